Background: an optimization exercise with open tools, aiming at small area. Do not read the settings as production practice.
Where RTL was checked, it was by simulation tests only, not by an equivalence proof against the original.
The runs stand in the order in which they began. Some may have run side by side, so a run need not build on the results above it, and the first need not be the original design.
Not every run is shown, and edits may drop behaviour that the tests do not exercise.
Only the layout flow was run in runs 9 and 10; the RTL was not checked for function there.
No driver is modelled on the clock port, so clock power and skew are understated where the tree is cut down; a real chip needs a root buffer or a tree.

[flow/config.mk]
export PLATFORM = sky130hd
export DESIGN_NAME = controllerModule
export DESIGN_NICKNAME = controllerModule
export VERILOG_FILES = /design/flow/design.v
export SDC_FILE = /design/flow/constraint.sdc
export NUM_CORES = 4
export LEC_CHECK = 0
export CAP_MARGIN = 20
export CORE_MARGIN = 2
export CORE_UTILIZATION = 40
export SLEW_MARGIN = 20
[flow/constraint.sdc]
create_clock -name core_clock -period 20.0 [get_ports {CLK}]
set_input_delay 4.0000 -clock core_clock [delete_from_list [all_inputs] [get_ports {CLK}]]
set_output_delay 4.0000 -clock core_clock [all_outputs]
set_load 0.01 [all_outputs]
[flow/design.v]
module BCDCounterA(CLK, D, ENABLE, LOAD, UP, CLR, Q, CO);
input CLK, ENABLE, LOAD, UP, CLR;
input [3:0] D;
output reg CO;
output reg [3:0] Q;
always @ (posedge CLK) begin
	if(CLR == 1) begin
		if(LOAD == 1 && ENABLE == 1) begin
			Q <= D;
		end
		else if(LOAD == 0 && ENABLE == 1 && UP == 1) begin
			Q <= Q + 4'd1;
			if(Q == 4'd9) begin
				Q <= 4'd0;
				CO <= 1'b1;
			end
			else begin
				CO <= 1'b0;
			end
		end
		else if(LOAD == 0 && ENABLE == 1 && UP == 0) begin
			Q <= Q - 4'd1;
			if(Q == 4'd0) begin
				Q <= 4'd9;
				CO <= 1'b1;
			end
			else begin
				CO <= 1'b0;
			end
		end
	end
	else begin
		Q <= 4'd0;
	end
end
endmodule
module BCD4(CLK, D1, D2, D3, D4, Q1, Q2, Q3, Q4, CLR, LOAD, ENABLE);
   input CLK, LOAD, CLR, ENABLE;
   input [3:0] D1, D2, D3, D4;
   output [3:0]Q1, Q2, Q3, Q4;
   wire CO;
   wire CO2, CO3, CO4, ENABLE2, ENABLE3, ENABLE4;
   BCDCounterA T1(CLK, D1, ENABLE, LOAD, 1'b0, CLR, Q1, CO);
   BCDCounterA T2(CLK, D2, ENABLE2, LOAD, 1'b0, CLR, Q2, CO2);
   BCDCounterA T3(CLK, D3, ENABLE3, LOAD, 1'b0, CLR, Q3, CO3);
   BCDCounterA T4(CLK, D4, ENABLE4, LOAD, 1'b0, CLR, Q4, CO4);
   assign ENABLE2 = (ENABLE && ((Q1 == 4'd0))) || (LOAD == 1);
   assign ENABLE3 = (ENABLE2 && ((Q2 == 4'd0))) || (LOAD == 1);
   assign ENABLE4 = (ENABLE3 && ((Q3 == 4'd0))) || (LOAD == 1);
endmodule
module Adder9999(S1, S2, S3, S4, Q1, Q2, Q3, Q4, binVal, Load);
input [3:0] Q1, Q2, Q3, Q4;
input [13:0] binVal;
input Load;
output reg [3:0] S1, S2, S3, S4;
integer i;
reg [3:0] thousand, hundred, ten, one;
reg [14:0] binSum;
always @ (*) begin
   binSum = (((Q1) + (Q2 * 10) + (Q3 * 100) + (Q4 * 1000) + binVal) > 9999) ? 9999 : ((Q1) + (Q2 * 10) + (Q3 * 100) + (Q4 * 1000) + binVal);
   thousand = 0;
   hundred = 0;
   ten = 0;
   one = 0;
   for(i = 13; i >=0; i = i - 1) begin
      if(thousand >= 5) begin
         thousand = thousand + 3;
      end
      if(hundred >= 5) begin
         hundred = hundred + 3;
      end
      if(ten >= 5) begin
         ten = ten + 3;
      end
      if(one >= 5) begin
         one = one + 3;
      end
      thousand = thousand << 1;
      thousand[0] = hundred[3];
      hundred = hundred << 1;
      hundred[0] = ten[3];
      ten = ten << 1;
      ten[0] = one[3];
      one = one << 1;
      one[0] = binSum[i];
   end
   S4 = thousand;
   S3 = hundred;
   S2 = ten;
   S1 = one;
end
endmodule
module controllerModule(B0, B1, B2, B3, RST, _4BCD, Q1, Q2, Q3, Q4, CLK);
   input B0, B1, B2, B3, RST, CLK;
   output [15:0] _4BCD;
   wire CLR;
   reg [13:0] addTime;
   output [3:0] Q1, Q2, Q3, Q4;
   wire Enable;
   wire [3:0] S1, S2, S3, S4, D1, D2, D3, D4;
   reg Load;
   reg Load_q;
   wire Press;
   assign CLR = ~RST;
   always @ (*)
   begin
      if(B0) begin
         addTime = 50;
         Load = 1;
      end
      else if(B1) begin
         addTime = 150;
         Load = 1;
      end
      else if(B2) begin
         addTime = 200;
         Load = 1;
      end
      else if(B3) begin
         addTime = 500;
         Load = 1;
      end
      else begin
         addTime = 0;
         Load = 0;
      end
   end
   always @ (posedge CLK) begin
      if(RST) Load_q <= 1'b0;
      else Load_q <= Load;
   end
   assign Press = Load && !Load_q;
   Adder9999 adder(S1, S2, S3, S4, Q1, Q2, Q3, Q4, addTime, Press);
   assign D1 = S1;
   assign D2 = S2;
   assign D3 = S3;
   assign D4 = S4;
   BCD4 bcd(CLK, D1, D2, D3, D4, Q1, Q2, Q3, Q4, CLR, Press, Enable);
   assign _4BCD = {Q4, Q3, Q2, Q1};
   assign Enable = (({Q4, Q3, Q2, Q1} > 0) && !Load) || (Press);
endmodule
[flow/run.sh]
#!/bin/bash
# synth_recipe.tcl (not shown) runs the flow's synth.tcl, then flattens the netlist and writes it again
# the make line also repeats each setting of config.mk as NAME=value (left out here)
make -C /OpenROAD-flow-scripts/flow DESIGN_CONFIG=/design/flow/config.mk WORK_HOME=/design/flow/orfs CLKGATE_MAP_FILE= SYNTH_SCRIPT=/design/flow/synth_recipe.tcl finish
==> flow_summary.yaml, run 1 <==
yosys:
  synth_compound_area_share_pct: 30.3
  avgSynthCellArea_um2: 7.68
  synth_top_area_cell: "ha_1"
  netlist_instances: 889
  seq_area_frac_synth_pct: 4.98
  netlist.area_leader.share_pct: 15.8
  synth_fa_ha_area_share_pct: 22.8
  ys.flop_type: "dfxtp_1"
  yosys.area_share.simple_pct: 22.9
  yosysWarnings: 3
  netlist_area_um2: 6830
  synth-edff-count: 0
  synth_top_family_by_area: "compound AO/OA/AOI/OAI gates"
  async_reset_ff_share_pct: 0
  synthXorXnorAreaFrac_pct: 6.29
  ys_seq_elements: 17
  synthTopCellsByArea: "ha_1, fa_1, dfxtp_1"
  synthMuxAreaShare_pct: 5.30
  yosysUniqueCellTypes: 106
sta:
  min_period_ns: 17.59
  setup_viol: 0
  hold_slack_ns: 0.675
  rsz0062_at_grt: "false"
  finClkSkew_ns: 0.00275
  layout_worst_path_cycle_share_pct: 87.9
  hold_viol: 0
  slew_viol_final: 0
  tightest_slew_ns: 0.767
  setup_tns_ns: 0
  timing.final.ws_setup_ns: 2.41
  max_freq_mhz: 56.9
  relSlewSlack_pct: 47.6
clock_network:
  cts-hold-fix-buffers: 0
  clock_latency_ns: 0.25
  cts_num_sinks: 17
  htreeDepth: 1
  clk_path_buf_depth: 2
  post_cts_buffers: 0
  tritoncts: "done"
  numCtsBuffers: 3
  cts_root_buffer: "clkbuf_16"
  cts_resized: 0
  clk_pin_slew_ns: 0.05
setup_path:
  r2r_slack_ns: 4.36
  critPathLaunchType: "input port"
  worst_r2r_path_depth: 61
  cp-end-kind: "flop"
  arrival_ns: 17.72
  rr_startpoint: "bcd.T4.Q[1]"
  reg2reg_to: "bcd.T4.Q[2]"
  slowest_stage: "o31ai_1"
  path_class: "input port to flop"
  critPathMaxFanout: 11
  cpPeakStageDelay_ns: 0.65
  required_ns: 20.14
  worst_path_most_repeated_cell: "ha_1"
floorplan:
  start_util_pct: 41.0
  ioPinCount: 38
  row_count: 47
  dieWidth_um: 135
  dieArea_um2: 18100
  dieHeight_um: 135
  core_area_um2: 16600
global_routing:
  grt_max_degree: 21
  grt_pass1_vias: 5808
  grt_util_all_layers_pct: 18.6
  grt_pass1_wl_um: 28700
  grt_overflow_total: 0
  antenna_found_initial: 0
cells_and_area:
  syn2layout_area_growth_pct: 8.32
  nets: 1021
  drive_gt1_share_pct: 10.1
  layout_commonest_cell: "ha_1"
  fillerInstances: 1725
  most-common-layout-cells: "ha_1, inv_1, nand2_1, nor2_1, a21oi_1"
  insertedDiodeCount: 0
hold_path:
  hp-class: "flop to flop"
  whs_path_depth: 2
  min_to: "bcd.T1.Q[0]"
  hp-start: "bcd.T1.Q[0]"
placed_design:
  detailed_place_hpwl_um: 13900
  dp_slack_ns: 2.30
  finalWeightedCongestion: 0.887
  portBuffers: 37
drt:
  drt_iter0_drc: 389
  drt-pass1-iter-count: 5
  route.detailed.drc: 0
  wl_um: 16900
  ant_nets: 0
  num_vias: 6457
  vias_per_cell: 5.74
  wire_per_inst_um: 15.0
status:
  status: "timing/DRC/antenna clean"
run:
  maxCapViolCount: 0
## layout make-up
| class | count | area, µm² | area share, % |
|---|---|---|---|
| Clock inverter | 1 | 5.00 | 0.0677 |
| Tap cell | 220 | 275 | 3.72 |
| Inverter | 83 | 312 | 4.21 |
| Multi-Input combinational cell | 760 | 6000 | 81.1 |
| Timing Repair Buffer | 40 | 393 | 5.31 |
| Clock buffer | 3 | 75.1 | 1.02 |
| Sequential cell | 17 | 340 | 4.60 |
## stage by stage
stage / utilization (%) / cell area, µm² / std cells
after floorplan: - / 6840 / 891
after global placement: 44.0 / 7320 / 1120
after detailed placement: 44.0 / 7320 / 1120
after CTS: 44.4 / 7400 / 1124
after global routing: 44.4 / 7400 / 1124
final: 44.4 / 7400 / 1124
## critical path: cells and delay by family
kind                       cells  cell delay [ns]
AOI/OAI and AO/OA             19             4.29
xor gates and xnor gates       4             1.08
adders and majority gates     13             3.75
buffers and inverters          9             1.25
muxes                          2             0.67
and+or+nand+nor               14             2.65
## state kept, by name, indices dropped and copies added (netlist names)
name      cells
Load_q        1
bcd.T2.Q      4
bcd.T4.Q      4
bcd.T1.Q      4
bcd.T3.Q      4
## per-layer routing
metal	GRT usage [%]	vias up	part of all wire, %
li1	-	3300	-
met1	27.8	3032	51
met2	30.8	119	45
met3	1.05	6	3.3
met4	1.58	0	0.60
met5	0	-	0
## cell usage after synthesis (all sizes together), types with 4 or more instances
cell	count
o31ai	6
mux2	10
xnor2	28
a31oi	14
and3	7
a2111oi	6
xor2	15
nor4	5
a32o	4
nor3b	5
nand3b	4
ha	86
dfxtp	17
nor2	70
nor3	22
o21ai	47
nand4	11
o21a	10
nand2b	12
clkbuf	8
o311ai	4
o21bai	4
a21o	17
a211oi	17
fa	24
a221oi	8
buf	23
nand3	30
and2	16
inv	82
or4	4
a21oi	57
a31o	7
a32oi	5
nand2	70
a2bb2oi	4
nor2b	13
a311oi	7
o211ai	16
o211a	5
or2	10
or3	12
a21boi	4
mux2i	20
## kinds of logic after synthesis
logic type / Yosys count
AND/OR/NAND/NOR: 301
flip-flops: 17
AO/OA/AOI/OAI: 272
adder cells (fa/ha/maj): 110
XOR/XNOR: 44
buffers and inverters: 114
multiplexers: 30
other: 1
## worst max-delay path by stage
stage          from           to  slack (ns)  cells after the start
2_1_floorplan    B3  bcd.T4.Q[2]        4.14                     61
3_3_place_gp     B3  bcd.T4.Q[2]        2.75                     60
3_5_place_dp     B3  bcd.T4.Q[2]        2.30                     61
4_1_cts          B3  bcd.T4.Q[2]        2.49                     61
5_1_grt          B3  bcd.T4.Q[2]        1.31                     60
6_report         B2  bcd.T4.Q[2]        2.41                     61
Power of run 1 is left out: the tool's default activity adds up to more than one toggle a clock period on the data nets, which glitch-free logic cannot reach.
==> inputs of run 2 (changes only) <==
==> flow/design.v (replaced) <==
module controllerModule(B0, B1, B2, B3, RST, _4BCD, Q1, Q2, Q3, Q4, CLK);
   input B0, B1, B2, B3, RST, CLK;
   output [15:0] _4BCD;
   output reg [3:0] Q1, Q2, Q3, Q4;
   reg Load_q;
   wire Load  = B0 | B1 | B2 | B3;
   wire Press = Load & ~Load_q;
   wire z1 = (Q1 == 4'd0);
   wire z2 = (Q2 == 4'd0);
   wire z3 = (Q3 == 4'd0);
   wire z4 = (Q4 == 4'd0);
   wire nz = ~(z1 & z2 & z3 & z4);
   wire t5 = B0 | B1;
   wire h1 = ~B0 & B1;
   wire h2 = ~B0 & ~B1 & B2;
   wire h5 = ~B0 & ~B1 & ~B2;
   wire [4:0] ts = Q2 + (t5 ? 5'd5 : 5'd0);
   wire cT = ts > 5'd9;
   wire [3:0] tn = cT ? ts - 5'd10 : ts[3:0];
   wire [4:0] hs = Q3 + {h5, h2, h1 | h5} + cT;
   wire cH = hs > 5'd9;
   wire [3:0] hn = cH ? hs - 5'd10 : hs[3:0];
   wire [4:0] ks = Q4 + cH;
   wire sat = ks > 5'd9;
   always @(posedge CLK) begin
      if (RST) begin
         Load_q <= 1'b0;
         Q1 <= 4'd0; Q2 <= 4'd0; Q3 <= 4'd0; Q4 <= 4'd0;
      end else begin
         Load_q <= Load;
         if (Press) begin
            if (sat) begin
               Q1 <= 4'd9; Q2 <= 4'd9; Q3 <= 4'd9; Q4 <= 4'd9;
            end else begin
               Q2 <= tn; Q3 <= hn; Q4 <= ks[3:0];
            end
         end else if (!Load && nz) begin
            Q1 <= z1 ? 4'd9 : Q1 - 4'd1;
            if (z1) Q2 <= z2 ? 4'd9 : Q2 - 4'd1;
            if (z1 & z2) Q3 <= z3 ? 4'd9 : Q3 - 4'd1;
            if (z1 & z2 & z3) Q4 <= Q4 - 4'd1;
         end
      end
   end
   assign _4BCD = {Q4, Q3, Q2, Q1};
endmodule
==> run 2 against run 1 <==
Still clean. Via count decreased by 76%. Worst hold slack got worse by 0.14 ns. First-iteration DRC count down 69%.
==> flow_summary.yaml, run 2 <==
sta:
  setup_viol: 0
  tightest_slew_ns: 0.896
  relSlewSlack_pct: 39.7
  rsz0062_at_grt: "false"
  min_period_ns: 9.89
  slew_viol_final: 0
  finClkSkew_ns: 0.00146
  max_freq_mhz: 101
  setup_tns_ns: 0
  hold_viol: 0
  layout_worst_path_cycle_share_pct: 49.4
clock_network:
  cts_num_sinks: 17
  cts_root_buffer: "clkbuf_8"
  clk_path_buf_depth: 2
  cts-hold-fix-buffers: 0
  tritoncts: "done"
  cts_resized: 0
  clock_latency_ns: 0.26
  numCtsBuffers: 3
  post_cts_buffers: 0
  htreeDepth: 1
  clk_pin_slew_ns: 0.07
yosys:
  yosys.area_share.simple_pct: 24.2
  synthTopCellsByArea: "dfxtp_1, ha_1, buf_4"
  synth_fa_ha_area_share_pct: 11.0
  synth-edff-count: 0
  netlist.area_leader.share_pct: 21.0
  async_reset_ff_share_pct: 0
  netlist_area_um2: 1620
  synthXorXnorAreaFrac_pct: 2.70
  synthMuxAreaShare_pct: 2.63
  synth.top_cells.by_count: "nor2_1, a21oi_1, dfxtp_1, buf_4, o21ai_0"
  synth.most_common_cell: "nor2_1"
  ys.flop_type: "dfxtp_1"
  synth_top_area_cell: "dfxtp_1"
  synth_compound_area_share_pct: 26.9
  yosysWarnings: 1
  ys_seq_elements: 17
  yosysUniqueCellTypes: 52
  seq_area_frac_synth_pct: 21.0
  netlist_instances: 209
  avgSynthCellArea_um2: 7.75
  synth_top_family_by_area: "compound AO/OA/AOI/OAI gates"
status:
  status: "timing/DRC/antenna clean"
cells_and_area:
  fillerInstances: 399
  most-common-layout-cells: "clkdlybuf4s50_1, nor2_1, dfxtp_1, a21oi_1, o21ai_0"
  final_util_pct: 49.7
  drive_gt1_share_pct: 7.86
  nets: 249
  syn2layout_area_growth_pct: 20.9
  insertedDiodeCount: 0
  finish.instance_area_um2: 1960
  layout_commonest_cell: "clkdlybuf4s50_1"
floorplan:
  dieArea_um2: 4580
  ioPinCount: 38
  dieWidth_um: 67.6
  row_count: 23
  core_area_um2: 3940
  start_util_pct: 41.1
  dieHeight_um: 67.6
hold_path:
  whs_path_depth: 2
  hp-class: "flop to flop"
drt:
  wl_um: 3800
  drt-pass1-iter-count: 4
  num_vias: 1564
  wire_per_inst_um: 13.6
  vias_per_cell: 5.61
  drt_iter0_drc: 120
  ant_nets: 0
  route.detailed.drc: 0
placed_design:
  detailed_place_hpwl_um: 2810
  finalWeightedCongestion: 0.809
  portBuffers: 37
  postPlaceCellArea_um2: 1910
global_routing:
  grt_pass1_wl_um: 6160
  grt_overflow_total: 0
  antenna_found_initial: 0
  grt_util_all_layers_pct: 17.4
  grt_pass1_vias: 1313
  grt_max_degree: 18
setup_path:
  reg2reg_to: "Q3[1]"
  required_ns: 20.16
  worst_r2r_path_depth: 23
  r2r_slack_ns: 14.26
  critPathLaunchType: "input port"
  endpoint: "Q3[1]"
  worst_path_most_repeated_cell: "ha_1"
  slowest_stage: "o31ai_1"
  critPathMaxFanout: 7
  arrival_ns: 10.04
  startpoint: "B1"
  path_class: "input port to flop"
  cp-end-kind: "flop"
  cpPeakStageDelay_ns: 0.80
  rr_startpoint: "Q2[0]"
run:
  maxCapViolCount: 0
-- run 2: cell count changes in the layout (fill, tap and decap cells not counted), sizes merged, moves of 18 or more --
cell,change
ha,-75
inv,-69
nand2,-63
nor2,-47
a21oi,-40
o21ai,-31
nand3,-26
xnor2,-24
fa,-22
mux2i,-18
-- run 2: how the worst min path moves through the flow --
stage / start / endpoint / slack (ns)
floorplan: Q1[3] / Q1[3] / 0.53
global placement: Q1[3] / Q1[3] / 0.52
detailed placement: Q1[3] / Q1[3] / 0.53
CTS: Q1[3] / Q1[3] / 0.54
global route: Q1[3] / Q1[3] / 0.61
finish: Q1[3] / Q1[3] / 0.54
-- run 2: per-layer routing --
metal	track usage [%]	up-vias	wire, µm
met4	2.30	0	0
met5	0	-	0
met3	3.50	0	194
met1	25.0	717	1880
li1	-	798	-
met2	27.3	49	1730
-- run 2: critical path, delay by kind of cell --
family,cells,cell delay [ns]
adder cells (fa/ha/maj),7,1.93
AO/OA/AOI/OAI,9,2.62
buffers and inverters,4,0.68
AND/OR/NAND/NOR,4,0.62
XOR/XNOR,1,0.19
-- run 2: kinds of logic after synthesis --
| group | count (synthesis) |
|---|---|
| AOI/OAI and AO/OA | 67 |
| xor gates and xnor gates | 5 |
| adders and majority gates | 13 |
| buffers and inverters | 34 |
| DFF | 17 |
| muxes | 4 |
| and+or+nand+nor | 69 |
-- run 2: area by class of cell --
| class | count | area [µm²] | share of cell area (%) |
|---|---|---|---|
| clock buffer | 3 | 41.3 | 2.11 |
| clock inverter | 1 | 5.00 | 0.255 |
| inverter | 13 | 48.8 | 2.49 |
| multi-input combinational | 158 | 1090 | 55.7 |
| sequential | 17 | 340 | 17.4 |
| tap | 50 | 62.6 | 3.19 |
| timing repair buffer | 37 | 370 | 18.9 |
-- run 2: metrics by stage --
step           instances  hold slack (ns)  setup WS (ns)
4_1_cts              279            0.536          10.14
2_1_floorplan        209            0.532          11.03
3_3_place_gp         275            0.521          10.04
3_5_place_dp         275            0.526           9.88
5_1_grt              279            0.608           9.57
6_report             279            0.537          10.11
Power of run 2 is not shown: the default activity estimate is doubtful for this run.
==> inputs of run 3 (changes only) <==
==> flow/design.v (replaced) <==
module controllerModule(B0, B1, B2, B3, RST, _4BCD, Q1, Q2, Q3, Q4, CLK);
   input B0, B1, B2, B3, RST, CLK;
   output [15:0] _4BCD;
   output reg [3:0] Q1, Q2, Q3, Q4;
   reg Load_q;
   wire Load  = B0 | B1 | B2 | B3;
   wire Press = Load & ~Load_q;
   wire z1 = ~(Q1[3] | Q1[2] | Q1[1] | Q1[0]);
   wire z2 = ~(Q2[3] | Q2[2] | Q2[1] | Q2[0]);
   wire z3 = ~(Q3[3] | Q3[2] | Q3[1] | Q3[0]);
   wire z4 = ~(Q4[3] | Q4[2] | Q4[1] | Q4[0]);
   wire d1 = ~Load & ~(z1 & z2 & z3 & z4);
   wire d2 = d1 & z1;
   wire d3 = d2 & z2;
   wire d4 = d3 & z3;
   function [3:0] tdec;
      input [3:0] q;
      tdec = {~q[0] & ~q[1] & ~q[2],
              ~q[0] & ~q[1] & (q[2] | q[3]),
              ~q[0] & (q[1] | q[2] | q[3]),
              1'b1};
   endfunction
   function [3:1] tup2;
      input [3:0] q;
      tup2 = {q[1] & q[2] | q[3], q[1], ~q[3]};
   endfunction
   function [3:0] tup5;
      input [3:0] q;
      tup5 = {q[3] | ~q[2] & q[1] & q[0] | q[2] & ~q[1] & ~q[0],
              ~(q[3] & ~q[0] | ~q[2] & q[1] & q[0]),
              q[0] & ~q[2] & ~q[3] | ~q[0] & (q[1] & q[2] | q[3]),
              1'b1};
   endfunction
   wire t5 = B0 | B1;
   wire cT = t5 & (Q2[3] | Q2[2] & (Q2[1] | Q2[0]));
   wire e1 = B0 ? cT : B1 & ~cT;
   wire e2 = ~B0 & (B1 ? cT : B2);
   wire e5 = ~B0 & ~B1 & ~B2;
   wire h9 = Q3[3] & Q3[0];
   wire cH = e1 & h9 | e2 & Q3[3] | e5 & (Q3[3] | Q3[2] & (Q3[1] | Q3[0]));
   wire k9 = Q4[3] & Q4[0];
   wire S = Press & cH & k9;
   wire [3:0] a2 = {4{t5}} & tup5(Q2);
   wire u3 = e2 | e1 & Q3[0];
   wire [3:0] a3 = e5 ? tup5(Q3) : {{3{u3}} & tup2(Q3), e1};
   wire u4 = cH & ~k9 & Q4[0];
   wire [3:0] a4 = {{3{u4}} & tup2(Q4), cH & ~k9};
   wire [3:0] f1 = {4{d1}} & tdec(Q1);
   wire [3:0] f2 = Press ? a2 : {4{d2}} & tdec(Q2);
   wire [3:0] f3 = Press ? a3 : {4{d3}} & tdec(Q3);
   wire [3:0] f4 = Press ? a4 : {4{d4}} & tdec(Q4);
   always @(posedge CLK) begin
      Load_q <= ~RST & Load;
      Q1 <= RST ? 4'd0 : S ? 4'd9 : Q1 ^ f1;
      Q2 <= RST ? 4'd0 : S ? 4'd9 : Q2 ^ f2;
      Q3 <= RST ? 4'd0 : S ? 4'd9 : Q3 ^ f3;
      Q4 <= RST ? 4'd0 : Q4 ^ f4;
   end
   assign _4BCD = {Q4, Q3, Q2, Q1};
endmodule
==> flow/flow/run.sh (new file) <==
#!/bin/bash
# Own layout flow: the standard ORFS flow, with three changes that only
# affect how the layout is made:
#  - ABC maps the logic with an area-oriented script (flow/abc_area.script)
#    instead of the speed script (the clock period leaves plenty of slack);
#  - every input and output port still gets its own buffer, but a buf_1;
#  - the clock tree uses small clock buffers (CTS_BUF_LIST in config.mk).
set -euo pipefail
W=$(pwd)
rm -rf "$W/scripts"
cp -r "$FLOW_HOME/scripts" "$W/scripts"
cp "$W/flow/abc_area.script" "$W/scripts/abc_speed.script"
export SCRIPTS_DIR="$W/scripts"
export BUFFER_PORTS_ARGS="-buffer_cell sky130_fd_sc_hd__buf_1"
bash standard.sh > "$W/standard.log" 2>&1
==> flow/flow/abc_area.script (new file) <==
strash
&get -n
&deepsyn -T 30
&put
dch -f
&get -n
&nf -a -R 1000
&put
==> flow/standard.sh (new file) <==
#!/bin/bash
# synth_recipe.tcl (not shown) runs the flow's synth.tcl, then flattens the netlist and writes it again
# the make line also repeats each setting of config.mk as NAME=value (left out here)
make -C /OpenROAD-flow-scripts/flow DESIGN_CONFIG=/design/flow/config.mk WORK_HOME=/design/flow/orfs CLKGATE_MAP_FILE= SYNTH_SCRIPT=/design/flow/synth_recipe.tcl "${@:-finish}"
--- a/flow/config.mk
+++ b/flow/config.mk
@@ -8,4 +8,7 @@
 export CAP_MARGIN = 20
 export CORE_MARGIN = 2
 export CORE_UTILIZATION = 40
+export CTS_BUF_LIST = sky130_fd_sc_hd__clkbuf_4
+export CTS_CLUSTER_DIAMETER = 200
+export CTS_CLUSTER_SIZE = 30
 export SLEW_MARGIN = 20
removed: flow/run.sh
==> run 3 against run 2 <==
Clock skew increased by 0.0036 ns. Worst hold slack got worse by 0.014 ns. Sequential share of layout area increased by 14 points. Setup slack improved by 2.2 ns. Largest cell class unchanged. Highest routed layer is now met4. Register-to-register slack improved by 2.0 ns. First-iteration DRC count decreased by 91%. Clock-buffer cell count increased by 1. Cell count decreased by 33%. Sequential cell count unchanged. Synthesized cell count decreased by 37%.
==> flow_summary.yaml, run 3 <==
status:
  status: "timing/DRC/antenna clean"
hold_path:
  whs_path_depth: 2
  hp-start: "Q1[1]"
  hp-class: "flop to flop"
global_routing:
  met2_usage_pct: 26.1
  grt_pass1_wl_um: 3510
  busiest_layer: "met2"
  grt_max_degree: 11
  grt_util_all_layers_pct: 16.7
  grt_overflow_total: 0
  antenna_found_initial: 0
  gr-usage-met3_pct: 6.01
  grt_pass1_vias: 778
  grt_util_met1_pct: 21.9
clock_network:
  clk_pin_slew_ns: 0.10
  cts-hold-fix-buffers: 0
  post_cts_buffers: 0
  cts_root_buffer: "clkbuf_4"
  htreeDepth: 1
  tritoncts: "done"
  clock_latency_ns: 0.29
  cts_num_sinks: 17
  cts_resized: 0
  clk_path_buf_depth: 2
  numCtsBuffers: 3
sta:
  layout_worst_path_cycle_share_pct: 38.3
  finClkSkew_ns: 0.00505
  slew_viol_final: 0
  max_freq_mhz: 130
  setup_tns_ns: 0
  tightest_slew_ns: 0.736
  hold_viol: 0
  timing.final.ws_setup_ns: 12.33
  rsz0062_at_grt: "false"
  setup_viol: 0
  relSlewSlack_pct: 49.6
  min_period_ns: 7.67
setup_path:
  cp-end-kind: "flop"
  path_class: "input port to flop"
  rr_startpoint: "Q1[0]"
  slowest_stage: "or3_1"
  critPathLaunchType: "input port"
  critPathMaxFanout: 6
  arrival_ns: 7.85
  worst_r2r_path_depth: 14
  crit_chain: "buf_1 > or3_1 > or3_1 > or2_0 > nor3_1 > nand2_1 > nor3_1 > nand2_1 > or3_1 > or4_1 > nor2_1 > nor3_1 > nor2_1 > nor2_1 > o21bai_1 > a21oi_1"
  cpPeakStageDelay_ns: 0.47
  required_ns: 20.18
  startpoint: "B0"
drt:
  drt_iter0_drc: 11
  route.detailed.drc: 0
  ant_nets: 0
  wl_um: 2300
  drt-pass1-iter-count: 4
  wire_per_inst_um: 12.3
  vias_per_cell: 5.32
  num_vias: 995
cells_and_area:
  finish.instance_area_um2: 1100
  most-common-layout-cells: "buf_1, nor2_1, dfxtp_1, a21oi_1, o21ai_0"
  drive_gt1_share_pct: 2.55
  syn2layout_area_growth_pct: 8.55
  insertedDiodeCount: 0
  nets: 164
  layout_commonest_cell: "buf_1"
placed_design:
  portBuffers: 37
  dp_slack_ns: 12.01
  postPlaceCellArea_um2: 1070
  detailed_place_hpwl_um: 1690
  finalWeightedCongestion: 0.780
floorplan:
  dieHeight_um: 54.2
  dieArea_um2: 2940
  core_area_um2: 2430
  ioPinCount: 38
  start_util_pct: 41.5
  row_count: 18
  dieWidth_um: 54.2
yosys:
  ys.flop_type: "dfxtp_1"
  avgSynthCellArea_um2: 7.65
  seq_area_frac_synth_pct: 33.7
  synthTopCellsByArea: "dfxtp_1, buf_4, nor2_1"
  netlist_area_um2: 1010
  yosysUniqueCellTypes: 29
  netlist.area_leader.share_pct: 33.7
  synth.most_common_cell: "nor2_1"
  yosysWarnings: 1
  synth-edff-count: 0
  async_reset_ff_share_pct: 0
  synth_top_area_cell: "dfxtp_1"
  netlist_instances: 132
  synth.top_cells.by_count: "nor2_1, dfxtp_1, buf_4, a21oi_1, o21ai_0"
  ys_seq_elements: 17
run:
  maxCapViolCount: 0
## run 3: worst paths after layout
check,slack [ns],end
worst min register to register,0.52,Q1[1]
worst max register to register,16.25,Q4[2]
worst max-delay path,12.33,Q4[2]
worst min-delay path,0.52,Q1[1]
## run 3: area by class of cell
type | count | area, µm²
multi-input cells | 98 | 546
fillers | 268 | 1340
well taps | 30 | 37.5
repair buffers | 37 | 139
inverters | 1 | 3.75
clock buffers | 4 | 30.0
flip-flops and latches | 17 | 340
## run 3: per-layer routing
metal	wire, µm	vias to the layer above
met1	1100	436
met2	996	39
li1	-	515
met4	26	0
met5	0	-
met3	184	5
## run 3: worst max-delay path: cells and delay by family
family | cells | cell delay (ns)
AOI/OAI and AO/OA | 2 | 0.17
and+or+nand+nor | 13 | 3.55
buffers and inverters | 1 | 0.12
## run 3: stage by stage
step / cells / hold WS (ns) / util [%]
after floorplan: 132 / 0.506 / -
after global placement: 183 / 0.479 / 43.8
after detailed placement: 183 / 0.517 / 43.8
after CTS: 187 / 0.533 / 45.1
after global routing: 187 / 0.560 / 45.1
final: 187 / 0.523 / 45.1
## run 3: cells by family (layout without fill, tap and decap cells)
group           Yosys count  after routing  share of synthesized area [%]
simple gates             55             55                           27.0
buf+inv                  17             42                           12.3
xor+xnor                  3              3                           2.60
compound gates           39             39                           23.4
mux                       1              1                          0.991
flops                    17             17                           33.7
Power of run 3 is not shown: the default activity estimate is doubtful for this run.
==> inputs of run 4 (changes only) <==
--- a/flow/flow/run.sh
+++ b/flow/flow/run.sh
@@ -12,4 +12,5 @@
 cp "$W/flow/abc_area.script" "$W/scripts/abc_speed.script"
 export SCRIPTS_DIR="$W/scripts"
 export BUFFER_PORTS_ARGS="-buffer_cell sky130_fd_sc_hd__buf_1"
+export CTS_ARGS="-buf_list sky130_fd_sc_hd__clkbuf_4 -root_buf sky130_fd_sc_hd__clkbuf_4 -dont_use_dummy_load -repair_clock_nets"
 bash standard.sh > "$W/standard.log" 2>&1
--- a/flow/config.mk
+++ b/flow/config.mk
@@ -9,6 +9,4 @@
 export CORE_MARGIN = 2
 export CORE_UTILIZATION = 40
 export CTS_BUF_LIST = sky130_fd_sc_hd__clkbuf_4
-export CTS_CLUSTER_DIAMETER = 200
-export CTS_CLUSTER_SIZE = 30
 export SLEW_MARGIN = 20
==> run 4 against run 3 <==
Sequential share of layout area barely moved. Register-to-register slack improved by 0.10 ns. Setup slack improved by 0.20 ns. Sequential cell count did not move. Fmax rose by 2.7%. Clock-buffer cell count fell by 1. Utilization fell by 0.36 points. Global-route usage rose by 1.0 points. Area after synthesis rose by 0.87%.
==> flow_summary.yaml, run 4 <==
status:
  status: "timing/DRC/antenna clean"
sta:
  timing.final.ws_setup_ns: 12.53
  layout_worst_path_cycle_share_pct: 37.3
  hold_slack_ns: 0.532
  setup_viol: 0
  min_period_ns: 7.47
  slew_viol_final: 0
  relSlewSlack_pct: 36.8
  max_freq_mhz: 134
  setup_tns_ns: 0
  finClkSkew_ns: 0.00574
  tightest_slew_ns: 0.924
  rsz0062_at_grt: "false"
  hold_viol: 0
cells_and_area:
  most-common-layout-cells: "buf_1, dfxtp_1, nor2_1, a21oi_1, nor3_1"
  drive_gt1_share_pct: 1.92
  fillerInstances: 259
  layout_commonest_cell: "buf_1"
  final_util_pct: 44.7
  nets: 164
  syn2layout_area_growth_pct: 7.74
  insertedDiodeCount: 0
yosys:
  netlist_instances: 132
  synth.top_cells.by_count: "dfxtp_1, buf_4, nor2_1, a21oi_1, nor3_1"
  synth_compound_area_share_pct: 23.8
  synth.most_common_cell: "dfxtp_1"
  synth-edff-count: 0
  avgSynthCellArea_um2: 7.72
  seq_area_frac_synth_pct: 33.4
  ys_seq_elements: 17
  synth_top_area_cell: "dfxtp_1"
  ys.flop_type: "dfxtp_1"
  synth_top_family_by_area: "simple AND/OR/NAND/NOR gates"
  netlist_area_um2: 1020
  netlist.area_leader.share_pct: 33.4
  yosysWarnings: 1
  synth_fa_ha_area_share_pct: 0
  synthXorXnorAreaFrac_pct: 3.44
  yosysUniqueCellTypes: 29
  synthMuxAreaShare_pct: 0.983
  yosys.area_share.simple_pct: 25.8
  async_reset_ff_share_pct: 0
  synthTopCellsByArea: "dfxtp_1, buf_4, a21oi_1"
clock_network:
  cts-hold-fix-buffers: 0
  tritoncts: "done"
  post_cts_buffers: 0
  htreeDepth: 1
  clk_pin_slew_ns: 0.10
  numCtsBuffers: 3
  clock_latency_ns: 0.29
  cts_num_sinks: 17
  clk_path_buf_depth: 2
  cts_root_buffer: "clkbuf_4"
  cts_resized: 0
placed_design:
  finalWeightedCongestion: 0.796
  portBuffers: 37
  dp_slack_ns: 12.26
  detailed_place_hpwl_um: 1770
global_routing:
  antenna_found_initial: 0
  grt_pass1_vias: 844
  grt_max_degree: 12
  grt_overflow_total: 0
  grt_util_all_layers_pct: 17.7
  grt_pass1_wl_um: 3770
hold_path:
  hp-class: "flop to flop"
  whs_path_depth: 1
setup_path:
  critPathLaunchType: "input port"
  worst_r2r_path_depth: 13
  required_ns: 20.18
  critPathMaxFanout: 6
  arrival_ns: 7.65
  cp-end-kind: "flop"
  path_class: "input port to flop"
drt:
  wire_per_inst_um: 12.4
  vias_per_cell: 5.37
  wl_um: 2300
  drt_iter0_drc: 24
  drt-pass1-iter-count: 4
  num_vias: 999
  ant_nets: 0
  route.detailed.drc: 0
floorplan:
  dieArea_um2: 2970
  core_area_um2: 2450
  dieWidth_um: 54.5
  row_count: 18
  ioPinCount: 38
  dieHeight_um: 54.5
  start_util_pct: 41.5
run:
  maxCapViolCount: 0
run 4: worst paths after layout:
path               from    end  slack [ns]
setup / recovery     B0  Q4[2]       12.53
hold / removal    Q4[2]  Q4[2]        0.53
setup reg to reg  Q1[0]  Q4[2]       16.35
hold reg to reg   Q4[2]  Q4[2]        0.53
run 4: critical path, stage by stage:
cell	delay, ns
buf_1	0.12
or3_1	0.43
or4_1	0.50
or3_1	0.35
nor3_1	0.21
nand2_1	0.19
or4_1	0.48
nand2b_1	0.23
nor4_1	0.25
nor2b_1	0.35
nor3_1	0.11
nor2_1	0.18
nor2_1	0.09
o21bai_1	0.12
a21oi_1	0.05
run 4: area by class of cell:
type	count	area (µm²)	area share [%]
clock buffer	3	22.5	2.05
inverter	2	7.51	0.684
multi-input combinational	97	551	50.2
sequential	17	340	31.0
tap	30	37.5	3.42
timing repair buffer	37	139	12.7
run 4: logic make-up (layout without fill, tap and decap cells):
logic type | Yosys count | after routing
flip-flops | 17 | 17
AND/OR/NAND/NOR | 54 | 54
buffers and inverters | 18 | 42
multiplexers | 1 | 1
XOR/XNOR | 4 | 4
AO/OA/AOI/OAI | 38 | 38
run 4: metrics by stage:
step,instance area (µm²),cells
after floorplan,1020,132
after global placement,1070,183
after detailed placement,1070,183
after CTS,1100,186
after global routing,1100,186
final,1100,186
run 4: metal layers:
| metal | up-vias | track usage, % | wire length, µm |
|---|---|---|---|
| li1 | 513 | - | - |
| met1 | 446 | 22.9 | 1050 |
| met2 | 36 | 29.3 | 1090 |
| met3 | 4 | 2.46 | 134 |
| met4 | 0 | 7.50 | 25 |
| met5 | - | 0 | 0 |
Power of run 4 is not shown: the default activity estimate is doubtful for this run.
==> inputs of run 5 (changes only) <==
--- a/flow/flow/run.sh
+++ b/flow/flow/run.sh
@@ -12,5 +12,5 @@
 cp "$W/flow/abc_area.script" "$W/scripts/abc_speed.script"
 export SCRIPTS_DIR="$W/scripts"
 export BUFFER_PORTS_ARGS="-buffer_cell sky130_fd_sc_hd__buf_1"
-export CTS_ARGS="-buf_list sky130_fd_sc_hd__clkbuf_4 -root_buf sky130_fd_sc_hd__clkbuf_4 -dont_use_dummy_load -repair_clock_nets"
+export CTS_ARGS="-buf_list sky130_fd_sc_hd__clkbuf_8 -root_buf sky130_fd_sc_hd__clkbuf_8 -dont_use_dummy_load -repair_clock_nets"
 bash standard.sh > "$W/standard.log" 2>&1
==> run 5 against run 4 <==
Still clean. Sequential share of layout area down 0.28 points. Cell count unchanged. Global-route usage down 0.12 points. Worst hold slack worse by 0.014 ns. Synthesized cell count unchanged. Critical path depth up 1. Utilization up 0.83 points. Cell area up 0.91%. Highest routed layer unchanged. Setup slack worse by 0.25 ns.
==> flow_summary.yaml, run 5 <==
setup_path:
  critPathMaxFanout: 6
  rr_startpoint: "Q1[0]"
  slowest_stage: "or3_1"
  startpoint: "B0"
  arrival_ns: 7.86
  path_delay_family: "simple AND/OR/NAND/NOR gates"
  critical_path_buf_inv_count: 1
  path_class: "input port to flop"
  cp-end-kind: "flop"
  crit_chain: "buf_1 > or3_1 > or3_1 > or2_0 > nor3_1 > nand2_1 > nor3_1 > nand2_1 > or3_1 > or4_1 > nor2_1 > nor3_1 > nor2_1 > nor2_1 > o21bai_1 > a21oi_1"
  critPathLaunchType: "input port"
  required_ns: 20.14
  cpPeakStageDelay_ns: 0.47
sta:
  rsz0062_at_grt: "false"
  setup_tns_ns: 0
  tightest_slew_ns: 0.749
  relSlewSlack_pct: 48.8
  timing.final.ws_setup_ns: 12.28
  hold_viol: 0
  hold_slack_ns: 0.518
  finClkSkew_ns: 0.000470
  setup_viol: 0
  max_freq_mhz: 130
  min_period_ns: 7.72
  slew_viol_final: 0
  layout_worst_path_cycle_share_pct: 38.6
drt:
  drt-pass1-iter-count: 4
  vias_per_cell: 5.35
  ant_nets: 0
  wl_um: 2340
  drt_iter0_drc: 10
  num_vias: 996
  wire_per_inst_um: 12.6
  route.detailed.drc: 0
cells_and_area:
  fillerInstances: 265
  nets: 164
  most-common-layout-cells: "buf_1, nor2_1, dfxtp_1, a21oi_1, o21ai_0"
  syn2layout_area_growth_pct: 9.67
  layout_commonest_cell: "buf_1"
  insertedDiodeCount: 0
  drive_gt1_share_pct: 1.92
global_routing:
  grt_pass1_vias: 787
  met2_usage_pct: 27.3
  busiest_layer: "met2"
  gr-usage-met3_pct: 6.01
  grt_max_degree: 11
  grt_overflow_total: 0
  grt_util_all_layers_pct: 17.6
  antenna_found_initial: 0
  grt_util_met1_pct: 22.1
  grt_pass1_wl_um: 3610
placed_design:
  detailed_place_hpwl_um: 1690
  dp_slack_ns: 12.01
  finalWeightedCongestion: 0.780
  portBuffers: 37
clock_network:
  cts_num_sinks: 17
  clk_pin_slew_ns: 0.06
  cts-hold-fix-buffers: 0
  post_cts_buffers: 0
  clk_path_buf_depth: 2
  htreeDepth: 1
  clock_latency_ns: 0.25
  cts_resized: 0
  numCtsBuffers: 3
  cts_root_buffer: "clkbuf_8"
  tritoncts: "done"
yosys:
  netlist.area_leader.share_pct: 33.7
  synth_top_area_cell: "dfxtp_1"
  async_reset_ff_share_pct: 0
  ys_seq_elements: 17
  ys.flop_type: "dfxtp_1"
  synth.most_common_cell: "nor2_1"
  yosysWarnings: 1
  avgSynthCellArea_um2: 7.65
  synth-edff-count: 0
  yosysUniqueCellTypes: 29
  synth.top_cells.by_count: "nor2_1, dfxtp_1, buf_4, a21oi_1, o21ai_0"
  seq_area_frac_synth_pct: 33.7
  netlist_area_um2: 1010
  synthTopCellsByArea: "dfxtp_1, buf_4, nor2_1"
  netlist_instances: 132
hold_path:
  hp-class: "flop to flop"
  hp-start: "Q1[1]"
floorplan:
  ioPinCount: 38
  core_area_um2: 2430
  dieArea_um2: 2940
  start_util_pct: 41.5
  dieHeight_um: 54.2
  row_count: 18
  dieWidth_um: 54.2
run:
  maxCapViolCount: 0
status:
  status: "timing/DRC/antenna clean"
==> run 5: changes by cell type in the layout (fill, tap and decap cells not counted), moves of 3 or more <==
| cell | previous run | this run |
|---|---|---|
| nor2_1 | 16 | 19 |
| clkbuf_8 | 0 | 3 |
| a31oi_1 | 4 | 7 |
| o21ai_0 | 5 | 9 |
| nor3_1 | 10 | 7 |
| nand2b_1 | 8 | 3 |
| clkbuf_4 | 3 | 0 |
==> run 5: metal layers <==
metal,vias to the layer above,wire length [µm]
met2,41,1020
met4,0,41
met5,-,0
met3,5,181
li1,511,-
met1,439,1100
==> run 5: worst reg2reg max path: cells and delay by family, from the launching register on <==
family	cells	cell delay [ns]
AND/OR/NAND/NOR	12	3.13
flip-flops	1	0.33
AO/OA/AOI/OAI	2	0.17
==> run 5: kinds of logic after synthesis <==
| group | share of synthesized area (%) |
|---|---|
| XOR/XNOR | 2.60 |
| AND/OR/NAND/NOR | 27.0 |
| multiplexers | 0.991 |
| buffers and inverters | 12.3 |
| AO/OA/AOI/OAI | 23.4 |
| flip-flops | 33.7 |
==> run 5: final cells by class <==
cell class	instances	area (µm²)	share of cell area, %
Sequential cell	17	340	30.7
Inverter	1	3.75	0.339
Timing Repair Buffer	37	139	12.5
Tap cell	30	37.5	3.39
Clock buffer	3	41.3	3.73
Multi-Input combinational cell	98	546	49.3
==> run 5: path summary, 6_finish.rpt <==
check | to | slack (ns) | cells after the start
max | Q4[2] | 12.28 | 16
min reg2reg | Q1[1] | 0.52 | 2
min | Q1[1] | 0.52 | 2
max reg2reg | Q4[2] | 16.26 | 14
==> run 5: through the flow <==
stage	utilization, %	area [µm²]	instances
finish	45.5	1110	186
global route	45.5	1110	186
CTS	45.5	1110	186
detailed placement	43.8	1070	183
global placement	43.8	1070	183
floorplan	-	1010	132
Power of run 5 is not shown: the default activity estimate is doubtful for this run.
==> inputs of run 6 (changes only) <==
--- a/flow/flow/run.sh
+++ b/flow/flow/run.sh
@@ -12,5 +12,5 @@
 cp "$W/flow/abc_area.script" "$W/scripts/abc_speed.script"
 export SCRIPTS_DIR="$W/scripts"
 export BUFFER_PORTS_ARGS="-buffer_cell sky130_fd_sc_hd__buf_1"
-export CTS_ARGS="-buf_list sky130_fd_sc_hd__clkbuf_8 -root_buf sky130_fd_sc_hd__clkbuf_8 -dont_use_dummy_load -repair_clock_nets"
+export CTS_ARGS="-buf_list sky130_fd_sc_hd__clkbuf_4 -root_buf sky130_fd_sc_hd__clkbuf_4 -dont_use_dummy_load -repair_clock_nets"
 bash standard.sh > "$W/standard.log" 2>&1
--- a/flow/config.mk
+++ b/flow/config.mk
@@ -6,7 +6,7 @@
 export NUM_CORES = 4
 export LEC_CHECK = 0
 export CAP_MARGIN = 20
-export CORE_MARGIN = 2
-export CORE_UTILIZATION = 40
+export CORE_AREA = 2 2 66 66
 export CTS_BUF_LIST = sky130_fd_sc_hd__clkbuf_4
+export DIE_AREA = 0 0 68 68
 export SLEW_MARGIN = 20
==> run 6 against run 5 <==
Utilization fell by 17 points. Clock skew is 0.017 ns higher. Non-clock buffer count unchanged. Cell count rose by 11%. Via count decreased by 1.6%. Die area grew 57%. Critical path type unchanged. Largest cell class unchanged.
==> flow_summary.yaml, run 6 <==
status:
  status: "timing/DRC/antenna clean"
cells_and_area:
  most-common-layout-cells: "buf_1, nor2_1, dfxtp_1, a21oi_1, o21ai_0"
  drive_gt1_share_pct: 1.92
  nets: 164
  insertedDiodeCount: 0
  finish.instance_area_um2: 1110
  fillerInstances: 456
  syn2layout_area_growth_pct: 10.3
  final_cells: 206
  layout_commonest_cell: "buf_1"
placed_design:
  portBuffers: 37
  dp.cells: 203
  detailed_place_hpwl_um: 1790
  finalWeightedCongestion: 0.771
  postPlaceCellArea_um2: 1090
  dp_slack_ns: 11.98
yosys:
  synthMuxAreaShare_pct: 0.991
  netlist_area_um2: 1010
  synth_fa_ha_area_share_pct: 0
  synth.top_cells.by_count: "nor2_1, dfxtp_1, buf_4, a21oi_1, o21ai_0"
  netlist.area_leader.share_pct: 33.7
  seq_area_frac_synth_pct: 33.7
  async_reset_ff_share_pct: 0
  yosys.area_share.simple_pct: 27.0
  synthXorXnorAreaFrac_pct: 2.60
  synth_compound_area_share_pct: 23.4
  netlist_instances: 132
  ys_seq_elements: 17
  synth-edff-count: 0
  yosysWarnings: 1
  synth_top_family_by_area: "simple AND/OR/NAND/NOR gates"
  synth_top_area_cell: "dfxtp_1"
  synthTopCellsByArea: "dfxtp_1, buf_4, nor2_1"
  ys.flop_type: "dfxtp_1"
  yosysUniqueCellTypes: 29
  avgSynthCellArea_um2: 7.65
  synth.most_common_cell: "nor2_1"
sta:
  rsz0062_at_grt: "false"
  setup_tns_ns: 0
  setup_viol: 0
  layout_worst_path_cycle_share_pct: 38.8
  relSlewSlack_pct: 47.0
  max_freq_mhz: 129
  tightest_slew_ns: 0.775
  slew_viol_final: 0
  hold_viol: 0
  min_period_ns: 7.75
  finClkSkew_ns: 0.0170
  timing.final.ws_setup_ns: 12.25
global_routing:
  grt_util_all_layers_pct: 10.4
  grt_pass1_wl_um: 3650
  antenna_found_initial: 0
  grt_max_degree: 11
  grt_pass1_vias: 798
  grt_overflow_total: 0
setup_path:
  path_class: "input port to flop"
  critPathMaxFanout: 6
  arrival_ns: 7.92
  cp-end-kind: "flop"
  required_ns: 20.17
  critPathLaunchType: "input port"
floorplan:
  core_area_um2: 3970
  ioPinCount: 38
  row_count: 23
  dieArea_um2: 4620
  dieWidth_um: 68
  dieHeight_um: 68
  start_util_pct: 25.4
drt:
  ant_nets: 0
  drt-pass1-iter-count: 4
  route.detailed.drc: 0
  vias_per_cell: 4.76
  num_vias: 980
  wl_um: 2360
  wire_per_inst_um: 11.5
  drt_iter0_drc: 60
clock_network:
  htreeDepth: 1
  tritoncts: "done"
  cts-hold-fix-buffers: 0
  clk_path_buf_depth: 2
  post_cts_buffers: 0
  clk_pin_slew_ns: 0.11
  numCtsBuffers: 3
  cts_resized: 0
  cts_num_sinks: 17
  clock_latency_ns: 0.30
  cts_root_buffer: "clkbuf_4"
hold_path:
  hp-class: "flop to flop"
run:
  maxCapViolCount: 0
-- run 6: cell count changes in the layout (fill, tap and decap cells not counted) --
cell	previous run	this run
clkbuf_8	3	0
clkbuf_4	0	3
-- run 6: per-stage QoR --
step                      util [%]  hold WS (ns)
after floorplan                  -         0.506
after global placement        27.5         0.494
after detailed placement      27.5         0.501
after CTS                     28.0         0.517
after global routing          28.0         0.559
final                         28.0         0.512
-- run 6: cell families (layout without fill, tap and decap cells) --
group                     Yosys count  in the layout
xor gates and xnor gates            3              3
DFF                                17             17
AOI/OAI and AO/OA                  39             39
and+or+nand+nor                    55             55
buffers and inverters              17             41
muxes                               1              1
-- run 6: worst paths after layout --
| kind | from | to | slack, ns | cells after the start |
|---|---|---|---|---|
| hold reg to reg | Q1[1] | Q1[1] | 0.51 | 2 |
| setup / recovery | B0 | Q4[2] | 12.25 | 16 |
| setup reg to reg | Q1[0] | Q4[2] | 16.17 | 14 |
| hold / removal | Q1[1] | Q1[1] | 0.51 | 2 |
-- run 6: layer usage --
metal / up-vias / global-route usage, % / share of wire, %
met5: - / 0 / 0
met4: 0 / 2.25 / 0.59
met3: 2 / 3.45 / 6.1
met2: 30 / 15.9 / 42
met1: 434 / 14.3 / 51
li1: 514 / - / -
-- run 6: worst max-delay path, cell delays in order --
cell	delay (ns)
buf_1	0.12
or3_1	0.47
or3_1	0.40
or2_0	0.25
nor3_1	0.35
nand2_1	0.14
nor3_1	0.38
nand2_1	0.17
or3_1	0.41
or4_1	0.47
nor2_1	0.23
nor3_1	0.09
nor2_1	0.17
nor2_1	0.09
o21bai_1	0.13
a21oi_1	0.05
-- run 6: layout make-up --
class	instances	area (µm²)	share of cell area, %
repair buffers	37	139	12.5
well taps	50	62.6	5.62
multi-input cells	98	546	49.0
clock buffers	3	22.5	2.02
flip-flops and latches	17	340	30.6
inverters	1	3.75	0.337
Power of run 6 is not shown: the default activity estimate is doubtful for this run.
==> inputs of run 7 (changes only) <==
--- a/flow/flow/run.sh
+++ b/flow/flow/run.sh
@@ -12,5 +12,6 @@
 cp "$W/flow/abc_area.script" "$W/scripts/abc_speed.script"
 export SCRIPTS_DIR="$W/scripts"
 export BUFFER_PORTS_ARGS="-buffer_cell sky130_fd_sc_hd__buf_1"
-export CTS_ARGS="-buf_list sky130_fd_sc_hd__clkbuf_4 -root_buf sky130_fd_sc_hd__clkbuf_4 -dont_use_dummy_load -repair_clock_nets"
+export CTS_ARGS="-buf_list sky130_fd_sc_hd__clkbuf_8 -root_buf sky130_fd_sc_hd__clkbuf_8 -dont_use_dummy_load -repair_clock_nets"
+export POST_CTS_TCL="$W/flow/post_cts.tcl"
 bash standard.sh > "$W/standard.log" 2>&1
==> flow/flow/post_cts.tcl (new file) <==
# Collapse the clock tree to its root buffer: the design has only 17 registers,
# which one clock buffer drives within the slew limit.
set block [ord::get_db_block]
set root [$block findInst clkbuf_0_CLK]
set root_net [[$root findITerm X] getNet]
foreach inst [$block getInsts] {
  set name [$inst getName]
  if { $inst eq $root } { continue }
  if { ![string match "clkbuf_*" $name] } { continue }
  set in_net [[$inst findITerm A] getNet]
  if { $in_net eq "NULL" || [$in_net getName] ne [$root_net getName] } { continue }
  set onet [[$inst findITerm X] getNet]
  foreach it [$onet getITerms] {
    if { [[$it getInst] getName] eq $name } { continue }
    $it disconnect
    $it connect $root_net
  }
  [$inst findITerm A] disconnect
  [$inst findITerm X] disconnect
  odb::dbInst_destroy $inst
  odb::dbNet_destroy $onet
  puts "post_cts: removed clock buffer $name"
}
detailed_placement
check_placement -verbose
estimate_parasitics -placement
report_clock_min_period
--- a/flow/config.mk
+++ b/flow/config.mk
@@ -7,6 +7,6 @@
 export LEC_CHECK = 0
 export CAP_MARGIN = 20
 export CORE_AREA = 2 2 66 66
-export CTS_BUF_LIST = sky130_fd_sc_hd__clkbuf_4
+export CTS_BUF_LIST = sky130_fd_sc_hd__clkbuf_8
 export DIE_AREA = 0 0 68 68
 export SLEW_MARGIN = 20
==> run 7 against run 6 <==
Sequential cell count unchanged. Via count grew 6.7%. Clock skew down 0.015 ns. Highest routed layer unchanged. Die area is the same. Synthesized cell count is 5.3% higher. First-iteration DRC count increased by 33%. Cell area up 2.1%.
==> flow_summary.yaml, run 7 <==
floorplan:
  start_util_pct: 26.2
  dieHeight_um: 68
  dieWidth_um: 68
  row_count: 23
  ioPinCount: 38
  core_area_um2: 3970
  dieArea_um2: 4620
global_routing:
  grt_util_met1_pct: 18.0
  met2_usage_pct: 21.1
  grt_overflow_total: 0
  grt_pass1_wl_um: 4060
  grt_util_all_layers_pct: 13.3
  gr-usage-met3_pct: 2.30
  grt_pass1_vias: 899
  busiest_layer: "met2"
  grt_max_degree: 18
  antenna_found_initial: 0
drt:
  route.detailed.drc: 0
  drt-pass1-iter-count: 4
  wl_um: 2560
  vias_per_cell: 4.96
  num_vias: 1046
  ant_nets: 0
  drt_iter0_drc: 80
  wire_per_inst_um: 12.1
placed_design:
  detailed_place_hpwl_um: 1930
  portBuffers: 37
  dp_slack_ns: 11.83
  finalWeightedCongestion: 0.850
sta:
  slew_viol_final: 0
  rsz0062_at_grt: "false"
  min_period_ns: 7.98
  tightest_slew_ns: 0.956
  max_freq_mhz: 125
  timing.final.ws_setup_ns: 12.02
  hold_slack_ns: 0.518
  setup_viol: 0
  relSlewSlack_pct: 34.6
  layout_worst_path_cycle_share_pct: 39.9
  setup_tns_ns: 0
  finClkSkew_ns: 0.00180
  hold_viol: 0
cells_and_area:
  nets: 169
  insertedDiodeCount: 0
  most-common-layout-cells: "buf_1, nor2_1, dfxtp_1, a21oi_1, nand2_1"
  drive_gt1_share_pct: 0.621
  final_util_pct: 28.6
  layout_commonest_cell: "buf_1"
  fillerInstances: 437
  syn2layout_area_growth_pct: 9.12
yosys:
  seq_area_frac_synth_pct: 32.7
  async_reset_ff_share_pct: 0
  ys.flop_type: "dfxtp_1"
  avgSynthCellArea_um2: 7.50
  yosysWarnings: 1
  ys_seq_elements: 17
  synth-edff-count: 0
  synth.top_cells.by_count: "nor2_1, dfxtp_1, buf_4, a21oi_1, nand2_1"
  yosysUniqueCellTypes: 26
  synth.most_common_cell: "nor2_1"
  synthTopCellsByArea: "dfxtp_1, buf_4, nor2_1"
  netlist_instances: 139
  netlist.area_leader.share_pct: 32.7
  netlist_area_um2: 1040
  synth_top_area_cell: "dfxtp_1"
setup_path:
  reg2reg_to: "Q3[0]"
  r2r_slack_ns: 16.00
  slowest_stage: "nor4_1"
  cp-end-kind: "flop"
  rr_startpoint: "Q1[0]"
  worst_r2r_path_depth: 13
  critPathMaxFanout: 7
  critical_path_buf_inv_count: 1
  required_ns: 20.05
  path_class: "input port to flop"
  path_delay_family: "simple AND/OR/NAND/NOR gates"
  critPathLaunchType: "input port"
  cpPeakStageDelay_ns: 0.79
  worst_path_most_repeated_cell: "or3_1"
  crit_chain: "buf_1 > or3_1 > or3_1 > or2_0 > nand2b_1 > or3_1 > or3_1 > nor3_1 > nand2b_1 > nor4_1 > nor2_1 > a311oi_1 > o21ai_0 > a21oi_1 > nor2_1"
  arrival_ns: 8.04
status:
  status: "timing/DRC/antenna clean"
run:
  maxCapViolCount: 0
hold_path:
  hp-start: "Q4[2]"
  min_to: "Q4[2]"
  whs_path_depth: 1
  hp-class: "flop to flop"
clock_network:
  cts_num_sinks: 17
  clock_latency_ns: 0.17
  clk_pin_slew_ns: 0.11
## run 7: cell count changes in the layout (fill, tap and decap cells not counted), moves of 3 or more
cell      delta
clkbuf_4     -3
nor4_1       +3
a31oi_1      -3
nand2_1      +3
nor2b_1      -3
## run 7: final cells by class
class | instances | area [µm²] | share of cell area (%)
Clock buffer | 1 | 13.8 | 1.21
Inverter | 3 | 11.3 | 0.990
Multi-Input combinational cell | 103 | 571 | 50.2
Timing Repair Buffer | 37 | 139 | 12.2
Tap cell | 50 | 62.6 | 5.50
Sequential cell | 17 | 340 | 29.9
## run 7: worst max-delay path by stage
stage               startpoint  endpoint  slack [ns]  depth (start not counted)
global placement            B0     Q3[0]       11.97                         15
detailed placement          B0     Q3[0]       11.83                         15
finish                      B0     Q3[0]       12.02                         15
floorplan                   B0     Q3[0]       12.50                         14
global route                B0     Q3[0]       11.47                         15
## run 7: cell families after synthesis
family | Yosys count | share of synthesized area, %
AOI/OAI and AO/OA | 38 | 22.8
buffers and inverters | 19 | 12.6
xor gates and xnor gates | 3 | 2.52
and+or+nand+nor | 59 | 26.5
muxes | 3 | 2.88
DFF | 17 | 32.7
## run 7: routing by layer
| metal | vias to the layer above | part of all wire [%] | wire [µm] |
|---|---|---|---|
| met2 | 39 | 45 | 1150 |
| met3 | 2 | 6.8 | 174 |
| met1 | 472 | 48 | 1220 |
| li1 | 533 | - | - |
| met4 | 0 | 0.51 | 13 |
| met5 | - | 0 | 0 |
## run 7: through the flow
stage	instance area, µm²	instances
2_1_floorplan	1040	139
3_3_place_gp	1120	210
3_5_place_dp	1120	210
5_1_grt	1140	211
6_report	1140	211
Power of run 7 is not shown: the default activity estimate is doubtful for this run.
==> inputs of run 8 (changes only) <==
==> flow/design.v (replaced) <==
module controllerModule(B0, B1, B2, B3, RST, _4BCD, Q1, Q2, Q3, Q4, CLK);
  input B0;
  wire B0;
  input B1;
  wire B1;
  input B2;
  wire B2;
  input B3;
  wire B3;
  input RST;
  wire RST;
  output [15:0] _4BCD;
  wire [15:0] _4BCD;
  output [3:0] Q1;
  reg [3:0] Q1;
  output [3:0] Q2;
  reg [3:0] Q2;
  output [3:0] Q3;
  reg [3:0] Q3;
  output [3:0] Q4;
  reg [3:0] Q4;
  input CLK;
  wire CLK;
  wire _000_;
  wire _001_;
  wire _002_;
  wire _003_;
  wire _004_;
  wire _005_;
  wire _006_;
  wire _007_;
  wire _008_;
  wire _009_;
  wire _010_;
  wire _011_;
  wire _012_;
  wire _013_;
  wire _014_;
  wire _015_;
  wire _016_;
  wire _017_;
  wire _018_;
  wire _019_;
  wire _020_;
  wire _021_;
  wire _022_;
  wire _023_;
  wire _024_;
  wire _025_;
  wire _026_;
  wire _027_;
  wire _028_;
  wire _029_;
  wire _030_;
  wire _031_;
  wire _032_;
  wire _033_;
  wire _034_;
  wire _035_;
  wire _036_;
  wire _037_;
  wire _038_;
  wire _039_;
  wire _040_;
  wire _041_;
  wire _042_;
  wire _043_;
  wire _044_;
  wire _045_;
  wire _046_;
  wire _047_;
  wire _048_;
  wire _049_;
  wire _050_;
  wire _051_;
  wire _052_;
  wire _053_;
  wire _054_;
  wire _055_;
  wire _056_;
  wire _057_;
  wire _058_;
  wire _059_;
  wire _060_;
  wire _061_;
  wire _062_;
  wire _063_;
  wire _064_;
  wire _065_;
  wire _066_;
  wire _067_;
  wire _068_;
  wire _069_;
  wire _070_;
  wire _071_;
  wire _072_;
  wire _073_;
  wire _074_;
  wire _075_;
  wire _076_;
  wire _077_;
  wire _078_;
  wire _079_;
  wire _080_;
  wire _081_;
  wire _082_;
  wire _083_;
  wire _084_;
  wire _085_;
  wire _086_;
  wire _087_;
  wire _088_;
  wire _089_;
  wire _090_;
  wire _091_;
  wire _092_;
  wire _093_;
  wire _094_;
  wire _095_;
  wire _096_;
  wire _097_;
  wire _098_;
  wire _099_;
  wire _100_;
  wire _101_;
  wire _102_;
  wire _103_;
  wire _104_;
  wire _105_;
  wire _106_;
  wire _107_;
  wire _108_;
  wire _109_;
  wire _110_;
  wire _111_;
  wire _112_;
  wire _113_;
  wire _114_;
  wire _115_;
  wire _116_;
  wire _117_;
  wire _118_;
  wire _119_;
  wire _120_;
  wire _121_;
  wire _122_;
  wire _123_;
  wire _124_;
  wire _125_;
  wire _126_;
  wire _127_;
  wire _128_;
  wire _129_;
  wire _130_;
  wire _131_;
  wire _132_;
  wire _133_;
  wire _134_;
  wire _135_;
  wire _136_;
  wire _137_;
  wire _138_;
  wire _139_;
  wire _140_;
  wire _141_;
  wire _142_;
  wire _143_;
  wire _144_;
  wire _145_;
  wire _146_;
  wire _147_;
  wire _148_;
  wire _149_;
  wire _150_;
  wire _151_;
  wire _152_;
  wire _153_;
  wire _154_;
  wire _155_;
  wire _156_;
  wire _157_;
  wire _158_;
  wire _159_;
  wire _160_;
  wire _161_;
  wire _162_;
  wire _163_;
  wire _164_;
  wire _165_;
  wire _166_;
  wire _167_;
  wire _168_;
  wire _169_;
  wire _170_;
  wire _171_;
  wire _172_;
  wire _173_;
  wire _174_;
  wire _175_;
  wire _176_;
  wire _177_;
  wire _178_;
  wire _179_;
  wire _180_;
  wire _181_;
  wire _182_;
  wire _183_;
  wire _184_;
  wire _185_;
  wire _186_;
  wire _187_;
  wire _188_;
  wire _189_;
  wire _190_;
  wire _191_;
  wire _192_;
  wire _193_;
  wire _194_;
  wire _195_;
  wire _196_;
  wire _197_;
  wire _198_;
  wire _199_;
  wire _200_;
  wire _201_;
  wire _202_;
  wire _203_;
  wire _204_;
  wire _205_;
  wire _206_;
  wire _207_;
  wire _208_;
  wire _209_;
  wire _210_;
  wire _211_;
  wire _212_;
  wire _213_;
  wire _214_;
  wire _215_;
  wire _216_;
  wire _217_;
  wire _218_;
  wire _219_;
  wire _220_;
  wire _221_;
  wire _222_;
  wire _223_;
  wire _224_;
  wire _225_;
  wire _226_;
  wire _227_;
  wire _228_;
  wire _229_;
  wire _230_;
  wire _231_;
  wire _232_;
  wire _233_;
  wire _234_;
  wire _235_;
  wire _236_;
  wire _237_;
  wire _238_;
  wire _239_;
  wire _240_;
  wire _241_;
  wire _242_;
  wire _243_;
  wire _244_;
  wire _245_;
  wire _246_;
  wire _247_;
  wire _248_;
  wire _249_;
  wire _250_;
  wire _251_;
  wire _252_;
  wire _253_;
  wire _254_;
  wire _255_;
  wire _256_;
  wire _257_;
  wire _258_;
  wire _259_;
  wire _260_;
  wire _261_;
  wire _262_;
  wire _263_;
  wire _264_;
  wire _265_;
  wire _266_;
  wire _267_;
  wire _268_;
  wire _269_;
  wire _270_;
  wire _271_;
  wire _272_;
  wire _273_;
  wire _274_;
  wire _275_;
  wire _276_;
  wire _277_;
  wire _278_;
  wire _279_;
  wire _280_;
  wire _281_;
  wire _282_;
  wire _283_;
  wire _284_;
  wire _285_;
  wire _286_;
  wire _287_;
  wire _288_;
  wire _289_;
  wire _290_;
  wire _291_;
  wire _292_;
  wire _293_;
  wire _294_;
  wire _295_;
  wire _296_;
  wire _297_;
  wire _298_;
  wire _299_;
  wire _300_;
  wire _301_;
  wire _302_;
  wire _303_;
  wire _304_;
  wire _305_;
  wire _306_;
  wire _307_;
  wire _308_;
  wire _309_;
  wire _310_;
  wire _311_;
  wire _312_;
  wire _313_;
  wire _314_;
  wire _315_;
  wire _316_;
  wire _317_;
  wire _318_;
  wire _319_;
  wire _320_;
  wire _321_;
  wire _322_;
  wire _323_;
  wire _324_;
  wire _325_;
  wire _326_;
  wire _327_;
  wire _328_;
  wire _329_;
  wire _330_;
  wire _331_;
  wire _332_;
  wire _333_;
  wire _334_;
  wire _335_;
  wire _336_;
  wire _337_;
  wire _338_;
  wire _339_;
  wire _340_;
  wire _341_;
  wire _342_;
  wire _343_;
  wire _344_;
  wire _345_;
  wire _346_;
  wire _347_;
  wire _348_;
  wire _349_;
  wire _350_;
  wire _351_;
  wire _352_;
  wire _353_;
  wire _354_;
  wire _355_;
  wire _356_;
  wire _357_;
  wire _358_;
  wire _359_;
  wire _360_;
  wire _361_;
  wire _362_;
  wire _363_;
  wire _364_;
  wire _365_;
  wire _366_;
  wire _367_;
  wire _368_;
  wire _369_;
  wire _370_;
  wire _371_;
  wire _372_;
  wire _373_;
  wire _374_;
  wire _375_;
  wire _376_;
  wire _377_;
  wire _378_;
  wire _379_;
  wire _380_;
  wire _381_;
  wire _382_;
  wire _383_;
  wire _384_;
  wire _385_;
  wire _386_;
  wire _387_;
  wire _388_;
  wire _389_;
  wire _390_;
  wire _391_;
  wire _392_;
  wire _393_;
  wire _394_;
  wire _395_;
  wire _396_;
  wire _397_;
  wire _398_;
  wire _399_;
  wire _400_;
  wire _401_;
  wire _402_;
  wire _403_;
  wire _404_;
  wire _405_;
  wire _406_;
  wire _407_;
  wire _408_;
  wire _409_;
  wire _410_;
  wire _411_;
  wire _412_;
  wire _413_;
  wire _414_;
  wire _415_;
  wire _416_;
  wire _417_;
  wire _418_;
  wire _419_;
  wire _420_;
  wire _421_;
  wire _422_;
  wire _423_;
  wire _424_;
  wire _425_;
  wire _426_;
  wire _427_;
  wire _428_;
  wire _429_;
  wire _430_;
  wire _431_;
  wire _432_;
  wire _433_;
  wire _434_;
  wire _435_;
  wire _436_;
  wire _437_;
  wire _438_;
  wire _439_;
  wire _440_;
  wire _441_;
  wire _442_;
  wire _443_;
  wire _444_;
  wire _445_;
  wire _446_;
  wire _447_;
  wire _448_;
  wire _449_;
  wire _450_;
  wire _451_;
  wire _452_;
  wire _453_;
  wire _454_;
  wire _455_;
  wire _456_;
  wire _457_;
  wire _458_;
  wire _459_;
  wire _460_;
  wire _461_;
  reg Load_q;
  always @(posedge CLK)
    Q4[0] <= _098_;
  always @(posedge CLK)
    Q4[1] <= _094_;
  always @(posedge CLK)
    Q4[2] <= _081_;
  always @(posedge CLK)
    Q4[3] <= _059_;
  always @(posedge CLK)
    Q3[1] <= _079_;
  always @(posedge CLK)
    Q3[2] <= _063_;
  always @(posedge CLK)
    Q3[0] <= _075_;
  always @(posedge CLK)
    Q3[3] <= _033_;
  always @(posedge CLK)
    Q2[1] <= _069_;
  always @(posedge CLK)
    Q2[2] <= _089_;
  always @(posedge CLK)
    Q2[0] <= _044_;
  always @(posedge CLK)
    Q2[3] <= _092_;
  always @(posedge CLK)
    Q1[1] <= _038_;
  always @(posedge CLK)
    Q1[2] <= _049_;
  always @(posedge CLK)
    Q1[0] <= _100_;
  always @(posedge CLK)
    Q1[3] <= _046_;
  always @(posedge CLK)
    Load_q <= _000_;
  assign _082_ = ~Q2[0];
  assign _014_ = ~Q3[0];
  assign _050_ = ~Q4[0];
  assign _104_ = _101_ & _102_;
  assign _026_ = _104_ & _103_;
  assign _101_ = ~B0;
  assign _102_ = ~B1;
  assign _103_ = ~B2;
  assign _105_ = B0 | B1;
  assign _001_ = _105_ | B2;
  assign _002_ = _106_ & _107_;
  assign _106_ = ~B3;
  assign _107_ = ~_001_;
  assign _018_ = ~_002_;
  assign _000_ = _108_ & _109_;
  assign _108_ = ~RST;
  assign _109_ = ~_002_;
  assign _113_ = _110_ & _111_;
  assign _007_ = _113_ & _112_;
  assign _110_ = ~Q2[3];
  assign _111_ = ~Q3[1];
  assign _112_ = ~Q3[0];
  assign _117_ = _114_ & _115_;
  assign _003_ = _117_ & _116_;
  assign _114_ = ~Q1[3];
  assign _115_ = ~Q1[2];
  assign _116_ = ~Q1[1];
  assign _004_ = _118_ & _119_;
  assign _118_ = ~Q2[0];
  assign _119_ = ~Q2[1];
  assign _005_ = _120_ | _121_;
  assign _120_ = ~_003_;
  assign _121_ = ~_004_;
  assign _008_ = _122_ & _123_;
  assign _122_ = ~Q2[2];
  assign _123_ = ~_005_;
  assign _124_ = Q3[3] | Q4[2];
  assign _125_ = _124_ | Q4[1];
  assign _006_ = _125_ | Q4[0];
  assign _129_ = _126_ & _127_;
  assign _009_ = _129_ & _128_;
  assign _126_ = ~Q3[2];
  assign _127_ = ~Q4[3];
  assign _128_ = ~_006_;
  assign _130_ = Q1[0] | B3;
  assign _010_ = _130_ | _001_;
  assign _137_ = _131_ & _132_;
  assign _138_ = _133_ & _134_;
  assign _139_ = _135_ & _136_;
  assign _140_ = _137_ | _138_;
  assign _011_ = _140_ | _139_;
  assign _131_ = ~_007_;
  assign _132_ = ~_010_;
  assign _133_ = ~_008_;
  assign _134_ = ~_010_;
  assign _135_ = ~_009_;
  assign _136_ = ~_010_;
  assign _144_ = _141_ | _142_;
  assign _012_ = _144_ | _143_;
  assign _141_ = ~_007_;
  assign _142_ = ~_008_;
  assign _143_ = ~_011_;
  assign _148_ = _145_ & _146_;
  assign _019_ = _148_ & _147_;
  assign _145_ = ~Q3[3];
  assign _146_ = ~Q3[2];
  assign _147_ = ~_012_;
  assign _149_ = Q3[2] & Q3[3];
  assign _150_ = _012_ & Q3[3];
  assign _020_ = _149_ | _150_;
  assign _154_ = _151_ & _152_;
  assign _013_ = _154_ | _153_;
  assign _151_ = ~Q2[0];
  assign _152_ = ~Q2[1];
  assign _153_ = ~Q2[2];
  assign _015_ = Q2[3] | _155_;
  assign _155_ = ~_013_;
  assign _160_ = _156_ & _157_;
  assign _161_ = _158_ & _159_;
  assign _016_ = _160_ | _161_;
  assign _156_ = ~B1;
  assign _157_ = ~B0;
  assign _158_ = ~_014_;
  assign _159_ = ~B0;
  assign _166_ = _162_ & _163_;
  assign _167_ = _164_ & _165_;
  assign _017_ = _166_ | _167_;
  assign _162_ = ~B0;
  assign _163_ = ~Load_q;
  assign _164_ = ~_014_;
  assign _165_ = ~Load_q;
  assign _172_ = _168_ & _169_;
  assign _173_ = _172_ | _170_;
  assign _021_ = _173_ | _171_;
  assign _168_ = ~_015_;
  assign _169_ = ~_016_;
  assign _170_ = ~_017_;
  assign _171_ = ~_018_;
  assign _177_ = _174_ & _175_;
  assign _030_ = _177_ | _176_;
  assign _174_ = ~_019_;
  assign _175_ = ~_020_;
  assign _176_ = ~_021_;
  assign _181_ = _178_ & _179_;
  assign _022_ = _181_ | _180_;
  assign _178_ = ~Q3[1];
  assign _179_ = ~Q3[0];
  assign _180_ = ~Q3[2];
  assign _023_ = _182_ & _183_;
  assign _182_ = ~_001_;
  assign _183_ = ~_022_;
  assign _024_ = _184_ & _185_;
  assign _184_ = ~Q3[3];
  assign _185_ = ~_023_;
  assign _025_ = _186_ & _187_;
  assign _186_ = ~_021_;
  assign _187_ = ~_024_;
  assign _191_ = _188_ | _189_;
  assign _031_ = _191_ | _190_;
  assign _188_ = ~Q4[3];
  assign _189_ = ~Q4[0];
  assign _190_ = ~_025_;
  assign _027_ = _021_ | _192_;
  assign _192_ = ~_024_;
  assign _028_ = _193_ & _194_;
  assign _193_ = ~Q3[1];
  assign _194_ = ~_026_;
  assign _201_ = _195_ & _196_;
  assign _202_ = _197_ & _198_;
  assign _203_ = _199_ & _200_;
  assign _204_ = _201_ | _202_;
  assign _029_ = _204_ | _203_;
  assign _195_ = ~Q3[1];
  assign _196_ = ~Q3[2];
  assign _197_ = ~Q3[0];
  assign _198_ = ~Q3[2];
  assign _199_ = ~_026_;
  assign _200_ = ~Q3[2];
  assign _205_ = _027_ | _028_;
  assign _032_ = _205_ | _029_;
  assign _212_ = _206_ & _207_;
  assign _213_ = _208_ & _209_;
  assign _214_ = _210_ & _211_;
  assign _215_ = _212_ | _213_;
  assign _033_ = _215_ | _214_;
  assign _206_ = ~_030_;
  assign _207_ = ~RST;
  assign _208_ = ~_031_;
  assign _209_ = ~RST;
  assign _210_ = ~_032_;
  assign _211_ = ~RST;
  assign _037_ = RST | _216_;
  assign _216_ = ~_031_;
  assign _035_ = _217_ | _218_;
  assign _217_ = ~Q1[1];
  assign _218_ = ~_010_;
  assign _034_ = _219_ & _220_;
  assign _219_ = ~Q1[1];
  assign _220_ = ~_010_;
  assign _224_ = _221_ & _222_;
  assign _036_ = _224_ | _223_;
  assign _221_ = ~Q1[3];
  assign _222_ = ~Q1[2];
  assign _223_ = ~_034_;
  assign _229_ = _225_ & _226_;
  assign _230_ = _227_ & _228_;
  assign _038_ = _229_ | _230_;
  assign _225_ = ~_035_;
  assign _226_ = ~_037_;
  assign _227_ = ~_036_;
  assign _228_ = ~_037_;
  assign _039_ = _231_ | _232_;
  assign _231_ = ~_003_;
  assign _232_ = ~_011_;
  assign _235_ = _233_ & _234_;
  assign _040_ = _235_ | Load_q;
  assign _233_ = ~B0;
  assign _234_ = ~B1;
  assign _041_ = _039_ & _040_;
  assign _066_ = _236_ & _237_;
  assign _236_ = ~Q2[0];
  assign _237_ = ~_041_;
  assign _241_ = _238_ & _239_;
  assign _042_ = _241_ | _240_;
  assign _238_ = ~Q2[0];
  assign _239_ = ~_041_;
  assign _240_ = ~_031_;
  assign _246_ = _242_ & _243_;
  assign _247_ = _244_ & _245_;
  assign _043_ = _246_ | _247_;
  assign _242_ = ~Q2[0];
  assign _243_ = ~_042_;
  assign _244_ = ~_041_;
  assign _245_ = ~_042_;
  assign _044_ = _248_ & _249_;
  assign _248_ = ~RST;
  assign _249_ = ~_043_;
  assign _254_ = _250_ & _251_;
  assign _255_ = _254_ & _252_;
  assign _045_ = _255_ | _253_;
  assign _250_ = ~Q1[2];
  assign _251_ = ~Q1[1];
  assign _252_ = ~_010_;
  assign _253_ = ~Q1[3];
  assign _262_ = _256_ & _257_;
  assign _263_ = _258_ & _259_;
  assign _264_ = _260_ & _261_;
  assign _265_ = _262_ | _263_;
  assign _046_ = _265_ | _264_;
  assign _256_ = ~_031_;
  assign _257_ = ~RST;
  assign _258_ = ~_039_;
  assign _259_ = ~RST;
  assign _260_ = ~_045_;
  assign _261_ = ~RST;
  assign _269_ = _266_ & _267_;
  assign _047_ = _269_ | _268_;
  assign _266_ = ~Q1[1];
  assign _267_ = ~_010_;
  assign _268_ = ~Q1[2];
  assign _272_ = Q1[2] | _270_;
  assign _048_ = _272_ | _271_;
  assign _270_ = ~_034_;
  assign _271_ = ~Q1[3];
  assign _277_ = _273_ & _274_;
  assign _278_ = _275_ & _276_;
  assign _049_ = _277_ | _278_;
  assign _273_ = ~_047_;
  assign _274_ = ~_037_;
  assign _275_ = ~_048_;
  assign _276_ = ~_037_;
  assign _283_ = _279_ & _280_;
  assign _284_ = _283_ & _281_;
  assign _051_ = _284_ & _282_;
  assign _279_ = ~Q4[3];
  assign _280_ = ~_050_;
  assign _281_ = ~_021_;
  assign _282_ = ~_024_;
  assign _289_ = _285_ & _286_;
  assign _290_ = _287_ & _288_;
  assign _052_ = _289_ | _290_;
  assign _285_ = ~_050_;
  assign _286_ = ~_051_;
  assign _287_ = ~_019_;
  assign _288_ = ~_051_;
  assign _293_ = Q4[1] & _291_;
  assign _294_ = _292_ & Q4[0];
  assign _053_ = _293_ | _294_;
  assign _291_ = ~Q4[0];
  assign _292_ = ~Q4[1];
  assign _054_ = _295_ & _296_;
  assign _295_ = ~_052_;
  assign _296_ = ~_053_;
  assign _055_ = _297_ & _298_;
  assign _297_ = ~_019_;
  assign _298_ = ~_037_;
  assign _056_ = Q4[3] & _299_;
  assign _299_ = ~RST;
  assign _304_ = _300_ & _301_;
  assign _305_ = _302_ & _303_;
  assign _057_ = _304_ | _305_;
  assign _300_ = ~_054_;
  assign _301_ = ~_056_;
  assign _302_ = ~_055_;
  assign _303_ = ~_056_;
  assign _309_ = _306_ & _307_;
  assign _058_ = _309_ & _308_;
  assign _306_ = ~Q4[2];
  assign _307_ = ~_052_;
  assign _308_ = ~_053_;
  assign _059_ = _310_ & _311_;
  assign _310_ = ~_057_;
  assign _311_ = ~_058_;
  assign _312_ = Q3[3] & _014_;
  assign _313_ = _312_ & _026_;
  assign _060_ = _313_ | _028_;
  assign _317_ = _314_ & _315_;
  assign _061_ = _317_ | _316_;
  assign _314_ = ~_021_;
  assign _315_ = ~_060_;
  assign _316_ = ~_012_;
  assign _321_ = _318_ & _319_;
  assign _322_ = _320_ & _061_;
  assign _062_ = _321_ | _322_;
  assign _318_ = ~Q3[2];
  assign _319_ = ~_061_;
  assign _320_ = ~_029_;
  assign _326_ = _323_ & _324_;
  assign _063_ = _326_ & _325_;
  assign _323_ = ~_019_;
  assign _324_ = ~_037_;
  assign _325_ = ~_062_;
  assign _329_ = _327_ & _040_;
  assign _330_ = _328_ & _040_;
  assign _064_ = _329_ | _330_;
  assign _327_ = ~_008_;
  assign _328_ = ~_011_;
  assign _065_ = _331_ & _332_;
  assign _331_ = ~_015_;
  assign _332_ = ~_064_;
  assign _335_ = Q2[1] & _333_;
  assign _336_ = _334_ & _065_;
  assign _067_ = _335_ | _336_;
  assign _333_ = ~_065_;
  assign _334_ = ~Q2[1];
  assign _339_ = _337_ & _338_;
  assign _340_ = _066_ & _067_;
  assign _068_ = _339_ | _340_;
  assign _337_ = ~_066_;
  assign _338_ = ~_067_;
  assign _069_ = _341_ & _342_;
  assign _341_ = ~_037_;
  assign _342_ = ~_068_;
  assign _347_ = _343_ & _344_;
  assign _348_ = _345_ & _346_;
  assign _070_ = _347_ | _348_;
  assign _343_ = ~B3;
  assign _344_ = ~B0;
  assign _345_ = ~_026_;
  assign _346_ = ~B0;
  assign _071_ = _349_ & _350_;
  assign _349_ = ~Load_q;
  assign _350_ = ~_070_;
  assign _353_ = _351_ & _352_;
  assign _354_ = _065_ & _071_;
  assign _072_ = _353_ | _354_;
  assign _351_ = ~_065_;
  assign _352_ = ~_071_;
  assign _073_ = _355_ | _356_;
  assign _355_ = ~Q3[0];
  assign _356_ = ~_072_;
  assign _074_ = Q3[0] | _072_;
  assign _363_ = _357_ & _358_;
  assign _364_ = _359_ & _360_;
  assign _365_ = _361_ & _362_;
  assign _366_ = _363_ | _364_;
  assign _075_ = _366_ | _365_;
  assign _357_ = ~_031_;
  assign _358_ = ~RST;
  assign _359_ = ~_073_;
  assign _360_ = ~RST;
  assign _361_ = ~_074_;
  assign _362_ = ~RST;
  assign _076_ = _367_ & _368_;
  assign _367_ = ~_001_;
  assign _368_ = ~_074_;
  assign _371_ = _369_ & _370_;
  assign _372_ = Q3[1] & _027_;
  assign _077_ = _371_ | _372_;
  assign _369_ = ~Q3[1];
  assign _370_ = ~_027_;
  assign _375_ = _373_ & _374_;
  assign _376_ = _076_ & _077_;
  assign _078_ = _375_ | _376_;
  assign _373_ = ~_076_;
  assign _374_ = ~_077_;
  assign _380_ = _377_ & _378_;
  assign _079_ = _380_ & _379_;
  assign _377_ = ~_019_;
  assign _378_ = ~_037_;
  assign _379_ = ~_078_;
  assign _383_ = _381_ & _382_;
  assign _384_ = Q4[2] & _054_;
  assign _080_ = _383_ | _384_;
  assign _381_ = ~Q4[2];
  assign _382_ = ~_054_;
  assign _081_ = _385_ & _386_;
  assign _385_ = ~RST;
  assign _386_ = ~_080_;
  assign _085_ = _387_ & _388_;
  assign _387_ = ~_005_;
  assign _388_ = ~_010_;
  assign _393_ = _389_ & _390_;
  assign _394_ = _391_ & _392_;
  assign _084_ = _393_ | _394_;
  assign _389_ = ~_082_;
  assign _390_ = ~_040_;
  assign _391_ = ~Q2[3];
  assign _392_ = ~_040_;
  assign _399_ = _395_ & _396_;
  assign _400_ = _397_ & _398_;
  assign _083_ = _399_ | _400_;
  assign _395_ = ~Q2[0];
  assign _396_ = ~Q2[2];
  assign _397_ = ~Q2[1];
  assign _398_ = ~Q2[2];
  assign _404_ = _401_ & _402_;
  assign _405_ = _403_ & _084_;
  assign _086_ = _404_ | _405_;
  assign _401_ = ~Q2[2];
  assign _402_ = ~_084_;
  assign _403_ = ~_083_;
  assign _087_ = _085_ | _086_;
  assign _409_ = _406_ | _407_;
  assign _088_ = _409_ | _408_;
  assign _406_ = ~Q2[3];
  assign _407_ = ~_085_;
  assign _408_ = ~_086_;
  assign _414_ = _410_ & _411_;
  assign _415_ = _412_ & _413_;
  assign _089_ = _414_ | _415_;
  assign _410_ = ~_087_;
  assign _411_ = ~_037_;
  assign _412_ = ~_088_;
  assign _413_ = ~_037_;
  assign _090_ = _416_ | _417_;
  assign _416_ = ~_065_;
  assign _417_ = ~_086_;
  assign _091_ = _418_ | _419_;
  assign _418_ = ~Q2[3];
  assign _419_ = ~_064_;
  assign _426_ = _420_ & _421_;
  assign _427_ = _422_ & _423_;
  assign _428_ = _424_ & _425_;
  assign _429_ = _426_ | _427_;
  assign _092_ = _429_ | _428_;
  assign _420_ = ~_031_;
  assign _421_ = ~RST;
  assign _422_ = ~_090_;
  assign _423_ = ~RST;
  assign _424_ = ~_091_;
  assign _425_ = ~RST;
  assign _432_ = Q4[1] & _430_;
  assign _433_ = _431_ & _052_;
  assign _093_ = _432_ | _433_;
  assign _430_ = ~_052_;
  assign _431_ = ~Q4[1];
  assign _094_ = _434_ & _435_;
  assign _434_ = ~RST;
  assign _435_ = ~_093_;
  assign _095_ = _436_ & _437_;
  assign _436_ = ~Q4[0];
  assign _437_ = ~_025_;
  assign _096_ = _438_ & _439_;
  assign _438_ = ~_019_;
  assign _439_ = ~_095_;
  assign _444_ = _440_ & _441_;
  assign _445_ = _442_ & _443_;
  assign _097_ = _444_ | _445_;
  assign _440_ = ~_050_;
  assign _441_ = ~_096_;
  assign _442_ = ~_019_;
  assign _443_ = ~_096_;
  assign _449_ = _446_ & _447_;
  assign _098_ = _449_ & _448_;
  assign _446_ = ~RST;
  assign _447_ = ~_051_;
  assign _448_ = ~_097_;
  assign _454_ = _450_ & _451_;
  assign _455_ = _452_ & _453_;
  assign _099_ = _454_ | _455_;
  assign _450_ = ~Q1[0];
  assign _451_ = ~_011_;
  assign _452_ = ~_018_;
  assign _453_ = ~_011_;
  assign _460_ = _456_ & _457_;
  assign _461_ = _458_ & _459_;
  assign _100_ = _460_ | _461_;
  assign _456_ = ~_031_;
  assign _457_ = ~RST;
  assign _458_ = ~_099_;
  assign _459_ = ~RST;
  assign _4BCD = { Q4, Q3, Q2, Q1 };
endmodule
--- a/flow/flow/run.sh
+++ b/flow/flow/run.sh
@@ -4,7 +4,9 @@
 #  - ABC maps the logic with an area-oriented script (flow/abc_area.script)
 #    instead of the speed script (the clock period leaves plenty of slack);
 #  - every input and output port still gets its own buffer, but a buf_1;
-#  - the clock tree uses small clock buffers (CTS_BUF_LIST in config.mk).
+#  - the clock tree is a single clkbuf_8 (CTS builds a root and two leaves,
+#    flow/post_cts.tcl moves the leaves' registers to the root's net).
+# Each tool's log stays under orfs/logs/; make's own output goes to standard.log.
 set -euo pipefail
 W=$(pwd)
 rm -rf "$W/scripts"
==> flow/flow/abc_area.script (replaced) <==
strash
dch -f
&get -n
&nf -a -R 1000
&put
==> run 8 against run 7 <==
Non-clock buffer count unchanged. Synthesized cell count decreased by 2.9%. Sequential cell count unchanged. Critical path depth decreased by 5. Register-to-register slack improved by 1.6 ns. First-iteration DRC count decreased by 26%. Via count decreased by 5.9%. Wire length decreased by 9.1%. Worst hold slack improved by 0.037 ns. Clock skew decreased by 0.00079 ns. Area after synthesis decreased by 3.6%. Die area unchanged.
==> flow_summary.yaml, run 8 <==
setup_path:
  path_class: "input port to flop"
  reg2reg_to: "Q4[3]"
  path_delay_family: "simple AND/OR/NAND/NOR gates"
  rr_startpoint: "Q2[0]"
  cpPeakStageDelay_ns: 0.43
  r2r_slack_ns: 17.56
  critPathLaunchType: "input port"
  slowest_stage: "or3_1"
  arrival_ns: 6.49
  required_ns: 20.12
  cp-end-kind: "flop"
  critPathMaxFanout: 6
  worst_r2r_path_depth: 10
  crit_chain: "buf_1 > or3_1 > or3_1 > a31oi_1 > nand3_1 > or3_1 > o21ai_0 > nand2_1 > o22ai_1 > o21a_1"
  critical_path_buf_inv_count: 1
  startpoint: "B0"
  worst_path_most_repeated_cell: "or3_1"
drt:
  route.detailed.drc: 0
  vias_per_cell: 4.75
  drt-pass1-iter-count: 4
  drt_iter0_drc: 59
  wl_um: 2330
  wire_per_inst_um: 11.2
  ant_nets: 0
  num_vias: 984
sta:
  setup_viol: 0
  finClkSkew_ns: 0.00101
  slew_viol_final: 0
  setup_tns_ns: 0
  relSlewSlack_pct: 63.7
  tightest_slew_ns: 0.544
  hold_viol: 0
  min_period_ns: 6.37
  max_freq_mhz: 157
  layout_worst_path_cycle_share_pct: 31.8
  rsz0062_at_grt: "false"
yosys:
  yosysWarnings: 1
  yosysUniqueCellTypes: 26
  netlist_area_um2: 1000
  synthTopCellsByArea: "dfxtp_1, buf_4, nor2_1"
  synth.most_common_cell: "nor2_1"
  synth-edff-count: 0
  synth.top_cells.by_count: "nor2_1, dfxtp_1, buf_4, a21oi_1, o21ai_0"
  ys_seq_elements: 17
  ys.flop_type: "dfxtp_1"
  synth_top_area_cell: "dfxtp_1"
  avgSynthCellArea_um2: 7.44
  netlist.area_leader.share_pct: 33.9
  netlist_instances: 135
  seq_area_frac_synth_pct: 33.9
  async_reset_ff_share_pct: 0
global_routing:
  grt_overflow_total: 0
  grt_max_degree: 18
  grt_pass1_vias: 888
  grt_pass1_wl_um: 3930
  grt_util_all_layers_pct: 12.5
  antenna_found_initial: 0
cells_and_area:
  nets: 165
  regArea_um2: 340
  drive_gt1_share_pct: 0.637
  multi_input_area_um2: 529
  layout_commonest_cell: "buf_1"
  fillerInstances: 469
  insertedDiodeCount: 0
  most-common-layout-cells: "buf_1, nor2_1, dfxtp_1, a21oi_1, o21ai_0"
  syn2layout_area_growth_pct: 9.46
run:
  maxCapViolCount: 0
floorplan:
  ioPinCount: 38
  core_area_um2: 3970
  row_count: 23
  dieWidth_um: 68
  start_util_pct: 25.3
  dieHeight_um: 68
  dieArea_um2: 4620
placed_design:
  portBuffers: 37
  detailed_place_hpwl_um: 1810
  finalWeightedCongestion: 0.800
hold_path:
  whs_path_depth: 2
  min_to: "Q1[1]"
  hp-start: "Q1[1]"
  hp-class: "flop to flop"
clock_network:
  cts_num_sinks: 17
  clk_pin_slew_ns: 0.11
  clock_latency_ns: 0.16
status:
  status: "timing/DRC/antenna clean"
-- run 8: changes by cell type after synthesis, moves of 3 or more --
cell     change
nor4_1       -3
o21ai_0      +4
nor2_1       +3
nand2_1      -3
xnor2_1      +6
-- run 8: worst reg2reg max path: stages, from the launching register on --
cell      delay [ns]
dfxtp_1         0.50
o21ai_0         0.14
nand2_1         0.10
o22ai_1         0.09
a211o_1         0.33
nor2_1          0.18
nand3_1         0.29
nand2b_1        0.31
nand2b_1        0.21
o22ai_1         0.08
o21a_1          0.12
-- run 8: cells by family after synthesis --
group,after synthesis,share of synthesized area [%]
AOI/OAI and AO/OA,36,20.4
xor gates and xnor gates,7,6.10
buffers and inverters,20,13.4
DFF,17,33.9
muxes,1,0.996
and+or+nand+nor,54,25.2
-- run 8: stage by stage --
step | cells | hold WS (ns) | cell area, µm² | utilization, % | worst slack (ns)
after global placement | 206 | 0.550 | 1090 | 27.3 | 13.51
after global routing | 207 | 0.601 | 1100 | 27.7 | 13.29
final | 207 | 0.555 | 1100 | 27.7 | 13.63
after floorplan | 135 | 0.534 | 1000 | - | 13.76
after detailed placement | 206 | 0.534 | 1090 | 27.3 | 13.44
-- run 8: how the worst max path moves through the flow --
stage | to | slack (ns) | cells past startpoint
floorplan | Q4[3] | 13.76 | 9
global route | Q4[2] | 13.29 | 10
finish | Q4[3] | 13.63 | 10
global placement | Q4[2] | 13.51 | 10
detailed placement | Q4[2] | 13.44 | 10
-- run 8: routing by layer --
metal | GRT usage (%) | wire length, µm | vias to the layer above | part of all wire, %
met1 | 16.3 | 1080 | 437 | 46
met3 | 1.81 | 199 | 2 | 8.5
li1 | - | - | 507 | -
met2 | 21.0 | 1040 | 38 | 44
met5 | 0 | 0 | - | 0
met4 | 4.25 | 17 | 0 | 0.73
-- run 8: cell type report --
cell class / instances / share of cell area, %
well taps: 50 / 5.69
clock buffers: 1 / 1.25
inverters: 4 / 1.37
repair buffers: 37 / 12.6
flip-flops and latches: 17 / 30.9
multi-input cells: 98 / 48.1
Power of run 8 is not shown: the default activity estimate is doubtful for this run.
==> inputs of run 9 (changes only) <==
==> flow/design.v (replaced) <==
module controllerModule(B0, B1, B2, B3, RST, _4BCD, Q1, Q2, Q3, Q4, CLK);
  input B0;
  wire B0;
  input B1;
  wire B1;
  input B2;
  wire B2;
  input B3;
  wire B3;
  input RST;
  wire RST;
  output [15:0] _4BCD;
  wire [15:0] _4BCD;
  output [3:0] Q1;
  reg [3:0] Q1;
  output [3:0] Q2;
  reg [3:0] Q2;
  output [3:0] Q3;
  reg [3:0] Q3;
  output [3:0] Q4;
  reg [3:0] Q4;
  input CLK;
  wire CLK;
  wire _000_;
  wire _001_;
  wire _002_;
  wire _003_;
  wire _004_;
  wire _005_;
  wire _006_;
  wire _007_;
  wire _008_;
  wire _009_;
  wire _010_;
  wire _011_;
  wire _012_;
  wire _013_;
  wire _014_;
  wire _015_;
  wire _016_;
  wire _017_;
  wire _018_;
  wire _019_;
  wire _020_;
  wire _021_;
  wire _022_;
  wire _023_;
  wire _024_;
  wire _025_;
  wire _026_;
  wire _027_;
  wire _028_;
  wire _029_;
  wire _030_;
  wire _031_;
  wire _032_;
  wire _033_;
  wire _034_;
  wire _035_;
  wire _036_;
  wire _037_;
  wire _038_;
  wire _039_;
  wire _040_;
  wire _041_;
  wire _042_;
  wire _043_;
  wire _044_;
  wire _045_;
  wire _046_;
  wire _047_;
  wire _048_;
  wire _049_;
  wire _050_;
  wire _051_;
  wire _052_;
  wire _053_;
  wire _054_;
  wire _055_;
  wire _056_;
  wire _057_;
  wire _058_;
  wire _059_;
  wire _060_;
  wire _061_;
  wire _062_;
  wire _063_;
  wire _064_;
  wire _065_;
  wire _066_;
  wire _067_;
  wire _068_;
  wire _069_;
  wire _070_;
  wire _071_;
  wire _072_;
  wire _073_;
  wire _074_;
  wire _075_;
  wire _076_;
  wire _077_;
  wire _078_;
  wire _079_;
  wire _080_;
  wire _081_;
  wire _082_;
  wire _083_;
  wire _084_;
  wire _085_;
  wire _086_;
  wire _087_;
  wire _088_;
  wire _089_;
  wire _090_;
  wire _091_;
  wire _092_;
  wire _093_;
  wire _094_;
  wire _095_;
  wire _096_;
  wire _097_;
  wire _098_;
  wire _099_;
  wire _100_;
  wire _101_;
  wire _102_;
  wire _103_;
  wire _104_;
  wire _105_;
  wire _106_;
  wire _107_;
  wire _108_;
  wire _109_;
  wire _110_;
  wire _111_;
  wire _112_;
  wire _113_;
  wire _114_;
  wire _115_;
  wire _116_;
  wire _117_;
  wire _118_;
  wire _119_;
  wire _120_;
  wire _121_;
  wire _122_;
  wire _123_;
  wire _124_;
  wire _125_;
  wire _126_;
  wire _127_;
  wire _128_;
  wire _129_;
  wire _130_;
  wire _131_;
  wire _132_;
  wire _133_;
  wire _134_;
  wire _135_;
  wire _136_;
  wire _137_;
  wire _138_;
  wire _139_;
  wire _140_;
  wire _141_;
  wire _142_;
  wire _143_;
  wire _144_;
  wire _145_;
  wire _146_;
  wire _147_;
  wire _148_;
  wire _149_;
  wire _150_;
  wire _151_;
  wire _152_;
  wire _153_;
  wire _154_;
  wire _155_;
  wire _156_;
  wire _157_;
  wire _158_;
  wire _159_;
  wire _160_;
  wire _161_;
  wire _162_;
  wire _163_;
  wire _164_;
  wire _165_;
  wire _166_;
  wire _167_;
  wire _168_;
  wire _169_;
  wire _170_;
  wire _171_;
  wire _172_;
  wire _173_;
  wire _174_;
  wire _175_;
  wire _176_;
  wire _177_;
  wire _178_;
  wire _179_;
  wire _180_;
  wire _181_;
  wire _182_;
  wire _183_;
  wire _184_;
  wire _185_;
  wire _186_;
  wire _187_;
  wire _188_;
  wire _189_;
  wire _190_;
  wire _191_;
  wire _192_;
  wire _193_;
  wire _194_;
  wire _195_;
  wire _196_;
  wire _197_;
  wire _198_;
  wire _199_;
  wire _200_;
  wire _201_;
  wire _202_;
  wire _203_;
  wire _204_;
  wire _205_;
  wire _206_;
  wire _207_;
  wire _208_;
  wire _209_;
  wire _210_;
  wire _211_;
  wire _212_;
  wire _213_;
  wire _214_;
  wire _215_;
  wire _216_;
  wire _217_;
  wire _218_;
  wire _219_;
  wire _220_;
  wire _221_;
  wire _222_;
  wire _223_;
  wire _224_;
  wire _225_;
  wire _226_;
  wire _227_;
  wire _228_;
  wire _229_;
  wire _230_;
  wire _231_;
  wire _232_;
  wire _233_;
  wire _234_;
  wire _235_;
  wire _236_;
  wire _237_;
  wire _238_;
  wire _239_;
  wire _240_;
  wire _241_;
  wire _242_;
  wire _243_;
  wire _244_;
  wire _245_;
  wire _246_;
  wire _247_;
  wire _248_;
  wire _249_;
  wire _250_;
  wire _251_;
  wire _252_;
  wire _253_;
  wire _254_;
  wire _255_;
  wire _256_;
  wire _257_;
  wire _258_;
  wire _259_;
  wire _260_;
  wire _261_;
  wire _262_;
  wire _263_;
  wire _264_;
  wire _265_;
  wire _266_;
  wire _267_;
  wire _268_;
  wire _269_;
  wire _270_;
  wire _271_;
  wire _272_;
  wire _273_;
  wire _274_;
  wire _275_;
  wire _276_;
  wire _277_;
  wire _278_;
  wire _279_;
  wire _280_;
  wire _281_;
  wire _282_;
  wire _283_;
  wire _284_;
  wire _285_;
  wire _286_;
  wire _287_;
  wire _288_;
  wire _289_;
  wire _290_;
  wire _291_;
  wire _292_;
  wire _293_;
  wire _294_;
  wire _295_;
  wire _296_;
  wire _297_;
  wire _298_;
  wire _299_;
  wire _300_;
  wire _301_;
  wire _302_;
  wire _303_;
  wire _304_;
  wire _305_;
  wire _306_;
  wire _307_;
  wire _308_;
  wire _309_;
  wire _310_;
  wire _311_;
  wire _312_;
  wire _313_;
  wire _314_;
  wire _315_;
  wire _316_;
  wire _317_;
  wire _318_;
  wire _319_;
  wire _320_;
  wire _321_;
  wire _322_;
  wire _323_;
  wire _324_;
  wire _325_;
  wire _326_;
  wire _327_;
  wire _328_;
  wire _329_;
  wire _330_;
  wire _331_;
  wire _332_;
  wire _333_;
  wire _334_;
  wire _335_;
  wire _336_;
  wire _337_;
  wire _338_;
  wire _339_;
  wire _340_;
  wire _341_;
  wire _342_;
  wire _343_;
  wire _344_;
  wire _345_;
  wire _346_;
  wire _347_;
  wire _348_;
  wire _349_;
  wire _350_;
  wire _351_;
  wire _352_;
  wire _353_;
  wire _354_;
  wire _355_;
  wire _356_;
  wire _357_;
  wire _358_;
  wire _359_;
  wire _360_;
  wire _361_;
  wire _362_;
  wire _363_;
  wire _364_;
  wire _365_;
  wire _366_;
  wire _367_;
  wire _368_;
  wire _369_;
  wire _370_;
  wire _371_;
  wire _372_;
  wire _373_;
  wire _374_;
  wire _375_;
  wire _376_;
  wire _377_;
  wire _378_;
  wire _379_;
  wire _380_;
  wire _381_;
  wire _382_;
  wire _383_;
  wire _384_;
  wire _385_;
  wire _386_;
  wire _387_;
  wire _388_;
  wire _389_;
  wire _390_;
  wire _391_;
  wire _392_;
  wire _393_;
  wire _394_;
  wire _395_;
  wire _396_;
  wire _397_;
  wire _398_;
  wire _399_;
  wire _400_;
  wire _401_;
  wire _402_;
  wire _403_;
  wire _404_;
  wire _405_;
  wire _406_;
  wire _407_;
  wire _408_;
  wire _409_;
  wire _410_;
  wire _411_;
  wire _412_;
  wire _413_;
  wire _414_;
  wire _415_;
  wire _416_;
  wire _417_;
  wire _418_;
  wire _419_;
  wire _420_;
  wire _421_;
  wire _422_;
  wire _423_;
  wire _424_;
  wire _425_;
  wire _426_;
  wire _427_;
  wire _428_;
  wire _429_;
  wire _430_;
  wire _431_;
  wire _432_;
  wire _433_;
  wire _434_;
  wire _435_;
  wire _436_;
  wire _437_;
  wire _438_;
  wire _439_;
  wire _440_;
  wire _441_;
  wire _442_;
  wire _443_;
  wire _444_;
  wire _445_;
  wire _446_;
  wire _447_;
  wire _448_;
  wire _449_;
  wire _450_;
  wire _451_;
  wire _452_;
  wire _453_;
  reg Load_q;
  always @(posedge CLK)
    Q2[1] <= _022_;
  always @(posedge CLK)
    Q2[2] <= _041_;
  always @(posedge CLK)
    Q2[0] <= _017_;
  always @(posedge CLK)
    Q2[3] <= _038_;
  always @(posedge CLK)
    Q1[1] <= _083_;
  always @(posedge CLK)
    Q1[2] <= _064_;
  always @(posedge CLK)
    Q1[0] <= _080_;
  always @(posedge CLK)
    Q1[3] <= _027_;
  always @(posedge CLK)
    Q3[1] <= _074_;
  always @(posedge CLK)
    Q3[2] <= _055_;
  always @(posedge CLK)
    Q3[0] <= _067_;
  always @(posedge CLK)
    Q3[3] <= _071_;
  always @(posedge CLK)
    Q4[0] <= _061_;
  always @(posedge CLK)
    Q4[1] <= _050_;
  always @(posedge CLK)
    Q4[2] <= _048_;
  always @(posedge CLK)
    Q4[3] <= _058_;
  always @(posedge CLK)
    Load_q <= _000_;
  assign _095_ = _093_ & _094_;
  assign _096_ = Q3[2] & _001_;
  assign _004_ = _095_ | _096_;
  assign _093_ = ~Q3[2];
  assign _094_ = ~_001_;
  assign _005_ = _002_ | _097_;
  assign _097_ = ~Q3[3];
  assign _101_ = _098_ | _099_;
  assign _007_ = _101_ | _100_;
  assign _098_ = ~_003_;
  assign _099_ = ~_004_;
  assign _100_ = ~_005_;
  assign _110_ = _102_ & _103_;
  assign _111_ = _104_ & _105_;
  assign _112_ = _106_ & _107_;
  assign _113_ = _108_ & _109_;
  assign _114_ = _110_ | _111_;
  assign _115_ = _114_ | _112_;
  assign _009_ = _115_ | _113_;
  assign _102_ = ~_002_;
  assign _103_ = ~_007_;
  assign _104_ = ~_002_;
  assign _105_ = ~_001_;
  assign _106_ = ~_006_;
  assign _107_ = ~_007_;
  assign _108_ = ~_006_;
  assign _109_ = ~_001_;
  assign _010_ = _116_ & _117_;
  assign _116_ = ~_008_;
  assign _117_ = ~_009_;
  assign _121_ = _118_ & _119_;
  assign _043_ = _121_ & _120_;
  assign _118_ = ~Q4[3];
  assign _119_ = ~_008_;
  assign _120_ = ~_009_;
  assign _125_ = _122_ | _123_;
  assign _015_ = _125_ | _124_;
  assign _122_ = ~Q4[3];
  assign _123_ = ~Q4[0];
  assign _124_ = ~_010_;
  assign _130_ = _126_ & _127_;
  assign _131_ = _128_ & _129_;
  assign _013_ = _130_ | _131_;
  assign _126_ = ~_011_;
  assign _127_ = ~Q2[0];
  assign _128_ = ~_012_;
  assign _129_ = ~Q2[0];
  assign _132_ = Q2[0] & _011_;
  assign _014_ = _132_ & _012_;
  assign _016_ = _133_ & _134_;
  assign _133_ = ~_013_;
  assign _134_ = ~_014_;
  assign _139_ = _135_ & _136_;
  assign _140_ = _137_ & _138_;
  assign _017_ = _139_ | _140_;
  assign _135_ = ~_015_;
  assign _136_ = ~RST;
  assign _137_ = ~_016_;
  assign _138_ = ~RST;
  assign _020_ = RST | _141_;
  assign _141_ = ~_015_;
  assign _144_ = _142_ & _143_;
  assign _145_ = Q2[1] & _013_;
  assign _019_ = _144_ | _145_;
  assign _142_ = ~Q2[1];
  assign _143_ = ~_013_;
  assign _148_ = _146_ & _147_;
  assign _149_ = _018_ & _019_;
  assign _021_ = _148_ | _149_;
  assign _146_ = ~_018_;
  assign _147_ = ~_019_;
  assign _022_ = _150_ & _151_;
  assign _150_ = ~_020_;
  assign _151_ = ~_021_;
  assign _024_ = _152_ | _153_;
  assign _152_ = ~Q1[3];
  assign _153_ = ~_023_;
  assign _062_ = _154_ & _155_;
  assign _154_ = ~Q1[2];
  assign _155_ = ~_024_;
  assign _159_ = _156_ & _157_;
  assign _026_ = _159_ | _158_;
  assign _156_ = ~Q1[2];
  assign _157_ = ~_025_;
  assign _158_ = ~Q1[3];
  assign _166_ = _160_ & _161_;
  assign _167_ = _162_ & _163_;
  assign _168_ = _164_ & _165_;
  assign _169_ = _166_ | _167_;
  assign _027_ = _169_ | _168_;
  assign _160_ = ~_011_;
  assign _161_ = ~RST;
  assign _162_ = ~_015_;
  assign _163_ = ~RST;
  assign _164_ = ~_026_;
  assign _165_ = ~RST;
  assign _029_ = _170_ & Q2[3];
  assign _170_ = ~Q2[0];
  assign _171_ = _028_ & _012_;
  assign _172_ = _011_ & _012_;
  assign _173_ = _028_ & _029_;
  assign _174_ = _011_ & _029_;
  assign _175_ = _171_ | _172_;
  assign _176_ = _175_ | _173_;
  assign _037_ = _176_ | _174_;
  assign _181_ = _177_ & _178_;
  assign _182_ = _179_ & _180_;
  assign _030_ = _181_ | _182_;
  assign _177_ = ~Q2[1];
  assign _178_ = ~Q2[2];
  assign _179_ = ~Q2[0];
  assign _180_ = ~Q2[2];
  assign _032_ = _183_ & _184_;
  assign _183_ = ~Q2[3];
  assign _184_ = ~_030_;
  assign _193_ = _185_ & _186_;
  assign _194_ = _187_ & _188_;
  assign _195_ = _189_ & _190_;
  assign _196_ = _191_ & _192_;
  assign _197_ = _193_ | _194_;
  assign _198_ = _197_ | _195_;
  assign _033_ = _198_ | _196_;
  assign _185_ = ~Q2[3];
  assign _186_ = ~_031_;
  assign _187_ = ~Q2[3];
  assign _188_ = ~_032_;
  assign _189_ = ~_012_;
  assign _190_ = ~_031_;
  assign _191_ = ~_012_;
  assign _192_ = ~_032_;
  assign _035_ = _199_ | _200_;
  assign _199_ = ~_015_;
  assign _200_ = ~_033_;
  assign _205_ = _201_ & _202_;
  assign _206_ = _203_ & _204_;
  assign _036_ = _205_ | _206_;
  assign _201_ = ~_034_;
  assign _202_ = ~RST;
  assign _203_ = ~_035_;
  assign _204_ = ~RST;
  assign _207_ = _034_ & _036_;
  assign _208_ = _035_ & _036_;
  assign _038_ = _207_ | _208_;
  assign _211_ = _209_ & _210_;
  assign _039_ = _211_ & _030_;
  assign _209_ = ~_037_;
  assign _210_ = ~_038_;
  assign _216_ = _212_ & _213_;
  assign _217_ = _214_ & _215_;
  assign _040_ = _216_ | _217_;
  assign _212_ = ~Q2[2];
  assign _213_ = ~_039_;
  assign _214_ = ~_037_;
  assign _215_ = ~_039_;
  assign _041_ = _218_ & _219_;
  assign _218_ = ~_020_;
  assign _219_ = ~_040_;
  assign _222_ = Q4[1] & _220_;
  assign _223_ = _221_ & Q4[0];
  assign _044_ = _222_ | _223_;
  assign _220_ = ~Q4[0];
  assign _221_ = ~Q4[1];
  assign _226_ = _224_ & _225_;
  assign _042_ = _226_ & _003_;
  assign _224_ = ~Q3[2];
  assign _225_ = ~Q3[3];
  assign _230_ = _227_ & _228_;
  assign _231_ = _229_ & Q4[0];
  assign _045_ = _230_ | _231_;
  assign _227_ = ~_042_;
  assign _228_ = ~Q4[0];
  assign _229_ = ~_043_;
  assign _046_ = _232_ & _233_;
  assign _232_ = ~_044_;
  assign _233_ = ~_045_;
  assign _236_ = _234_ & _235_;
  assign _237_ = Q4[2] & _046_;
  assign _047_ = _236_ | _237_;
  assign _234_ = ~Q4[2];
  assign _235_ = ~_046_;
  assign _048_ = _238_ & _239_;
  assign _238_ = ~RST;
  assign _239_ = ~_047_;
  assign _242_ = Q4[1] & _240_;
  assign _243_ = _241_ & _045_;
  assign _049_ = _242_ | _243_;
  assign _240_ = ~_045_;
  assign _241_ = ~Q4[1];
  assign _050_ = _244_ & _245_;
  assign _244_ = ~RST;
  assign _245_ = ~_049_;
  assign _054_ = _020_ | _246_;
  assign _246_ = ~_007_;
  assign _247_ = Q3[1] & _008_;
  assign _051_ = _247_ & _006_;
  assign _068_ = ~_051_;
  assign _251_ = _248_ & _249_;
  assign _052_ = _251_ | _250_;
  assign _248_ = ~_003_;
  assign _249_ = ~_051_;
  assign _250_ = ~_004_;
  assign _252_ = _003_ | _004_;
  assign _053_ = _252_ | _051_;
  assign _257_ = _253_ & _254_;
  assign _258_ = _255_ & _256_;
  assign _055_ = _257_ | _258_;
  assign _253_ = ~_052_;
  assign _254_ = ~_054_;
  assign _255_ = ~_053_;
  assign _256_ = ~_054_;
  assign _265_ = _259_ & _260_;
  assign _266_ = _261_ & _262_;
  assign _267_ = _263_ & _264_;
  assign _268_ = _265_ | _266_;
  assign _057_ = _268_ | _267_;
  assign _259_ = ~Q4[1];
  assign _260_ = ~Q4[3];
  assign _261_ = ~Q4[0];
  assign _262_ = ~Q4[3];
  assign _263_ = ~_010_;
  assign _264_ = ~Q4[3];
  assign _275_ = _269_ & _270_;
  assign _276_ = _275_ & _271_;
  assign _277_ = _272_ & _273_;
  assign _278_ = _277_ & _274_;
  assign _058_ = _276_ | _278_;
  assign _269_ = ~_056_;
  assign _270_ = ~_057_;
  assign _271_ = ~RST;
  assign _272_ = ~_046_;
  assign _273_ = ~_057_;
  assign _274_ = ~RST;
  assign _279_ = _043_ & Q4[0];
  assign _280_ = _042_ & Q4[0];
  assign _059_ = _279_ | _280_;
  assign _284_ = _281_ & _282_;
  assign _060_ = _284_ & _283_;
  assign _281_ = ~Q4[0];
  assign _282_ = ~_010_;
  assign _283_ = ~_042_;
  assign _288_ = _285_ & _286_;
  assign _061_ = _288_ & _287_;
  assign _285_ = ~RST;
  assign _286_ = ~_059_;
  assign _287_ = ~_060_;
  assign _293_ = _289_ & _290_;
  assign _294_ = _291_ & _292_;
  assign _063_ = _293_ | _294_;
  assign _289_ = ~Q1[2];
  assign _290_ = ~_062_;
  assign _291_ = ~_025_;
  assign _292_ = ~_062_;
  assign _064_ = _295_ & _296_;
  assign _295_ = ~_020_;
  assign _296_ = ~_063_;
  assign _299_ = _297_ & _298_;
  assign _300_ = _018_ & _065_;
  assign _066_ = _299_ | _300_;
  assign _297_ = ~_018_;
  assign _298_ = ~_065_;
  assign _305_ = _301_ & _302_;
  assign _306_ = _303_ & _304_;
  assign _067_ = _305_ | _306_;
  assign _301_ = ~_015_;
  assign _302_ = ~RST;
  assign _303_ = ~_066_;
  assign _304_ = ~RST;
  assign _069_ = _307_ | _308_;
  assign _307_ = ~_005_;
  assign _308_ = ~_068_;
  assign _313_ = _309_ & _310_;
  assign _314_ = _311_ & _312_;
  assign _070_ = _313_ | _314_;
  assign _309_ = ~_052_;
  assign _310_ = ~_054_;
  assign _311_ = ~_069_;
  assign _312_ = ~_054_;
  assign _071_ = _315_ & _316_;
  assign _315_ = ~RST;
  assign _316_ = ~_070_;
  assign _319_ = _317_ & _318_;
  assign _320_ = Q3[1] & _008_;
  assign _072_ = _319_ | _320_;
  assign _317_ = ~Q3[1];
  assign _318_ = ~_008_;
  assign _323_ = _321_ & _322_;
  assign _324_ = _006_ & _072_;
  assign _073_ = _323_ | _324_;
  assign _321_ = ~_006_;
  assign _322_ = ~_072_;
  assign _074_ = _325_ & _326_;
  assign _325_ = ~_054_;
  assign _326_ = ~_073_;
  assign _330_ = _327_ & _328_;
  assign _077_ = _330_ & _329_;
  assign _327_ = ~Q1[3];
  assign _328_ = ~Q1[2];
  assign _329_ = ~_075_;
  assign _334_ = _331_ & _332_;
  assign _078_ = _334_ & _333_;
  assign _331_ = ~Q1[0];
  assign _332_ = ~_076_;
  assign _333_ = ~_077_;
  assign _339_ = _335_ & _336_;
  assign _340_ = _337_ & _338_;
  assign _079_ = _339_ | _340_;
  assign _335_ = ~Q1[0];
  assign _336_ = ~_078_;
  assign _337_ = ~_076_;
  assign _338_ = ~_078_;
  assign _345_ = _341_ & _342_;
  assign _346_ = _343_ & _344_;
  assign _080_ = _345_ | _346_;
  assign _341_ = ~_015_;
  assign _342_ = ~RST;
  assign _343_ = ~_079_;
  assign _344_ = ~RST;
  assign _350_ = _347_ & _348_;
  assign _081_ = _350_ | _349_;
  assign _347_ = ~Q1[3];
  assign _348_ = ~Q1[2];
  assign _349_ = ~_023_;
  assign _354_ = _351_ & _352_;
  assign _082_ = _354_ | _353_;
  assign _351_ = ~Q1[0];
  assign _352_ = ~_076_;
  assign _353_ = ~Q1[1];
  assign _359_ = _355_ & _356_;
  assign _360_ = _357_ & _358_;
  assign _083_ = _359_ | _360_;
  assign _355_ = ~_081_;
  assign _356_ = ~_020_;
  assign _357_ = ~_082_;
  assign _358_ = ~_020_;
  assign _056_ = ~Q4[2];
  assign _086_ = ~Load_q;
  assign _364_ = _361_ & _362_;
  assign _084_ = _364_ & _363_;
  assign _361_ = ~B0;
  assign _362_ = ~B1;
  assign _363_ = ~B2;
  assign _369_ = _365_ & _366_;
  assign _370_ = _369_ & _367_;
  assign _085_ = _370_ & _368_;
  assign _365_ = ~B0;
  assign _366_ = ~B1;
  assign _367_ = ~B2;
  assign _368_ = ~B3;
  assign _076_ = B3 | _371_;
  assign _371_ = ~_084_;
  assign _000_ = _372_ & _373_;
  assign _372_ = ~RST;
  assign _373_ = ~_085_;
  assign _374_ = B3 & _086_;
  assign _001_ = _374_ & _084_;
  assign _381_ = _375_ & _376_;
  assign _382_ = _381_ & _377_;
  assign _383_ = _378_ & _379_;
  assign _384_ = _383_ & _380_;
  assign _002_ = _382_ | _384_;
  assign _375_ = ~Q3[2];
  assign _376_ = ~_085_;
  assign _377_ = ~Load_q;
  assign _378_ = ~_001_;
  assign _379_ = ~_085_;
  assign _380_ = ~Load_q;
  assign _008_ = _385_ & _002_;
  assign _385_ = ~Q3[3];
  assign _390_ = _386_ & _387_;
  assign _391_ = _388_ & _389_;
  assign _092_ = _390_ | _391_;
  assign _386_ = ~B0;
  assign _387_ = ~_001_;
  assign _388_ = ~_086_;
  assign _389_ = ~_001_;
  assign _028_ = Q2[1] | Q2[0];
  assign _395_ = _392_ & _393_;
  assign _023_ = _395_ & _394_;
  assign _392_ = ~Q1[1];
  assign _393_ = ~Q1[0];
  assign _394_ = ~_076_;
  assign _396_ = Q1[1] | Q1[0];
  assign _025_ = _396_ | _076_;
  assign _087_ = _397_ & _398_;
  assign _397_ = ~Q4[1];
  assign _398_ = ~Q4[0];
  assign _402_ = _399_ & _400_;
  assign _088_ = _402_ & _401_;
  assign _399_ = ~Q3[2];
  assign _400_ = ~Q3[3];
  assign _401_ = ~_028_;
  assign _406_ = _403_ & _404_;
  assign _089_ = _406_ & _405_;
  assign _403_ = ~Q1[1];
  assign _404_ = ~Q4[3];
  assign _405_ = ~Q4[2];
  assign _411_ = _407_ & _408_;
  assign _412_ = _411_ & _409_;
  assign _090_ = _412_ & _410_;
  assign _407_ = ~Q3[0];
  assign _408_ = ~Q3[1];
  assign _409_ = ~Q2[3];
  assign _410_ = ~Q2[2];
  assign _417_ = _413_ | _414_;
  assign _418_ = _417_ | _415_;
  assign _075_ = _418_ | _416_;
  assign _413_ = ~_087_;
  assign _414_ = ~_088_;
  assign _415_ = ~_089_;
  assign _416_ = ~_090_;
  assign _091_ = _419_ & _420_;
  assign _419_ = ~Q1[3];
  assign _420_ = ~Q1[2];
  assign _424_ = _421_ | _422_;
  assign _011_ = _424_ | _423_;
  assign _421_ = ~_023_;
  assign _422_ = ~_075_;
  assign _423_ = ~_091_;
  assign _428_ = _425_ & _426_;
  assign _034_ = _428_ & _427_;
  assign _425_ = ~Q2[2];
  assign _426_ = ~_028_;
  assign _427_ = ~_011_;
  assign _432_ = _429_ & _430_;
  assign _012_ = _432_ | _431_;
  assign _429_ = ~B0;
  assign _430_ = ~B1;
  assign _431_ = ~_086_;
  assign _437_ = _433_ & _434_;
  assign _438_ = _435_ & _436_;
  assign _031_ = _437_ | _438_;
  assign _433_ = ~Q2[2];
  assign _434_ = ~_012_;
  assign _435_ = ~_028_;
  assign _436_ = ~_012_;
  assign _441_ = _439_ & _440_;
  assign _018_ = _441_ | Q2[3];
  assign _439_ = ~_034_;
  assign _440_ = ~_031_;
  assign _444_ = Q3[0] & _442_;
  assign _445_ = _443_ & _092_;
  assign _065_ = _444_ | _445_;
  assign _442_ = ~_092_;
  assign _443_ = ~Q3[0];
  assign _446_ = Q3[0] & _092_;
  assign _447_ = Q3[0] & _018_;
  assign _448_ = _092_ & _018_;
  assign _449_ = _446_ | _447_;
  assign _006_ = _449_ | _448_;
  assign _453_ = _450_ & _451_;
  assign _003_ = _453_ & _452_;
  assign _450_ = ~Q3[1];
  assign _451_ = ~_008_;
  assign _452_ = ~_006_;
  assign _4BCD = { Q4, Q3, Q2, Q1 };
endmodule
==> flow/flow/abc_area.script (replaced) <==
strash
&get -n
&deepsyn -J 200 -S 0
&dch -f
&nf -a -R 1000 -p
&put
==> run 9 against run 8 <==
Worst hold slack lost 0.036 ns. Cell area grew 2.0%. Sequential share of layout area shrank 0.62 points. Critical endpoint is now Q2[2]. Critical path depth grew 7. Setup slack lost 1.5 ns. Highest routed layer unchanged. Fmax shrank 19%. Sequential cell count is the same. Largest cell class unchanged. Clock-buffer cell count is the same. First-iteration DRC count shrank 46%. Clock skew grew 0.0011 ns. Cell count shrank 3.4%. Still clean on timing, DRC and antenna. Synthesized cell count shrank 5.2%.
==> flow_summary.yaml, run 9 <==
clock_network:
  cts_num_sinks: 17
  clk_pin_slew_ns: 0.11
  clock_latency_ns: 0.16
drt:
  route.detailed.drc: 0
  drt-pass1-iter-count: 4
  wl_um: 2300
  num_vias: 953
  wire_per_inst_um: 11.5
  vias_per_cell: 4.77
  ant_nets: 0
  drt_iter0_drc: 32
setup_path:
  critPathLaunchType: "input port"
  path_class: "input port to flop"
  crit_chain: "buf_1 > nor4_1 > nand2b_1 > or2_0 > nand3b_1 > or4_1 > a21o_1 > fa_1 > nand2b_1 > and3b_1 > nor4_1 > a221oi_1 > a21oi_1 > o21a_1 > nor3b_1 > a21oi_1 > nor2_1"
  cp-end-kind: "flop"
  critPathMaxFanout: 5
  required_ns: 20.11
  r2r_slack_ns: 16.16
  slowest_stage: "nor4_1"
  arrival_ns: 7.98
  cpPeakStageDelay_ns: 0.50
yosys:
  synthMuxAreaShare_pct: 0
  netlist.area_leader.share_pct: 33.1
  yosysWarnings: 1
  ys.flop_type: "dfxtp_1"
  netlist_instances: 128
  synth_compound_area_share_pct: 14.5
  netlist_area_um2: 1030
  synth_fa_ha_area_share_pct: 5.60
  avgSynthCellArea_um2: 8.03
  ys_seq_elements: 17
  synth-edff-count: 0
  yosysUniqueCellTypes: 30
  synth_top_family_by_area: "simple AND/OR/NAND/NOR gates"
  synth_top_area_cell: "dfxtp_1"
  synthXorXnorAreaFrac_pct: 5.12
  synth.top_cells.by_count: "dfxtp_1, nor2_1, buf_4, a21oi_1, nor3_1"
  synthTopCellsByArea: "dfxtp_1, buf_4, nor2_1"
  yosys.area_share.simple_pct: 27.8
  async_reset_ff_share_pct: 0
  seq_area_frac_synth_pct: 33.1
cells_and_area:
  syn2layout_area_growth_pct: 9.26
  nets: 162
  drive_gt1_share_pct: 0.667
  layout_commonest_cell: "buf_1"
  most-common-layout-cells: "buf_1, dfxtp_1, nor2_1, a21oi_1, nor3_1"
  insertedDiodeCount: 0
sta:
  finClkSkew_ns: 0.00215
  slew_viol_final: 0
  max_freq_mhz: 127
  tightest_slew_ns: 0.715
  hold_viol: 0
  min_period_ns: 7.87
  setup_viol: 0
  setup_tns_ns: 0
  layout_worst_path_cycle_share_pct: 39.3
  relSlewSlack_pct: 51.9
  rsz0062_at_grt: "false"
floorplan:
  dieWidth_um: 68
  ioPinCount: 38
  dieArea_um2: 4620
  dieHeight_um: 68
  row_count: 23
  start_util_pct: 25.9
  core_area_um2: 3970
hold_path:
  hp-class: "flop to flop"
global_routing:
  grt_util_all_layers_pct: 12.2
  grt_overflow_total: 0
  grt_pass1_wl_um: 3750
  grt_max_degree: 18
  antenna_found_initial: 0
  grt_pass1_vias: 780
placed_design:
  detailed_place_hpwl_um: 1760
  finalWeightedCongestion: 0.768
  portBuffers: 37
status:
  status: "timing/DRC/antenna clean"
run:
  maxCapViolCount: 0
-- run 9: changes by cell type in the layout (fill, tap and decap cells not counted), sizes merged, moves of 3 or more --
cell    before  now
ha           0    3
nand2b       2    6
nand3        4    1
nor2        23   17
nor2b        0    3
nor4         0    5
o21ai       11    3
or3          4    0
-- run 9: metal layers --
layer | up-vias | wire [µm] | part of all wire [%] | track usage, %
met4 | 0 | 46 | 2.0 | 2.25
met3 | 6 | 181 | 7.9 | 2.30
met2 | 36 | 1020 | 44 | 17.0
met5 | - | 0 | 0 | 0
met1 | 438 | 1050 | 46 | 19.1
li1 | 473 | - | - | -
-- run 9: kinds of logic after synthesis --
family          count (synthesis)
compound gates                 24
xor+xnor                        6
fa+ha+maj                       4
buf+inv                        22
simple gates                   55
flops                          17
-- run 9: per-stage QoR --
stage / std cells / hold WS (ns) / util (%) / area (µm²) / setup WS, ns
floorplan: 128 / 0.508 / - / 1030 / 12.54
detailed placement: 199 / 0.509 / 27.9 / 1110 / 11.93
global placement: 199 / 0.516 / 27.9 / 1110 / 11.93
global route: 200 / 0.590 / 28.3 / 1120 / 11.65
finish: 200 / 0.519 / 28.3 / 1120 / 12.13
-- run 9: critical path: cells and delay by family --
family	cells	cell delay [ns]
adders and majority gates	1	0.43
AOI/OAI and AO/OA	5	0.86
and+or+nand+nor	10	2.59
buffers and inverters	1	0.10
-- run 9: worst paths after layout --
check / start / to / depth (start not counted)
min reg2reg: Q1[0] / Q1[0] / 2
max: B0 / Q2[2] / 17
max reg2reg: Q4[0] / Q2[2] / 17
min: Q1[0] / Q1[0] / 2
-- run 9: area by class of cell --
cell class	instances	area (µm²)
Inverter	6	22.5
Sequential cell	17	340
Tap cell	50	62.6
Clock buffer	1	13.8
Multi-Input combinational cell	89	544
Timing Repair Buffer	37	139
Fill cell	453	2850
Power of run 9 is not shown: the default activity estimate is doubtful for this run.
==> inputs of run 10 (changes only) <==
==> flow/flow/run.sh (replaced) <==
#!/bin/bash
# Own layout flow: the standard ORFS flow, with changes that only
# affect how the layout is made:
#  - ABC optimises and maps the logic for area (flow/abc_area.script: a
#    deterministic &deepsyn run, then area mapping) instead of the speed
#    script, as the clock period leaves plenty of slack; half/full adders are
#    not extracted before ABC;
#  - every input and output port still gets its own buffer, but a buf_1;
#  - the clock tree is a single clkbuf_8 (CTS builds a root and two leaves,
#    flow/post_cts.tcl moves the leaves' registers to the root's net).
# Each tool's log stays under orfs/logs/; make's own output goes to standard.log.
set -euo pipefail
W=$(pwd)
rm -rf "$W/scripts"
cp -r "$FLOW_HOME/scripts" "$W/scripts"
cp "$W/flow/abc_area.script" "$W/scripts/abc_speed.script"
export SCRIPTS_DIR="$W/scripts"
# no separate half/full-adder extraction: ABC sees all of the logic
export ADDER_MAP_FILE=
export BUFFER_PORTS_ARGS="-buffer_cell sky130_fd_sc_hd__buf_1"
export CTS_ARGS="-buf_list sky130_fd_sc_hd__clkbuf_8 -root_buf sky130_fd_sc_hd__clkbuf_8 -dont_use_dummy_load -repair_clock_nets"
export POST_CTS_TCL="$W/flow/post_cts.tcl"
bash standard.sh > "$W/standard.log" 2>&1
==> run 10 against run 9 <==
Still clean. Clock-buffer cell count unchanged. First-iteration DRC count rose to 3.0 times the previous value. Clock skew about the same. Cell area down 1.8%. Worst hold slack better by 0.0023 ns. Critical path depth up 2. Global-route usage up 0.073 points. Non-clock buffer count unchanged. Cell count up 0.50%. Critical endpoint unchanged. Largest cell class unchanged. Highest routed layer unchanged.
==> flow_summary.yaml, run 10 <==
status:
  status: "timing/DRC/antenna clean"
hold_path:
  whs_path_depth: 2
  hp-start: "Q4[2]"
  min_to: "Q4[3]"
  hp-class: "flop to flop"
setup_path:
  reg2reg_to: "Q2[2]"
  crit_chain: "buf_1 > nor3_1 > nand2b_1 > nor3_1 > nand3_1 > nor3_1 > o21bai_1 > maj3_1 > or3_1 > nand2_1 > nand4_1 > nand3_1 > clkinv_1 > a221o_1 > a21oi_1 > o21a_1 > nor3b_1 > a21oi_1 > nor2_1"
  r2r_slack_ns: 16.04
  critPathMaxFanout: 5
  arrival_ns: 7.65
  cpPeakStageDelay_ns: 0.44
  critPathLaunchType: "input port"
  path_delay_family: "simple AND/OR/NAND/NOR gates"
  required_ns: 20.06
  path_class: "input port to flop"
  rr_startpoint: "Q2[0]"
  worst_path_most_repeated_cell: "nor3_1"
  cp-end-kind: "flop"
  worst_r2r_path_depth: 18
  critical_path_buf_inv_count: 2
  slowest_stage: "maj3_1"
placed_design:
  portBuffers: 37
  finalWeightedCongestion: 0.796
  detailed_place_hpwl_um: 1720
yosys:
  synth-edff-count: 0
  ys.flop_type: "dfxtp_1"
  netlist_instances: 129
  seq_area_frac_synth_pct: 33.8
  netlist_area_um2: 1010
  yosysWarnings: 1
  ys_seq_elements: 17
  async_reset_ff_share_pct: 0
  netlist.area_leader.share_pct: 33.8
  synth.top_cells.by_count: "dfxtp_1, a21oi_1, buf_4, nor2_1, nor3_1"
  synth.most_common_cell: "dfxtp_1"
  yosysUniqueCellTypes: 28
  synthTopCellsByArea: "dfxtp_1, buf_4, a21oi_1"
  synth_top_area_cell: "dfxtp_1"
  avgSynthCellArea_um2: 7.81
floorplan:
  row_count: 23
  start_util_pct: 25.4
  ioPinCount: 38
  dieArea_um2: 4620
  core_area_um2: 3970
  dieHeight_um: 68
  dieWidth_um: 68
cells_and_area:
  syn2layout_area_growth_pct: 9.44
  most-common-layout-cells: "buf_1, dfxtp_1, a21oi_1, nor2_1, nor3_1"
  nets: 159
  insertedDiodeCount: 0
  layout_commonest_cell: "buf_1"
  drive_gt1_share_pct: 0.662
  fillerInstances: 467
sta:
  layout_worst_path_cycle_share_pct: 37.9
  max_freq_mhz: 132
  finClkSkew_ns: 0.00215
  rsz0062_at_grt: "false"
  setup_viol: 0
  relSlewSlack_pct: 61.1
  slew_viol_final: 0
  hold_viol: 0
  setup_tns_ns: 0
  min_period_ns: 7.59
  tightest_slew_ns: 0.578
clock_network:
  clk_pin_slew_ns: 0.11
  clock_latency_ns: 0.16
  cts_num_sinks: 17
run:
  maxCapViolCount: 0
drt:
  drt-pass1-iter-count: 5
  num_vias: 939
  wire_per_inst_um: 11.5
  ant_nets: 0
  vias_per_cell: 4.67
  route.detailed.drc: 0
  drt_iter0_drc: 95
  wl_um: 2310
global_routing:
  grt_pass1_vias: 822
  grt_overflow_total: 0
  grt_max_degree: 18
  grt_util_all_layers_pct: 12.3
  grt_pass1_wl_um: 3760
  antenna_found_initial: 0
## run 10: changes by cell type in the layout (fill, tap and decap cells not counted), moves of 3 or more
cell,previous run,this run
a21oi_1,11,16
and2_0,0,3
ha_1,3,0
nand2b_1,6,3
xnor2_1,4,7
## run 10: area by class of cell
class | instances | area (µm²) | area share (%)
repair buffers | 37 | 139 | 12.6
multi-input cells | 92 | 532 | 48.2
flip-flops and latches | 17 | 340 | 30.9
well taps | 50 | 62.6 | 5.68
clock buffers | 1 | 13.8 | 1.25
inverters | 4 | 15.0 | 1.36
## run 10: metrics by stage
step	setup slack [ns]	utilization [%]	instance area [µm²]	std cells	hold WS [ns]
finish	12.41	27.8	1100	201	0.521
global route	11.94	27.8	1100	201	0.563
detailed placement	12.25	27.4	1090	200	0.513
global placement	12.32	27.4	1090	200	0.505
floorplan	12.75	-	1010	129	0.508
## run 10: how the worst max path moves through the flow
stage                 end  slack (ns)  cells past startpoint  from
floorplan           Q2[2]       12.75                     18    B1
global placement    Q2[2]       12.32                     19    B0
detailed placement  Q2[2]       12.25                     19    B1
finish              Q2[2]       12.41                     19    B0
global route        Q2[2]       11.94                     18    B1
## run 10: worst register-to-register path, cell delays in order, from the launching register on
cell and delay (ns):
dfxtp_1 0.44, or2_0 0.26, nor3_1 0.07, nand4_1 0.12
nand3_1 0.17, nor3_1 0.30, o21bai_1 0.20, maj3_1 0.44
or3_1 0.42, nand2_1 0.14, nand4_1 0.15, nand3_1 0.15
clkinv_1 0.10, a221o_1 0.37, a21oi_1 0.15, o21a_1 0.16
nor3b_1 0.05, a21oi_1 0.11, nor2_1 0.05
## run 10: metal layers
metal	global-route usage (%)	routed length [µm]	up-vias	part of all wire (%)
met2	19.9	1010	33	44
met3	2.47	151	4	6.5
li1	-	-	480	-
met1	16.8	1120	422	48
met5	0	0	-	0
met4	2.50	31	0	1.3
## run 10: logic make-up (layout without fill, tap and decap cells)
kind of cell | Yosys count | count (layout) | share of synthesized area (%)
AOI/OAI and AO/OA | 28 | 28 | 16.3
xor gates and xnor gates | 11 | 11 | 9.56
adders and majority gates | 1 | 1 | 0.994
buffers and inverters | 20 | 42 | 13.4
DFF | 17 | 17 | 33.8
and+or+nand+nor | 52 | 52 | 26.0
Power of run 10 is not shown: the default activity estimate is doubtful for this run.
==> inputs of run 11 (changes only) <==
==> flow/design.v: back to that of run 8 <==
==> run 11 against run 10 <==
Critical endpoint is now Q4[2]. Still clean on timing, DRC and antenna. Register-to-register slack improved by 1.4 ns. Setup slack improved by 1.1 ns. Via count did not move. Area after synthesis fell by 1.5%.
==> flow_summary.yaml, run 11 <==
setup_path:
  arrival_ns: 6.56
  critPathLaunchType: "input port"
  cp-end-kind: "flop"
  slowest_stage: "or3_1"
  path_class: "input port to flop"
  worst_path_most_repeated_cell: "or3_1"
  cpPeakStageDelay_ns: 0.42
  worst_r2r_path_depth: 9
  startpoint: "B0"
  critPathMaxFanout: 6
  required_ns: 20.05
  rr_startpoint: "Q1[0]"
  crit_chain: "buf_1 > or3_1 > or3_1 > a31oi_1 > nand3_1 > or3_1 > or2_0 > o21ai_0 > nand2_1 > xor2_1 > nor2_1"
cells_and_area:
  layout_commonest_cell: "buf_1"
  nets: 162
  fillerInstances: 469
  drive_gt1_share_pct: 0.649
  syn2layout_area_growth_pct: 9.58
  insertedDiodeCount: 0
  most-common-layout-cells: "buf_1, nor2_1, dfxtp_1, a21oi_1, nand2_1"
  multi_input_area_um2: 517
  regArea_um2: 340
hold_path:
  hp-class: "flop to flop"
  hp-start: "Q1[3]"
  whs_path_depth: 2
floorplan:
  ioPinCount: 38
  row_count: 23
  dieWidth_um: 68
  start_util_pct: 25.0
  dieHeight_um: 68
  dieArea_um2: 4620
  core_area_um2: 3970
placed_design:
  finalWeightedCongestion: 0.804
  portBuffers: 37
  detailed_place_hpwl_um: 1760
yosys:
  netlist_area_um2: 992
  synth.most_common_cell: "nor2_1"
  ys.flop_type: "dfxtp_1"
  avgSynthCellArea_um2: 7.52
  synth-edff-count: 0
  synth_top_area_cell: "dfxtp_1"
  async_reset_ff_share_pct: 0
  seq_area_frac_synth_pct: 34.3
  yosysUniqueCellTypes: 24
  ys_seq_elements: 17
  netlist_instances: 132
  synthTopCellsByArea: "dfxtp_1, buf_4, nor2_1"
  yosysWarnings: 1
  synth.top_cells.by_count: "nor2_1, dfxtp_1, buf_4, a21oi_1, nand2_1"
  netlist.area_leader.share_pct: 34.3
sta:
  relSlewSlack_pct: 62.8
  setup_tns_ns: 0
  layout_worst_path_cycle_share_pct: 32.5
  setup_viol: 0
  tightest_slew_ns: 0.558
  rsz0062_at_grt: "false"
  max_freq_mhz: 154
  finClkSkew_ns: 0.00254
  hold_viol: 0
  slew_viol_final: 0
  min_period_ns: 6.51
drt:
  wl_um: 2230
  route.detailed.drc: 0
  num_vias: 939
  wire_per_inst_um: 10.9
  drt_iter0_drc: 49
  ant_nets: 0
  drt-pass1-iter-count: 4
  vias_per_cell: 4.60
clock_network:
  clk_pin_slew_ns: 0.11
  clock_latency_ns: 0.16
  cts_num_sinks: 17
run:
  maxCapViolCount: 0
global_routing:
  grt_pass1_wl_um: 3650
  antenna_found_initial: 0
  grt_max_degree: 18
  grt_pass1_vias: 755
  grt_overflow_total: 0
  grt_util_all_layers_pct: 11.9
status:
  status: "timing/DRC/antenna clean"
[run 11: cell count changes in the layout (fill, tap and decap cells not counted), sizes merged, moves of 4 or more]
cell   change
nor2       +7
a21oi      -5
a31oi      +4
nand2      +4
o21ai      +4
[run 11: kinds of logic (layout without fill, tap and decap cells)]
logic type | count (synthesis) | after routing | synth area share [%]
compound gates | 32 | 32 | 18.7
simple gates | 53 | 53 | 24.5
xor+xnor | 9 | 9 | 7.94
mux | 1 | 1 | 1.01
buf+inv | 20 | 42 | 13.6
flops | 17 | 17 | 34.3
[run 11: critical path, delay by kind of cell]
family / cells / cell delay (ns)
compound gates: 2 / 0.47
simple gates: 7 / 1.80
xor+xnor: 1 / 0.16
buf+inv: 1 / 0.13
[run 11: per-stage QoR]
stage               instances  hold slack, ns  utilization (%)  instance area [µm²]  worst slack, ns
floorplan                 132           0.517                -                  992            13.64
global placement          203           0.511             27.0                 1070            13.38
detailed placement        203           0.522             27.0                 1070            13.30
global route              204           0.563             27.4                 1090            13.24
finish                    204           0.534             27.4                 1090            13.49
[run 11: layer usage]
metal	part of all wire, %	GRT usage [%]	wire, µm	vias to the layer above
met5	0	0	0	-
met4	0.54	2.00	12	0
met3	7.2	1.81	160	2
met2	41	17.0	914	38
met1	51	18.8	1140	411
li1	-	-	-	488
[run 11: layout make-up]
type,instances,area share [%]
Clock buffer,1,1.27
Inverter,4,1.38
Multi-Input combinational cell,95,47.5
Sequential cell,17,31.3
Tap cell,50,5.75
Timing Repair Buffer,37,12.8
[run 11: final timing paths]
kind | to | slack [ns]
worst max-delay path | Q4[2] | 13.49
worst min register to register | Q1[2] | 0.53
worst min-delay path | Q1[2] | 0.53
worst max register to register | Q4[2] | 17.49
Power of run 11 is not shown: the default activity estimate is doubtful for this run.
==> inputs of run 12 (changes only) <==
--- a/flow/flow/run.sh
+++ b/flow/flow/run.sh
@@ -18,6 +18,6 @@
 # no separate half/full-adder extraction: ABC sees all of the logic
 export ADDER_MAP_FILE=
 export BUFFER_PORTS_ARGS="-buffer_cell sky130_fd_sc_hd__buf_1"
-export CTS_ARGS="-buf_list sky130_fd_sc_hd__clkbuf_8 -root_buf sky130_fd_sc_hd__clkbuf_8 -dont_use_dummy_load -repair_clock_nets"
+export CTS_ARGS="-buf_list sky130_fd_sc_hd__buf_6 -root_buf sky130_fd_sc_hd__buf_6 -dont_use_dummy_load -repair_clock_nets"
 export POST_CTS_TCL="$W/flow/post_cts.tcl"
 bash standard.sh > "$W/standard.log" 2>&1
==> run 12 against run 11 <==
Die area stayed put. Sequential share of layout area rose by 0.072 points. Utilization decreased by 0.063 points. Synthesized cell count is the same. Worst hold slack improved by 0.00059 ns. Via count down 2.6%.
==> flow_summary.yaml, run 12 <==
cells_and_area:
  layout_commonest_cell: "buf_1"
  syn2layout_area_growth_pct: 9.33
  drive_gt1_share_pct: 0.649
  nets: 162
  most-common-layout-cells: "buf_1, nor2_1, dfxtp_1, a21oi_1, nand2_1"
  insertedDiodeCount: 0
setup_path:
  cp-end-kind: "flop"
  path_class: "input port to flop"
  slowest_stage: "or3_1"
  worst_path_most_repeated_cell: "or3_1"
  endpoint: "Q4[2]"
  arrival_ns: 6.57
  required_ns: 20.02
  critical_path_buf_inv_count: 1
  cpPeakStageDelay_ns: 0.42
  critPathMaxFanout: 6
  cp_num_cells: 11
  startpoint: "B0"
  reg2reg_to: "Q4[2]"
  rr_startpoint: "Q1[0]"
  critPathLaunchType: "input port"
  r2r_slack_ns: 17.48
  path_delay_family: "simple AND/OR/NAND/NOR gates"
  worst_r2r_path_depth: 9
  crit_chain: "buf_1 > or3_1 > or3_1 > a31oi_1 > nand3_1 > or3_1 > or2_0 > o21ai_0 > nand2_1 > xor2_1 > nor2_1"
yosys:
  synth.most_common_cell: "nor2_1"
  netlist.area_leader.share_pct: 34.3
  avgSynthCellArea_um2: 7.52
  synthTopCellsByArea: "dfxtp_1, buf_4, nor2_1"
  ys_seq_elements: 17
  netlist_instances: 132
  synth-edff-count: 0
  seq_area_frac_synth_pct: 34.3
  async_reset_ff_share_pct: 0
  synth_top_area_cell: "dfxtp_1"
  yosysUniqueCellTypes: 24
  yosysWarnings: 1
  netlist_area_um2: 992
  synth.top_cells.by_count: "nor2_1, dfxtp_1, buf_4, a21oi_1, nand2_1"
  ys.flop_type: "dfxtp_1"
sta:
  relSlewSlack_pct: 62.3
  layout_worst_path_cycle_share_pct: 32.7
  max_freq_mhz: 153
  setup_tns_ns: 0
  timing.final.ws_setup_ns: 13.46
  tightest_slew_ns: 0.565
  setup_viol: 0
  slew_viol_final: 0
  min_period_ns: 6.54
  hold_viol: 0
  rsz0062_at_grt: "false"
  finClkSkew_ns: 0.00458
floorplan:
  row_count: 23
  ioPinCount: 38
  dieWidth_um: 68
  start_util_pct: 25.0
  dieHeight_um: 68
  core_area_um2: 3970
  dieArea_um2: 4620
drt:
  wire_per_inst_um: 10.8
  route.detailed.drc: 0
  vias_per_cell: 4.49
  num_vias: 915
  drt-pass1-iter-count: 4
  ant_nets: 0
  drt_iter0_drc: 33
  wl_um: 2210
global_routing:
  antenna_found_initial: 0
  grt_pass1_wl_um: 3650
  grt_util_all_layers_pct: 11.9
  grt_overflow_total: 0
  grt_pass1_vias: 755
  grt_max_degree: 18
hold_path:
  hp-start: "Q1[3]"
  hp-class: "flop to flop"
placed_design:
  finalWeightedCongestion: 0.804
  portBuffers: 37
  detailed_place_hpwl_um: 1760
  dp_slack_ns: 13.30
clock_network:
  clock_latency_ns: 0.14
  clk_pin_slew_ns: 0.11
  cts_num_sinks: 17
status:
  status: "timing/DRC/antenna clean"
run:
  maxCapViolCount: 0
run 12: through the flow:
stage | hold slack, ns | instance area (µm²) | utilization [%] | std cells
final | 0.534 | 1080 | 27.3 | 204
after global routing | 0.564 | 1080 | 27.3 | 204
after detailed placement | 0.522 | 1070 | 27.0 | 203
after global placement | 0.511 | 1070 | 27.0 | 203
after floorplan | 0.517 | 992 | - | 132
run 12: final cells by class:
class,instances,area [µm²]
fill,469,2890
clock buffer,1,11.3
inverter,4,15.0
tap,50,62.6
timing repair buffer,37,139
sequential,17,340
multi-input combinational,95,517
run 12: logic make-up (layout without fill, tap and decap cells):
| family | after synthesis | in the layout | synth area share [%] |
|---|---|---|---|
| and+or+nand+nor | 53 | 53 | 24.5 |
| AOI/OAI and AO/OA | 32 | 32 | 18.7 |
| buffers and inverters | 20 | 42 | 13.6 |
| DFF | 17 | 17 | 34.3 |
| xor gates and xnor gates | 9 | 9 | 7.94 |
| muxes | 1 | 1 | 1.01 |
run 12: how the worst min path moves through the flow:
| stage | slack, ns | endpoint | depth (start not counted) |
|---|---|---|---|
| floorplan | 0.52 | Q1[2] | 2 |
| global placement | 0.51 | Q1[2] | 2 |
| detailed placement | 0.52 | Q1[2] | 2 |
| global route | 0.56 | Q1[2] | 2 |
| finish | 0.53 | Q1[2] | 2 |
run 12: worst reg2reg max path, cell delays in order, from the launching register on:
cell and delay [ns]:
dfxtp_1 0.36, or3_1 0.45, a31oi_1 0.35, nand3_1 0.16, or3_1 0.38, or2_0 0.23
o21ai_0 0.13, nand2_1 0.15, xor2_1 0.16, nor2_1 0.05
run 12: layer usage:
metal | GRT usage, % | up-vias | share of wire [%]
li1 | - | 488 | -
met1 | 18.8 | 396 | 52
met2 | 17.0 | 29 | 41
met3 | 1.81 | 2 | 6.1
met4 | 2.00 | 0 | 0.54
met5 | 0 | - | 0
Power of run 12 is not shown: the default activity estimate is doubtful for this run.
==> inputs of run 13 (changes only) <==
--- a/flow/flow/run.sh
+++ b/flow/flow/run.sh
@@ -6,7 +6,7 @@
 #    script, as the clock period leaves plenty of slack; half/full adders are
 #    not extracted before ABC;
 #  - every input and output port still gets its own buffer, but a buf_1;
-#  - the clock tree is a single clkbuf_8 (CTS builds a root and two leaves,
+#  - the clock tree is a single buf_6 (CTS builds a root and two leaves,
 #    flow/post_cts.tcl moves the leaves' registers to the root's net).
 # Each tool's log stays under orfs/logs/; make's own output goes to standard.log.
 set -euo pipefail
--- a/flow/config.mk
+++ b/flow/config.mk
@@ -7,6 +7,6 @@
 export LEC_CHECK = 0
 export CAP_MARGIN = 20
 export CORE_AREA = 2 2 66 66
-export CTS_BUF_LIST = sky130_fd_sc_hd__clkbuf_8
+export CTS_BUF_LIST = sky130_fd_sc_hd__clkbuf_4
 export DIE_AREA = 0 0 68 68
 export SLEW_MARGIN = 20
==> run 13 against run 12 <==
Still clean on timing, DRC and antenna. First-iteration DRC count unchanged. Worst hold slack is the same. Cell area is the same. Synthesized cell count unchanged.
==> flow_summary.yaml, run 13 <==
yosys:
  synth_top_family_by_area: "simple AND/OR/NAND/NOR gates"
  synth.most_common_cell: "nor2_1"
  synth_fa_ha_area_share_pct: 0
  yosysUniqueCellTypes: 24
  async_reset_ff_share_pct: 0
  seq_area_frac_synth_pct: 34.3
  yosysWarnings: 1
  avgSynthCellArea_um2: 7.52
  synth_top_area_cell: "dfxtp_1"
  ys_seq_elements: 17
  netlist_instances: 132
  synth_compound_area_share_pct: 18.7
  synthMuxAreaShare_pct: 1.01
  synth-edff-count: 0
  yosys.area_share.simple_pct: 24.5
  netlist_area_um2: 992
  netlist.area_leader.share_pct: 34.3
  ys.flop_type: "dfxtp_1"
  synthXorXnorAreaFrac_pct: 7.94
  synthTopCellsByArea: "dfxtp_1, buf_4, nor2_1"
  synth.top_cells.by_count: "nor2_1, dfxtp_1, buf_4, a21oi_1, nand2_1"
setup_path:
  slowest_stage: "or3_1"
  crit_chain: "buf_1 > or3_1 > or3_1 > a31oi_1 > nand3_1 > or3_1 > or2_0 > o21ai_0 > nand2_1 > xor2_1 > nor2_1"
  worst_path_most_repeated_cell: "or3_1"
  arrival_ns: 6.57
  cp-end-kind: "flop"
  required_ns: 20.02
  reg2reg_to: "Q4[2]"
  cpPeakStageDelay_ns: 0.42
  startpoint: "B0"
  rr_startpoint: "Q1[0]"
  worst_r2r_path_depth: 9
  r2r_slack_ns: 17.48
  path_class: "input port to flop"
  critPathLaunchType: "input port"
  endpoint: "Q4[2]"
  critPathMaxFanout: 6
floorplan:
  ioPinCount: 38
  dieArea_um2: 4620
  start_util_pct: 25.0
  row_count: 23
  core_area_um2: 3970
  dieWidth_um: 68
  dieHeight_um: 68
drt:
  ant_nets: 0
  num_vias: 915
  top_layer: "met4"
  drt_iter0_drc: 33
  wire_per_inst_um: 10.8
  wl_met3_um: 135
  wl_met1_um: 1150
  drt-pass1-iter-count: 4
  route.detailed.drc: 0
  wl_met2_um: 908
  vias_per_cell: 4.49
  wl_um: 2210
sta:
  rsz0062_at_grt: "false"
  min_period_ns: 6.54
  setup_tns_ns: 0
  timing.final.ws_setup_ns: 13.46
  tightest_slew_ns: 0.565
  finClkSkew_ns: 0.00458
  setup_viol: 0
  relSlewSlack_pct: 62.3
  layout_worst_path_cycle_share_pct: 32.7
  slew_viol_final: 0
  hold_viol: 0
  max_freq_mhz: 153
hold_path:
  hp-class: "flop to flop"
cells_and_area:
  nets: 162
  most-common-layout-cells: "buf_1, nor2_1, dfxtp_1, a21oi_1, nand2_1"
  layout_commonest_cell: "buf_1"
  drive_gt1_share_pct: 0.649
  insertedDiodeCount: 0
  syn2layout_area_growth_pct: 9.33
clock_network:
  cts_num_sinks: 17
  clk_pin_slew_ns: 0.11
  clock_latency_ns: 0.14
placed_design:
  portBuffers: 37
  finalWeightedCongestion: 0.804
  detailed_place_hpwl_um: 1760
  dp_slack_ns: 13.30
global_routing:
  grt_pass1_vias: 755
  grt_overflow_total: 0
  grt_max_degree: 18
  grt_pass1_wl_um: 3650
  antenna_found_initial: 0
  grt_util_all_layers_pct: 11.9
run:
  maxCapViolCount: 0
status:
  status: "timing/DRC/antenna clean"
==> run 13: critical path: cells and delay by family <==
family | cells | cell delay [ns]
compound gates | 2 | 0.48
xor+xnor | 1 | 0.16
buf+inv | 1 | 0.13
simple gates | 7 | 1.81
==> run 13: cells by family after synthesis <==
logic type,Yosys count
AOI/OAI and AO/OA,32
xor gates and xnor gates,9
buffers and inverters,20
DFF,17
muxes,1
and+or+nand+nor,53
==> run 13: layout make-up <==
class,instances,area (µm²)
Multi-Input combinational cell,95,517
Fill cell,469,2890
Sequential cell,17,340
Clock buffer,1,11.3
Timing Repair Buffer,37,139
Inverter,4,15.0
Tap cell,50,62.6
==> run 13: routing by layer <==
metal  up-vias  global-route usage, %
met5         -                      0
li1        488                      -
met4         0                   2.00
met1       396                   18.8
met3         2                   1.81
met2        29                   17.0
==> run 13: worst min path at each step <==
stage                from     to  slack [ns]  cells past startpoint
global route        Q1[3]  Q1[2]        0.56                      2
finish              Q1[3]  Q1[2]        0.53                      2
detailed placement  Q1[3]  Q1[2]        0.52                      2
floorplan           Q1[3]  Q1[2]        0.52                      2
global placement    Q1[3]  Q1[2]        0.51                      2
==> run 13: stage by stage <==
step	util [%]	instances	instance area [µm²]	hold WS (ns)
after global routing	27.3	204	1080	0.564
after global placement	27.0	203	1070	0.511
after floorplan	-	132	992	0.517
after detailed placement	27.0	203	1070	0.522
final	27.3	204	1080	0.534
Power of run 13 is not shown: the default activity estimate is doubtful for this run.
==> inputs of run 14 (changes only) <==
==> flow/design.v (replaced) <==
module controllerModule(B0, B1, B2, B3, RST, _4BCD, Q1, Q2, Q3, Q4, CLK);
  input B0;
  wire B0;
  input B1;
  wire B1;
  input B2;
  wire B2;
  input B3;
  wire B3;
  input RST;
  wire RST;
  output [15:0] _4BCD;
  wire [15:0] _4BCD;
  output [3:0] Q1;
  reg [3:0] Q1;
  output [3:0] Q2;
  reg [3:0] Q2;
  output [3:0] Q3;
  reg [3:0] Q3;
  output [3:0] Q4;
  reg [3:0] Q4;
  input CLK;
  wire CLK;
  wire _000_;
  wire _001_;
  wire _002_;
  wire _003_;
  wire _004_;
  wire _005_;
  wire _006_;
  wire _007_;
  wire _008_;
  wire _009_;
  wire _010_;
  wire _011_;
  wire _012_;
  wire _013_;
  wire _014_;
  wire _015_;
  wire _016_;
  wire _017_;
  wire _018_;
  wire _019_;
  wire _020_;
  wire _021_;
  wire _022_;
  wire _023_;
  wire _024_;
  wire _025_;
  wire _026_;
  wire _027_;
  wire _028_;
  wire _029_;
  wire _030_;
  wire _031_;
  wire _032_;
  wire _033_;
  wire _034_;
  wire _035_;
  wire _036_;
  wire _037_;
  wire _038_;
  wire _039_;
  wire _040_;
  wire _041_;
  wire _042_;
  wire _043_;
  wire _044_;
  wire _045_;
  wire _046_;
  wire _047_;
  wire _048_;
  wire _049_;
  wire _050_;
  wire _051_;
  wire _052_;
  wire _053_;
  wire _054_;
  wire _055_;
  wire _056_;
  wire _057_;
  wire _058_;
  wire _059_;
  wire _060_;
  wire _061_;
  wire _062_;
  wire _063_;
  wire _064_;
  wire _065_;
  wire _066_;
  wire _067_;
  wire _068_;
  wire _069_;
  wire _070_;
  wire _071_;
  wire _072_;
  wire _073_;
  wire _074_;
  wire _075_;
  wire _076_;
  wire _077_;
  wire _078_;
  wire _079_;
  wire _080_;
  wire _081_;
  wire _082_;
  wire _083_;
  wire _084_;
  wire _085_;
  wire _086_;
  wire _087_;
  wire _088_;
  wire _089_;
  wire _090_;
  wire _091_;
  wire _092_;
  wire _093_;
  wire _094_;
  wire _095_;
  wire _096_;
  wire _097_;
  wire _098_;
  wire _099_;
  wire _100_;
  wire _101_;
  wire _102_;
  wire _103_;
  wire _104_;
  wire _105_;
  wire _106_;
  wire _107_;
  wire _108_;
  wire _109_;
  wire _110_;
  wire _111_;
  wire _112_;
  wire _113_;
  wire _114_;
  wire _115_;
  wire _116_;
  wire _117_;
  wire _118_;
  wire _119_;
  wire _120_;
  wire _121_;
  wire _122_;
  wire _123_;
  wire _124_;
  wire _125_;
  wire _126_;
  wire _127_;
  wire _128_;
  wire _129_;
  wire _130_;
  wire _131_;
  wire _132_;
  wire _133_;
  wire _134_;
  wire _135_;
  wire _136_;
  wire _137_;
  wire _138_;
  wire _139_;
  wire _140_;
  wire _141_;
  wire _142_;
  wire _143_;
  wire _144_;
  wire _145_;
  wire _146_;
  wire _147_;
  wire _148_;
  wire _149_;
  wire _150_;
  wire _151_;
  wire _152_;
  wire _153_;
  wire _154_;
  wire _155_;
  wire _156_;
  wire _157_;
  wire _158_;
  wire _159_;
  wire _160_;
  wire _161_;
  wire _162_;
  wire _163_;
  wire _164_;
  wire _165_;
  wire _166_;
  wire _167_;
  wire _168_;
  wire _169_;
  wire _170_;
  wire _171_;
  wire _172_;
  wire _173_;
  wire _174_;
  wire _175_;
  wire _176_;
  wire _177_;
  wire _178_;
  wire _179_;
  wire _180_;
  wire _181_;
  wire _182_;
  wire _183_;
  wire _184_;
  wire _185_;
  wire _186_;
  wire _187_;
  wire _188_;
  wire _189_;
  wire _190_;
  wire _191_;
  wire _192_;
  wire _193_;
  wire _194_;
  wire _195_;
  wire _196_;
  wire _197_;
  wire _198_;
  wire _199_;
  wire _200_;
  wire _201_;
  wire _202_;
  wire _203_;
  wire _204_;
  wire _205_;
  wire _206_;
  wire _207_;
  wire _208_;
  wire _209_;
  wire _210_;
  wire _211_;
  wire _212_;
  wire _213_;
  wire _214_;
  wire _215_;
  wire _216_;
  wire _217_;
  wire _218_;
  wire _219_;
  wire _220_;
  wire _221_;
  wire _222_;
  wire _223_;
  wire _224_;
  wire _225_;
  wire _226_;
  wire _227_;
  wire _228_;
  wire _229_;
  wire _230_;
  wire _231_;
  wire _232_;
  wire _233_;
  wire _234_;
  wire _235_;
  wire _236_;
  wire _237_;
  wire _238_;
  wire _239_;
  wire _240_;
  wire _241_;
  wire _242_;
  wire _243_;
  wire _244_;
  wire _245_;
  wire _246_;
  wire _247_;
  wire _248_;
  wire _249_;
  wire _250_;
  wire _251_;
  wire _252_;
  wire _253_;
  wire _254_;
  wire _255_;
  wire _256_;
  wire _257_;
  wire _258_;
  wire _259_;
  wire _260_;
  wire _261_;
  wire _262_;
  wire _263_;
  wire _264_;
  wire _265_;
  wire _266_;
  wire _267_;
  wire _268_;
  wire _269_;
  wire _270_;
  wire _271_;
  wire _272_;
  wire _273_;
  wire _274_;
  wire _275_;
  wire _276_;
  wire _277_;
  wire _278_;
  wire _279_;
  wire _280_;
  wire _281_;
  wire _282_;
  wire _283_;
  wire _284_;
  wire _285_;
  wire _286_;
  wire _287_;
  wire _288_;
  wire _289_;
  wire _290_;
  wire _291_;
  wire _292_;
  wire _293_;
  wire _294_;
  wire _295_;
  wire _296_;
  wire _297_;
  wire _298_;
  wire _299_;
  wire _300_;
  wire _301_;
  wire _302_;
  wire _303_;
  wire _304_;
  wire _305_;
  wire _306_;
  wire _307_;
  wire _308_;
  wire _309_;
  wire _310_;
  wire _311_;
  wire _312_;
  wire _313_;
  wire _314_;
  wire _315_;
  wire _316_;
  wire _317_;
  wire _318_;
  wire _319_;
  wire _320_;
  wire _321_;
  wire _322_;
  wire _323_;
  wire _324_;
  wire _325_;
  wire _326_;
  wire _327_;
  wire _328_;
  wire _329_;
  wire _330_;
  wire _331_;
  wire _332_;
  wire _333_;
  wire _334_;
  wire _335_;
  wire _336_;
  wire _337_;
  wire _338_;
  wire _339_;
  wire _340_;
  wire _341_;
  wire _342_;
  wire _343_;
  wire _344_;
  wire _345_;
  wire _346_;
  wire _347_;
  wire _348_;
  wire _349_;
  wire _350_;
  wire _351_;
  wire _352_;
  wire _353_;
  wire _354_;
  wire _355_;
  wire _356_;
  wire _357_;
  wire _358_;
  wire _359_;
  wire _360_;
  wire _361_;
  wire _362_;
  wire _363_;
  wire _364_;
  wire _365_;
  wire _366_;
  wire _367_;
  wire _368_;
  wire _369_;
  wire _370_;
  wire _371_;
  wire _372_;
  wire _373_;
  wire _374_;
  wire _375_;
  wire _376_;
  wire _377_;
  wire _378_;
  wire _379_;
  wire _380_;
  wire _381_;
  wire _382_;
  wire _383_;
  wire _384_;
  wire _385_;
  wire _386_;
  wire _387_;
  wire _388_;
  wire _389_;
  wire _390_;
  wire _391_;
  wire _392_;
  wire _393_;
  wire _394_;
  wire _395_;
  wire _396_;
  wire _397_;
  wire _398_;
  wire _399_;
  wire _400_;
  wire _401_;
  wire _402_;
  wire _403_;
  wire _404_;
  wire _405_;
  wire _406_;
  wire _407_;
  wire _408_;
  wire _409_;
  wire _410_;
  wire _411_;
  wire _412_;
  wire _413_;
  wire _414_;
  wire _415_;
  wire _416_;
  wire _417_;
  wire _418_;
  wire _419_;
  wire _420_;
  wire _421_;
  wire _422_;
  wire _423_;
  wire _424_;
  wire _425_;
  wire _426_;
  wire _427_;
  wire _428_;
  wire _429_;
  wire _430_;
  wire _431_;
  wire _432_;
  wire _433_;
  wire _434_;
  wire _435_;
  wire _436_;
  wire _437_;
  wire _438_;
  wire _439_;
  wire _440_;
  wire _441_;
  wire _442_;
  wire _443_;
  wire _444_;
  wire _445_;
  wire _446_;
  wire _447_;
  wire _448_;
  wire _449_;
  wire _450_;
  wire _451_;
  wire _452_;
  wire _453_;
  wire _454_;
  wire _455_;
  wire _456_;
  wire _457_;
  reg Load_q;
  always @(posedge CLK)
    Q4[0] <= _091_;
  always @(posedge CLK)
    Q4[1] <= _088_;
  always @(posedge CLK)
    Q4[2] <= _076_;
  always @(posedge CLK)
    Q4[3] <= _060_;
  always @(posedge CLK)
    Q3[1] <= _074_;
  always @(posedge CLK)
    Q3[2] <= _062_;
  always @(posedge CLK)
    Q3[0] <= _069_;
  always @(posedge CLK)
    Q3[3] <= _036_;
  always @(posedge CLK)
    Q2[1] <= _065_;
  always @(posedge CLK)
    Q2[2] <= _083_;
  always @(posedge CLK)
    Q2[0] <= _044_;
  always @(posedge CLK)
    Q2[3] <= _086_;
  always @(posedge CLK)
    Q1[1] <= _039_;
  always @(posedge CLK)
    Q1[2] <= _050_;
  always @(posedge CLK)
    Q1[0] <= _093_;
  always @(posedge CLK)
    Q1[3] <= _047_;
  always @(posedge CLK)
    Load_q <= _000_;
  assign _002_ = ~Q2[0];
  assign _017_ = ~Q3[1];
  assign _057_ = ~Q4[2];
  assign _097_ = _094_ & _095_;
  assign _007_ = _097_ & _096_;
  assign _094_ = ~B0;
  assign _095_ = ~B1;
  assign _096_ = ~B2;
  assign _102_ = _098_ & _099_;
  assign _103_ = _102_ & _100_;
  assign _001_ = _103_ & _101_;
  assign _098_ = ~B0;
  assign _099_ = ~B1;
  assign _100_ = ~B2;
  assign _101_ = ~B3;
  assign _000_ = _104_ & _105_;
  assign _104_ = ~RST;
  assign _105_ = ~_001_;
  assign _004_ = _106_ & _107_;
  assign _106_ = ~Q2[0];
  assign _107_ = ~Q2[1];
  assign _005_ = _108_ & _109_;
  assign _108_ = ~Q2[3];
  assign _109_ = ~Q2[2];
  assign _112_ = _110_ & _111_;
  assign _003_ = _112_ | Load_q;
  assign _110_ = ~B0;
  assign _111_ = ~B1;
  assign _117_ = _113_ & _114_;
  assign _118_ = _115_ & _116_;
  assign _006_ = _117_ | _118_;
  assign _113_ = ~_002_;
  assign _114_ = ~_003_;
  assign _115_ = ~Q2[3];
  assign _116_ = ~_003_;
  assign _119_ = _004_ & _006_;
  assign _120_ = _005_ & _006_;
  assign _008_ = _119_ | _120_;
  assign _124_ = _121_ & _122_;
  assign _009_ = _124_ & _123_;
  assign _121_ = ~B0;
  assign _122_ = ~_007_;
  assign _123_ = ~_008_;
  assign _131_ = _125_ & _126_;
  assign _132_ = _131_ & _127_;
  assign _133_ = _128_ & _129_;
  assign _134_ = _133_ & _130_;
  assign _010_ = _132_ | _134_;
  assign _125_ = ~B0;
  assign _126_ = ~_001_;
  assign _127_ = ~Load_q;
  assign _128_ = ~_008_;
  assign _129_ = ~_001_;
  assign _130_ = ~Load_q;
  assign _138_ = _135_ & _136_;
  assign _013_ = _138_ | _137_;
  assign _135_ = ~Q3[0];
  assign _136_ = ~_009_;
  assign _137_ = ~_010_;
  assign _011_ = _139_ | _140_;
  assign _139_ = ~B3;
  assign _140_ = ~_007_;
  assign _012_ = _141_ & _142_;
  assign _141_ = ~Load_q;
  assign _142_ = ~_011_;
  assign _146_ = _143_ & _144_;
  assign _014_ = _146_ | _145_;
  assign _143_ = ~Q3[3];
  assign _144_ = ~Q3[1];
  assign _145_ = ~_012_;
  assign _151_ = _147_ & _148_;
  assign _152_ = _149_ & _150_;
  assign _015_ = _151_ | _152_;
  assign _147_ = ~Q3[2];
  assign _148_ = ~Q3[3];
  assign _149_ = ~_012_;
  assign _150_ = ~Q3[3];
  assign _157_ = _153_ & _154_;
  assign _158_ = _155_ & _156_;
  assign _016_ = _157_ | _158_;
  assign _153_ = ~_013_;
  assign _154_ = ~_015_;
  assign _155_ = ~_014_;
  assign _156_ = ~_015_;
  assign _052_ = _159_ | _160_;
  assign _159_ = ~Q4[0];
  assign _160_ = ~_016_;
  assign _164_ = _161_ | _162_;
  assign _034_ = _164_ | _163_;
  assign _161_ = ~Q4[3];
  assign _162_ = ~Q4[0];
  assign _163_ = ~_016_;
  assign _169_ = _165_ & _166_;
  assign _170_ = _167_ & _168_;
  assign _018_ = _169_ | _170_;
  assign _165_ = ~_011_;
  assign _166_ = ~Load_q;
  assign _167_ = ~_017_;
  assign _168_ = ~_013_;
  assign _031_ = _171_ & _172_;
  assign _171_ = ~Q3[3];
  assign _172_ = ~_018_;
  assign _028_ = _173_ | _174_;
  assign _173_ = ~Q3[3];
  assign _174_ = ~_013_;
  assign _178_ = _175_ & _176_;
  assign _019_ = _178_ & _177_;
  assign _175_ = ~Q1[3];
  assign _176_ = ~Q1[2];
  assign _177_ = ~Q1[1];
  assign _020_ = _179_ | _180_;
  assign _179_ = ~_004_;
  assign _180_ = ~_019_;
  assign _184_ = _181_ & _182_;
  assign _022_ = _184_ & _183_;
  assign _181_ = ~Q2[3];
  assign _182_ = ~Q2[2];
  assign _183_ = ~_020_;
  assign _025_ = Q1[0] | _185_;
  assign _185_ = ~_001_;
  assign _189_ = _186_ & _187_;
  assign _023_ = _189_ & _188_;
  assign _186_ = ~Q3[3];
  assign _187_ = ~Q3[2];
  assign _188_ = ~Q3[1];
  assign _021_ = Q4[1] | Q4[0];
  assign _194_ = _190_ & _191_;
  assign _195_ = _194_ & _192_;
  assign _024_ = _195_ & _193_;
  assign _190_ = ~Q3[0];
  assign _191_ = ~Q4[3];
  assign _192_ = ~Q4[2];
  assign _193_ = ~_021_;
  assign _196_ = _022_ & _023_;
  assign _197_ = _196_ & _024_;
  assign _026_ = _197_ | _025_;
  assign _027_ = _026_ | _198_;
  assign _198_ = ~_022_;
  assign _029_ = _199_ & _200_;
  assign _199_ = ~Q3[0];
  assign _200_ = ~_027_;
  assign _209_ = _201_ & _202_;
  assign _210_ = _203_ & _204_;
  assign _211_ = _205_ & _206_;
  assign _212_ = _207_ & _208_;
  assign _213_ = _209_ | _210_;
  assign _214_ = _213_ | _211_;
  assign _030_ = _214_ | _212_;
  assign _201_ = ~_018_;
  assign _202_ = ~_029_;
  assign _203_ = ~_018_;
  assign _204_ = ~_017_;
  assign _205_ = ~_028_;
  assign _206_ = ~_029_;
  assign _207_ = ~_028_;
  assign _208_ = ~_017_;
  assign _215_ = Q3[1] & Q3[0];
  assign _216_ = _215_ & _007_;
  assign _217_ = _216_ | _030_;
  assign _032_ = _217_ | Q3[2];
  assign _033_ = _218_ & _219_;
  assign _218_ = ~_031_;
  assign _219_ = ~_032_;
  assign _220_ = _016_ & _034_;
  assign _221_ = _033_ & _034_;
  assign _035_ = _220_ | _221_;
  assign _228_ = _222_ & _223_;
  assign _229_ = _228_ & _224_;
  assign _230_ = _225_ & _226_;
  assign _231_ = _230_ & _227_;
  assign _036_ = _229_ | _231_;
  assign _222_ = ~_031_;
  assign _223_ = ~_035_;
  assign _224_ = ~RST;
  assign _225_ = ~_032_;
  assign _226_ = ~_035_;
  assign _227_ = ~RST;
  assign _037_ = RST | _232_;
  assign _232_ = ~_034_;
  assign _235_ = Q1[1] & _233_;
  assign _236_ = _234_ & _025_;
  assign _038_ = _235_ | _236_;
  assign _233_ = ~_025_;
  assign _234_ = ~Q1[1];
  assign _240_ = _237_ & _238_;
  assign _039_ = _240_ & _239_;
  assign _237_ = ~_019_;
  assign _238_ = ~_037_;
  assign _239_ = ~_038_;
  assign _040_ = _026_ | _241_;
  assign _241_ = ~_019_;
  assign _041_ = _242_ | _243_;
  assign _242_ = ~_003_;
  assign _243_ = ~_040_;
  assign _042_ = _244_ | _245_;
  assign _244_ = ~_002_;
  assign _245_ = ~_041_;
  assign _249_ = _246_ | _247_;
  assign _043_ = _249_ | _248_;
  assign _246_ = ~Q2[0];
  assign _247_ = ~_003_;
  assign _248_ = ~_040_;
  assign _256_ = _250_ & _251_;
  assign _257_ = _252_ & _253_;
  assign _258_ = _254_ & _255_;
  assign _259_ = _256_ | _257_;
  assign _044_ = _259_ | _258_;
  assign _250_ = ~_034_;
  assign _251_ = ~RST;
  assign _252_ = ~_042_;
  assign _253_ = ~RST;
  assign _254_ = ~_043_;
  assign _255_ = ~RST;
  assign _263_ = _260_ & _261_;
  assign _045_ = _263_ & _262_;
  assign _260_ = ~Q1[2];
  assign _261_ = ~Q1[1];
  assign _262_ = ~_025_;
  assign _046_ = _045_ | _264_;
  assign _264_ = ~Q1[3];
  assign _271_ = _265_ & _266_;
  assign _272_ = _267_ & _268_;
  assign _273_ = _269_ & _270_;
  assign _274_ = _271_ | _272_;
  assign _047_ = _274_ | _273_;
  assign _265_ = ~_034_;
  assign _266_ = ~RST;
  assign _267_ = ~_040_;
  assign _268_ = ~RST;
  assign _269_ = ~_046_;
  assign _270_ = ~RST;
  assign _048_ = _275_ | _276_;
  assign _275_ = ~Q1[3];
  assign _276_ = ~_045_;
  assign _280_ = _277_ & _278_;
  assign _049_ = _280_ | _279_;
  assign _277_ = ~Q1[1];
  assign _278_ = ~_025_;
  assign _279_ = ~Q1[2];
  assign _285_ = _281_ & _282_;
  assign _286_ = _283_ & _284_;
  assign _050_ = _285_ | _286_;
  assign _281_ = ~_048_;
  assign _282_ = ~_037_;
  assign _283_ = ~_049_;
  assign _284_ = ~_037_;
  assign _051_ = _287_ | _288_;
  assign _287_ = ~_023_;
  assign _288_ = ~_029_;
  assign _053_ = _289_ & _290_;
  assign _289_ = ~Q4[0];
  assign _290_ = ~_051_;
  assign _054_ = _291_ & _292_;
  assign _291_ = ~Q4[3];
  assign _292_ = ~_052_;
  assign _056_ = _293_ & _294_;
  assign _293_ = ~_053_;
  assign _294_ = ~_054_;
  assign _055_ = _295_ | _296_;
  assign _295_ = ~Q4[1];
  assign _296_ = ~Q4[0];
  assign _301_ = _297_ & _298_;
  assign _302_ = _299_ & _300_;
  assign _058_ = _301_ | _302_;
  assign _297_ = ~_021_;
  assign _298_ = ~_056_;
  assign _299_ = ~_055_;
  assign _300_ = ~_056_;
  assign _309_ = _303_ & _304_;
  assign _310_ = _305_ & _306_;
  assign _311_ = _307_ & _308_;
  assign _312_ = _309_ | _310_;
  assign _059_ = _312_ | _311_;
  assign _303_ = ~Q4[1];
  assign _304_ = ~Q4[3];
  assign _305_ = ~Q4[0];
  assign _306_ = ~Q4[3];
  assign _307_ = ~_016_;
  assign _308_ = ~Q4[3];
  assign _319_ = _313_ & _314_;
  assign _320_ = _319_ & _315_;
  assign _321_ = _316_ & _317_;
  assign _322_ = _321_ & _318_;
  assign _060_ = _320_ | _322_;
  assign _313_ = ~_057_;
  assign _314_ = ~_059_;
  assign _315_ = ~RST;
  assign _316_ = ~_058_;
  assign _317_ = ~_059_;
  assign _318_ = ~RST;
  assign _327_ = _323_ & _324_;
  assign _328_ = _325_ & _326_;
  assign _061_ = _327_ | _328_;
  assign _323_ = ~Q3[2];
  assign _324_ = ~_033_;
  assign _325_ = ~_030_;
  assign _326_ = ~_033_;
  assign _062_ = _329_ & _330_;
  assign _329_ = ~_037_;
  assign _330_ = ~_061_;
  assign _333_ = _331_ & _332_;
  assign _334_ = Q2[1] & _008_;
  assign _063_ = _333_ | _334_;
  assign _331_ = ~Q2[1];
  assign _332_ = ~_008_;
  assign _338_ = _335_ & _336_;
  assign _064_ = _338_ | _337_;
  assign _335_ = ~_042_;
  assign _336_ = ~_063_;
  assign _337_ = ~_027_;
  assign _345_ = _339_ & _340_;
  assign _346_ = _345_ & _341_;
  assign _347_ = _342_ & _343_;
  assign _348_ = _347_ & _344_;
  assign _065_ = _346_ | _348_;
  assign _339_ = ~_042_;
  assign _340_ = ~_064_;
  assign _341_ = ~_037_;
  assign _342_ = ~_063_;
  assign _343_ = ~_064_;
  assign _344_ = ~_037_;
  assign _066_ = _009_ | _349_;
  assign _349_ = ~_010_;
  assign _067_ = _350_ | _351_;
  assign _350_ = ~_027_;
  assign _351_ = ~_066_;
  assign _354_ = _352_ & _353_;
  assign _355_ = Q3[0] & _067_;
  assign _068_ = _354_ | _355_;
  assign _352_ = ~Q3[0];
  assign _353_ = ~_067_;
  assign _360_ = _356_ & _357_;
  assign _361_ = _358_ & _359_;
  assign _069_ = _360_ | _361_;
  assign _356_ = ~_034_;
  assign _357_ = ~RST;
  assign _358_ = ~_068_;
  assign _359_ = ~RST;
  assign _364_ = _362_ & _363_;
  assign _365_ = Q3[1] & _013_;
  assign _070_ = _364_ | _365_;
  assign _362_ = ~Q3[1];
  assign _363_ = ~_013_;
  assign _369_ = _366_ & _367_;
  assign _072_ = _369_ & _368_;
  assign _366_ = ~_016_;
  assign _367_ = ~_029_;
  assign _368_ = ~_070_;
  assign _373_ = _370_ & _371_;
  assign _071_ = _373_ | _372_;
  assign _370_ = ~_016_;
  assign _371_ = ~_029_;
  assign _372_ = ~_070_;
  assign _073_ = _374_ | _375_;
  assign _374_ = ~_051_;
  assign _375_ = ~_071_;
  assign _379_ = _376_ & _377_;
  assign _074_ = _379_ & _378_;
  assign _376_ = ~_037_;
  assign _377_ = ~_072_;
  assign _378_ = ~_073_;
  assign _382_ = _380_ & _381_;
  assign _383_ = Q4[2] & _058_;
  assign _075_ = _382_ | _383_;
  assign _380_ = ~Q4[2];
  assign _381_ = ~_058_;
  assign _076_ = _384_ & _385_;
  assign _384_ = ~RST;
  assign _385_ = ~_075_;
  assign _077_ = _386_ | _387_;
  assign _386_ = ~Q2[0];
  assign _387_ = ~Q2[1];
  assign _078_ = _388_ & _389_;
  assign _388_ = ~_020_;
  assign _389_ = ~_025_;
  assign _398_ = _390_ & _391_;
  assign _399_ = _392_ & _393_;
  assign _400_ = _394_ & _395_;
  assign _401_ = _396_ & _397_;
  assign _402_ = _398_ | _399_;
  assign _403_ = _402_ | _400_;
  assign _079_ = _403_ | _401_;
  assign _390_ = ~_006_;
  assign _391_ = ~_078_;
  assign _392_ = ~_006_;
  assign _393_ = ~Q2[3];
  assign _394_ = ~_077_;
  assign _395_ = ~_078_;
  assign _396_ = ~_077_;
  assign _397_ = ~Q2[3];
  assign _080_ = _404_ & _405_;
  assign _404_ = ~Q2[2];
  assign _405_ = ~_079_;
  assign _408_ = _406_ & _407_;
  assign _081_ = _408_ & Q2[2];
  assign _406_ = ~_006_;
  assign _407_ = ~_078_;
  assign _082_ = _409_ & _410_;
  assign _409_ = ~_080_;
  assign _410_ = ~_081_;
  assign _083_ = _411_ & _412_;
  assign _411_ = ~_037_;
  assign _412_ = ~_082_;
  assign _417_ = _413_ & _414_;
  assign _418_ = _415_ & _416_;
  assign _084_ = _417_ | _418_;
  assign _413_ = ~Q2[3];
  assign _414_ = ~_008_;
  assign _415_ = ~_003_;
  assign _416_ = ~_008_;
  assign _419_ = _080_ & _027_;
  assign _420_ = _084_ & _027_;
  assign _085_ = _419_ | _420_;
  assign _425_ = _421_ & _422_;
  assign _426_ = _423_ & _424_;
  assign _086_ = _425_ | _426_;
  assign _421_ = ~_034_;
  assign _422_ = ~RST;
  assign _423_ = ~_085_;
  assign _424_ = ~RST;
  assign _429_ = Q4[1] & _427_;
  assign _430_ = _428_ & _056_;
  assign _087_ = _429_ | _430_;
  assign _427_ = ~_056_;
  assign _428_ = ~Q4[1];
  assign _088_ = _431_ & _432_;
  assign _431_ = ~RST;
  assign _432_ = ~_087_;
  assign _089_ = _433_ | _434_;
  assign _433_ = ~Q4[0];
  assign _434_ = ~_051_;
  assign _090_ = _435_ & _436_;
  assign _435_ = ~_016_;
  assign _436_ = ~_053_;
  assign _443_ = _437_ & _438_;
  assign _444_ = _443_ & _439_;
  assign _445_ = _440_ & _441_;
  assign _446_ = _445_ & _442_;
  assign _091_ = _444_ | _446_;
  assign _437_ = ~_089_;
  assign _438_ = ~RST;
  assign _439_ = ~_054_;
  assign _440_ = ~_090_;
  assign _441_ = ~RST;
  assign _442_ = ~_054_;
  assign _092_ = _001_ | _447_;
  assign _447_ = ~Q1[0];
  assign _454_ = _448_ & _449_;
  assign _455_ = _450_ & _451_;
  assign _456_ = _452_ & _453_;
  assign _457_ = _454_ | _455_;
  assign _093_ = _457_ | _456_;
  assign _448_ = ~_034_;
  assign _449_ = ~RST;
  assign _450_ = ~_026_;
  assign _451_ = ~RST;
  assign _452_ = ~_092_;
  assign _453_ = ~RST;
  assign _4BCD = { Q4, Q3, Q2, Q1 };
endmodule
==> run 14 against run 13 <==
Clock skew is 0.0033 ns lower. Still clean on timing, DRC and antenna. Clock-buffer cell count stayed put. Sequential cell count stayed put. Global-route usage hardly changed. Die area stayed put. Critical endpoint is now Q1[1]. Area after synthesis is 2.3% lower. Utilization is 0.57 points lower. Setup slack worse by 0.027 ns.
==> flow_summary.yaml, run 14 <==
floorplan:
  ioPinCount: 38
  start_util_pct: 24.4
  row_count: 23
  dieWidth_um: 68
  dieHeight_um: 68
  core_area_um2: 3970
  dieArea_um2: 4620
yosys:
  synthTopCellsByArea: "dfxtp_1, buf_4, nor2_1"
  netlist.area_leader.share_pct: 35.1
  synth-edff-count: 0
  async_reset_ff_share_pct: 0
  ys_seq_elements: 17
  seq_area_frac_synth_pct: 35.1
  yosysWarnings: 1
  yosysUniqueCellTypes: 25
  ys.flop_type: "dfxtp_1"
  synth.top_cells.by_count: "dfxtp_1, nor2_1, buf_4, nand2_1, a21oi_1"
  synth_top_area_cell: "dfxtp_1"
  avgSynthCellArea_um2: 7.64
  netlist_area_um2: 970
  netlist_instances: 127
setup_path:
  worst_r2r_path_depth: 9
  critPathLaunchType: "input port"
  path_class: "input port to flop"
  r2r_slack_ns: 17.15
  required_ns: 20.03
  rr_startpoint: "Load_q"
  reg2reg_to: "Q1[1]"
  arrival_ns: 6.60
  cp-end-kind: "flop"
  critPathMaxFanout: 7
sta:
  hold_slack_ns: 0.524
  rsz0062_at_grt: "false"
  slew_viol_final: 0
  min_period_ns: 6.57
  tightest_slew_ns: 0.636
  layout_worst_path_cycle_share_pct: 32.9
  setup_viol: 0
  relSlewSlack_pct: 56.5
  finClkSkew_ns: 0.00133
  setup_tns_ns: 0
  max_freq_mhz: 152
  hold_viol: 0
placed_design:
  detailed_place_hpwl_um: 1820
  portBuffers: 37
  finalWeightedCongestion: 0.718
global_routing:
  grt_util_all_layers_pct: 11.9
  grt_max_degree: 18
  grt_pass1_vias: 834
  grt_overflow_total: 0
  antenna_found_initial: 0
  grt_pass1_wl_um: 3730
cells_and_area:
  insertedDiodeCount: 0
  multi_input_area_um2: 498
  regArea_um2: 340
  drive_gt1_share_pct: 0.671
  nets: 157
  most-common-layout-cells: "buf_1, dfxtp_1, nor2_1, nand2_1, a21oi_1"
  syn2layout_area_growth_pct: 9.55
  layout_commonest_cell: "buf_1"
  fillerInstances: 457
drt:
  drt-pass1-iter-count: 5
  route.detailed.drc: 0
  num_vias: 959
  wl_um: 2350
  wire_per_inst_um: 11.8
  vias_per_cell: 4.82
  drt_iter0_drc: 93
  ant_nets: 0
run:
  maxCapViolCount: 0
hold_path:
  min_to: "Q4[3]"
  hp-start: "Q4[2]"
  whs_path_depth: 2
  hp-class: "flop to flop"
status:
  status: "timing/DRC/antenna clean"
clock_network:
  clock_latency_ns: 0.14
  cts_num_sinks: 17
  clk_pin_slew_ns: 0.12
-- run 14: cell count changes in the layout (fill, tap and decap cells not counted), sizes merged, moves of 2 or more --
cell    before  now
o21a         1    3
o21ai        8    5
nor3         7    5
nor4         0    2
or3          3    1
xnor2        7    4
nand2        9   13
nor2        22   17
o31ai        2    0
a211oi       2    5
-- run 14: logic make-up (layout without fill, tap and decap cells) --
logic type,Yosys count,in the layout,synth area share (%)
buffers and inverters,19,41,13.5
xor gates and xnor gates,6,6,5.42
AOI/OAI and AO/OA,35,35,22.6
DFF,17,17,35.1
and+or+nand+nor,50,50,23.4
-- run 14: layer usage --
metal | routed length (µm) | up-vias | part of all wire [%] | track usage, %
met5 | 0 | - | 0 | 0
met4 | 12 | 0 | 0.51 | 1.75
met3 | 220 | 2 | 9.4 | 1.97
met2 | 1040 | 47 | 44 | 19.5
met1 | 1070 | 432 | 46 | 16.7
li1 | - | 478 | - | -
-- run 14: worst max-delay path, stage by stage --
cell and delay [ns]:
buf_1 0.13, o21bai_1 0.33, a21oi_1 0.11, o21a_1 0.17
a211oi_1 0.30, o21ai_0 0.28, a21oi_1 0.48, nand3_1 0.35
nand2b_1 0.34, nor3_1 0.10
-- run 14: final cells by class --
cell class | instances | share of cell area [%]
tap | 50 | 5.89
multi-input combinational | 91 | 46.9
clock buffer | 1 | 1.06
inverter | 3 | 1.06
timing repair buffer | 37 | 13.1
sequential | 17 | 32.0
-- run 14: worst max-delay path by stage --
stage	from	cells after the start	end	slack, ns
2_1_floorplan	B0	12	Q4[2]	13.95
3_3_place_gp	B0	10	Q1[1]	13.23
3_5_place_dp	B0	10	Q1[1]	13.31
5_1_grt	B0	10	Q1[1]	13.19
6_report	B0	10	Q1[1]	13.43
-- run 14: per-stage QoR --
| step | setup slack, ns | instances | area [µm²] | utilization (%) |
|---|---|---|---|---|
| after detailed placement | 13.31 | 198 | 1050 | 26.5 |
| after floorplan | 13.95 | 127 | 970 | - |
| after global routing | 13.19 | 199 | 1060 | 26.7 |
| final | 13.43 | 199 | 1060 | 26.7 |
| after global placement | 13.23 | 198 | 1050 | 26.5 |
Power of run 14 is not shown: the default activity estimate is doubtful for this run.
==> inputs of run 15 (changes only) <==
==> flow/design.v (replaced) <==
module controllerModule(B0, B1, B2, B3, RST, _4BCD, Q1, Q2, Q3, Q4, CLK);
  input B0;
  wire B0;
  input B1;
  wire B1;
  input B2;
  wire B2;
  input B3;
  wire B3;
  input RST;
  wire RST;
  output [15:0] _4BCD;
  wire [15:0] _4BCD;
  output [3:0] Q1;
  reg [3:0] Q1;
  output [3:0] Q2;
  reg [3:0] Q2;
  output [3:0] Q3;
  reg [3:0] Q3;
  output [3:0] Q4;
  reg [3:0] Q4;
  input CLK;
  wire CLK;
  wire _000_;
  wire _001_;
  wire _002_;
  wire _003_;
  wire _004_;
  wire _005_;
  wire _006_;
  wire _007_;
  wire _008_;
  wire _009_;
  wire _010_;
  wire _011_;
  wire _012_;
  wire _013_;
  wire _014_;
  wire _015_;
  wire _016_;
  wire _017_;
  wire _018_;
  wire _019_;
  wire _020_;
  wire _021_;
  wire _022_;
  wire _023_;
  wire _024_;
  wire _025_;
  wire _026_;
  wire _027_;
  wire _028_;
  wire _029_;
  wire _030_;
  wire _031_;
  wire _032_;
  wire _033_;
  wire _034_;
  wire _035_;
  wire _036_;
  wire _037_;
  wire _038_;
  wire _039_;
  wire _040_;
  wire _041_;
  wire _042_;
  wire _043_;
  wire _044_;
  wire _045_;
  wire _046_;
  wire _047_;
  wire _048_;
  wire _049_;
  wire _050_;
  wire _051_;
  wire _052_;
  wire _053_;
  wire _054_;
  wire _055_;
  wire _056_;
  wire _057_;
  wire _058_;
  wire _059_;
  wire _060_;
  wire _061_;
  wire _062_;
  wire _063_;
  wire _064_;
  wire _065_;
  wire _066_;
  wire _067_;
  wire _068_;
  wire _069_;
  wire _070_;
  wire _071_;
  wire _072_;
  wire _073_;
  wire _074_;
  wire _075_;
  wire _076_;
  wire _077_;
  wire _078_;
  wire _079_;
  wire _080_;
  wire _081_;
  wire _082_;
  wire _083_;
  wire _084_;
  wire _085_;
  wire _086_;
  wire _087_;
  wire _088_;
  wire _089_;
  wire _090_;
  wire _091_;
  wire _092_;
  wire _093_;
  wire _094_;
  wire _095_;
  wire _096_;
  wire _097_;
  wire _098_;
  wire _099_;
  wire _100_;
  wire _101_;
  wire _102_;
  wire _103_;
  wire _104_;
  wire _105_;
  wire _106_;
  wire _107_;
  wire _108_;
  wire _109_;
  wire _110_;
  wire _111_;
  wire _112_;
  wire _113_;
  wire _114_;
  wire _115_;
  wire _116_;
  wire _117_;
  wire _118_;
  wire _119_;
  wire _120_;
  wire _121_;
  wire _122_;
  wire _123_;
  wire _124_;
  wire _125_;
  wire _126_;
  wire _127_;
  wire _128_;
  wire _129_;
  wire _130_;
  wire _131_;
  wire _132_;
  wire _133_;
  wire _134_;
  wire _135_;
  wire _136_;
  wire _137_;
  wire _138_;
  wire _139_;
  wire _140_;
  wire _141_;
  wire _142_;
  wire _143_;
  wire _144_;
  wire _145_;
  wire _146_;
  wire _147_;
  wire _148_;
  wire _149_;
  wire _150_;
  wire _151_;
  wire _152_;
  wire _153_;
  wire _154_;
  wire _155_;
  wire _156_;
  wire _157_;
  wire _158_;
  wire _159_;
  wire _160_;
  wire _161_;
  wire _162_;
  wire _163_;
  wire _164_;
  wire _165_;
  wire _166_;
  wire _167_;
  wire _168_;
  wire _169_;
  wire _170_;
  wire _171_;
  wire _172_;
  wire _173_;
  wire _174_;
  wire _175_;
  wire _176_;
  wire _177_;
  wire _178_;
  wire _179_;
  wire _180_;
  wire _181_;
  wire _182_;
  wire _183_;
  wire _184_;
  wire _185_;
  wire _186_;
  wire _187_;
  wire _188_;
  wire _189_;
  wire _190_;
  wire _191_;
  wire _192_;
  wire _193_;
  wire _194_;
  wire _195_;
  wire _196_;
  wire _197_;
  wire _198_;
  wire _199_;
  wire _200_;
  wire _201_;
  wire _202_;
  wire _203_;
  wire _204_;
  wire _205_;
  wire _206_;
  wire _207_;
  wire _208_;
  wire _209_;
  wire _210_;
  wire _211_;
  wire _212_;
  wire _213_;
  wire _214_;
  wire _215_;
  wire _216_;
  wire _217_;
  wire _218_;
  wire _219_;
  wire _220_;
  wire _221_;
  wire _222_;
  wire _223_;
  wire _224_;
  wire _225_;
  wire _226_;
  wire _227_;
  wire _228_;
  wire _229_;
  wire _230_;
  wire _231_;
  wire _232_;
  wire _233_;
  wire _234_;
  wire _235_;
  wire _236_;
  wire _237_;
  wire _238_;
  wire _239_;
  wire _240_;
  wire _241_;
  wire _242_;
  wire _243_;
  wire _244_;
  wire _245_;
  wire _246_;
  wire _247_;
  wire _248_;
  wire _249_;
  wire _250_;
  wire _251_;
  wire _252_;
  wire _253_;
  wire _254_;
  wire _255_;
  wire _256_;
  wire _257_;
  wire _258_;
  wire _259_;
  wire _260_;
  wire _261_;
  wire _262_;
  wire _263_;
  wire _264_;
  wire _265_;
  wire _266_;
  wire _267_;
  wire _268_;
  wire _269_;
  wire _270_;
  wire _271_;
  wire _272_;
  wire _273_;
  wire _274_;
  wire _275_;
  wire _276_;
  wire _277_;
  wire _278_;
  wire _279_;
  wire _280_;
  wire _281_;
  wire _282_;
  wire _283_;
  wire _284_;
  wire _285_;
  wire _286_;
  wire _287_;
  wire _288_;
  wire _289_;
  wire _290_;
  wire _291_;
  wire _292_;
  wire _293_;
  wire _294_;
  wire _295_;
  wire _296_;
  wire _297_;
  wire _298_;
  wire _299_;
  wire _300_;
  wire _301_;
  wire _302_;
  wire _303_;
  wire _304_;
  wire _305_;
  wire _306_;
  wire _307_;
  wire _308_;
  wire _309_;
  wire _310_;
  wire _311_;
  wire _312_;
  wire _313_;
  wire _314_;
  wire _315_;
  wire _316_;
  wire _317_;
  wire _318_;
  wire _319_;
  wire _320_;
  wire _321_;
  wire _322_;
  wire _323_;
  wire _324_;
  wire _325_;
  wire _326_;
  wire _327_;
  wire _328_;
  wire _329_;
  wire _330_;
  wire _331_;
  wire _332_;
  wire _333_;
  wire _334_;
  wire _335_;
  wire _336_;
  wire _337_;
  wire _338_;
  wire _339_;
  wire _340_;
  wire _341_;
  wire _342_;
  wire _343_;
  wire _344_;
  wire _345_;
  wire _346_;
  wire _347_;
  wire _348_;
  wire _349_;
  wire _350_;
  wire _351_;
  wire _352_;
  wire _353_;
  wire _354_;
  wire _355_;
  wire _356_;
  wire _357_;
  wire _358_;
  wire _359_;
  wire _360_;
  wire _361_;
  wire _362_;
  wire _363_;
  wire _364_;
  wire _365_;
  wire _366_;
  wire _367_;
  wire _368_;
  wire _369_;
  wire _370_;
  wire _371_;
  wire _372_;
  wire _373_;
  wire _374_;
  wire _375_;
  wire _376_;
  wire _377_;
  wire _378_;
  wire _379_;
  wire _380_;
  wire _381_;
  wire _382_;
  wire _383_;
  wire _384_;
  wire _385_;
  wire _386_;
  wire _387_;
  wire _388_;
  wire _389_;
  wire _390_;
  wire _391_;
  wire _392_;
  wire _393_;
  wire _394_;
  wire _395_;
  wire _396_;
  wire _397_;
  wire _398_;
  wire _399_;
  wire _400_;
  wire _401_;
  wire _402_;
  wire _403_;
  wire _404_;
  wire _405_;
  wire _406_;
  wire _407_;
  wire _408_;
  wire _409_;
  wire _410_;
  wire _411_;
  wire _412_;
  wire _413_;
  wire _414_;
  wire _415_;
  wire _416_;
  wire _417_;
  wire _418_;
  wire _419_;
  wire _420_;
  wire _421_;
  wire _422_;
  wire _423_;
  wire _424_;
  wire _425_;
  wire _426_;
  wire _427_;
  wire _428_;
  wire _429_;
  wire _430_;
  wire _431_;
  wire _432_;
  wire _433_;
  wire _434_;
  wire _435_;
  wire _436_;
  wire _437_;
  wire _438_;
  wire _439_;
  wire _440_;
  wire _441_;
  wire _442_;
  wire _443_;
  wire _444_;
  wire _445_;
  wire _446_;
  reg Load_q;
  always @(posedge CLK)
    Q4[0] <= _089_;
  always @(posedge CLK)
    Q4[1] <= _087_;
  always @(posedge CLK)
    Q4[2] <= _075_;
  always @(posedge CLK)
    Q4[3] <= _063_;
  always @(posedge CLK)
    Q3[1] <= _035_;
  always @(posedge CLK)
    Q3[2] <= _065_;
  always @(posedge CLK)
    Q3[0] <= _073_;
  always @(posedge CLK)
    Q3[3] <= _044_;
  always @(posedge CLK)
    Q2[1] <= _070_;
  always @(posedge CLK)
    Q2[2] <= _081_;
  always @(posedge CLK)
    Q2[0] <= _052_;
  always @(posedge CLK)
    Q2[3] <= _084_;
  always @(posedge CLK)
    Q1[1] <= _048_;
  always @(posedge CLK)
    Q1[2] <= _057_;
  always @(posedge CLK)
    Q1[0] <= _091_;
  always @(posedge CLK)
    Q1[3] <= _054_;
  always @(posedge CLK)
    Load_q <= _000_;
  assign _076_ = ~Q2[0];
  assign _066_ = ~Q2[1];
  assign _007_ = ~B0;
  assign _095_ = _092_ & _093_;
  assign _003_ = _095_ & _094_;
  assign _092_ = ~B0;
  assign _093_ = ~B1;
  assign _094_ = ~B2;
  assign _096_ = B0 | B1;
  assign _001_ = _096_ | B2;
  assign _002_ = _097_ & _098_;
  assign _097_ = ~B3;
  assign _098_ = ~_001_;
  assign _000_ = _099_ & _100_;
  assign _099_ = ~RST;
  assign _100_ = ~_002_;
  assign _004_ = _101_ | _102_;
  assign _101_ = ~B3;
  assign _102_ = ~_003_;
  assign _009_ = _103_ & _104_;
  assign _103_ = ~Load_q;
  assign _104_ = ~_004_;
  assign _105_ = Q2[0] & Q2[2];
  assign _106_ = Q2[1] & Q2[2];
  assign _005_ = _105_ | _106_;
  assign _109_ = _107_ & _108_;
  assign _006_ = _109_ | Load_q;
  assign _107_ = ~B0;
  assign _108_ = ~B1;
  assign _113_ = _110_ & _111_;
  assign _008_ = _113_ & _112_;
  assign _110_ = ~Q2[3];
  assign _111_ = ~_005_;
  assign _112_ = ~_006_;
  assign _118_ = _114_ & _115_;
  assign _119_ = _116_ & _117_;
  assign _010_ = _118_ | _119_;
  assign _114_ = ~_007_;
  assign _115_ = ~_009_;
  assign _116_ = ~_008_;
  assign _117_ = ~_009_;
  assign _120_ = _007_ & _010_;
  assign _121_ = Load_q & _010_;
  assign _122_ = _008_ & _010_;
  assign _123_ = _120_ | _121_;
  assign _011_ = _123_ | _122_;
  assign _128_ = _124_ & _125_;
  assign _129_ = _128_ & _126_;
  assign _012_ = _129_ | _127_;
  assign _124_ = ~Load_q;
  assign _125_ = ~_003_;
  assign _126_ = ~_008_;
  assign _127_ = ~_011_;
  assign _133_ = _130_ & _131_;
  assign _013_ = _133_ | _132_;
  assign _130_ = ~Q3[0];
  assign _131_ = ~_011_;
  assign _132_ = ~_012_;
  assign _019_ = _134_ | _135_;
  assign _134_ = ~Q3[3];
  assign _135_ = ~_013_;
  assign _136_ = Q1[0] | B3;
  assign _014_ = _136_ | _001_;
  assign _045_ = _137_ & _138_;
  assign _137_ = ~Q1[1];
  assign _138_ = ~_014_;
  assign _139_ = Q1[3] | Q1[2];
  assign _140_ = _139_ | Q1[1];
  assign _015_ = _140_ | _014_;
  assign _145_ = _141_ & _142_;
  assign _146_ = _145_ & _143_;
  assign _016_ = _146_ & _144_;
  assign _141_ = ~Q2[0];
  assign _142_ = ~Q2[2];
  assign _143_ = ~Q2[1];
  assign _144_ = ~_015_;
  assign _017_ = Q2[3] | _147_;
  assign _147_ = ~_016_;
  assign _018_ = Q3[0] | _017_;
  assign _151_ = _148_ & _149_;
  assign _152_ = _150_ & Q3[1];
  assign _020_ = _151_ | _152_;
  assign _148_ = ~_018_;
  assign _149_ = ~Q3[1];
  assign _150_ = ~_013_;
  assign _157_ = _153_ & _154_;
  assign _158_ = _155_ & _156_;
  assign _034_ = _157_ | _158_;
  assign _153_ = ~_009_;
  assign _154_ = ~_020_;
  assign _155_ = ~_019_;
  assign _156_ = ~_020_;
  assign _029_ = _159_ | _160_;
  assign _159_ = ~Q3[2];
  assign _160_ = ~_009_;
  assign _165_ = _161_ & _162_;
  assign _166_ = _163_ & _164_;
  assign _021_ = _165_ | _166_;
  assign _161_ = ~Q3[2];
  assign _162_ = ~Q3[3];
  assign _163_ = ~_009_;
  assign _164_ = ~Q3[3];
  assign _027_ = ~_021_;
  assign _170_ = _167_ & _168_;
  assign _022_ = _170_ | _169_;
  assign _167_ = ~Q3[3];
  assign _168_ = ~Q3[1];
  assign _169_ = ~_009_;
  assign _175_ = _171_ & _172_;
  assign _176_ = _173_ & _174_;
  assign _023_ = _175_ | _176_;
  assign _171_ = ~_013_;
  assign _172_ = ~_021_;
  assign _173_ = ~_022_;
  assign _174_ = ~_021_;
  assign _058_ = _177_ | _178_;
  assign _177_ = ~Q4[0];
  assign _178_ = ~_023_;
  assign _182_ = _179_ | _180_;
  assign _024_ = _182_ | _181_;
  assign _179_ = ~Q4[3];
  assign _180_ = ~Q4[0];
  assign _181_ = ~_023_;
  assign _025_ = RST | _183_;
  assign _183_ = ~_024_;
  assign _188_ = _184_ & _185_;
  assign _189_ = _188_ & _186_;
  assign _026_ = _189_ & _187_;
  assign _184_ = ~Q3[3];
  assign _185_ = ~Q3[2];
  assign _186_ = ~Q3[1];
  assign _187_ = ~_018_;
  assign _032_ = _190_ & _191_;
  assign _190_ = ~_025_;
  assign _191_ = ~_026_;
  assign _195_ = _192_ & _193_;
  assign _028_ = _195_ | _194_;
  assign _192_ = ~_013_;
  assign _193_ = ~_027_;
  assign _194_ = ~_018_;
  assign _202_ = _196_ & _197_;
  assign _203_ = _198_ & _199_;
  assign _204_ = _200_ & _201_;
  assign _205_ = _202_ | _203_;
  assign _030_ = _205_ | _204_;
  assign _196_ = ~Q3[3];
  assign _197_ = ~_028_;
  assign _198_ = ~_009_;
  assign _199_ = ~_028_;
  assign _200_ = ~_013_;
  assign _201_ = ~_028_;
  assign _210_ = _206_ & _207_;
  assign _211_ = _210_ | _208_;
  assign _031_ = _211_ | _209_;
  assign _206_ = ~Q3[0];
  assign _207_ = ~_029_;
  assign _208_ = ~_030_;
  assign _209_ = ~Q3[1];
  assign _215_ = _212_ & _213_;
  assign _033_ = _215_ | _214_;
  assign _212_ = ~Q3[1];
  assign _213_ = ~_030_;
  assign _214_ = ~_031_;
  assign _035_ = _032_ & _033_;
  assign _036_ = _216_ & _217_;
  assign _216_ = ~_034_;
  assign _217_ = ~_035_;
  assign _041_ = _218_ & _219_;
  assign _218_ = ~Q3[3];
  assign _219_ = ~_036_;
  assign _229_ = _220_ & _221_;
  assign _230_ = _229_ & _222_;
  assign _231_ = _223_ & _224_;
  assign _232_ = _231_ & _225_;
  assign _233_ = _226_ & _227_;
  assign _234_ = _233_ & _228_;
  assign _235_ = _230_ | _232_;
  assign _037_ = _235_ | _234_;
  assign _220_ = ~Q3[1];
  assign _221_ = ~_034_;
  assign _222_ = ~Q3[2];
  assign _223_ = ~Q3[0];
  assign _224_ = ~_034_;
  assign _225_ = ~Q3[2];
  assign _226_ = ~_003_;
  assign _227_ = ~_034_;
  assign _228_ = ~Q3[2];
  assign _236_ = _023_ & _032_;
  assign _237_ = _037_ & _032_;
  assign _042_ = _236_ | _237_;
  assign _038_ = Q4[0] | _238_;
  assign _238_ = ~_026_;
  assign _039_ = _239_ & _240_;
  assign _239_ = ~Q4[1];
  assign _240_ = ~_038_;
  assign _040_ = _241_ & _242_;
  assign _241_ = ~Q4[3];
  assign _242_ = ~Q4[2];
  assign _243_ = _039_ & _040_;
  assign _043_ = _243_ | RST;
  assign _247_ = _244_ & _245_;
  assign _044_ = _247_ & _246_;
  assign _244_ = ~_041_;
  assign _245_ = ~_042_;
  assign _246_ = ~_043_;
  assign _046_ = _248_ | _249_;
  assign _248_ = ~Q1[1];
  assign _249_ = ~_014_;
  assign _047_ = _250_ | _251_;
  assign _250_ = ~_045_;
  assign _251_ = ~_015_;
  assign _256_ = _252_ & _253_;
  assign _257_ = _254_ & _255_;
  assign _048_ = _256_ | _257_;
  assign _252_ = ~_046_;
  assign _253_ = ~_025_;
  assign _254_ = ~_047_;
  assign _255_ = ~_025_;
  assign _262_ = _258_ & _259_;
  assign _263_ = _260_ & _261_;
  assign _049_ = _262_ | _263_;
  assign _258_ = ~_006_;
  assign _259_ = ~Q2[0];
  assign _260_ = ~_015_;
  assign _261_ = ~Q2[0];
  assign _264_ = Q2[0] & _006_;
  assign _050_ = _264_ & _015_;
  assign _051_ = _265_ & _266_;
  assign _265_ = ~_049_;
  assign _266_ = ~_050_;
  assign _271_ = _267_ & _268_;
  assign _272_ = _269_ & _270_;
  assign _052_ = _271_ | _272_;
  assign _267_ = ~_024_;
  assign _268_ = ~_043_;
  assign _269_ = ~_051_;
  assign _270_ = ~_043_;
  assign _277_ = _273_ & _274_;
  assign _278_ = _277_ & _275_;
  assign _053_ = _278_ | _276_;
  assign _273_ = ~Q1[2];
  assign _274_ = ~Q1[1];
  assign _275_ = ~_014_;
  assign _276_ = ~Q1[3];
  assign _285_ = _279_ & _280_;
  assign _286_ = _281_ & _282_;
  assign _287_ = _283_ & _284_;
  assign _288_ = _285_ | _286_;
  assign _054_ = _288_ | _287_;
  assign _279_ = ~_015_;
  assign _280_ = ~_043_;
  assign _281_ = ~_024_;
  assign _282_ = ~_043_;
  assign _283_ = ~_053_;
  assign _284_ = ~_043_;
  assign _291_ = Q1[2] | _289_;
  assign _055_ = _291_ | _290_;
  assign _289_ = ~_045_;
  assign _290_ = ~Q1[3];
  assign _295_ = _292_ & _293_;
  assign _056_ = _295_ | _294_;
  assign _292_ = ~Q1[1];
  assign _293_ = ~_014_;
  assign _294_ = ~Q1[2];
  assign _300_ = _296_ & _297_;
  assign _301_ = _298_ & _299_;
  assign _057_ = _300_ | _301_;
  assign _296_ = ~_055_;
  assign _297_ = ~_025_;
  assign _298_ = ~_056_;
  assign _299_ = ~_025_;
  assign _059_ = _302_ & _303_;
  assign _302_ = ~Q4[3];
  assign _303_ = ~_058_;
  assign _308_ = _304_ & _305_;
  assign _309_ = _306_ & _307_;
  assign _060_ = _308_ | _309_;
  assign _304_ = ~Q4[1];
  assign _305_ = ~_039_;
  assign _306_ = ~_059_;
  assign _307_ = ~_039_;
  assign _061_ = _310_ & _311_;
  assign _310_ = ~Q4[2];
  assign _311_ = ~_060_;
  assign _316_ = _312_ & _313_;
  assign _317_ = _314_ & _315_;
  assign _062_ = _316_ | _317_;
  assign _312_ = ~Q4[1];
  assign _313_ = ~Q4[3];
  assign _314_ = ~_059_;
  assign _315_ = ~Q4[3];
  assign _321_ = _318_ & _319_;
  assign _063_ = _321_ & _320_;
  assign _318_ = ~RST;
  assign _319_ = ~_061_;
  assign _320_ = ~_062_;
  assign _326_ = _322_ & _323_;
  assign _327_ = _324_ & _325_;
  assign _064_ = _326_ | _327_;
  assign _322_ = ~Q3[2];
  assign _323_ = ~_037_;
  assign _324_ = ~_034_;
  assign _325_ = ~_037_;
  assign _331_ = _328_ & _329_;
  assign _065_ = _331_ & _330_;
  assign _328_ = ~_025_;
  assign _329_ = ~_026_;
  assign _330_ = ~_064_;
  assign _334_ = _332_ & _333_;
  assign _335_ = _008_ & _049_;
  assign _067_ = _334_ | _335_;
  assign _332_ = ~_008_;
  assign _333_ = ~_049_;
  assign _340_ = _336_ & _337_;
  assign _341_ = _338_ & _339_;
  assign _068_ = _340_ | _341_;
  assign _336_ = ~_066_;
  assign _337_ = ~_067_;
  assign _338_ = ~_017_;
  assign _339_ = ~_067_;
  assign _342_ = _066_ & _067_;
  assign _069_ = _342_ | _068_;
  assign _346_ = _343_ & _344_;
  assign _070_ = _346_ & _345_;
  assign _343_ = ~_025_;
  assign _344_ = ~_026_;
  assign _345_ = ~_069_;
  assign _071_ = _347_ | _348_;
  assign _347_ = ~_011_;
  assign _348_ = ~_017_;
  assign _351_ = _349_ & _350_;
  assign _352_ = Q3[0] & _071_;
  assign _072_ = _351_ | _352_;
  assign _349_ = ~Q3[0];
  assign _350_ = ~_071_;
  assign _357_ = _353_ & _354_;
  assign _358_ = _355_ & _356_;
  assign _073_ = _357_ | _358_;
  assign _353_ = ~_024_;
  assign _354_ = ~_043_;
  assign _355_ = ~_072_;
  assign _356_ = ~_043_;
  assign _361_ = Q4[2] & _359_;
  assign _362_ = _360_ & _060_;
  assign _074_ = _361_ | _362_;
  assign _359_ = ~_060_;
  assign _360_ = ~Q4[2];
  assign _075_ = _363_ & _364_;
  assign _363_ = ~_043_;
  assign _364_ = ~_074_;
  assign _078_ = _365_ | _366_;
  assign _365_ = ~Q2[3];
  assign _366_ = ~_016_;
  assign _367_ = _076_ & Q2[3];
  assign _077_ = _367_ | _006_;
  assign _373_ = _368_ & _369_;
  assign _374_ = _373_ & _370_;
  assign _375_ = _374_ | _371_;
  assign _079_ = _375_ | _372_;
  assign _368_ = ~Q2[0];
  assign _369_ = ~Q2[1];
  assign _370_ = ~_015_;
  assign _371_ = ~_077_;
  assign _372_ = ~Q2[2];
  assign _376_ = Q2[0] & Q2[1];
  assign _377_ = _376_ | _077_;
  assign _080_ = _377_ | Q2[2];
  assign _384_ = _378_ & _379_;
  assign _385_ = _380_ & _381_;
  assign _386_ = _382_ & _383_;
  assign _387_ = _384_ | _385_;
  assign _081_ = _387_ | _386_;
  assign _378_ = ~_078_;
  assign _379_ = ~_025_;
  assign _380_ = ~_079_;
  assign _381_ = ~_025_;
  assign _382_ = ~_080_;
  assign _383_ = ~_025_;
  assign _082_ = _388_ | _389_;
  assign _388_ = ~Q2[3];
  assign _389_ = ~_006_;
  assign _394_ = _016_ & _390_;
  assign _395_ = _016_ & _391_;
  assign _396_ = _082_ & _392_;
  assign _397_ = _082_ & _393_;
  assign _398_ = _394_ | _395_;
  assign _399_ = _398_ | _396_;
  assign _083_ = _399_ | _397_;
  assign _390_ = ~_080_;
  assign _391_ = ~_008_;
  assign _392_ = ~_080_;
  assign _393_ = ~_008_;
  assign _406_ = _400_ & _401_;
  assign _407_ = _402_ & _403_;
  assign _408_ = _404_ & _405_;
  assign _409_ = _406_ | _407_;
  assign _084_ = _409_ | _408_;
  assign _400_ = ~_017_;
  assign _401_ = ~_043_;
  assign _402_ = ~_024_;
  assign _403_ = ~_043_;
  assign _404_ = ~_083_;
  assign _405_ = ~_043_;
  assign _413_ = _410_ & _411_;
  assign _085_ = _413_ | _412_;
  assign _410_ = ~Q4[3];
  assign _411_ = ~_058_;
  assign _412_ = ~_038_;
  assign _416_ = _414_ & _415_;
  assign _417_ = Q4[1] & _085_;
  assign _086_ = _416_ | _417_;
  assign _414_ = ~Q4[1];
  assign _415_ = ~_085_;
  assign _087_ = _418_ & _419_;
  assign _418_ = ~_043_;
  assign _419_ = ~_086_;
  assign _422_ = _420_ & _421_;
  assign _088_ = _422_ | _026_;
  assign _420_ = ~Q4[0];
  assign _421_ = ~_023_;
  assign _429_ = _423_ & _424_;
  assign _430_ = _429_ & _425_;
  assign _431_ = _426_ & _427_;
  assign _432_ = _431_ & _428_;
  assign _089_ = _430_ | _432_;
  assign _423_ = ~_038_;
  assign _424_ = ~_059_;
  assign _425_ = ~_043_;
  assign _426_ = ~_088_;
  assign _427_ = ~_059_;
  assign _428_ = ~_043_;
  assign _436_ = _433_ & _434_;
  assign _090_ = _436_ | _435_;
  assign _433_ = ~B3;
  assign _434_ = ~_001_;
  assign _435_ = ~Q1[0];
  assign _443_ = _437_ & _438_;
  assign _444_ = _439_ & _440_;
  assign _445_ = _441_ & _442_;
  assign _446_ = _443_ | _444_;
  assign _091_ = _446_ | _445_;
  assign _437_ = ~_014_;
  assign _438_ = ~_043_;
  assign _439_ = ~_024_;
  assign _440_ = ~_043_;
  assign _441_ = ~_090_;
  assign _442_ = ~_043_;
  assign _4BCD = { Q4, Q3, Q2, Q1 };
endmodule
==> run 15 against run 14 <==
Register-to-register slack got worse by 0.81 ns. Critical path depth rose by 2. Clock-buffer cell count unchanged. Clock skew increased by 0.0020 ns. Via count rose by 1.0%. Sequential share of layout area rose by 0.11 points. Non-clock buffer count did not move. Utilization is 0.095 points lower. Wire length fell by 3.5%. Global-route usage is 0.35 points higher. Cell count fell by 1.0%. Synthesized cell count decreased by 1.6%. Critical path type unchanged. Largest cell class unchanged.
==> flow_summary.yaml, run 15 <==
cells_and_area:
  most-common-layout-cells: "buf_1, nor2_1, dfxtp_1, a21oi_1"
  drive_gt1_share_pct: 0.680
  insertedDiodeCount: 0
  syn2layout_area_growth_pct: 9.59
  finish.instance_area_um2: 1060
  layout_commonest_cell: "buf_1"
  nets: 155
global_routing:
  busiest_layer: "met2"
  met2_usage_pct: 19.2
  grt_max_degree: 18
  gr-usage-met3_pct: 2.14
  grt_pass1_wl_um: 3770
  antenna_found_initial: 0
  grt_util_met1_pct: 17.1
  grt_overflow_total: 0
  grt_util_all_layers_pct: 12.3
  grt_pass1_vias: 789
drt:
  vias_per_cell: 4.92
  wl_um: 2260
  num_vias: 969
  drt-pass1-iter-count: 7
  drt_iter0_drc: 54
  route.detailed.drc: 0
  ant_nets: 0
  wire_per_inst_um: 11.5
yosys:
  netlist_area_um2: 966
  seq_area_frac_synth_pct: 35.2
  netlist_instances: 125
  yosysWarnings: 1
  synth.most_common_cell: "nor2_1"
  avgSynthCellArea_um2: 7.73
  synth_top_area_cell: "dfxtp_1"
  yosysUniqueCellTypes: 30
  synth.top_cells.by_count: "nor2_1, dfxtp_1, buf_4, a21oi_1"
  synthTopCellsByArea: "dfxtp_1, buf_4, a21oi_1"
  ys.flop_type: "dfxtp_1"
  netlist.area_leader.share_pct: 35.2
  async_reset_ff_share_pct: 0
  synth-edff-count: 0
  ys_seq_elements: 17
setup_path:
  worst_r2r_path_depth: 14
  cp-end-kind: "flop"
  reg2reg_to: "Q3[3]"
  cp_num_cells: 12
  cpPeakStageDelay_ns: 0.48
  slowest_stage: "or4_1"
  arrival_ns: 7.40
  critical_path_buf_inv_count: 1
  path_class: "input port to flop"
  required_ns: 20.04
  r2r_slack_ns: 16.34
  startpoint: "B0"
  endpoint: "Q4[1]"
  critPathLaunchType: "input port"
  critPathMaxFanout: 9
  path_delay_family: "simple AND/OR/NAND/NOR gates"
  rr_startpoint: "Load_q"
  crit_chain: "buf_1 > or3_1 > or3_1 > nor3_1 > nand2b_1 > or4_1 > or3_1 > nor4_1 > nand2b_1 > nor2_1 > a21o_1 > nor2_1"
  worst_path_most_repeated_cell: "or3_1"
floorplan:
  dieArea_um2: 4620
  ioPinCount: 38
  row_count: 23
  dieWidth_um: 68
  start_util_pct: 24.3
  core_area_um2: 3970
  dieHeight_um: 68
placed_design:
  postPlaceCellArea_um2: 1050
  detailed_place_hpwl_um: 1810
  finalWeightedCongestion: 0.800
  portBuffers: 37
sta:
  max_freq_mhz: 136
  finClkSkew_ns: 0.00337
  rsz0062_at_grt: "false"
  layout_worst_path_cycle_share_pct: 36.8
  min_period_ns: 7.36
  slew_viol_final: 0
  tightest_slew_ns: 0.644
  relSlewSlack_pct: 56.7
  hold_viol: 0
  setup_tns_ns: 0
  setup_viol: 0
status:
  status: "timing/DRC/antenna clean"
hold_path:
  hp-class: "flop to flop"
clock_network:
  cts_num_sinks: 17
  clk_pin_slew_ns: 0.12
  clock_latency_ns: 0.14
run:
  maxCapViolCount: 0
## run 15: changes by cell type in the layout (fill, tap and decap cells not counted), moves of 3 or more
cell and change:
a211oi_1 -5, o21ai_0 +3, nand2_1 -5, a21oi_1 +4
## run 15: how the worst min path moves through the flow
stage	startpoint	endpoint	slack, ns	cells after the start
floorplan	Q1[3]	Q1[2]	0.52	2
global placement	Q1[2]	Q1[2]	0.52	2
global route	Q1[1]	Q1[1]	0.55	2
finish	Q1[1]	Q1[1]	0.53	2
detailed placement	Q1[1]	Q1[1]	0.51	2
## run 15: routing by layer
layer  part of all wire, %  vias to the layer above  wire length [µm]
li1                      -                      485                 -
met1                    45                      438              1020
met2                    47                       40              1050
met3                   6.5                        6               148
met4                   1.9                        0                43
met5                     0                        -                 0
## run 15: stage by stage
stage / hold WS, ns / std cells / util (%) / setup slack, ns
final: 0.529 / 197 / 26.7 / 12.64
after global routing: 0.551 / 197 / 26.7 / 12.14
after floorplan: 0.518 / 125 / - / 12.95
after detailed placement: 0.514 / 196 / 26.4 / 12.49
after global placement: 0.516 / 196 / 26.4 / 12.57
## run 15: layout make-up
class,count,area (µm²)
clock buffers,1,11.3
flip-flops and latches,17,340
inverters,2,7.51
repair buffers,37,139
well taps,50,62.6
fillers,457,2910
multi-input cells,90,498
## run 15: logic make-up after synthesis
family	Yosys count	synth area share, %
simple gates	46	21.9
compound gates	39	25.0
buf+inv	18	13.2
flops	17	35.2
xor+xnor	4	3.63
mux	1	1.04
## run 15: worst register-to-register path, delay by kind of cell, from the launching register on
family | cells | cell delay, ns
and+or+nand+nor | 8 | 1.69
buffers and inverters | 1 | 0.18
DFF | 1 | 0.37
AOI/OAI and AO/OA | 5 | 1.35
Power of run 15 is not shown: the default activity estimate is doubtful for this run.
==> inputs of run 16 (changes only) <==
==> flow/design.v (replaced) <==
module controllerModule(B0, B1, B2, B3, RST, _4BCD, Q1, Q2, Q3, Q4, CLK);
  input B0, B1, B2, B3, RST, CLK;
  output [15:0] _4BCD;
  output reg [3:0] Q1, Q2, Q3, Q4;
  reg Load_q;
  wire nLoad_q;
  wire [3:0] nQ1, nQ2, nQ3, nQ4;
  wire new_n40, new_n41, new_n42, new_n43, new_n44, new_n45, new_n46, new_n47, new_n48, new_n49, new_n50, new_n51, new_n52, new_n53, new_n54, new_n55, new_n56, new_n57, new_n58, new_n59, new_n60, new_n61, new_n62, new_n63, new_n64, new_n65, new_n66, new_n67, new_n68, new_n69, new_n70, new_n71, new_n72, new_n74, new_n75, new_n76, new_n77, new_n78, new_n79, new_n80, new_n81, new_n82, new_n83, new_n84, new_n85, new_n86, new_n87, new_n88, new_n89, new_n90, new_n91, new_n92, new_n93, new_n94, new_n95, new_n96, new_n98, new_n99, new_n100, new_n102, new_n103, new_n105, new_n106, new_n108, new_n109, new_n110, new_n112, new_n113, new_n114, new_n115, new_n116, new_n118, new_n119, new_n120, new_n121, new_n122, new_n123, new_n124, new_n126, new_n128, new_n129, new_n130, new_n132, new_n133, new_n134, new_n135, new_n136, new_n137, new_n138, new_n139, new_n141, new_n142, new_n143, new_n144, new_n145, new_n146, new_n147, new_n148, new_n149, new_n150, new_n152, new_n153, new_n154, new_n155, new_n156, new_n158, new_n160, new_n161, new_n162, new_n163, new_n165, new_n166, new_n167, new_n168, new_n169, new_n171;
  assign new_n40 = ~B1 & ~B0;
  assign new_n41 = ~B2 & new_n40;
  assign new_n42 = ~B3 & new_n41;
  assign new_n43 = ~Q3[2] & ~Q3[3];
  assign new_n44 = ~Load_q & ~new_n42;
  assign new_n45 = ~new_n40 & new_n44;
  assign new_n46 = ~Q1[0] & new_n42;
  assign new_n47 = ~Q1[1] & new_n46;
  assign new_n48 = ~Q1[2] & new_n47;
  assign new_n49 = ~Q1[3] & new_n48;
  assign new_n50 = ~new_n45 & ~new_n49;
  assign new_n51 = ~Q2[0] & ~new_n50;
  assign new_n52 = ~Q2[1] & new_n51;
  assign new_n53 = ~Q2[2] & ~new_n45;
  assign new_n54 = new_n52 & new_n53;
  assign new_n55 = Q2[3] & new_n53;
  assign new_n56 = new_n54 & ~new_n55;
  assign new_n57 = ~Q2[3] & new_n45;
  assign new_n58 = Q2[2] & ~new_n52;
  assign new_n59 = new_n57 & ~new_n58;
  assign new_n60 = ~Q3[0] & new_n59;
  assign new_n61 = Q3[0] & ~new_n59;
  assign new_n62 = ~new_n60 & ~new_n61;
  assign new_n63 = ~Q3[1] & new_n62;
  assign new_n64 = new_n56 & new_n63;
  assign new_n65 = new_n43 & new_n64;
  assign new_n66 = ~Q4[0] & new_n65;
  assign new_n67 = ~Q4[1] & new_n66;
  assign new_n68 = ~Q4[2] & ~Q4[3];
  assign new_n69 = new_n67 & new_n68;
  assign new_n70 = ~RST & ~new_n69;
  assign new_n71 = ~new_n66 & new_n70;
  assign new_n72 = ~new_n65 & new_n71;
  assign nLoad_q = ~new_n42 & new_n72;
  assign new_n74 = Q1[0] & ~new_n42;
  assign new_n75 = new_n41 & new_n44;
  assign new_n76 = ~new_n43 & new_n75;
  assign new_n77 = ~Q3[3] & new_n75;
  assign new_n78 = ~new_n56 & ~new_n77;
  assign new_n79 = new_n63 & ~new_n78;
  assign new_n80 = new_n76 & ~new_n79;
  assign new_n81 = new_n44 & ~new_n60;
  assign new_n82 = B0 & new_n45;
  assign new_n83 = ~new_n76 & new_n78;
  assign new_n84 = ~new_n82 & new_n83;
  assign new_n85 = new_n62 & ~new_n84;
  assign new_n86 = Q3[3] & ~new_n85;
  assign new_n87 = new_n81 & new_n86;
  assign new_n88 = ~new_n80 & ~new_n87;
  assign new_n89 = Q4[3] & ~new_n88;
  assign new_n90 = Q4[0] & new_n72;
  assign new_n91 = new_n71 & ~new_n90;
  assign new_n92 = new_n89 & ~new_n91;
  assign new_n93 = new_n72 & ~new_n92;
  assign new_n94 = ~new_n56 & new_n93;
  assign new_n95 = ~new_n46 & new_n94;
  assign new_n96 = ~new_n74 & new_n95;
  assign nQ1[0] = new_n70 & ~new_n96;
  assign new_n98 = ~new_n49 & new_n93;
  assign new_n99 = Q1[1] & new_n95;
  assign new_n100 = ~new_n47 & ~new_n99;
  assign nQ1[1] = new_n98 & ~new_n100;
  assign new_n102 = Q1[2] & ~new_n47;
  assign new_n103 = ~new_n48 & ~new_n102;
  assign nQ1[2] = new_n98 & ~new_n103;
  assign new_n105 = ~Q1[3] & new_n98;
  assign new_n106 = new_n70 & ~nQ1[1];
  assign nQ1[3] = ~new_n105 & new_n106;
  assign new_n108 = Q2[0] & new_n50;
  assign new_n109 = ~new_n51 & new_n94;
  assign new_n110 = ~new_n108 & new_n109;
  assign nQ2[0] = new_n70 & ~new_n110;
  assign new_n112 = Q2[1] & new_n109;
  assign new_n113 = ~new_n52 & ~new_n112;
  assign new_n114 = ~new_n59 & new_n113;
  assign new_n115 = new_n59 & ~new_n113;
  assign new_n116 = new_n94 & ~new_n115;
  assign nQ2[1] = ~new_n114 & new_n116;
  assign new_n118 = ~new_n55 & new_n116;
  assign new_n119 = new_n52 & new_n118;
  assign new_n120 = ~new_n52 & new_n53;
  assign new_n121 = ~Q2[2] & ~new_n112;
  assign new_n122 = new_n57 & ~new_n121;
  assign new_n123 = new_n94 & ~new_n122;
  assign new_n124 = ~new_n120 & new_n123;
  assign nQ2[2] = ~new_n119 & new_n124;
  assign new_n126 = new_n70 & ~new_n118;
  assign nQ2[3] = ~new_n124 & new_n126;
  assign new_n128 = ~new_n62 & new_n84;
  assign new_n129 = ~new_n85 & ~new_n92;
  assign new_n130 = ~new_n128 & new_n129;
  assign nQ3[0] = new_n70 & ~new_n130;
  assign new_n132 = ~new_n88 & new_n98;
  assign new_n133 = new_n81 & ~new_n132;
  assign new_n134 = ~new_n129 & ~new_n133;
  assign new_n135 = ~new_n85 & new_n133;
  assign new_n136 = ~new_n134 & ~new_n135;
  assign new_n137 = ~Q3[1] & new_n136;
  assign new_n138 = Q3[1] & ~new_n136;
  assign new_n139 = new_n93 & ~new_n138;
  assign nQ3[1] = ~new_n137 & new_n139;
  assign new_n141 = new_n135 & ~new_n139;
  assign new_n142 = ~new_n77 & ~new_n79;
  assign new_n143 = new_n80 & ~nQ3[1];
  assign new_n144 = new_n142 & ~new_n143;
  assign new_n145 = new_n141 & ~new_n144;
  assign new_n146 = ~Q3[2] & ~new_n145;
  assign new_n147 = ~new_n141 & new_n144;
  assign new_n148 = ~new_n146 & ~new_n147;
  assign new_n149 = new_n93 & ~new_n148;
  assign new_n150 = new_n146 & new_n147;
  assign nQ3[2] = new_n149 & ~new_n150;
  assign new_n152 = ~Q3[3] & new_n149;
  assign new_n153 = new_n90 & new_n132;
  assign new_n154 = new_n70 & ~new_n153;
  assign new_n155 = ~new_n132 & new_n154;
  assign new_n156 = ~nQ3[1] & new_n155;
  assign nQ3[3] = ~new_n152 & new_n156;
  assign new_n158 = new_n91 & new_n155;
  assign nQ4[0] = new_n154 & ~new_n158;
  assign new_n160 = new_n71 & ~new_n153;
  assign new_n161 = Q4[1] & ~new_n160;
  assign new_n162 = new_n70 & ~new_n161;
  assign new_n163 = ~Q4[1] & new_n160;
  assign nQ4[1] = new_n162 & ~new_n163;
  assign new_n165 = ~nQ4[0] & ~new_n162;
  assign new_n166 = ~new_n67 & ~new_n165;
  assign new_n167 = Q4[2] & new_n166;
  assign new_n168 = ~Q4[2] & ~new_n166;
  assign new_n169 = ~new_n167 & ~new_n168;
  assign nQ4[2] = new_n70 & ~new_n169;
  assign new_n171 = ~new_n68 & new_n71;
  assign nQ4[3] = ~nQ4[2] & new_n171;
  always @(posedge CLK) begin
    Load_q <= nLoad_q;
    Q1 <= nQ1;
    Q2 <= nQ2;
    Q3 <= nQ3;
    Q4 <= nQ4;
  end
  assign _4BCD = {Q4, Q3, Q2, Q1};
endmodule
==> flow/flow/abc_area.script (replaced) <==
strash
&get -n
&deepsyn -J 200 -S 7
&dch -f
&nf -a -R 1000 -p
&put
==> run 16 against run 15 <==
Sequential share of layout area rose by 0.31 points. Worst hold slack gained 0.024 ns. Area after synthesis is 1.0% lower. Non-clock buffer count unchanged. Cell area down 0.95%. Fmax is 20% lower. Sequential cell count unchanged. Still clean. Utilization decreased by 0.25 points.
==> flow_summary.yaml, run 16 <==
sta:
  finClkSkew_ns: 0.00470
  setup_tns_ns: 0
  tightest_slew_ns: 0.650
  hold_viol: 0
  max_freq_mhz: 109
  rsz0062_at_grt: "false"
  min_period_ns: 9.19
  setup_viol: 0
  relSlewSlack_pct: 56.1
  slew_viol_final: 0
  layout_worst_path_cycle_share_pct: 46.0
clock_network:
  clk_pin_slew_ns: 0.12
  clock_latency_ns: 0.15
  cts_num_sinks: 17
setup_path:
  critical_path_buf_inv_count: 1
  worst_path_most_repeated_cell: "nand2b_1"
  required_ns: 20.03
  crit_chain: "buf_1 > or4_1 > nor3_1 > or3b_1 > a21oi_1 > nand2b_1 > nor4_1 > nand2_1 > or3_1 > nor3_1 > a21o_1 > nand2b_1 > nand2b_1 > nand2b_1 > nor2b_1 > nand2b_1 > a211oi_1 > nand2_1 > a21boi_0 > o21ai_0 > nor2_1 > nor4_1"
  critPathLaunchType: "input port"
  rr_startpoint: "Q1[0]"
  arrival_ns: 9.23
  cp-end-kind: "flop"
  critPathMaxFanout: 11
  startpoint: "B2"
  path_class: "input port to flop"
  path_delay_family: "simple AND/OR/NAND/NOR gates"
  slowest_stage: "or4_1"
  cpPeakStageDelay_ns: 0.58
yosys:
  synth_top_area_cell: "dfxtp_1"
  synth-edff-count: 0
  netlist.area_leader.share_pct: 35.6
  ys_seq_elements: 17
  netlist_instances: 123
  yosysUniqueCellTypes: 27
  avgSynthCellArea_um2: 7.77
  ys.flop_type: "dfxtp_1"
  synth.most_common_cell: "nor2_1"
  synthTopCellsByArea: "dfxtp_1, buf_4, nor2_1"
  yosysWarnings: 1
  async_reset_ff_share_pct: 0
  synth.top_cells.by_count: "nor2_1, dfxtp_1, buf_4, nand2_1, a21oi_1"
  netlist_area_um2: 956
  seq_area_frac_synth_pct: 35.6
cells_and_area:
  syn2layout_area_growth_pct: 9.69
  multi_input_area_um2: 495
  drive_gt1_share_pct: 0.690
  regArea_um2: 340
  fillerInstances: 461
  most-common-layout-cells: "buf_1, nor2_1, dfxtp_1, nand2_1, a21oi_1"
  insertedDiodeCount: 0
  nets: 153
  layout_commonest_cell: "buf_1"
global_routing:
  antenna_found_initial: 0
  grt_pass1_wl_um: 3170
  grt_pass1_vias: 705
  grt_overflow_total: 0
  grt_util_all_layers_pct: 11.0
  grt_max_degree: 18
drt:
  ant_nets: 0
  num_vias: 892
  wire_per_inst_um: 10.8
  route.detailed.drc: 0
  drt-pass1-iter-count: 4
  drt_iter0_drc: 54
  wl_um: 2100
  vias_per_cell: 4.57
floorplan:
  row_count: 23
  dieArea_um2: 4620
  core_area_um2: 3970
  dieWidth_um: 68
  start_util_pct: 24.1
  dieHeight_um: 68
  ioPinCount: 38
run:
  maxCapViolCount: 0
hold_path:
  hp-class: "flop to flop"
  hp-start: "Q4[2]"
status:
  status: "timing/DRC/antenna clean"
placed_design:
  finalWeightedCongestion: 0.776
  detailed_place_hpwl_um: 1640
  portBuffers: 37
==> run 16: cell count changes in the layout (fill, tap and decap cells not counted), sizes merged, moves of 2 or more <==
cell,change
clkinv,-2
nor2b,+5
or2,+2
a31oi,-2
nand2b,+2
nor2,+5
a21oi,-8
or3,-2
a211oi,+2
nor4,+3
o21ai,-5
==> run 16: layer usage <==
layer	GRT usage (%)	vias up	share of wire, %
li1	-	459	-
met1	14.6	403	47
met2	18.6	28	46
met3	2.47	2	6.1
met4	1.50	0	0.62
met5	0	-	0
==> run 16: metrics by stage <==
step           std cells  utilization (%)  setup WS (ns)  hold slack, ns  area, µm²
6_report             195             26.4          10.81           0.553       1050
5_1_grt              195             26.4          10.24           0.585       1050
3_5_place_dp         194             26.1          10.64           0.539       1040
3_3_place_gp         194             26.1          10.71           0.529       1040
2_1_floorplan        123                -          11.53           0.545        956
==> run 16: cells by family (layout without fill, tap and decap cells) <==
kind of cell / after synthesis / in the layout / share of synthesized area (%)
and+or+nand+nor: 63 / 63 / 32.6
AOI/OAI and AO/OA: 22 / 22 / 14.7
DFF: 17 / 17 / 35.6
buffers and inverters: 16 / 38 / 12.6
xor gates and xnor gates: 5 / 5 / 4.58
==> run 16: path summary, 6_finish.rpt <==
path	end	slack (ns)	depth (start not counted)
max	Q3[3]	10.81	22
min	Q4[2]	0.55	1
max reg2reg	Q3[3]	14.93	20
min reg2reg	Q4[2]	0.55	1
==> run 16: worst reg2reg max path, stage by stage, from the launching register on <==
cell	delay [ns]
dfxtp_1	0.38
nor3_1	0.35
or3b_1	0.43
a21oi_1	0.28
nand2b_1	0.13
nor4_1	0.42
nand2_1	0.13
or3_1	0.38
nor3_1	0.22
a21o_1	0.37
nand2b_1	0.20
nand2b_1	0.18
nand2b_1	0.19
nor2b_1	0.12
nand2b_1	0.19
a211oi_1	0.35
nand2_1	0.09
a21boi_0	0.26
o21ai_0	0.15
nor2_1	0.10
nor4_1	0.05
==> run 16: layout make-up <==
type	instances	share of cell area, %
timing repair buffer	37	13.2
tap	50	5.97
sequential	17	32.5
multi-input combinational	90	47.3
clock buffer	1	1.07
Power of run 16 is not shown: the default activity estimate is doubtful for this run.
==> inputs of run 17 (changes only) <==
==> flow/design.v (replaced) <==
module controllerModule(B0, B1, B2, B3, RST, _4BCD, Q1, Q2, Q3, Q4, CLK);
  input B0, B1, B2, B3, RST, CLK;
  output [15:0] _4BCD;
  output reg [3:0] Q1, Q2, Q3, Q4;
  reg Load_q;
  wire nLoad_q;
  wire [3:0] nQ1, nQ2, nQ3, nQ4;
  wire new_n40, new_n41, new_n42, new_n43, new_n44, new_n45, new_n46, new_n47, new_n48, new_n49, new_n50, new_n51, new_n52, new_n53, new_n54, new_n55, new_n56, new_n57, new_n58, new_n59, new_n60, new_n61, new_n62, new_n64, new_n65, new_n66, new_n67, new_n68, new_n69, new_n70, new_n71, new_n72, new_n73, new_n74, new_n75, new_n76, new_n77, new_n78, new_n79, new_n80, new_n81, new_n82, new_n83, new_n84, new_n85, new_n86, new_n87, new_n88, new_n90, new_n91, new_n92, new_n93, new_n94, new_n96, new_n97, new_n98, new_n101, new_n102, new_n103, new_n105, new_n106, new_n107, new_n108, new_n109, new_n111, new_n112, new_n113, new_n114, new_n115, new_n116, new_n117, new_n119, new_n120, new_n121, new_n123, new_n124, new_n125, new_n127, new_n128, new_n129, new_n130, new_n131, new_n132, new_n133, new_n135, new_n136, new_n137, new_n138, new_n139, new_n140, new_n141, new_n142, new_n143, new_n144, new_n145, new_n146, new_n148, new_n149, new_n150, new_n151, new_n153, new_n154, new_n155, new_n156, new_n157, new_n159, new_n160, new_n161, new_n162, new_n164, new_n165, new_n166, new_n167, new_n168, new_n170, new_n171;
  assign new_n40 = ~B1 & ~B0;
  assign new_n41 = ~B2 & new_n40;
  assign new_n42 = ~B3 & new_n41;
  assign new_n43 = ~Q3[0] & ~Q3[1];
  assign new_n44 = ~Load_q & ~new_n40;
  assign new_n45 = ~Q1[0] & new_n42;
  assign new_n46 = ~Q1[1] & new_n45;
  assign new_n47 = ~Q1[2] & new_n46;
  assign new_n48 = ~Q1[3] & new_n47;
  assign new_n49 = ~new_n44 & ~new_n48;
  assign new_n50 = ~Q2[0] & ~new_n49;
  assign new_n51 = ~Q2[1] & new_n50;
  assign new_n52 = ~new_n44 & new_n51;
  assign new_n53 = ~Q2[2] & ~Q2[3];
  assign new_n54 = new_n52 & new_n53;
  assign new_n55 = new_n43 & new_n54;
  assign new_n56 = ~Q3[2] & ~Q3[3];
  assign new_n57 = new_n55 & new_n56;
  assign new_n58 = ~Q4[0] & new_n57;
  assign new_n59 = ~Q4[1] & new_n58;
  assign new_n60 = ~Q4[2] & ~Q4[3];
  assign new_n61 = new_n59 & new_n60;
  assign new_n62 = ~RST & ~new_n61;
  assign nLoad_q = ~new_n42 & new_n62;
  assign new_n64 = ~Q2[3] & new_n44;
  assign new_n65 = Q2[2] & ~new_n51;
  assign new_n66 = new_n64 & ~new_n65;
  assign new_n67 = B0 & new_n66;
  assign new_n68 = ~Load_q & ~new_n42;
  assign new_n69 = ~new_n67 & new_n68;
  assign new_n70 = ~B0 & ~new_n41;
  assign new_n71 = ~new_n66 & new_n70;
  assign new_n72 = new_n69 & ~new_n71;
  assign new_n73 = ~new_n54 & ~new_n72;
  assign new_n74 = ~Q3[0] & ~new_n73;
  assign new_n75 = ~new_n41 & new_n74;
  assign new_n76 = new_n69 & ~new_n75;
  assign new_n77 = Q3[2] & ~new_n43;
  assign new_n78 = new_n41 & new_n77;
  assign new_n79 = ~Q3[3] & ~new_n78;
  assign new_n80 = new_n76 & ~new_n79;
  assign new_n81 = Q4[0] & new_n80;
  assign new_n82 = Q4[3] & new_n81;
  assign new_n83 = ~new_n57 & ~new_n82;
  assign new_n84 = new_n62 & new_n83;
  assign new_n85 = ~new_n54 & new_n84;
  assign new_n86 = Q1[0] & ~new_n42;
  assign new_n87 = ~new_n45 & ~new_n86;
  assign new_n88 = new_n85 & new_n87;
  assign nQ1[0] = new_n62 & ~new_n88;
  assign new_n90 = Q1[1] & ~new_n45;
  assign new_n91 = ~new_n46 & ~new_n90;
  assign new_n92 = Q1[3] & ~new_n47;
  assign new_n93 = ~new_n48 & ~new_n92;
  assign new_n94 = new_n84 & new_n93;
  assign nQ1[1] = ~new_n91 & new_n94;
  assign new_n96 = Q1[2] & ~new_n46;
  assign new_n97 = ~Q1[3] & ~new_n96;
  assign new_n98 = ~new_n92 & ~new_n97;
  assign nQ1[2] = new_n84 & new_n98;
  assign nQ1[3] = new_n62 & ~new_n94;
  assign new_n101 = Q2[0] & new_n49;
  assign new_n102 = ~new_n50 & ~new_n101;
  assign new_n103 = new_n84 & new_n102;
  assign nQ2[0] = new_n62 & ~new_n103;
  assign new_n105 = Q2[1] & ~new_n50;
  assign new_n106 = ~new_n51 & ~new_n105;
  assign new_n107 = new_n66 & ~new_n106;
  assign new_n108 = new_n85 & ~new_n107;
  assign new_n109 = ~new_n66 & new_n106;
  assign nQ2[1] = new_n108 & ~new_n109;
  assign new_n111 = ~Q2[2] & ~new_n105;
  assign new_n112 = new_n44 & new_n106;
  assign new_n113 = ~new_n52 & ~new_n64;
  assign new_n114 = ~new_n112 & new_n113;
  assign new_n115 = ~new_n111 & ~new_n114;
  assign new_n116 = ~Q2[2] & new_n114;
  assign new_n117 = ~new_n115 & ~new_n116;
  assign nQ2[2] = new_n85 & new_n117;
  assign new_n119 = ~Q2[3] & new_n108;
  assign new_n120 = new_n62 & ~nQ2[2];
  assign new_n121 = ~nQ2[1] & new_n120;
  assign nQ2[3] = ~new_n119 & new_n121;
  assign new_n123 = Q3[0] & new_n73;
  assign new_n124 = ~new_n74 & ~new_n123;
  assign new_n125 = ~new_n82 & new_n124;
  assign nQ3[0] = new_n62 & ~new_n125;
  assign new_n127 = new_n69 & ~new_n80;
  assign new_n128 = Q3[1] & new_n127;
  assign new_n129 = ~Q3[1] & ~new_n127;
  assign new_n130 = ~new_n128 & ~new_n129;
  assign new_n131 = new_n74 & new_n130;
  assign new_n132 = ~new_n74 & ~new_n130;
  assign new_n133 = new_n84 & ~new_n132;
  assign nQ3[1] = ~new_n131 & new_n133;
  assign new_n135 = ~Q3[1] & ~new_n41;
  assign new_n136 = new_n76 & ~new_n135;
  assign new_n137 = new_n43 & new_n80;
  assign new_n138 = new_n84 & new_n137;
  assign new_n139 = new_n136 & ~new_n138;
  assign new_n140 = ~new_n55 & ~new_n139;
  assign new_n141 = Q3[1] & new_n41;
  assign new_n142 = ~nQ3[1] & new_n141;
  assign new_n143 = ~Q3[2] & ~new_n142;
  assign new_n144 = ~new_n140 & ~new_n143;
  assign new_n145 = ~Q3[2] & new_n140;
  assign new_n146 = new_n84 & ~new_n145;
  assign nQ3[2] = ~new_n144 & new_n146;
  assign new_n148 = new_n79 & ~new_n136;
  assign new_n149 = ~new_n80 & ~new_n148;
  assign new_n150 = new_n83 & ~new_n149;
  assign new_n151 = new_n62 & ~new_n150;
  assign nQ3[3] = ~nQ3[2] & new_n151;
  assign new_n153 = new_n81 & new_n84;
  assign new_n154 = Q4[0] & ~new_n57;
  assign new_n155 = ~new_n58 & ~new_n154;
  assign new_n156 = ~new_n80 & new_n155;
  assign new_n157 = new_n62 & ~new_n156;
  assign nQ4[0] = ~new_n153 & new_n157;
  assign new_n159 = ~new_n58 & ~new_n153;
  assign new_n160 = ~Q4[1] & new_n159;
  assign new_n161 = Q4[1] & ~new_n159;
  assign new_n162 = new_n62 & ~new_n161;
  assign nQ4[1] = ~new_n160 & new_n162;
  assign new_n164 = Q4[1] & new_n153;
  assign new_n165 = ~new_n59 & ~new_n164;
  assign new_n166 = Q4[2] & ~new_n165;
  assign new_n167 = ~Q4[2] & new_n165;
  assign new_n168 = ~new_n166 & ~new_n167;
  assign nQ4[2] = new_n62 & new_n168;
  assign new_n170 = ~RST & ~new_n60;
  assign new_n171 = ~new_n58 & new_n170;
  assign nQ4[3] = ~new_n168 & new_n171;
  always @(posedge CLK) begin
    Load_q <= nLoad_q;
    Q1 <= nQ1;
    Q2 <= nQ2;
    Q3 <= nQ3;
    Q4 <= nQ4;
  end
  assign _4BCD = {Q4, Q3, Q2, Q1};
endmodule
==> flow/flow/abc_area.script (replaced) <==
strash
&get -n
&deepsyn -J 200 -S 0
&dch -f
&nf -a -R 1000 -p
&put
==> run 17 against run 16 <==
Still clean on timing, DRC and antenna. Sequential cell count unchanged. Non-clock buffer count stayed put. Clock-buffer cell count did not move.
==> flow_summary.yaml, run 17 <==
status:
  status: "timing/DRC/antenna clean"
sta:
  setup_viol: 0
  hold_viol: 0
  min_period_ns: 8.64
  slew_viol_final: 0
  tightest_slew_ns: 0.546
  relSlewSlack_pct: 63.3
  setup_tns_ns: 0
  timing.final.ws_setup_ns: 11.36
  max_freq_mhz: 116
  finClkSkew_ns: 0.00215
  rsz0062_at_grt: "false"
  layout_worst_path_cycle_share_pct: 43.2
global_routing:
  antenna_found_initial: 0
  grt_util_all_layers_pct: 10.5
  grt_max_degree: 18
  grt_pass1_wl_um: 3190
  grt_pass1_vias: 679
  grt_overflow_total: 0
setup_path:
  path_class: "input port to flop"
  cpPeakStageDelay_ns: 0.49
  required_ns: 20.05
  critPathLaunchType: "input port"
  cp-end-kind: "flop"
  worst_path_most_repeated_cell: "a21oi_1"
  critPathMaxFanout: 8
  crit_chain: "buf_1 > or3_1 > or4_1 > or3_1 > a21oi_1 > nand2b_1 > a211oi_1 > a211o_1 > or2_0 > a21oi_1 > a21oi_1 > nor2b_1 > nand3_1 > o31ai_1 > nor2_1 > and3_1 > a21oi_1 > xor2_1 > nor4b_1"
  r2r_slack_ns: 15.30
  arrival_ns: 8.70
  slowest_stage: "or4_1"
yosys:
  netlist_instances: 114
  yosysWarnings: 1
  synthTopCellsByArea: "dfxtp_1, buf_4, a21oi_1"
  yosysUniqueCellTypes: 26
  netlist_area_um2: 920
  async_reset_ff_share_pct: 0
  synth-edff-count: 0
  avgSynthCellArea_um2: 8.07
  ys.flop_type: "dfxtp_1"
  ys_seq_elements: 17
  synth.most_common_cell: "dfxtp_1"
  seq_area_frac_synth_pct: 37.0
  synth.top_cells.by_count: "dfxtp_1, buf_4, nor2_1, a21oi_1, nor3_1"
  netlist.area_leader.share_pct: 37.0
  synth_top_area_cell: "dfxtp_1"
cells_and_area:
  nets: 144
  most-common-layout-cells: "buf_1, dfxtp_1, nor2_1, a21oi_1, nor3_1"
  layout_commonest_cell: "buf_1"
  drive_gt1_share_pct: 0.735
  regArea_um2: 340
  fillerInstances: 456
  multi_input_area_um2: 459
  insertedDiodeCount: 0
  syn2layout_area_growth_pct: 10.1
hold_path:
  hp-class: "flop to flop"
floorplan:
  dieWidth_um: 68
  dieArea_um2: 4620
  start_util_pct: 23.2
  ioPinCount: 38
  core_area_um2: 3970
  dieHeight_um: 68
  row_count: 23
placed_design:
  detailed_place_hpwl_um: 1610
  dp_slack_ns: 11.22
  portBuffers: 37
  finalWeightedCongestion: 0.805
clock_network:
  clock_latency_ns: 0.14
  cts_num_sinks: 17
  clk_pin_slew_ns: 0.12
drt:
  num_vias: 873
  wire_per_inst_um: 11.2
  wl_um: 2090
  drt-pass1-iter-count: 4
  route.detailed.drc: 0
  drt_iter0_drc: 95
  vias_per_cell: 4.69
  ant_nets: 0
run:
  maxCapViolCount: 0
[run 17: logic make-up after synthesis]
logic type      count (synthesis)  share of synthesized area [%]
buf+inv                        16                           13.1
simple gates                   48                           26.7
compound gates                 28                           18.5
flops                          17                           37.0
xor+xnor                        5                           4.76
[run 17: final timing paths]
kind,start,cells after the start,end
worst max-delay path,B0,19,Q4[3]
worst min-delay path,Q1[1],2,Q1[1]
worst max register to register,Q1[0],17,Q4[3]
worst min register to register,Q1[1],2,Q1[1]
[run 17: worst max-delay path: cells and delay by family]
| family | cells | cell delay, ns |
|---|---|---|
| AND/OR/NAND/NOR | 10 | 2.80 |
| AO/OA/AOI/OAI | 7 | 1.59 |
| XOR/XNOR | 1 | 0.19 |
| buffers and inverters | 1 | 0.12 |
[run 17: routing by layer]
metal	up-vias	part of all wire [%]	track usage [%]
met3	0	7.7	1.64
met2	40	47	17.0
met4	0	0	2.25
met5	-	0	0
li1	443	-	-
met1	390	45	14.7
[run 17: layout make-up]
type / count / area share (%)
timing repair buffer: 37 / 13.7
sequential: 17 / 33.6
tap: 50 / 6.18
multi-input combinational: 81 / 45.4
clock buffer: 1 / 1.11
[run 17: metrics by stage]
stage	area [µm²]	utilization [%]	hold WS [ns]	cells
2_1_floorplan	920	-	0.510	114
5_1_grt	1010	25.5	0.529	186
6_report	1010	25.5	0.506	186
3_5_place_dp	1000	25.2	0.489	185
3_3_place_gp	1000	25.2	0.485	185
Power of run 17 is not shown: the default activity estimate is doubtful for this run.
==> inputs of run 18 (changes only) <==
==> flow/design.v (replaced) <==
module controllerModule(B0, B1, B2, B3, RST, _4BCD, Q1, Q2, Q3, Q4, CLK);
  input B0, B1, B2, B3, RST, CLK;
  output [15:0] _4BCD;
  output reg [3:0] Q1, Q2, Q3, Q4;
  reg Load_q;
  wire nLoad_q;
  wire [3:0] nQ1, nQ2, nQ3, nQ4;
  wire new_n40, new_n41, new_n42, new_n43, new_n44, new_n45, new_n46, new_n47, new_n48, new_n49, new_n50, new_n51, new_n52, new_n53, new_n54, new_n55, new_n56, new_n57, new_n58, new_n59, new_n60, new_n61, new_n62, new_n63, new_n64, new_n65, new_n66, new_n67, new_n68, new_n69, new_n70, new_n71, new_n72, new_n73, new_n74, new_n75, new_n76, new_n77, new_n78, new_n79, new_n80, new_n81, new_n82, new_n83, new_n84, new_n85, new_n87, new_n88, new_n89, new_n90, new_n91, new_n92, new_n93, new_n94, new_n96, new_n97, new_n98, new_n99, new_n100, new_n102, new_n103, new_n106, new_n107, new_n108, new_n110, new_n111, new_n112, new_n113, new_n114, new_n116, new_n117, new_n118, new_n119, new_n120, new_n122, new_n123, new_n124, new_n126, new_n127, new_n128, new_n130, new_n131, new_n132, new_n133, new_n134, new_n135, new_n136, new_n138, new_n139, new_n140, new_n141, new_n142, new_n143, new_n144, new_n145, new_n146, new_n148, new_n149, new_n150, new_n151, new_n153, new_n154, new_n155, new_n157, new_n158, new_n159, new_n160, new_n162, new_n163, new_n164, new_n165, new_n166, new_n168;
  assign new_n40 = ~B1 & ~B0;
  assign new_n41 = ~B2 & new_n40;
  assign new_n42 = ~B3 & new_n41;
  assign new_n43 = ~Q2[2] & ~Q2[3];
  assign new_n44 = ~Q1[0] & new_n42;
  assign new_n45 = ~Q1[1] & new_n44;
  assign new_n46 = ~Q1[2] & new_n45;
  assign new_n47 = ~Q1[3] & new_n46;
  assign new_n48 = ~Load_q & ~new_n42;
  assign new_n49 = ~new_n40 & new_n48;
  assign new_n50 = ~new_n47 & ~new_n49;
  assign new_n51 = ~Q2[0] & ~new_n50;
  assign new_n52 = ~Q2[1] & new_n51;
  assign new_n53 = new_n47 & new_n52;
  assign new_n54 = new_n43 & new_n53;
  assign new_n55 = ~Q3[0] & ~Q3[1];
  assign new_n56 = new_n41 & ~new_n55;
  assign new_n57 = new_n54 & ~new_n56;
  assign new_n58 = ~new_n43 & ~new_n52;
  assign new_n59 = Q2[3] & new_n52;
  assign new_n60 = new_n49 & ~new_n59;
  assign new_n61 = ~new_n58 & new_n60;
  assign new_n62 = B0 & new_n61;
  assign new_n63 = new_n48 & ~new_n62;
  assign new_n64 = ~B0 & ~new_n41;
  assign new_n65 = ~new_n61 & new_n64;
  assign new_n66 = new_n63 & ~new_n65;
  assign new_n67 = ~new_n54 & ~new_n66;
  assign new_n68 = ~Q3[0] & ~new_n67;
  assign new_n69 = new_n49 & new_n68;
  assign new_n70 = new_n63 & ~new_n69;
  assign new_n71 = Q3[2] & new_n56;
  assign new_n72 = ~Q3[3] & ~new_n71;
  assign new_n73 = new_n70 & ~new_n72;
  assign new_n74 = ~Q3[1] & ~new_n41;
  assign new_n75 = new_n70 & ~new_n74;
  assign new_n76 = new_n72 & ~new_n75;
  assign new_n77 = ~new_n73 & ~new_n76;
  assign new_n78 = ~Q3[2] & ~new_n77;
  assign new_n79 = new_n57 & new_n78;
  assign new_n80 = ~Q4[0] & new_n79;
  assign new_n81 = ~Q4[2] & ~Q4[3];
  assign new_n82 = ~Q4[1] & new_n80;
  assign new_n83 = new_n81 & new_n82;
  assign new_n84 = ~RST & ~new_n83;
  assign new_n85 = ~new_n80 & new_n84;
  assign nLoad_q = ~new_n42 & new_n85;
  assign new_n87 = Q1[0] & ~new_n42;
  assign new_n88 = Q4[0] & new_n73;
  assign new_n89 = Q4[3] & new_n88;
  assign new_n90 = ~new_n79 & new_n85;
  assign new_n91 = ~new_n89 & new_n90;
  assign new_n92 = ~new_n54 & new_n91;
  assign new_n93 = ~new_n44 & new_n92;
  assign new_n94 = ~new_n87 & new_n93;
  assign nQ1[0] = new_n84 & ~new_n94;
  assign new_n96 = ~new_n47 & new_n92;
  assign new_n97 = Q1[3] & new_n93;
  assign new_n98 = new_n96 & ~new_n97;
  assign new_n99 = Q1[1] & new_n93;
  assign new_n100 = ~new_n45 & ~new_n99;
  assign nQ1[1] = new_n98 & ~new_n100;
  assign new_n102 = Q1[2] & ~new_n45;
  assign new_n103 = ~new_n46 & ~new_n102;
  assign nQ1[2] = new_n98 & ~new_n103;
  assign nQ1[3] = new_n84 & ~new_n98;
  assign new_n106 = Q2[0] & new_n50;
  assign new_n107 = ~new_n51 & new_n92;
  assign new_n108 = ~new_n106 & new_n107;
  assign nQ2[0] = new_n84 & ~new_n108;
  assign new_n110 = Q2[1] & new_n107;
  assign new_n111 = ~new_n52 & ~new_n110;
  assign new_n112 = new_n61 & ~new_n111;
  assign new_n113 = new_n92 & ~new_n112;
  assign new_n114 = ~new_n61 & new_n111;
  assign nQ2[1] = new_n113 & ~new_n114;
  assign new_n116 = ~new_n53 & ~new_n60;
  assign new_n117 = ~Q2[2] & new_n116;
  assign new_n118 = new_n92 & ~new_n117;
  assign new_n119 = ~Q2[2] & ~new_n110;
  assign new_n120 = ~new_n116 & ~new_n119;
  assign nQ2[2] = new_n118 & ~new_n120;
  assign new_n122 = ~Q2[3] & new_n113;
  assign new_n123 = new_n84 & ~nQ2[1];
  assign new_n124 = ~nQ2[2] & new_n123;
  assign nQ2[3] = ~new_n122 & new_n124;
  assign new_n126 = Q3[0] & new_n67;
  assign new_n127 = ~new_n68 & new_n91;
  assign new_n128 = ~new_n126 & new_n127;
  assign nQ3[0] = new_n84 & ~new_n128;
  assign new_n130 = new_n63 & ~new_n73;
  assign new_n131 = ~Q3[1] & new_n130;
  assign new_n132 = Q3[1] & ~new_n130;
  assign new_n133 = ~new_n131 & ~new_n132;
  assign new_n134 = ~new_n68 & new_n133;
  assign new_n135 = new_n91 & ~new_n134;
  assign new_n136 = ~new_n127 & ~new_n133;
  assign nQ3[1] = new_n135 & ~new_n136;
  assign new_n138 = ~new_n56 & new_n73;
  assign new_n139 = new_n75 & ~new_n138;
  assign new_n140 = ~new_n57 & ~new_n139;
  assign new_n141 = ~Q3[2] & new_n140;
  assign new_n142 = Q3[1] & new_n56;
  assign new_n143 = ~nQ3[0] & new_n142;
  assign new_n144 = ~Q3[2] & ~new_n143;
  assign new_n145 = ~new_n140 & ~new_n144;
  assign new_n146 = new_n91 & ~new_n145;
  assign nQ3[2] = ~new_n141 & new_n146;
  assign new_n148 = ~new_n77 & new_n91;
  assign new_n149 = new_n88 & new_n148;
  assign new_n150 = new_n84 & ~new_n149;
  assign new_n151 = ~nQ3[2] & new_n150;
  assign nQ3[3] = ~new_n148 & new_n151;
  assign new_n153 = Q4[0] & new_n90;
  assign new_n154 = ~new_n73 & ~new_n153;
  assign new_n155 = new_n85 & new_n154;
  assign nQ4[0] = new_n150 & ~new_n155;
  assign new_n157 = new_n85 & ~new_n149;
  assign new_n158 = Q4[1] & ~new_n157;
  assign new_n159 = new_n84 & ~new_n158;
  assign new_n160 = ~Q4[1] & new_n157;
  assign nQ4[1] = new_n159 & ~new_n160;
  assign new_n162 = ~new_n151 & ~new_n159;
  assign new_n163 = ~new_n82 & ~new_n162;
  assign new_n164 = Q4[2] & ~new_n163;
  assign new_n165 = new_n84 & ~new_n164;
  assign new_n166 = ~Q4[2] & new_n163;
  assign nQ4[2] = new_n165 & ~new_n166;
  assign new_n168 = ~new_n81 & new_n85;
  assign nQ4[3] = ~nQ4[2] & new_n168;
  always @(posedge CLK) begin
    Load_q <= nLoad_q;
    Q1 <= nQ1;
    Q2 <= nQ2;
    Q3 <= nQ3;
    Q4 <= nQ4;
  end
  assign _4BCD = {Q4, Q3, Q2, Q1};
endmodule
==> run 18 against run 17 <==
Still clean on timing, DRC and antenna. Sequential share of layout area is 0.13 points higher. Utilization is 0.095 points lower. Die area stayed put. Critical path depth is 5 higher. First-iteration DRC count is 7.4% higher. Via count is 2.3% lower. Cell count is 0.54% higher. Wire length is 3.9% lower. Clock-buffer cell count stayed put. Critical path type unchanged.
==> flow_summary.yaml, run 18 <==
status:
  status: "timing/DRC/antenna clean"
global_routing:
  grt_util_all_layers_pct: 10.3
  antenna_found_initial: 0
  gr-usage-met3_pct: 2.96
  grt_max_degree: 18
  grt_pass1_vias: 703
  busiest_layer: "met2"
  met2_usage_pct: 16.1
  grt_util_met1_pct: 13.9
  grt_overflow_total: 0
  grt_pass1_wl_um: 3080
drt:
  num_vias: 853
  route.detailed.drc: 0
  vias_per_cell: 4.56
  wl_um: 2010
  ant_nets: 0
  drt_iter0_drc: 102
  wire_per_inst_um: 10.7
  drt-pass1-iter-count: 5
sta:
  hold_viol: 0
  setup_viol: 0
  max_freq_mhz: 102
  min_period_ns: 9.85
  rsz0062_at_grt: "false"
  finClkSkew_ns: 0.00125
  tightest_slew_ns: 0.818
  layout_worst_path_cycle_share_pct: 49.3
  slew_viol_final: 0
  setup_tns_ns: 0
  relSlewSlack_pct: 45.0
setup_path:
  arrival_ns: 9.91
  rr_startpoint: "Q1[0]"
  cpPeakStageDelay_ns: 0.73
  required_ns: 20.06
  cp-end-kind: "flop"
  critPathMaxFanout: 10
  critPathLaunchType: "input port"
  path_class: "input port to flop"
  startpoint: "B0"
  crit_chain: "buf_1 > nor4_1 > nand2b_1 > or4_1 > a21oi_1 > nand2_1 > a211oi_1 > a211o_1 > o21ai_0 > nand2b_1 > o21bai_1 > nor2_1 > a21oi_1 > or4_1 > nor3_1 > a21o_1 > a31oi_1 > nand2_1 > nor2_1 > or2_0 > a21oi_1 > xor2_1 > nor2_1 > nor4_1"
  slowest_stage: "nor4_1"
floorplan:
  dieHeight_um: 68
  ioPinCount: 38
  dieArea_um2: 4620
  row_count: 23
  core_area_um2: 3970
  start_util_pct: 23.1
  dieWidth_um: 68
cells_and_area:
  most-common-layout-cells: "buf_1, nor2_1, dfxtp_1, a21oi_1, nor3_1"
  final_cells: 187
  layout_commonest_cell: "buf_1"
  nets: 145
  syn2layout_area_growth_pct: 10.1
  insertedDiodeCount: 0
  drive_gt1_share_pct: 0.730
clock_network:
  clock_latency_ns: 0.14
  cts_num_sinks: 17
  clk_pin_slew_ns: 0.11
yosys:
  synth_top_area_cell: "dfxtp_1"
  synth-edff-count: 0
  synth.most_common_cell: "nor2_1"
  seq_area_frac_synth_pct: 37.2
  netlist.area_leader.share_pct: 37.2
  synthTopCellsByArea: "dfxtp_1, buf_4, nor2_1"
  netlist_area_um2: 916
  netlist_instances: 115
  ys.flop_type: "dfxtp_1"
  synth.top_cells.by_count: "nor2_1, dfxtp_1, buf_4, a21oi_1, nor3_1"
  yosysUniqueCellTypes: 25
  async_reset_ff_share_pct: 0
  yosysWarnings: 1
  ys_seq_elements: 17
  avgSynthCellArea_um2: 7.96
placed_design:
  dp.cells: 186
  portBuffers: 37
  detailed_place_hpwl_um: 1560
  finalWeightedCongestion: 0.810
run:
  maxCapViolCount: 0
hold_path:
  hp-class: "flop to flop"
  hp-start: "Q2[0]"
run 18: cell count changes after synthesis, sizes merged, moves of 2 or more:
cell / delta
xnor2: +3
a21oi: -2
nor2: +7
o21ai: -4
nand2: +2
nor2b: -4
o31ai: -2
and3: -3
clkinv: +2
or3: -2
run 18: kinds of logic after synthesis:
| group | Yosys count | share of synthesized area, % |
|---|---|---|
| AOI/OAI and AO/OA | 24 | 16.5 |
| buffers and inverters | 18 | 13.9 |
| xor gates and xnor gates | 9 | 8.61 |
| and+or+nand+nor | 47 | 23.8 |
| DFF | 17 | 37.2 |
run 18: cell type report:
type	instances	area [µm²]
timing repair buffer	37	139
fill	463	2960
tap	50	62.6
multi-input combinational	80	448
sequential	17	340
clock buffer	1	11.3
inverter	2	7.51
run 18: final timing paths:
check / slack, ns / to / cells after the start
worst max register to register: 14.54 / Q4[3] / 22
worst min register to register: 0.54 / Q2[0] / 2
worst max-delay path: 10.15 / Q4[3] / 24
worst min-delay path: 0.54 / Q2[0] / 2
run 18: routing by layer:
metal  part of all wire [%]  vias to the layer above
met4                   0.60                        0
met5                      0                        -
met3                    9.2                        2
li1                       -                      428
met2                     44                       38
met1                     46                      385
run 18: per-stage QoR:
| step | util [%] | hold slack, ns | worst slack [ns] | cell area (µm²) |
|---|---|---|---|---|
| 2_1_floorplan | - | 0.537 | 11.09 | 916 |
| 3_3_place_gp | 25.1 | 0.522 | 10.16 | 997 |
| 3_5_place_dp | 25.1 | 0.524 | 10.03 | 997 |
| 5_1_grt | 25.4 | 0.599 | 9.46 | 1010 |
| 6_report | 25.4 | 0.538 | 10.15 | 1010 |
run 18: worst max-delay path: cells and delay by family:
kind            cells  cell delay (ns)
compound gates      9             2.11
xor+xnor            1             0.15
simple gates       13             3.52
buf+inv             1             0.13
Power of run 18 is not shown: the default activity estimate is doubtful for this run.

## afterwards: timing with drivers on the ports
How much do the figures lean on ideal ports? The routed layouts below were timed once more, with nothing changed but the port constraints. Step 1: set_driving_cell puts a clkbuf_16 on CLK and a buf_2 on each other input, an assumption about the parent block. Step 2 adds t to the input delays and takes it off the output delays; t is the mean of the earliest and latest rising clock arrival at the registers after step 1. Input paths then give back, and output paths get back, about the clock's delay inside the block. a / b / c = ideal / step 1 / step 2; a / b = the first two.
| run | t, ns | setup slack, ns | worst setup path after step 2 | worst slew at a driven data input, ns | pins driven straight from the clock port |
|---|---|---|---|---|---|
| run 1 | 0.275 | 2.414 / 2.414 / 2.140 | input to register | 0.03 | 1 |
| run 2 | 0.279 | 10.114 / 10.117 / 9.838 | input to register | 0.03 | 1 |
| run 3 | 0.315 | 12.331 / 12.332 / 12.018 | input to register | 0.03 | 1 |
| run 4 | 0.305 | 12.531 / 12.529 / 12.224 | input to register | 0.03 | 1 |
| run 5 | 0.276 | 12.278 / 12.284 / 12.008 | input to register | 0.03 | 1 |
| run 6 | 0.309 | 12.249 / 12.248 / 11.939 | input to register | 0.03 | 1 |
| run 7 | 0.190 | 12.016 / 12.019 / 11.829 | input to register | 0.03 | 1 |
| run 8 | 0.185 | 13.631 / 13.634 / 13.448 | input to register | 0.03 | 1 |
| run 9 | 0.189 | 12.135 / 12.139 / 11.950 | input to register | 0.03 | 1 |
| run 10 | 0.189 | 12.415 / 12.418 / 12.229 | input to register | 0.03 | 1 |
| run 11 | 0.185 | 13.492 / 13.495 / 13.309 | input to register | 0.03 | 1 |
| run 12 | 0.162 | 13.455 / 13.459 / 13.297 | input to register | 0.03 | 1 |
| run 13 | 0.162 | 13.455 / 13.459 / 13.297 | input to register | 0.03 | 1 |
| run 14 | 0.165 | 13.428 / 13.430 / 13.266 | input to register | 0.03 | 1 |
| run 15 | 0.167 | 12.637 / 12.643 / 12.477 | input to register | 0.04 | 1 |
| run 16 | 0.169 | 10.808 / 10.814 / 10.645 | input to register | 0.03 | 1 |
| run 17 | 0.164 | 11.357 / 11.361 / 11.197 | input to register | 0.03 | 1 |
| run 18 | 0.162 | 10.148 / 10.153 / 9.992 | input to register | 0.03 | 1 |
After both steps every run listed still meets setup and hold. The setup slack of run 3, which loses most, moves by +0.001 ns with the drivers and by -0.313 ns with both steps.
